What follows belongs to an exercise in optimizing a design on an open flow for small area and a short achievable clock period; a production flow would make more cautious choices.
The RTL was checked by simulation tests, not by an equivalence proof against the original design.
The runs stand in the order in which they began. Some may have run side by side, so a run need not build on the results above it, and the first need not be the original design.
Not every run is shown, and edits may drop behaviour that the tests do not exercise.

File: design.v
`timescale 1ns / 1ps
module hamming_distance#(
    parameter DEBUG = 0
)(
    input       clk,
    input       reset_n,
    input       i_vld,
    input [1:0] i_mask,
    input [1:0] i_a,
    input [1:0] i_b,    
    output      o_vld,
    output[1:0] o_metric    
);
reg       result[1:0];
reg [1:0] bit_cnt;
reg [1:0] sh_vld;
genvar i;
generate
    for(i=0; i<2; i=i+1) begin   
        always@(posedge clk) begin
            if  (!reset_n) result[i] <= 0;           
            else if(i_vld) result[i] <= (i_a[i] ^ i_b[i]) & i_mask[i];
        end
    end
endgenerate
always@(posedge clk) begin
    if(!reset_n) begin
        sh_vld  <= 0;
        bit_cnt <= 0;
    end else begin
        if(sh_vld[0]) 
            bit_cnt <= result[1] + result[0];
        sh_vld  <= {sh_vld[0], i_vld};        
    end
end
assign o_vld = sh_vld[1];
assign o_metric = bit_cnt;
endmodule
`timescale 1ns / 1ps
module metric_calc#(
    parameter DEBUG = 0
)(
    input       clk,
    input       reset_n,
    input       i_vld,
    input [7:0] i_delta_T,
    input [1:0] i_rib_0,          
    input [1:0] i_rib_1,          
    input [1:0] i_cur_rib,        
    input       A,                
    output              o_vld,
    output        [1:0] o_path,         
    output signed [5:0] o_metric,       
    output              o_decode_sym    
);
localparam mask = 2'b11;
wire             hamm_vld;
wire       [1:0] metric_0, metric_1;
reg              sh_vld;
reg              decode_sym;
reg        [1:0] path;
reg signed [5:0] metric;
reg        [1:0] rib_0r, rib_1r, cur_rib_r;
reg              vld_rsn;
reg        [7:0] delta_T;
always@(posedge clk) begin
    if(!reset_n) delta_T <= i_delta_T;
end
always@(posedge clk) begin
    vld_rsn   <= i_vld;
    rib_0r    <= i_rib_0;
    rib_1r    <= i_rib_1;
    cur_rib_r <= i_cur_rib;
end
hamming_distance#(
    .DEBUG(DEBUG)
) hamm0(
    .clk     (clk      ),
    .reset_n (reset_n  ),
    .i_vld   (vld_rsn  ),
    .i_mask  (mask     ),
    .i_a     (rib_0r   ),
    .i_b     (cur_rib_r),
    .o_vld   (),
    .o_metric(metric_0)
);
hamming_distance#(
    .DEBUG(DEBUG)
) hamm1(
    .clk     (clk      ),
    .reset_n (reset_n  ),
    .i_vld   (vld_rsn  ),
    .i_mask  (mask     ),
    .i_a     (rib_1r   ),
    .i_b     (cur_rib_r),
    .o_vld   (hamm_vld ),
    .o_metric(metric_1 )
);
always@(posedge clk) begin
    if (!reset_n) begin
        path       <= 0;
        decode_sym <= 0;
        metric     <= 0;
        sh_vld     <= 0;
    end else begin
        if (hamm_vld) begin
            if (metric_0 >= metric_1) begin
                path       <= A ? rib_0r : rib_1r;
                decode_sym <= A ? 1'b0 : 1'b1;
                if(metric_1 == 2'b0)                     
                    metric <= A ? $signed({1'b0, metric_0}) * $signed(-delta_T) : $signed(1);                   
                else
                    metric <= A ? $signed({1'b0, metric_0}) * $signed(-delta_T) : $signed({1'b0, metric_1}) * $signed(-delta_T); 
            end else begin                
                path       <= A ? rib_1r : rib_0r;
                decode_sym <= A ? 1'b1 : 1'b0;
                if(metric_0 == 2'b0)
                    metric <= A ? $signed({1'b0, metric_1}) * $signed(-delta_T) : $signed(1);
                else
                    metric <= A ? $signed({1'b0, metric_1}) * $signed(-delta_T) : $signed({1'b0, metric_0}) * $signed(-delta_T);
            end
        end
        sh_vld <= hamm_vld;
    end
end
assign o_path       = path;
assign o_metric     = (metric == 5'b1) ? metric : metric + 5'b1;  
assign o_decode_sym = decode_sym;
assign o_vld        = sh_vld;
endmodule
`timescale 1ns / 1ps
module recover_encoder #(
    parameter DEBUG = 0
)(
    input        clk,
    input        reset_n,
    input        i_diff_en,     
    input [1 :0] i_code_rate,   
    input        i_vld,
    input [88:0] i_data,
    output       o_vld,
    output[1 :0] o_rib_0,
    output[1 :0] o_rib_1    
);
localparam[88:0] mask_1_2 = 89'hD354E3267;                       
localparam[88:0] mask_3_4 = 89'h87AFC51E7688DDEE;                
localparam[88:0] mask_7_8 = 89'o77663166177600720153763372136;   
wire [127:0] data_mask0, data_mask1;
reg  [88 :0] data_r0, data_r1;
reg  [88 :0] mask;
reg  [7  :0] vld_rsn;
reg          diff_reg0, diff_reg1;
reg          parity_0, parity_1;
reg xor_0_0[63 :0];
reg xor_0_1[63 :0];
reg xor_1_0[31 :0];
reg xor_1_1[31 :0];
reg xor_2_0[15 :0];
reg xor_2_1[15 :0];
reg xor_3_0[7  :0];
reg xor_3_1[7  :0];
reg xor_4_0[3  :0];
reg xor_4_1[3  :0];
reg xor_5_0[1  :0];
reg xor_5_1[1  :0];
always@(posedge clk) begin
    if (!reset_n) begin
        case (i_code_rate)
            2'b00:   mask[88:0] <= mask_1_2[88:0];
            2'b01:   mask[88:0] <= mask_3_4[88:0];
            2'b10:   mask[88:0] <= mask_7_8[88:0];
            default: mask[88:0] <= mask_1_2[88:0];
        endcase
    end
end
always@(posedge clk) begin
    if(!reset_n) vld_rsn <= 0;
    else         vld_rsn[7:0] <= {vld_rsn[6:0], i_vld};
end
always@(posedge clk) begin
    if (!reset_n) begin
        diff_reg0  <= 0;
        diff_reg1  <= 1;
    end else if (i_vld) begin  
        if (i_diff_en) begin
            diff_reg0  <= 1'b0 ^ i_data[1];   
            diff_reg1  <= 1'b1 ^ i_data[1];   
        end else begin
            diff_reg0  <= 1'b0;
            diff_reg1  <= 1'b1;
        end
    end
end
always@(posedge clk) begin
    if(!reset_n) begin
        data_r0 <= 0;
        data_r1 <= 0;
    end else begin
        data_r0[88:0] <= {i_data[88:1], diff_reg0} ;  
        data_r1[88:0] <= {i_data[88:1], diff_reg1} ;
    end
end
assign data_mask0 = {{39{1'b0}}, data_r0[88:0]} & mask[88:0];
assign data_mask1 = {{39{1'b0}}, data_r1[88:0]} & mask[88:0];
genvar i;
generate 
    for (i=0; i<64; i++) begin
        always@(posedge clk) begin            
            if (!reset_n) begin
                xor_0_0[i] <= 0;
                xor_0_1[i] <= 0;
            end else begin
                xor_0_0[i] <= data_mask0[2*i] ^ data_mask0[2*i+1];
                xor_0_1[i] <= data_mask1[2*i] ^ data_mask1[2*i+1];
            end
        end
    end
endgenerate
generate
    for (i=0; i<32; i++) begin
        always@(posedge clk) begin
            if (!reset_n) begin
                xor_1_0[i] <= 0;
                xor_1_1[i] <= 0;
            end else begin
                xor_1_0[i] <= xor_0_0[2*i] ^ xor_0_0[2*i+1];
                xor_1_1[i] <= xor_0_1[2*i] ^ xor_0_1[2*i+1];
            end
        end
    end
endgenerate
generate
    for (i=0; i<16; i++) begin
        always@(posedge clk) begin
            if (!reset_n) begin
                xor_2_0[i] <= 0;
                xor_2_1[i] <= 0;
            end else begin
                xor_2_0[i] <= xor_1_0[2*i] ^ xor_1_0[2*i+1];
                xor_2_1[i] <= xor_1_1[2*i] ^ xor_1_1[2*i+1];
            end
        end
    end
endgenerate
generate
    for (i=0; i<8; i++) begin
        always@(posedge clk) begin
            if (!reset_n) begin
                xor_3_0[i] <= 0;
                xor_3_1[i] <= 0;
            end else begin        
                xor_3_0[i] <= xor_2_0[2*i] ^ xor_2_0[2*i+1];
                xor_3_1[i] <= xor_2_1[2*i] ^ xor_2_1[2*i+1];
            end
        end
    end
endgenerate
generate
    for (i=0; i<4; i++) begin
        always@(posedge clk) begin
            if (!reset_n) begin
                xor_4_0[i] <= 0;
                xor_4_1[i] <= 0;
            end else begin
                xor_4_0[i] <= xor_3_0[2*i] ^ xor_3_0[2*i+1];
                xor_4_1[i] <= xor_3_1[2*i] ^ xor_3_1[2*i+1];
            end
        end
    end
endgenerate
generate
    for (i=0; i<2; i++) begin
        always@(posedge clk) begin
            if (!reset_n) begin
                xor_5_0[i] <= 0;
                xor_5_1[i] <= 0;
            end else begin
                xor_5_0[i] <= xor_4_0[2*i] ^ xor_4_0[2*i+1];
                xor_5_1[i] <= xor_4_1[2*i] ^ xor_4_1[2*i+1];
            end
        end
    end
endgenerate
always@(posedge clk) begin
    if (!reset_n) begin
        parity_0 <= 0;
        parity_1 <= 0;
    end else begin
        parity_0 <= xor_5_0[0] ^ xor_5_0[1];
        parity_1 <= xor_5_1[0] ^ xor_5_1[1];
    end
end
assign o_vld   = vld_rsn[7];
assign o_rib_0 = {1'b0, parity_0};
assign o_rib_1 = {1'b1, parity_1};
endmodule
`timescale 1ns / 1ps
module fano_decoder#(
    parameter MAX_SH_W           = 256    
)(
    input                         clk,
    input                         reset_n,
    input                         i_vld,
    input [1                  :0] i_data,              
    input                         i_diff_en,
    input [7                  :0] i_delta_T,
    input [15                 :0] i_forward_step,
    output                        o_vld,
    output                        o_dec_sym
);
localparam code_len1_2 = 36;
localparam mask_1_2    = 89'hFFFFFFFFF;
reg[3:0] state, nextstate;
reg[MAX_SH_W-1:0] A;
reg start_rib_calc;
reg forward_move;
reg back_move;
reg start_init;
reg T_up, T_down;
reg inverse_A;
reg norm_en, norm_en_next;
reg metric_norm;
reg [MAX_SH_W-1:0] pointer;
reg [MAX_SH_W-1:0] sh_d;
reg [MAX_SH_W-1:0] sh_p;
reg [MAX_SH_W-1:0] decode_sh;
reg                metric_vld_sh, forward_move_sh, back_move_sh;
wire[1         :0] rib_0, rib_1;
wire[1         :0] cur_rib;
wire[88        :0] data_to_enc;
wire               rib_d, rib_p;
wire               A_w;
wire               A_back;
wire               to_enc_vld;
wire               encode_vld;
wire               metric_vld;
wire               dec_sym;
wire[1         :0] path;
wire signed[5  :0] metric;
reg                metric_vld_mp_sh;
wire [88       :0] data_to_enc_mp;
wire               to_enc_vld_mp;
wire               rib_mp_d, rib_mp_p;
wire               A_w_mp;
wire [1        :0] cur_rib_mp;
wire [1        :0] rib_1_mp, rib_0_mp;
wire               encode_vld_mp;
wire [1        :0] path_mp;
wire signed [5 :0] metric_mp;
wire               dec_sym_mp;
wire               metric_vld_mp;
reg                A_bit_erase;
reg               in_vld;
reg [1        :0] in_data;
reg signed [15:0] T;
reg signed [15:0] Mp, Mc, Ms;
reg        [11:0] forward_cnt;
reg                nlocal_rst;
always@(posedge clk) begin
    nlocal_rst  <= reset_n;
    in_data     <= i_data;
    if(!reset_n) in_vld <= 1'b0;
    else         in_vld <= i_vld;
end
always@(posedge clk) begin
    if(!nlocal_rst) begin
        sh_d        <= 0;
        sh_p        <= 0;
    end else if(in_vld) begin
        sh_d        <= {sh_d[MAX_SH_W-2:0], in_data[1]};
        sh_p        <= {sh_p[MAX_SH_W-2:0], in_data[0]};
    end
end
assign data_to_enc[88:0] = (decode_sh >> (pointer-1)) & mask_1_2;
assign to_enc_vld = start_rib_calc;
recover_encoder recover_encoder_inst(
    .clk        (clk        ),
    .reset_n    (nlocal_rst ),
    .i_diff_en  (i_diff_en  ),
    .i_code_rate(2'b00      ),
    .i_vld      (to_enc_vld ),
    .i_data     (data_to_enc),
    .o_vld      (encode_vld ),
    .o_rib_0    (rib_0      ),
    .o_rib_1    (rib_1      )
);
assign rib_d = sh_d >> (pointer-1);
assign rib_p = sh_p >> (pointer-1);
assign cur_rib = {rib_d, rib_p};
assign A_w = A >> pointer;
metric_calc metric_calc_inst0(
    .clk         (clk       ),
    .reset_n     (nlocal_rst),
    .i_vld       (encode_vld),
    .i_delta_T   (i_delta_T ),
    .i_rib_0     (rib_0     ),
    .i_rib_1     (rib_1     ),
    .i_cur_rib   (cur_rib   ),
    .A           (A_w       ),
    .o_vld       (metric_vld),
    .o_path      (path      ),
    .o_metric    (metric    ),
    .o_decode_sym(dec_sym   )
);
assign data_to_enc_mp[88:0] = (decode_sh >> pointer) & mask_1_2;
assign to_enc_vld_mp = back_move_sh;
recover_encoder recover_encoder_mp_inst(
    .clk        (clk           ),
    .reset_n    (nlocal_rst    ),
    .i_diff_en  (i_diff_en     ),
    .i_code_rate(2'b00         ),
    .i_vld      (to_enc_vld_mp ),
    .i_data     (data_to_enc_mp),
    .o_vld      (encode_vld_mp ),
    .o_rib_0    (rib_0_mp      ),
    .o_rib_1    (rib_1_mp      )
);
assign rib_mp_d   = sh_d >> pointer;
assign rib_mp_p   = sh_p >> pointer;
assign cur_rib_mp = {rib_mp_d, rib_mp_p};
assign A_w_mp     = A >> (pointer+1);
metric_calc metric_calc_inst1(
    .clk         (clk          ),
    .reset_n     (nlocal_rst   ),
    .i_vld       (encode_vld_mp),
    .i_delta_T   (i_delta_T    ),
    .i_rib_0     (rib_0_mp     ),
    .i_rib_1     (rib_1_mp     ),
    .i_cur_rib   (cur_rib_mp   ),
    .A           (A_w_mp       ),
    .o_vld       (metric_vld_mp),
    .o_path      (path_mp      ),
    .o_metric    (metric_mp    ),
    .o_decode_sym(dec_sym_mp   )
);
always@(posedge clk) begin
    if(!nlocal_rst) begin
        Ms               <= 0;
        metric_vld_sh    <= 0;
        forward_move_sh  <= 0;
        back_move_sh     <= 0;
        metric_vld_mp_sh <= 0;
    end else begin
        if(metric_vld) Ms <= Mc + metric;
        metric_vld_sh     <= metric_vld;
        metric_vld_mp_sh  <= metric_vld_mp;
        forward_move_sh   <= forward_move;
        back_move_sh      <= back_move;
    end
end
always@(posedge clk) begin
    if(!nlocal_rst)
        decode_sh <= 0;
    else if(in_vld)
        decode_sh <= decode_sh << 1;
    else if(forward_move)
        decode_sh <= dec_sym ?  decode_sh |  ({{(MAX_SH_W-1){1'b0}}, 1'b1} << (pointer-1)):
                                decode_sh & ~({{(MAX_SH_W-1){1'b0}}, 1'b1} << (pointer-1));
end
always@(posedge clk) begin
    if(!nlocal_rst) begin
        Mc <= 0;
        Mp <= 0;
    end else if (forward_move) begin
        Mp <= Mc;
        Mc <= Ms;
    end else if (back_move) begin
        Mc <= Mp;
    end else if(metric_norm) begin
        Mp <= Mp >> 1;
        Mc <= Mc >> 1;
    end else if(metric_vld_mp) begin
        if     (forward_cnt == 0) Mp <= -16'd32768;
        else if(forward_cnt == 1) Mp <= 16'd0;
        else                      Mp <= Mp - metric_mp;
    end
end
always@(posedge clk) begin
    if   (!nlocal_rst || start_init) pointer <= 0;
    else if(in_vld || back_move    ) pointer <= pointer < MAX_SH_W - code_len1_2 ? pointer + 1 : pointer;
    else if(forward_move           ) pointer <= pointer > 0                      ? pointer - 1 : 0;
end
always@(posedge clk) begin
    if(!nlocal_rst || start_init) T <= 0;
    else if(T_down              ) T <= T - i_delta_T;
    else if(T_up                ) T <= T + i_delta_T;
    else if(metric_norm         ) T <= T >> 1;
end
always@(posedge clk) begin
    if  (!nlocal_rst || start_init) forward_cnt <= 0;
    else if(forward_move          ) forward_cnt <= forward_cnt < MAX_SH_W ? forward_cnt + 1 : forward_cnt;
    else if(back_move             ) forward_cnt <= forward_cnt > 0        ? forward_cnt - 1 : 0;
end
always@(posedge clk) begin
    if     (!nlocal_rst || start_init  ) A <= 0;
    else if(in_vld                     ) A <= A << 1;
    else if(inverse_A                  ) A <= A |  ({{(MAX_SH_W-1){1'b0}}, 1'b1} << pointer);
    else if(forward_move || A_bit_erase) A <= A & ~({{(MAX_SH_W-1){1'b0}}, 1'b1} << pointer);
end
always@(posedge clk) begin
    if(!nlocal_rst) norm_en <= 1'b0;
    else            norm_en <= norm_en_next;
end
localparam INIT          = 0;
localparam IDLE          = 1;
localparam METRIC_CALC   = 2;
localparam FORWARD_MOVE  = 3;
localparam BACKWARD_MOVE = 4;
always@(posedge clk) begin
    if(!nlocal_rst) state <= INIT;
    else            state <= nextstate;
end
reg signed[15:0] thresh;
always@(posedge clk) begin
    thresh <= T + i_delta_T;
end
assign A_back = A >> (pointer-1);
always@(*) begin
    nextstate         = INIT;
    start_rib_calc    = 0;
    forward_move      = 0;
    back_move         = 0;
    start_init        = 0;
    T_up              = 0;
    T_down            = 0;
    inverse_A         = 0;
    metric_norm       = 0;
    A_bit_erase       = 0;
    norm_en_next      = norm_en;
    case(state)
        INIT: begin
            start_init = 1;
            nextstate  = IDLE;
        end
        IDLE: begin
            nextstate = IDLE;
            if( T == i_forward_step && norm_en) begin
                metric_norm  = 1;
                norm_en_next = 0;
            end
            if(pointer > 0) begin
                start_rib_calc = 1;
                A_bit_erase    = 1;
                nextstate      = METRIC_CALC;
            end
        end
        METRIC_CALC: begin
            nextstate    = METRIC_CALC;
            norm_en_next = 1;
            T_down       = 0;
            if(metric_vld_sh) begin
                if(Ms >= T) begin
                    forward_move = 1;
                    nextstate = FORWARD_MOVE;
                end else if(Mp >= T) begin
                    back_move = 1;
                    nextstate = BACKWARD_MOVE;
                end else begin
                    T_down    = 1;
                    nextstate = IDLE;
                end
            end
        end
        FORWARD_MOVE: begin
            nextstate    = FORWARD_MOVE;
            norm_en_next = 1;
            if(forward_move_sh) begin
                if(Mp < thresh) T_up = 1;
                nextstate = IDLE;
            end
        end
        BACKWARD_MOVE: begin
            nextstate    = BACKWARD_MOVE;
            norm_en_next = 1;
            if(metric_vld_mp_sh) begin
                if (A_back) begin
                    if(Mp >= T) begin
                        back_move = 1;
                        nextstate = BACKWARD_MOVE;
                    end else begin
                        T_down    = 1;
                        nextstate = IDLE;
                    end
                end else begin
                    inverse_A  = 1;
                    start_rib_calc = 1;
                    nextstate  = METRIC_CALC;
                end
            end
        end
        default: begin
            nextstate = INIT;
        end
    endcase
end
assign o_dec_sym = decode_sh[MAX_SH_W-1];
assign o_vld     = in_vld;
endmodule
File: run.sh
#!/bin/bash
# synth_recipe.tcl (not shown) runs the flow's synth.tcl, then flattens the netlist and writes it again
# the make line also repeats each setting of config.mk as NAME=value (left out here)
make -C /OpenROAD-flow-scripts/flow DESIGN_CONFIG=/design/flow/config.mk WORK_HOME=/design/flow/orfs CLKGATE_MAP_FILE= SYNTH_SCRIPT=/design/flow/synth_recipe.tcl finish
File: config.mk
export PLATFORM = sky130hd
export DESIGN_NAME = fano_decoder
export DESIGN_NICKNAME = fano_decoder
export VERILOG_FILES = /design/flow/design.v
export SDC_FILE = /design/flow/constraint.sdc
export NUM_CORES = 4
export LEC_CHECK = 0
export CAP_MARGIN = 20
export CORE_MARGIN = 2
export CORE_UTILIZATION = 40
export PLACE_DENSITY = 0.6
export SLEW_MARGIN = 20
File: constraint.sdc
create_clock -name core_clock -period 11.0 [get_ports {clk}]
set_input_delay 2.2000 -clock core_clock [delete_from_list [all_inputs] [get_ports {clk}]]
set_output_delay 2.2000 -clock core_clock [all_outputs]
set_load 0.01 [all_outputs]
==> summary.txt, run 1 <==
Clock transition at path regs=60 ps; first drt pass iteration count=10; Clock Tree Root=clkbuf_16; post-DP HPWL=525 mm; most common cell after layout, fill and taps aside=dfxtp_1; Post-synth EDFFs=6; flop and latch count out of synthesis=1,579; final WL=730 mm; initial DRC count=23,300; area taken by multi-input logic gates=89,200 sq um; Die H=568 um; status=timing/DRC/antenna clean; final instance area=139,000 sq um; CP startpoint=pointer[0]; vias in the first global route=123,000; GR Overflow Total=0; CTS tree=built; clk latency of the worst-skew pair=960 ps; Worst EP arrival=10,690 ps; # IOs=32; Critical Path End Type=register; Initial Util=0.401; DR vias=138,000; port bufs=31; initial antenna violation count=75; syn avg cell area=8.14 sq um; critical setup path kind=register to register; WL/cell=38.2 um; post-synth cell types=105; post-CTS sizing=0; Clock Skews=92.6 ps; most frequent cells in the layout=1,563 x dfxtp_1, 1,560 x nor2_1, 1,448 x nand2_1, 978 x mux2i_1, 904 x a21oi_1; # setup viols final=0; RR Startpoint=pointer[0]; CTS Hold Bufs=0; Register Area=31,700 sq um; crit-path max FO=40; CP required=11,780 ps; vias per cell=7.22; routability cong.=1.12; Fmax=101 MHz; Die ar.=323,000 sq um; setup TNS=0 ps; asr flop ratio synth=0; ys flop type=dfxtp_1; Tcrit/Tclk final=0.901; crit path launch type=register; Tightest Hold Check Type=register to register; Max Cap Viol=0; first-pass GRT wire length=1010 mm; share of synthesized area occupied by flip-flops and latches=0.249; pin count of the biggest net entering global routing=178; P&R area growth vs syn=9.40%; Max clock buf depth=4; RSZ-0062 raised after global routing=false; yosys warns=17; Period minus WS final=9910 ps; relative slew slack=0.0901; worst-margin pin slew=1350 ps; post-synth top area cell=dfxtp_1; DR DRC count=0; synthesized instance count=15,700; post-CTS setup buffers=0; endpoints failing hold=0; syn_nets=15,800; Netlist Area Pre-Place=127,000 sq um; hold path start=recover_encoder_inst.parity_1; CTS sink count=1,579; Final Slew Violations=0; Core Region=318,000 sq um; die width=568 um; Final nets=14,900; Synth area leaders=dfxtp_1 25%, mux4_2 13%, mux2i_1 7.7%, nor2_1 4.7%, nand2_1 4.3%; row count=207; fill count=31,600; ANT nets after route=0; Synth top area share=0.247; CTS Buf Count=196; Total GRT Usage=0.433; fraction of layout cells with a size suffix above 1=0.143; Placed Area=132,000 sq um; CTS HTree Levels=4
[Yosys cell counts (299+ instances only)]
library cell  count
nor2_1         1610
dfxtp_1        1573
nand2_1        1451
clkbuf_1       1311
mux2i_1         978
a21oi_1         907
mux4_2          749
nand3_1         637
o21ai_0         590
nor3_1          480
xnor2_1         355
o211ai_1        328
buf_1           327
a211oi_1        314
nand4_1         307
nor4_1          299
[worst paths after layout]
check                           depth (start not counted)                     endpoint  slack, ps
worst max-delay path                                   18  metric_calc_inst1.metric[4]       1090
worst min-delay path                                    0  metric_calc_inst0.rib_1r[0]        330
worst max register to register                         18  metric_calc_inst1.metric[4]       1090
worst min register to register                          0  metric_calc_inst0.rib_1r[0]        330
[cell families after synthesis]
group | after synthesis | share of synthesized area
AO/OA/AOI/OAI | 3844 | 0.203
XOR/XNOR | 524 | 0.0360
adder cells (fa/ha/maj) | 147 | 0.0149
buffers and inverters | 1946 | 0.0588
flip-flops | 1579 | 0.249
multiplexers | 1859 | 0.221
AND/OR/NAND/NOR | 5752 | 0.217
[layout make-up]
cell class,instances,area share
Clock inverter,76,0.00718
Multi-Input combinational cell,12100,0.640
Antenna cell,43,0.000772
Clock buffer,279,0.0413
Tap cell,4180,0.0375
Timing Repair Buffer,646,0.0412
Inverter,163,0.00467
Sequential cell,1579,0.227
[metrics by stage]
stage | util | setup WS, ps | instances | hold WS, ps
finish | 0.439 | 1090 | 19100 | 326
floorplan | - | 697 | 15700 | 310
global placement | 0.417 | 1910 | 18700 | 311
detailed placement | 0.417 | 2140 | 18700 | 314
CTS | 0.438 | 2090 | 19000 | 330
global route | 0.439 | 1480 | 19100 | 338
[metal layers]
layer	vias up	track usage	routed length, um
li1	57300	-	-
met1	67700	0.560	278000
met2	10400	0.594	288000
met3	2439	0.154	99500
met4	58	0.307	63400
met5	-	0	416
[worst max-delay path, cell delays in order (launching register included)]
cell and delay [ps]:
dfxtp_4 920, ha_1 470, nand3_1 240, or3_1 590, nor4_1 350, buf_4 260, nand4_1 730, nand4bb_1 990
nor2_1 1020, nand2_1 220, xnor2_1 340, or4_1 810, or4_1 540, nor4_1 1120, nand4_1 190, buf_4 310
mux2_2 290, a22oi_1 180, a21oi_1 80
Power of run 1 is not shown: default switching activity piles up to over one toggle a cycle in this logic, so the estimate is an artifact.
==> inputs of run 2 (changes only) <==
==> design.v (replaced) <==
`timescale 1ns / 1ps
module fano_decoder#(
    parameter MAX_SH_W           = 256    
)(
    input                         clk,
    input                         reset_n,
    input                         i_vld,
    input [1                  :0] i_data,              
    input                         i_diff_en,
    input [7                  :0] i_delta_T,
    input [15                 :0] i_forward_step,
    output                        o_vld,
    output                        o_dec_sym
);
localparam        PMAX   = MAX_SH_W - 36;    
localparam [35:0] PMASK  = 36'hD354E3267;
localparam        AW     = PMAX + 2;         
localparam        SW     = PMAX + 1;         
localparam [2:0] S_INIT = 3'd0, S_IDLE = 3'd1, S_MC = 3'd2, S_FM = 3'd3, S_BM = 3'd4;
reg        nlocal_rst;
reg        in_vld;
reg [1:0]  in_data;
reg        diff_en;
reg [7:0]  dT;
reg [15:0] fstep;
always @(posedge clk) begin
    nlocal_rst <= reset_n;
    in_data    <= i_data;
    in_vld     <= reset_n & i_vld;
    diff_en    <= i_diff_en;
    dT         <= i_delta_T;
    fstep      <= i_forward_step;
end
reg [2:0]          state;
reg [3:0]          ph;           
reg                norm_en;
reg [7:0]          pointer;
reg [8:0]          fcnt;
reg [SW-1:0]       sh_d, sh_p;
reg [MAX_SH_W-1:0] decode_sh;
reg [AW-1:0]       A;
reg signed [15:0]  T, Mp, Mc, Ms;
reg                tup;          
reg        diff0, diffm;         
reg        par;                  
reg        e_r, d_r;             
reg        sym;                  
reg [5:0]  om;                   
wire st_mc = state == S_MC;
wire st_bm = state == S_BM;
wire [35:0] win   = decode_sh >> pointer;           
wire [7:0]  shidx = pointer - {7'd0, st_mc};        
wire        rd_d  = sh_d >> shidx;
wire        rd_p  = sh_p >> shidx;
wire [2:0]  awin  = {A, 1'b0} >> pointer;           
function automatic par0_f(input [35:0] w);          
    integer k;
    begin
        par0_f = 1'b0;
        for (k = 1; k < 36; k = k + 1) par0_f = par0_f ^ (PMASK[k] & w[k-1]);
    end
endfunction
function automatic parm_f(input [35:0] w);          
    integer k;
    begin
        parm_f = 1'b0;
        for (k = 1; k < 36; k = k + 1) parm_f = parm_f ^ (PMASK[k] & w[k]);
    end
endfunction
wire [5:0] nd  = -dT[5:0];
wire [5:0] n2  = {nd[4:0], 1'b0};
wire [5:0] c1  = (nd == 6'd1) ? 6'd1 : nd + 6'd1;    
wire [5:0] c2  = n2 + 6'd1;                          
reg [2:0] nextstate;
reg start_rib_calc, forward_move, back_move, T_up, T_down, inverse_A, metric_norm, A_bit_erase;
reg norm_en_next;
wire ptr_nz  = pointer != 8'd0;
wire ptr_sat = pointer == PMAX[7:0];
always @(*) begin
    nextstate      = S_INIT;
    start_rib_calc = 1'b0;
    forward_move   = 1'b0;
    back_move      = 1'b0;
    T_up           = 1'b0;
    T_down         = 1'b0;
    inverse_A      = 1'b0;
    metric_norm    = 1'b0;
    A_bit_erase    = 1'b0;
    norm_en_next   = norm_en;
    case (state)
        S_INIT: nextstate = S_IDLE;
        S_IDLE: begin
            nextstate = S_IDLE;
            if (T == $signed(fstep) && norm_en) begin
                metric_norm  = 1'b1;
                norm_en_next = 1'b0;
            end
            if (ptr_nz) begin
                start_rib_calc = 1'b1;
                A_bit_erase    = 1'b1;
                nextstate      = S_MC;
            end
        end
        S_MC: begin
            nextstate    = S_MC;
            norm_en_next = 1'b1;
            if (ph == 4'd13) begin
                if (Ms >= T) begin
                    forward_move = 1'b1;
                    nextstate    = S_FM;
                end else if (Mp >= T) begin
                    back_move    = 1'b1;
                    nextstate    = S_BM;
                end else begin
                    T_down       = 1'b1;
                    nextstate    = S_IDLE;
                end
            end
        end
        S_FM: begin
            norm_en_next = 1'b1;
            T_up         = tup;
            nextstate    = S_IDLE;
        end
        S_BM: begin
            nextstate    = S_BM;
            norm_en_next = 1'b1;
            if (ph == 4'd14) begin
                if (awin[0]) begin
                    if (Mp >= T) begin
                        back_move = 1'b1;
                    end else begin
                        T_down    = 1'b1;
                        nextstate = S_IDLE;
                    end
                end else begin
                    inverse_A      = 1'b1;
                    start_rib_calc = 1'b1;
                    nextstate      = S_MC;
                end
            end
        end
        default: nextstate = S_INIT;
    endcase
end
wire start_init = state == S_INIT;
always @(posedge clk) begin
    if (!nlocal_rst) begin
        state   <= S_INIT;
        norm_en <= 1'b0;
        ph      <= 4'd0;
    end else begin
        state   <= nextstate;
        norm_en <= norm_en_next;
        ph      <= (start_rib_calc || back_move) ? 4'd1 : ph + 4'd1;
    end
end
always @(posedge clk) begin
    if (!nlocal_rst) begin
        diff0 <= 1'b0;
        diffm <= 1'b0;
        par   <= 1'b0;
        e_r   <= 1'b0;
        d_r   <= 1'b0;
        sym   <= 1'b0;
        om    <= 6'd0;
    end else begin
        if (start_rib_calc) begin
            par   <= par0_f(win) ^ diff0;
            diff0 <= diff_en & win[0];
        end else if (st_bm && ph == 4'd1) begin
            par   <= parm_f(win) ^ diffm;
            diffm <= diff_en & win[1];
        end
        if ((st_mc && ph == 4'd8) || (st_bm && ph == 4'd9)) begin
            e_r <= rd_d ^ rd_p ^ par;
            d_r <= rd_d;
        end
        if (st_mc && ph == 4'd11) begin
            om  <= e_r ? c1 : awin[1] ? c2 : 6'd1;
            sym <= awin[1] ^ (e_r | d_r);
        end else if (st_bm && ph == 4'd12) begin
            om  <= e_r ? c1 : awin[2] ? c2 : 6'd1;
        end
    end
end
always @(posedge clk) begin
    if (!nlocal_rst) begin
        sh_d <= {SW{1'b0}};
        sh_p <= {SW{1'b0}};
    end else if (in_vld) begin
        sh_d <= {sh_d[SW-2:0], in_data[1]};
        sh_p <= {sh_p[SW-2:0], in_data[0]};
    end
end
always @(posedge clk) begin
    if (!nlocal_rst)
        decode_sh <= {MAX_SH_W{1'b0}};
    else if (in_vld)
        decode_sh <= decode_sh << 1;
    else if (forward_move)
        decode_sh <= sym ? decode_sh |  ({{(MAX_SH_W-1){1'b0}}, 1'b1} << (pointer - 8'd1))
                         : decode_sh & ~({{(MAX_SH_W-1){1'b0}}, 1'b1} << (pointer - 8'd1));
end
always @(posedge clk) begin
    if (!nlocal_rst || start_init) A <= {AW{1'b0}};
    else if (in_vld)               A <= A << 1;
    else if (inverse_A)            A <= A |  ({{(AW-1){1'b0}}, 1'b1} << pointer);
    else if (forward_move || A_bit_erase)
                                   A <= A & ~({{(AW-1){1'b0}}, 1'b1} << pointer);
end
always @(posedge clk) begin
    if (!nlocal_rst || start_init)  pointer <= 8'd0;
    else if (in_vld || back_move)   pointer <= ptr_sat ? pointer : pointer + 8'd1;
    else if (forward_move)          pointer <= pointer - 8'd1;
end
always @(posedge clk) begin
    if (!nlocal_rst || start_init)  fcnt <= 9'd0;
    else if (forward_move)          fcnt <= fcnt[8] ? fcnt : fcnt + 9'd1;
    else if (back_move)             fcnt <= (fcnt != 9'd0) ? fcnt - 9'd1 : 9'd0;
end
always @(posedge clk) begin
    if (!nlocal_rst || start_init)  T <= 16'sd0;
    else if (T_down)                T <= T - $signed({8'd0, dT});
    else if (T_up)                  T <= T + $signed({8'd0, dT});
    else if (metric_norm)           T <= {1'b0, T[15:1]};
end
always @(posedge clk) begin
    if (!nlocal_rst) tup <= 1'b0;
    else             tup <= Mc < (T + $signed({8'd0, dT}));
end
wire signed [15:0] om_x = {{10{om[5]}}, om};
always @(posedge clk) begin
    if (!nlocal_rst)
        Ms <= 16'sd0;
    else if (st_mc && ph == 4'd12)
        Ms <= Mc + om_x;
end
always @(posedge clk) begin
    if (!nlocal_rst) begin
        Mc <= 16'sd0;
        Mp <= 16'sd0;
    end else if (forward_move) begin
        Mp <= Mc;
        Mc <= Ms;
    end else if (back_move) begin
        Mc <= Mp;
    end else if (metric_norm) begin
        Mp <= {1'b0, Mp[15:1]};
        Mc <= {1'b0, Mc[15:1]};
    end else if (st_bm && ph == 4'd13) begin
        if      (fcnt == 9'd0) Mp <= 16'h8000;
        else if (fcnt == 9'd1) Mp <= 16'sd0;
        else                   Mp <= Mp - om_x;
    end
end
assign o_dec_sym = decode_sh[MAX_SH_W-1];
assign o_vld     = in_vld;
endmodule
==> run 2 against run 1 <==
Compared with the run above: cell count shrank 47%; critical path depth shrank 5; via count shrank 50%; worst setup slack gained 3400 ps; final area shrank 41%; register-to-register slack gained 3400 ps; sequential share of layout area grew 3.0 points; still clean on timing, DRC and antenna; global-route usage shrank 12 points; non-clock buffer count shrank 461; worst hold slack gained 140 ps; first-iteration DRC count shrank 56%; routed wire length shrank 57%.
==> summary.txt, run 2 <==
WL/cell=31.2 um; yosys warns=1; relative slew slack=0.130; row count=160; Tcrit/Tclk final=0.594; most frequent cells in the layout=1,041 x dfxtp_1, 1,016 x mux2i_1, 1,003 x nor2_1, 697 x mux4_2, 513 x o21ai_0; flop and latch count out of synthesis=1,051; CTS HTree Levels=3; CP delay by family, top=buffers and inverters; Fmax=153 MHz; crit-path max FO=113; ys flop type=dfxtp_1; Worst EP arrival=7270 ps; ANT nets after route=0; vias in the first global route=63,400; CP required=11,730 ps; count leader, synth=dfxtp_1; synthesized instance count=7,997; Clock transition at path regs=60 ps; vias per cell=6.82; worst-margin pin slew=1270 ps; CTS tree=built; met3 Usage GRT=0.0927; CTS Hold Bufs=0; first drt pass iteration count=8; Netlist Area Pre-Place=76,400 sq um; RSZ-0062 raised after global routing=false; clk latency of the worst-skew pair=840 ps; port bufs=31; Post-synth EDFFs=0; die width=441 um; status=timing/DRC/antenna clean; most common cell after layout, fill and taps aside=dfxtp_1; CTS sink count=1,051; routability cong.=1.10; Final Slew Violations=0; critical setup path kind=register to register; Max Cap Viol=0; Top Usage Layer GRT=met2; Die ar.=194,000 sq um; Period minus WS final=6540 ps; pin count of the biggest net entering global routing=261; CTS Buf Count=118; DR DRC count=0; DR vias=68,700; post-synth top area cell=dfxtp_1; CP max stage delay=790 ps; P&R area growth vs syn=7.02%; Tightest Hold Check Type=register to register; GR Overflow Total=0; asr flop ratio synth=0; Critical Path, Cell by Cell=buf_12 > buf_4 > mux4_2 > mux4_2 > nand2b_1 > o211ai_1 > a41o_1 > and2_4 > buf_4 > buf_4 > nand2_1 > o311a_1 > nor2_1; syn avg cell area=9.55 sq um; fraction of layout cells with a size suffix above 1=0.164; crit path launch type=register; Synth area leaders=dfxtp_1 28%, mux4_2 21%, mux2i_1 13%, nor2_1 5.0%, o21ai_0 3.4%; # setup viols final=0; met2 layer usage reported by global route=0.458; first-pass GRT wire length=457 mm; Critical Path End Type=register; Synth top area share=0.276; Slowest-stage cell, CP=buf_4; WP buf/inv=4; final std cells w/o fill=10,100; # IOs=32; endpoints failing hold=0; Core Region=190,000 sq um; post-DP HPWL=214 mm; placed cell count=9,853; initial DRC count=10,200; Initial Util=0.402; Clock Skews=73.0 ps; fill count=18,100; post-synth cell types=87; Die H=441 um; post-CTS sizing=0; synth cell count leaders=1,051 x dfxtp_1, 1,016 x mux2i_1, 1,010 x nor2_1; setup TNS=0 ps; Total GRT Usage=0.315; Final nets=7,611; Max clock buf depth=3; initial antenna violation count=27; final WL=315 mm; GR Layer Usage met1=0.421; share of synthesized area occupied by flip-flops and latches=0.276; post-CTS setup buffers=0; Clock Tree Root=clkbuf_16; syn_nets=8,145; CP dominant cell by count=buf_4
## run 2: cell count changes in the layout (fill, tap and decap cells not counted), moves of 268 or more
| cell | before | now |
|---|---|---|
| nand3_1 | 635 | 148 |
| o211ai_1 | 328 | 56 |
| nand4_1 | 307 | 23 |
| xnor2_1 | 339 | 71 |
| nor2_1 | 1560 | 1003 |
| nor3_1 | 460 | 186 |
| dfxtp_1 | 1563 | 1041 |
| nand2_1 | 1448 | 414 |
| a21oi_1 | 904 | 378 |
| buf_4 | 548 | 137 |
## run 2: logic make-up after synthesis
logic type	Yosys count	share of synthesized area
adder cells (fa/ha/maj)	118	0.0197
buffers and inverters	932	0.0539
AO/OA/AOI/OAI	1896	0.166
AND/OR/NAND/NOR	2076	0.118
XOR/XNOR	105	0.0126
flip-flops	1051	0.276
multiplexers	1819	0.355
## run 2: cell type report
cell class	count	area (sq um)	share of cell area
Multi-Input combinational cell	6014	51400	0.629
Sequential cell	1051	21100	0.258
Clock buffer	174	3390	0.0415
Tap cell	2511	3140	0.0384
Timing Repair Buffer	185	1690	0.0207
Clock inverter	44	592	0.00724
Inverter	93	377	0.00461
Antenna cell	7	17.5	0.000214
## run 2: through the flow
| stage | utilization | setup slack [ps] | hold slack, ps | instance area (sq um) |
|---|---|---|---|---|
| 2_1_floorplan | - | 5310 | 441 | 76400 |
| 3_3_place_gp | 0.409 | 4550 | 457 | 77600 |
| 3_5_place_dp | 0.409 | 4440 | 460 | 77700 |
| 4_1_cts | 0.430 | 4420 | 475 | 81700 |
| 5_1_grt | 0.430 | 4010 | 489 | 81700 |
| 6_report | 0.430 | 4460 | 468 | 81700 |
## run 2: path summary, 6_finish.rpt
check	start	to	slack [ps]	cells past startpoint
min	sh_d[195]	sh_d[196]	470	2
min reg2reg	sh_d[195]	sh_d[196]	470	2
max reg2reg	pointer[0]	register	4460	13
max	pointer[0]	register	4460	13
## run 2: worst reg2reg max path, cell delays in order, from the launching register on
cell	delay [ps]
dfxtp_4	590
buf_12	640
buf_4	710
mux4_2	620
mux4_2	470
nand2b_1	170
o211ai_1	130
a41o_1	290
and2_4	590
buf_4	790
buf_4	680
nand2_1	260
o311a_1	410
nor2_1	110
## run 2: routing by layer
| layer | vias to the layer above | routed length [um] |
|---|---|---|
| met3 | 940 | 35700 |
| met4 | 22 | 19100 |
| met2 | 4142 | 133000 |
| li1 | 29500 | - |
| met1 | 34100 | 127000 |
| met5 | - | 242 |
Power of run 2 is not shown: the default activity estimate is doubtful for this run.
==> inputs of run 3 (changes only) <==
==> design.v (replaced) <==
`timescale 1ns / 1ps
module fano_decoder#(
    parameter MAX_SH_W           = 256    
)(
    input                         clk,
    input                         reset_n,
    input                         i_vld,
    input [1                  :0] i_data,              
    input                         i_diff_en,
    input [7                  :0] i_delta_T,
    input [15                 :0] i_forward_step,
    output                        o_vld,
    output                        o_dec_sym
);
localparam        PMAX   = MAX_SH_W - 36;    
localparam [35:0] PMASK  = 36'hD354E3267;
localparam        AW     = PMAX + 2;         
localparam        SW     = PMAX + 1;         
localparam        NW     = 36;               
localparam [2:0] S_INIT = 3'd0, S_IDLE = 3'd1, S_MC = 3'd2, S_FM = 3'd3, S_BM = 3'd4;
reg        nlocal_rst;
reg        in_vld;
reg [1:0]  in_data;
reg        diff_en;
reg [7:0]  dT;
reg [15:0] fstep;
always @(posedge clk) begin
    nlocal_rst <= reset_n;
    in_data    <= i_data;
    in_vld     <= reset_n & i_vld;
    diff_en    <= i_diff_en;
    dT         <= i_delta_T;
    fstep      <= i_forward_step;
end
reg [2:0]          state;
reg [3:0]          ph;           
reg                norm_en;
reg [7:0]          pointer;
reg [8:0]          fcnt;
reg [SW-1:0]       sh_d, sh_p;
reg [MAX_SH_W-1:0] decode_sh;
reg [AW-1:0]       A;
reg [NW-1:0]       W;            
reg signed [15:0]  T, Mp, Mc, Ms;
reg                tup;          
reg        diff0, diffm;         
reg        par;                  
reg        e_r, d_r;             
reg        sym;                  
reg [5:0]  om;                   
reg        fm_r, bm_r, td_r, inv_r;    
wire st_init = state == S_INIT;
wire st_idle = state == S_IDLE;
wire st_mc   = state == S_MC;
wire st_fm   = state == S_FM;
wire st_bm   = state == S_BM;
wire ptr_nz  = |pointer;
wire ptr_sat = pointer == PMAX[7:0];
wire metric_norm    = st_idle & norm_en & (T == $signed(fstep));
wire A_bit_erase    = st_idle & ptr_nz;
wire forward_move   = fm_r;
wire back_move      = bm_r;
wire T_down         = td_r;
wire inverse_A      = inv_r;
wire start_rib_calc = A_bit_erase | inv_r;
wire T_up           = st_fm & tup;
reg  [7:0] ridx;
wire [7:0] ptr_next = (!nlocal_rst || st_init) ? 8'd0 :
                      (in_vld || back_move)    ? (ptr_sat ? pointer : pointer + 8'd1) :
                      forward_move             ? pointer - 8'd1 : pointer;
wire       k_neg    = (st_mc && ph == 4'd7) || (st_bm && ph == 4'd12);
wire       k_pos    = st_bm && ph == 4'd11;
always @(posedge clk) begin
    ridx <= ptr_next + {{7{k_neg}}, k_neg | k_pos};
end
wire [AW-1:0] rsel;
genvar gi;
generate
    for (gi = 0; gi < AW; gi = gi + 1) begin : g_sel
        assign rsel[gi] = ridx == gi;
    end
endgenerate
reg  [7:0] nrx;
always @(posedge clk) begin
    if (!nlocal_rst)                 nrx <= 8'd0;
    else if (in_vld && nrx != SW[7:0]) nrx <= nrx + 8'd1;
end
wire rx_ok  = ridx < nrx;
wire rd_d   = rx_ok & |(rsel[SW-1:0] & sh_d);
wire rd_p   = rx_ok & |(rsel[SW-1:0] & sh_p);
wire rd_a   = |(rsel & A);
wire rd_top = |(rsel[PMAX-1:0] & decode_sh[MAX_SH_W-1:NW]);    
function automatic par0_f(input [NW-1:0] w);          
    integer k;
    begin
        par0_f = 1'b0;
        for (k = 1; k < 36; k = k + 1) par0_f = par0_f ^ (PMASK[k] & w[k-1]);
    end
endfunction
function automatic parm_f(input [NW-1:0] w);          
    integer k;
    begin
        parm_f = 1'b0;
        for (k = 1; k < 36; k = k + 1) parm_f = parm_f ^ (PMASK[k] & w[k]);
    end
endfunction
wire [5:0] nd  = -dT[5:0];
wire [5:0] c1  = (nd == 6'd1) ? 6'd1 : nd + 6'd1;    
wire [5:0] c2  = {nd[4:0], 1'b1};                    
wire signed [15:0] om_x = {{10{om[5]}}, om};
always @(posedge clk) begin
    if (!nlocal_rst) begin
        state   <= S_INIT;
        norm_en <= 1'b0;
        ph      <= 4'd0;
    end else begin
        case (state)
            S_INIT: state <= S_IDLE;
            S_IDLE: if (ptr_nz) state <= S_MC;
            S_MC:   if (fm_r) state <= S_FM; else if (bm_r) state <= S_BM; else if (td_r) state <= S_IDLE;
            S_FM:   state <= S_IDLE;
            S_BM:   if (td_r) state <= S_IDLE; else if (inv_r) state <= S_MC;
            default: state <= S_INIT;
        endcase
        if (st_idle) begin
            if (metric_norm) norm_en <= 1'b0;
        end else if (!st_init) norm_en <= 1'b1;
        ph <= (start_rib_calc || back_move) ? 4'd1 : ph + 4'd1;
    end
end
wire signed [15:0] ms_n = Mc + om_x;
wire signed [15:0] mp_n = (fcnt == 9'd0) ? 16'sh8000 : (fcnt == 9'd1) ? 16'sd0 : Mp - om_x;
wire fwd_n  = ms_n >= T;
wire bck_n  = Mp >= T;
wire mpge_n = mp_n >= T;
wire dmc    = st_mc && ph == 4'd12;
wire dbm    = st_bm && ph == 4'd13;
wire ab_n   = (in_vld && ptr_sat) ? A[PMAX-2] : rd_a;      
always @(posedge clk) begin
    if (!nlocal_rst) begin
        fm_r  <= 1'b0;
        bm_r  <= 1'b0;
        td_r  <= 1'b0;
        inv_r <= 1'b0;
    end else begin
        fm_r  <= dmc & fwd_n;
        bm_r  <= (dmc & ~fwd_n & bck_n) | (dbm & ab_n & mpge_n);
        td_r  <= (dmc & ~fwd_n & ~bck_n) | (dbm & ab_n & ~mpge_n);
        inv_r <= dbm & ~ab_n;
    end
end
always @(posedge clk) begin
    if (!nlocal_rst) begin
        diff0 <= 1'b0;
        diffm <= 1'b0;
        par   <= 1'b0;
        e_r   <= 1'b0;
        d_r   <= 1'b0;
        sym   <= 1'b0;
        om    <= 6'd0;
    end else begin
        if (start_rib_calc) begin
            par   <= par0_f(W) ^ diff0;
            diff0 <= diff_en & W[0];
        end else if (st_bm && ph == 4'd1) begin
            par   <= parm_f(W) ^ diffm;
            diffm <= diff_en & W[1];
        end
        if ((st_mc && ph == 4'd8) || (st_bm && ph == 4'd9)) begin
            e_r <= rd_d ^ rd_p ^ par;
            d_r <= rd_d;
        end
        if (st_mc && ph == 4'd11) begin
            om  <= e_r ? c1 : rd_a ? c2 : 6'd1;
            sym <= rd_a ^ (e_r | d_r);
        end else if (st_bm && ph == 4'd12) begin
            om  <= e_r ? c1 : rd_a ? c2 : 6'd1;
        end
    end
end
always @(posedge clk) begin
    if (in_vld) begin
        sh_d <= {sh_d[SW-2:0], in_data[1]};
        sh_p <= {sh_p[SW-2:0], in_data[0]};
    end
end
wire [MAX_SH_W-1:0] wsel = {{(MAX_SH_W-AW+1){1'b0}}, rsel[AW-1:1]};   
always @(posedge clk) begin
    if (!nlocal_rst)
        decode_sh <= {MAX_SH_W{1'b0}};
    else if (in_vld)
        decode_sh <= decode_sh << 1;
    else if (forward_move)
        decode_sh <= (decode_sh & ~wsel) | ({MAX_SH_W{sym}} & wsel);
end
wire a_wr = inverse_A | forward_move | A_bit_erase;
always @(posedge clk) begin
    if (!nlocal_rst || st_init) A <= {AW{1'b0}};
    else if (in_vld)            A <= A << 1;
    else if (a_wr)              A <= (A & ~rsel) | ({AW{inverse_A}} & rsel);
end
always @(posedge clk) begin
    if (!nlocal_rst || st_init) W <= {NW{1'b0}};
    else if (in_vld) begin
        if (ptr_sat)            W <= {W[NW-2:0], decode_sh[PMAX-1]};
    end else if (back_move) begin
        if (!ptr_sat)           W <= {rd_top, W[NW-1:1]};
    end else if (forward_move)  W <= {W[NW-2:0], sym};
end
always @(posedge clk) begin
    pointer <= ptr_next;
end
always @(posedge clk) begin
    if (!nlocal_rst || st_init)  fcnt <= 9'd0;
    else if (forward_move)       fcnt <= fcnt[8] ? fcnt : fcnt + 9'd1;
    else if (back_move)          fcnt <= (fcnt != 9'd0) ? fcnt - 9'd1 : 9'd0;
end
always @(posedge clk) begin
    if (!nlocal_rst || st_init)  T <= 16'sd0;
    else if (T_down)             T <= T - $signed({8'd0, dT});
    else if (T_up)               T <= T + $signed({8'd0, dT});
    else if (metric_norm)        T <= {1'b0, T[15:1]};
end
always @(posedge clk) begin
    if (!nlocal_rst) tup <= 1'b0;
    else             tup <= Mc < (T + $signed({8'd0, dT}));
end
always @(posedge clk) begin
    if (!nlocal_rst) Ms <= 16'sd0;
    else if (dmc)    Ms <= ms_n;
end
always @(posedge clk) begin
    if (!nlocal_rst) begin
        Mc <= 16'sd0;
        Mp <= 16'sd0;
    end else if (forward_move) begin
        Mp <= Mc;
        Mc <= Ms;
    end else if (back_move) begin
        Mc <= Mp;
    end else if (metric_norm) begin
        Mp <= {1'b0, Mp[15:1]};
        Mc <= {1'b0, Mc[15:1]};
    end else if (dbm) begin
        Mp <= mp_n;
    end
end
assign o_dec_sym = decode_sh[MAX_SH_W-1];
assign o_vld     = in_vld;
endmodule
==> run 3 against run 2 <==
Compared with the run above: highest routed layer unchanged; utilization up 1.3 points; still clean; critical path depth down 3; via count down 22%.
==> summary.txt, run 3 <==
Period minus WS final=5390 ps; first drt pass iteration count=9; Clock transition at path regs=60 ps; Die H=390 um; crit path launch type=register; CTS Hold Bufs=0; WL/cell=28.3 um; die width=390 um; Max Cap Viol=0; Final Slew Violations=0; initial antenna violation count=6; pin count of the biggest net entering global routing=253; synthesized instance count=6,626; endpoints failing hold=0; Critical Path, Cell by Cell=buf_4 > nand4bb_1 > nor2_1 > a2111oi_0 > nand4_1 > or4_1 > nor4_2 > nand3_1 > o2111ai_1 > o32ai_1; CTS Buf Count=130; Slowest-stage cell, CP=a2111oi_0; crit-path max FO=52; Tightest Hold Check Type=register to register; port bufs=31; Initial Util=0.403; CP delay by family, top=simple AND/OR/NAND/NOR gates; synth cell count leaders=990 x nand2_1, 665 x dfxtp_1, 485 x mux2i_1; Max clock buf depth=3; post-CTS sizing=0; post-DP HPWL=152 mm; Max Used Layer=met5; P&R area growth vs syn=9.93%; Synth top area share=0.224; post-CTS setup buffers=0; flop and latch count out of synthesis=1,107; syn avg cell area=8.98 sq um; setup TNS=0 ps; Fmax=186 MHz; ys flop type=dfxtp_1; CTS sink count=1,107; final instance area=65,400 sq um; Die ar.=152,000 sq um; metal3 WL=30.5 mm; Synth area leaders=dfxtp_1 22%, edfxtp_1 22%, mux2i_1 8.2%, nand2_1 6.2%, a21oi_1 3.2%; WP buf/inv=1; routability cong.=1.03; worst-margin pin slew=1240 ps; first-pass GRT wire length=340 mm; Core Region=148,000 sq um; final WL=236 mm; CTS tree=built; Placed Area=60,900 sq um; DR vias=53,300; CP max stage delay=840 ps; critical setup path kind=register to register; count leader, synth=nand2_1; Total GRT Usage=0.299; most frequent cells in the layout=990 x nand2_1, 652 x dfxtp_1, 485 x mux2i_1, 442 x edfxtp_1, 404 x nor2_1; post-synth top area cell=dfxtp_1; max reg flops=255; DR DRC count=0; vias per cell=6.40; # setup viols final=0; ANT nets after route=0; CTS HTree Levels=4; vias in the first global route=48,600; relative slew slack=0.169; Netlist Area Pre-Place=59,500 sq um; Met2 Wirelength=97.9 mm; Post-synth EDFFs=442; fraction of layout cells with a size suffix above 1=0.0660; # IOs=32; GR Overflow Total=0; RSZ-0062 raised after global routing=false; Tcrit/Tclk final=0.490; asr flop ratio synth=0; most common cell after layout, fill and taps aside=nand2_1; Critical Path End Type=register; Clock Tree Root=clkbuf_16; Worst EP arrival=6040 ps; clk latency of the worst-skew pair=820 ps; row count=141; status=timing/DRC/antenna clean; wire length on met1=94.6 mm; yosys warns=1; share of synthesized area occupied by flip-flops and latches=0.447; Clock Skews=43.3 ps; syn_nets=6,798; Final nets=6,475; post-synth cell types=94; initial DRC count=8,458; register bank with the most flops=decode_sh; CP required=11,650 ps
## run 3: cell types whose count changed after synthesis, moves of 228 or more
cell / previous run / this run
edfxtp_1: 0 / 442
o21ai_0: 514 / 286
mux4_2: 697 / 0
nand2_1: 419 / 990
mux2i_1: 1016 / 485
nor2_1: 1010 / 405
dfxtp_1: 1051 / 665
## run 3: kinds of logic (layout without fill, tap and decap cells)
group | after synthesis | after routing | share of synthesized area
and+or+nand+nor | 2523 | 2523 | 0.204
adders and majority gates | 142 | 142 | 0.0305
AOI/OAI and AO/OA | 1554 | 1554 | 0.167
muxes | 505 | 505 | 0.0855
other | 0 | 3 | 0
buffers and inverters | 676 | 455 | 0.0485
DFF | 1107 | 1107 | 0.447
xor gates and xnor gates | 119 | 119 | 0.0175
## run 3: area by class of cell
cell class              count  area, sq um
clock buffers             171         3620
diodes                      3         7.51
flip-flops and latches   1107        26600
multi-input cells        4843        30300
fillers                 14100        82300
clock inverters            63          825
well taps                1930         2410
repair buffers            146         1280
inverters                  75          282
## run 3: final timing paths
path	depth (start not counted)	slack, ps	to	startpoint
worst max-delay path	10	5610	td_r	ridx[1]
worst min-delay path	0	410	sh_p[0]	in_data[0]
worst max register to register	10	5610	td_r	ridx[1]
worst min register to register	0	410	sh_p[0]	in_data[0]
## run 3: metrics by stage
step | cells | hold slack (ps) | utilization | worst slack (ps)
finish | 8338 | 409 | 0.443 | 5610
global route | 8335 | 414 | 0.443 | 5460
CTS | 8334 | 413 | 0.442 | 5780
detailed placement | 8100 | 391 | 0.412 | 5820
global placement | 8099 | 403 | 0.412 | 5790
floorplan | 6626 | 386 | - | 3050
## run 3: layer usage
metal	up-vias	track usage
met5	-	0.00670
met4	10	0.141
met3	706	0.0882
met2	3531	0.427
met1	25800	0.411
li1	23300	-
Power of run 3 is not shown: the default activity estimate is doubtful for this run.
==> inputs of run 4 (changes only) <==
--- a/design.v
+++ b/design.v
@@ -74,11 +74,24 @@
     ridx <= ptr_next + {{7{k_neg}}, k_neg | k_pos};
 end
-wire [AW-1:0] rsel;
+wire [15:0] hi_r, lo_r;
 genvar gi;
 generate
-    for (gi = 0; gi < AW; gi = gi + 1) begin : g_sel
-        assign rsel[gi] = ridx == gi;
+    for (gi = 0; gi < 16; gi = gi + 1) begin : g_pre
+        assign hi_r[gi] = ridx[7:4] == gi;
+        assign lo_r[gi] = ridx[3:0] == gi;
     end
 endgenerate
+function automatic rd_f(input [255:0] x, input [15:0] h, input [15:0] l);
+    integer a, b;
+    reg g;
+    begin
+        rd_f = 1'b0;
+        for (a = 0; a < 16; a = a + 1) begin
+            g = 1'b0;
+            for (b = 0; b < 16; b = b + 1) g = g | (l[b] & x[16*a+b]);
+            rd_f = rd_f | (h[a] & g);
+        end
+    end
+endfunction
 reg  [7:0] nrx;
 always @(posedge clk) begin
@@ -87,8 +100,8 @@
 end
 wire rx_ok  = ridx < nrx;
-wire rd_d   = rx_ok & |(rsel[SW-1:0] & sh_d);
-wire rd_p   = rx_ok & |(rsel[SW-1:0] & sh_p);
-wire rd_a   = |(rsel & A);
-wire rd_top = |(rsel[PMAX-1:0] & decode_sh[MAX_SH_W-1:NW]);    
+wire rd_d   = rx_ok & rd_f({{(256-SW){1'b0}}, sh_d}, hi_r, lo_r);
+wire rd_p   = rx_ok & rd_f({{(256-SW){1'b0}}, sh_p}, hi_r, lo_r);
+wire rd_a   = rd_f({{(256-AW){1'b0}}, A}, hi_r, lo_r);
+wire rd_top = rd_f({{(256-PMAX){1'b0}}, decode_sh[MAX_SH_W-1:NW]}, hi_r, lo_r);    
 function automatic par0_f(input [NW-1:0] w);          
     integer k;
@@ -185,19 +198,39 @@
     end
 end
-wire [MAX_SH_W-1:0] wsel = {{(MAX_SH_W-AW+1){1'b0}}, rsel[AW-1:1]};   
-always @(posedge clk) begin
-    if (!nlocal_rst)
-        decode_sh <= {MAX_SH_W{1'b0}};
-    else if (in_vld)
-        decode_sh <= decode_sh << 1;
-    else if (forward_move)
-        decode_sh <= (decode_sh & ~wsel) | ({MAX_SH_W{sym}} & wsel);
-end
-wire a_wr = inverse_A | forward_move | A_bit_erase;
-always @(posedge clk) begin
-    if (!nlocal_rst || st_init) A <= {AW{1'b0}};
-    else if (in_vld)            A <= A << 1;
-    else if (a_wr)              A <= (A & ~rsel) | ({AW{inverse_A}} & rsel);
-end
+wire        clr_a  = !nlocal_rst || st_init;
+wire        a_wr   = inverse_A | forward_move | A_bit_erase;
+wire [15:0] hi_wa  = (hi_r & {16{a_wr}}) | {16{clr_a}};
+wire [15:0] lo_wa  = lo_r | {16{clr_a}};
+wire        a_dat  = inverse_A & !clr_a;
+wire        a_sh   = in_vld & !st_init;
+wire        clr_d  = !nlocal_rst;
+wire [15:0] hi_wd  = (hi_r & {16{forward_move}}) | {16{clr_d}};
+wire [15:0] lo_wd  = lo_r | {16{clr_d}};
+wire        d_dat  = sym & !clr_d;
+always @(posedge clk) begin
+    if (in_vld) decode_sh[0] <= 1'b0;
+    else if (hi_wd[0] & lo_wd[1]) decode_sh[0] <= d_dat;        
+end
+generate
+    for (gi = 1; gi < MAX_SH_W; gi = gi + 1) begin : g_dec
+        if (gi < PMAX) begin : g_w
+            always @(posedge clk) begin
+                if (in_vld)                                        decode_sh[gi] <= decode_sh[gi-1];
+                else if (hi_wd[(gi+1)/16] & lo_wd[(gi+1)%16])    decode_sh[gi] <= d_dat;
+            end
+        end else begin : g_nw
+            always @(posedge clk) begin
+                if (in_vld)      decode_sh[gi] <= decode_sh[gi-1];
+                else if (clr_d)  decode_sh[gi] <= 1'b0;
+            end
+        end
+    end
+    for (gi = 0; gi < AW; gi = gi + 1) begin : g_a
+        always @(posedge clk) begin
+            if (a_sh)                              A[gi] <= (gi == 0) ? 1'b0 : A[(gi == 0) ? 0 : gi-1];
+            else if (hi_wa[gi/16] & lo_wa[gi%16])  A[gi] <= a_dat;
+        end
+    end
+endgenerate
 always @(posedge clk) begin
     if (!nlocal_rst || st_init) W <= {NW{1'b0}};
==> run 4 against run 3 <==
Compared with the run above: still clean; first-iteration DRC count shrank 26%; worst hold slack improved by 10 ps; critical path depth rose by 7; critical endpoint is now bm_r.
==> summary.txt, run 4 <==
Max clock buf depth=3; Fmax=200 MHz; first drt pass iteration count=9; CP delay by family, top=compound AO/OA/AOI/OAI gates; syn_nets=5,046; Critical Path End Type=register; Netlist Area Pre-Place=54,100 sq um; Final nets=4,876; Max Cap Viol=0; count leader, synth=edfxtp_1; row count=134; max reg flops=256; routability cong.=0.868; first-pass GRT wire length=258 mm; Critical Path, Cell by Cell=inv_1 > ha_1 > o21a_1 > o2111a_1 > o41a_1 > nor3_1 > o31ai_1 > a21oi_1 > or3_1 > nand3_1 > ha_1 > nand3_1 > or3_1 > nand2b_1 > a22oi_1 > o32ai_1 > o32ai_1; CTS tree=built; most frequent cells in the layout=918 x edfxtp_1, 668 x nand2_1, 550 x o21ai_0, 244 x a21o_1, 204 x a22oi_1; Core Region=134,000 sq um; Clock Skews=70.0 ps; GR Overflow Total=0; Met2 Wirelength=77.1 mm; CTS sink count=1,107; Initial Util=0.404; CTS Buf Count=117; Period minus WS final=5010 ps; RSZ-0062 raised after global routing=false; synth cell count leaders=918 x edfxtp_1, 670 x nand2_1, 550 x o21ai_0; pin count of the biggest net entering global routing=222; # setup viols final=0; Clock transition at path regs=60 ps; WL/cell=26.7 um; fill count=12,200; post-DP HPWL=106 mm; share of synthesized area occupied by flip-flops and latches=0.579; CTS HTree Levels=3; Final Util=0.447; CP required=11,650 ps; wire length on met1=73.0 mm; Clock Tree Root=clkbuf_16; asr flop ratio synth=0; fraction of layout cells with a size suffix above 1=0.0812; CP max stage delay=820 ps; Register Area=31,400 sq um; P&R area growth vs syn=10.6%; most common cell after layout, fill and taps aside=edfxtp_1; status=timing/DRC/antenna clean; post-synth top area cell=edfxtp_1; metal3 WL=19.2 mm; synthesized instance count=4,874; initial antenna violation count=4; Die H=372 um; crit-path max FO=14; Tightest Hold Check Type=register to register; Synth area leaders=edfxtp_1 51%, dfxtp_1 7.0%, o21ai_0 5.1%, nand2_1 4.6%, a21o_1 3.4%; WP buf/inv=1; post-CTS sizing=0; Post-synth EDFFs=918; Slowest-stage cell, CP=dfxtp_1; Ant. Diodes=0; post-CTS setup buffers=0; Final Slew Violations=0; ys flop type=edfxtp_1; DR vias=41,200; clk latency of the worst-skew pair=770 ps; critical setup path kind=register to register; Total GRT Usage=0.248; crit path launch type=register; Max Used Layer=met5; Worst EP arrival=5660 ps; syn avg cell area=11.1 sq um; flop and latch count out of synthesis=1,107; area taken by multi-input logic gates=21,100 sq um; ANT nets after route=0; initial DRC count=6,250; port bufs=31; # IOs=32; Tcrit/Tclk final=0.456; yosys warns=1; relative slew slack=0.105; endpoints failing hold=0; DR DRC count=0; vias per cell=6.26; worst-margin pin slew=1340 ps; top flop regs=decode_sh: 256 flops, A: 222 flops; CTS Hold Bufs=0; setup TNS=0 ps; post-synth cell types=90; vias in the first global route=38,500; final WL=175 mm; register bank with the most flops=decode_sh; die width=372 um; Die ar.=138,000 sq um; Synth top area share=0.509
==> run 4: layout make-up <==
class | instances | share of cell area
clock inverters | 64 | 0.0119
flip-flops and latches | 1107 | 0.524
multi-input cells | 3274 | 0.352
well taps | 1768 | 0.0369
inverters | 78 | 0.00489
clock buffers | 155 | 0.0528
repair buffers | 126 | 0.0180
==> run 4: final timing paths <==
kind,startpoint,to,slack [ps],cells past startpoint
min,in_data[1],sh_d[0],420,0
max,om[5],bm_r,5990,17
max reg2reg,om[5],bm_r,5990,17
min reg2reg,in_data[1],sh_d[0],420,0
==> run 4: per-layer routing <==
layer,vias up,track usage
met5,-,0
met4,2,0.0796
met3,349,0.0570
met2,2346,0.372
met1,20500,0.354
li1,18000,-
==> run 4: stage by stage <==
| step | cell area (sq um) | instances | setup slack, ps | hold slack (ps) |
|---|---|---|---|---|
| 4_1_cts | 59800 | 6570 | 6090 | 428 |
| 3_5_place_dp | 56000 | 6351 | 6120 | 392 |
| 6_report | 59900 | 6572 | 5990 | 419 |
| 2_1_floorplan | 54100 | 4874 | 2080 | 386 |
| 5_1_grt | 59900 | 6572 | 5700 | 424 |
| 3_3_place_gp | 55900 | 6351 | 6230 | 407 |
==> run 4: cells by family after synthesis <==
logic type                 synth area share
AOI/OAI and AO/OA                     0.199
xor gates and xnor gates             0.0190
adders and majority gates            0.0335
buffers and inverters                0.0369
DFF                                   0.579
muxes                                0.0231
and+or+nand+nor                       0.109
Power of run 4 is not shown: the default activity estimate is doubtful for this run.
==> inputs of run 5 (changes only) <==
==> design.v (replaced) <==
`timescale 1ns / 1ps
module fano_decoder#(
    parameter MAX_SH_W           = 256    
)(
    input                         clk,
    input                         reset_n,
    input                         i_vld,
    input [1                  :0] i_data,              
    input                         i_diff_en,
    input [7                  :0] i_delta_T,
    input [15                 :0] i_forward_step,
    output                        o_vld,
    output                        o_dec_sym
);
localparam        PMAX   = MAX_SH_W - 36;    
localparam [35:0] PMASK  = 36'hD354E3267;
localparam        AW     = PMAX + 2;         
localparam        SW     = PMAX + 1;         
localparam        NW     = 36;               
localparam [2:0] S_INIT = 3'd0, S_IDLE = 3'd1, S_MC = 3'd2, S_FM = 3'd3, S_BM = 3'd4;
reg        nlocal_rst;
reg        in_vld;
reg [1:0]  in_data;
reg        diff_en;
reg [7:0]  dT;
reg [15:0] fstep;
always @(posedge clk) begin
    nlocal_rst <= reset_n;
    in_data    <= i_data;
    in_vld     <= reset_n & i_vld;
    diff_en    <= i_diff_en;
    dT         <= i_delta_T;
    fstep      <= i_forward_step;
end
reg [2:0]          state;
reg [3:0]          ph;           
reg                norm_en;
reg [7:0]          pointer;
reg [7:0]          ridx;         
reg [7:0]          nrx;          
reg [8:0]          fcnt;
reg [SW-1:0]       sh_d, sh_p;
reg [MAX_SH_W-1:0] decode_sh;
reg [AW-1:0]       A;
reg [NW-1:0]       W;            
reg signed [15:0]  T, Mp, Mc;
reg signed [15:0]  thr;          
reg                tup;          
reg                mp_ge;        
reg        diff0, diffm;         
reg        par;                  
reg        rdd, rdp;             
reg        rda;                  
reg        ab;                   
reg        top;                  
reg        e_r, d_r;             
reg signed [15:0] s;             
reg        f0, f1;               
reg        fm_r, bm_r, td_r, inv_r;    
wire st_init = state == S_INIT;
wire st_idle = state == S_IDLE;
wire st_mc   = state == S_MC;
wire st_fm   = state == S_FM;
wire st_bm   = state == S_BM;
wire ptr_nz  = |pointer;
wire ptr_sat = pointer == PMAX[7:0];
wire sat_sh  = in_vld & ptr_sat;           
wire [3:0] q = st_bm ? ph - 4'd1 : ph;
wire metric_norm    = st_idle & norm_en & (T == $signed(fstep));
wire A_bit_erase    = st_idle & ptr_nz;
wire forward_move   = fm_r;
wire back_move      = bm_r;
wire T_down         = td_r;
wire inverse_A      = inv_r;
wire start_rib_calc = A_bit_erase | inv_r;
wire T_up           = st_fm & tup;
always @(posedge clk) begin
    if (!nlocal_rst) begin
        state   <= S_INIT;
        norm_en <= 1'b0;
        ph      <= 4'd0;
    end else begin
        case (state)
            S_INIT: state <= S_IDLE;
            S_IDLE: if (ptr_nz) state <= S_MC;
            S_MC:   if (fm_r) state <= S_FM; else if (bm_r) state <= S_BM; else if (td_r) state <= S_IDLE;
            S_FM:   state <= S_IDLE;
            S_BM:   if (td_r) state <= S_IDLE; else if (inv_r) state <= S_MC;
            default: state <= S_INIT;
        endcase
        if (st_idle) begin
            if (metric_norm) norm_en <= 1'b0;
        end else if (!st_init) norm_en <= 1'b1;
        ph <= (start_rib_calc || back_move) ? 4'd1 : ph + 4'd1;
    end
end
wire [7:0] ptr_next = (!nlocal_rst || st_init) ? 8'd0 :
                      (in_vld || back_move)    ? (ptr_sat ? pointer : pointer + 8'd1) :
                      forward_move             ? pointer - 8'd1 : pointer;
wire k_neg = (st_mc && ph == 4'd6) || (st_bm && ph == 4'd9);
wire k_pos = st_bm && ph == 4'd10;
always @(posedge clk) begin
    pointer <= ptr_next;
    ridx    <= ptr_next + {{7{k_neg}}, k_neg | k_pos};
end
always @(posedge clk) begin
    if (!nlocal_rst || st_init)  fcnt <= 9'd0;
    else if (forward_move)       fcnt <= fcnt[8] ? fcnt : fcnt + 9'd1;
    else if (back_move)          fcnt <= (fcnt != 9'd0) ? fcnt - 9'd1 : 9'd0;
end
wire [15:0] hi_r, lo_r;
genvar gi;
generate
    for (gi = 0; gi < 16; gi = gi + 1) begin : g_pre
        assign hi_r[gi] = ridx[7:4] == gi;
        assign lo_r[gi] = ridx[3:0] == gi;
    end
endgenerate
function automatic rd_f(input [255:0] x, input [15:0] h, input [15:0] l);
    integer a, b;
    reg g;
    begin
        rd_f = 1'b0;
        for (a = 0; a < 16; a = a + 1) begin
            g = 1'b0;
            for (b = 0; b < 16; b = b + 1) g = g | (l[b] & x[16*a+b]);
            rd_f = rd_f | (h[a] & g);
        end
    end
endfunction
always @(posedge clk) begin
    if (!nlocal_rst)                   nrx <= 8'd0;
    else if (in_vld && nrx != SW[7:0]) nrx <= nrx + 8'd1;
end
wire pl_d   = (ridx < nrx) & rd_f({{(256-SW){1'b0}}, sh_d}, hi_r, lo_r);
wire pl_p   = (ridx < nrx) & rd_f({{(256-SW){1'b0}}, sh_p}, hi_r, lo_r);
wire pl_a   = rd_f({{(256-AW){1'b0}}, A}, hi_r, lo_r);
wire pl_top = rd_f({{(256-PMAX){1'b0}}, decode_sh[MAX_SH_W-1:NW]}, hi_r, lo_r);
always @(posedge clk) begin
    if (st_mc && ph == 4'd7) begin            
        rdd <= sat_sh ? sh_d[PMAX-2] & (nrx > PMAX-2) : pl_d;
        rdp <= sat_sh ? sh_p[PMAX-2] & (nrx > PMAX-2) : pl_p;
    end else if (st_bm && ph == 4'd8) begin   
        rdd <= sat_sh ? sh_d[PMAX-1] & (nrx > PMAX-1) : pl_d;
        rdp <= sat_sh ? sh_p[PMAX-1] & (nrx > PMAX-1) : pl_p;
    end
    if (st_mc && ph == 4'd10)                 
        rda <= sat_sh ? A[PMAX-1] : pl_a;
    else if (st_bm && ph == 4'd11)            
        rda <= sat_sh ? A[PMAX] : pl_a;
    if (st_bm && ph == 4'd10)                 
        ab  <= sat_sh ? A[PMAX-2] : pl_a;
    else if (sat_sh)
        ab  <= A[PMAX-2];
    if ((st_mc && ph == 4'd12) || (st_bm && ph == 4'd13))
        top <= pl_top;                        
end
function automatic par0_f(input [NW-1:0] w);          
    integer k;
    begin
        par0_f = 1'b0;
        for (k = 1; k < 36; k = k + 1) par0_f = par0_f ^ (PMASK[k] & w[k-1]);
    end
endfunction
function automatic parm_f(input [NW-1:0] w);          
    integer k;
    begin
        parm_f = 1'b0;
        for (k = 1; k < 36; k = k + 1) parm_f = parm_f ^ (PMASK[k] & w[k]);
    end
endfunction
always @(posedge clk) begin
    if (!nlocal_rst) begin
        diff0 <= 1'b0;
        diffm <= 1'b0;
        par   <= 1'b0;
        e_r   <= 1'b0;
        d_r   <= 1'b0;
    end else begin
        if (start_rib_calc) begin
            par   <= par0_f(W) ^ diff0;
            diff0 <= diff_en & W[0];
        end else if (st_bm && ph == 4'd1) begin
            par   <= parm_f(W) ^ diffm;
            diffm <= diff_en & W[1];
        end
        if (q == 4'd8 && (st_mc || st_bm)) begin
            e_r <= rdd ^ rdp ^ par;
            d_r <= rdd;
        end
    end
end
wire [5:0] nd  = -dT[5:0];
wire [5:0] c1  = (nd == 6'd1) ? 6'd1 : nd + 6'd1;
wire [5:0] c2  = {nd[4:0], 1'b1};
wire [5:0] om  = e_r ? c1 : (q == 4'd9 || (q == 4'd10 ? 1'b0 : !rda)) ? 6'd1 : c2;
wire signed [15:0] om_x = {{10{om[5]}}, om};
wire       sym = rda ^ (e_r | d_r);               
always @(posedge clk) begin
    s   <= st_bm ? Mp - om_x : Mc + om_x;
    if (q == 4'd10) f0 <= s >= T;
    if (q == 4'd11) f1 <= s >= T;
    thr   <= T + $signed({8'd0, dT});
    tup   <= Mc < thr;
    mp_ge <= Mp >= T;
end
wire dmc    = st_mc && ph == 4'd12;
wire dbm    = st_bm && ph == 4'd13;
wire fwd    = rda ? f1 : f0;
wire mpge_n = (fcnt == 9'd0) ? (T == 16'sh8000) :
              (fcnt == 9'd1) ? (T <= 16'sd0)    : fwd;
wire ab_n   = sat_sh ? A[PMAX-2] : ab;
always @(posedge clk) begin
    if (!nlocal_rst) begin
        fm_r  <= 1'b0;
        bm_r  <= 1'b0;
        td_r  <= 1'b0;
        inv_r <= 1'b0;
    end else begin
        fm_r  <= dmc & fwd;
        bm_r  <= (dmc & ~fwd & mp_ge) | (dbm & ab_n & mpge_n);
        td_r  <= (dmc & ~fwd & ~mp_ge) | (dbm & ab_n & ~mpge_n);
        inv_r <= dbm & ~ab_n;
    end
end
always @(posedge clk) begin
    if (!nlocal_rst || st_init)  T <= 16'sd0;
    else if (T_down)             T <= T - $signed({8'd0, dT});
    else if (T_up)               T <= thr;
    else if (metric_norm)        T <= {1'b0, T[15:1]};
end
always @(posedge clk) begin
    if (!nlocal_rst) begin
        Mc <= 16'sd0;
        Mp <= 16'sd0;
    end else if (forward_move) begin
        Mp <= Mc;
        Mc <= s;
    end else if (back_move) begin
        Mc <= Mp;
    end else if (metric_norm) begin
        Mp <= {1'b0, Mp[15:1]};
        Mc <= {1'b0, Mc[15:1]};
    end else if (dbm) begin
        Mp <= (fcnt == 9'd0) ? 16'sh8000 : (fcnt == 9'd1) ? 16'sd0 : s;
    end
end
wire        clr_a  = !nlocal_rst || st_init;
wire        a_wr   = inverse_A | forward_move | A_bit_erase;
wire [15:0] hi_wa  = (hi_r & {16{a_wr}}) | {16{clr_a}};
wire [15:0] lo_wa  = lo_r | {16{clr_a}};
wire        a_dat  = inverse_A & !clr_a;
wire        a_sh   = in_vld & !st_init;
wire        clr_d  = !nlocal_rst;
wire [15:0] hi_wd  = (hi_r & {16{forward_move}}) | {16{clr_d}};
wire [15:0] lo_wd  = lo_r | {16{clr_d}};
wire        d_dat  = sym & !clr_d;
always @(posedge clk) begin
    if (in_vld) begin
        sh_d <= {sh_d[SW-2:0], in_data[1]};
        sh_p <= {sh_p[SW-2:0], in_data[0]};
    end
end
always @(posedge clk) begin
    if (in_vld) decode_sh[0] <= 1'b0;
    else if (hi_wd[0] & lo_wd[1]) decode_sh[0] <= d_dat;        
end
generate
    for (gi = 1; gi < MAX_SH_W; gi = gi + 1) begin : g_dec
        if (gi < PMAX) begin : g_w
            always @(posedge clk) begin
                if (in_vld)                                      decode_sh[gi] <= decode_sh[gi-1];
                else if (hi_wd[(gi+1)/16] & lo_wd[(gi+1)%16])    decode_sh[gi] <= d_dat;
            end
        end else begin : g_nw
            always @(posedge clk) begin
                if (in_vld)      decode_sh[gi] <= decode_sh[gi-1];
                else if (clr_d)  decode_sh[gi] <= 1'b0;
            end
        end
    end
    for (gi = 0; gi < AW; gi = gi + 1) begin : g_a
        always @(posedge clk) begin
            if (a_sh)                              A[gi] <= (gi == 0) ? 1'b0 : A[(gi == 0) ? 0 : gi-1];
            else if (hi_wa[gi/16] & lo_wa[gi%16])  A[gi] <= a_dat;
        end
    end
endgenerate
always @(posedge clk) begin
    if (!nlocal_rst || st_init) W <= {NW{1'b0}};
    else if (in_vld) begin
        if (ptr_sat)            W <= {W[NW-2:0], decode_sh[PMAX-1]};
    end else if (back_move) begin
        if (!ptr_sat)           W <= {top, W[NW-1:1]};
    end else if (forward_move)  W <= {W[NW-2:0], sym};
end
assign o_dec_sym = decode_sh[MAX_SH_W-1];
assign o_vld     = in_vld;
endmodule
--- a/config.mk
+++ b/config.mk
@@ -8,5 +8,6 @@
 export CAP_MARGIN = 20
 export CORE_MARGIN = 2
-export CORE_UTILIZATION = 40
-export PLACE_DENSITY = 0.6
+export CORE_UTILIZATION = 60
+export PLACE_DENSITY = 0.75
+export SETUP_SLACK_MARGIN = 5
 export SLEW_MARGIN = 20
==> run 5 against run 4 <==
Compared with the run above: still clean; utilization up 21 points; clock skew shrank 21 ps; routed wire length shrank 0.51%; count of clock-buffer cells in the layout decreased by 12; first-iteration DRC count up 32%; global-route usage grew 12 points; worst hold slack lost 16 ps; fmax down 3.4%; die area fell by 33%; critical path type unchanged.
==> summary.txt, run 5 <==
fraction of layout cells with a size suffix above 1=0.0836; Synth top area share=0.509; routability cong.=0.942; Tightest Hold Check Type=register to register; post-CTS sizing=0; setup TNS=0 ps; WL/cell=28.9 um; CTS Buf Count=117; worst-margin pin slew=1270 ps; CTS Hold Bufs=0; top flop regs=decode_sh: 256 flops, A: 222 flops; vias in the first global route=40,100; CP required=11,600 ps; P&R area growth vs syn=9.21%; count leader, synth=edfxtp_1; Post-synth EDFFs=924; most common cell after layout, fill and taps aside=edfxtp_1; reg2reg end=s[15]; vias per cell=7.11; first-pass GRT wire length=256 mm; Max clock buf depth=3; synth cell count leaders=924 x edfxtp_1, 670 x nand2_1, 562 x o21ai_0; final std cells w/o fill=6,030; synthesized instance count=4,896; Tcrit/Tclk final=0.472; GR Overflow Total=0; Final Util=0.662; share of synthesized area occupied by flip-flops and latches=0.582; syn avg cell area=11.1 sq um; Die ar.=93,300 sq um; # IOs=32; row count=110; initial antenna violation count=7; Fmax=193 MHz; post-DP HPWL=107 mm; CP dominant cell by count=inv_1; post-CTS setup buffers=0; ys flop type=edfxtp_1; Final Slew Violations=0; Die H=305 um; register bank with the most flops=decode_sh; ANT nets after route=0; max reg flops=256; clk latency of the worst-skew pair=740 ps; Final nets=4,902; Slowest-stage cell, CP=dfxtp_1; Core Region=90,000 sq um; CP max stage delay=500 ps; crit path launch type=register; hold path start=in_data[1]; Initial Util=0.606; Worst EP arrival=5790 ps; flop and latch count out of synthesis=1,124; Total GRT Usage=0.365; Clock transition at path regs=60 ps; critical setup path kind=register to register; most frequent cells in the layout=924 x edfxtp_1, 667 x nand2_1, 562 x o21ai_0, 236 x a21o_1, 227 x nor2_1; Critical Path End Type=register; final WL=174 mm; worst reg2reg path depth=22; post-synth cell types=93; status=timing/DRC/antenna clean; Hold Crit Depth=0; final worst hold slack=403 ps; WP buf/inv=4; CTS sink count=1,124; DR DRC count=0; Max Cap Viol=0; # setup viols final=0; asr flop ratio synth=0; CP delay by family, top=compound AO/OA/AOI/OAI gates; Netlist Area Pre-Place=54,500 sq um; RR Startpoint=ph[0]; post-synth top area cell=edfxtp_1; initial DRC count=8,252; CTS HTree Levels=3; Period minus WS final=5190 ps; first drt pass iteration count=8; worst reg2reg setup slack=5810 ps; yosys warns=1; relative slew slack=0.151; die width=305 um; crit-path max FO=12; endpoints failing hold=0; syn_nets=5,054; Clock Skews=49.2 ps; fill count=6,745; CTS tree=built; Clock Tree Root=clkbuf_16; Synth area leaders=edfxtp_1 51%, dfxtp_1 7.3%, o21ai_0 5.2%, nand2_1 4.6%, a21o_1 3.2%; pin count of the biggest net entering global routing=222; RSZ-0062 raised after global routing=false; placed cell count=5,800; Hold Path End=sh_d[0]; port bufs=31; DR vias=42,900; Critical Path, Cell by Cell=inv_1 > ha_1 > and2_1 > a21o_1 > a21oi_1 > nor3_1 > a31oi_1 > o21ai_0 > nor3b_1 > a211oi_1 > buf_4 > inv_1 > ha_1 > nor3_1 > inv_1 > o311a_1 > o41ai_1 > o2111ai_1 > o211ai_1 > xor2_1 > mux2i_1 > xnor2_1
run 5: worst reg2reg max path, delay by kind of cell, from the launching register on:
family                   cells  cell delay, ps
AO/OA/AOI/OAI                9            2170
XOR/XNOR                     2             320
multiplexers                 1              90
adder cells (fa/ha/maj)      2             530
buffers and inverters        4             680
AND/OR/NAND/NOR              4             770
flip-flops                   1             500
run 5: layer usage:
layer,GRT usage,up-vias,share of wire
met5,0,-,0.00017
met4,0.197,4,0.064
met3,0.0949,691,0.14
met2,0.539,3535,0.43
met1,0.496,20600,0.36
li1,-,18100,-
run 5: layout make-up:
class                           instances  area (sq um)  share of cell area
Sequential cell                      1124         31800               0.534
Multi-Input combinational cell       3287         21000               0.353
Clock buffer                          143          3090              0.0518
Tap cell                             1176          1470              0.0247
Timing Repair Buffer                  125          1080              0.0181
Clock inverter                         79           783              0.0132
Inverter                               89           334             0.00561
Antenna cell                            7          17.5            0.000294
run 5: kinds of logic (layout without fill, tap and decap cells):
logic type               count (synthesis)  after routing  synth area share
buffers and inverters                  485            436            0.0375
other                                    0              7                 0
XOR/XNOR                               123            123            0.0198
adder cells (fa/ha/maj)                128            128            0.0301
AND/OR/NAND/NOR                       1281           1281             0.103
AO/OA/AOI/OAI                         1611           1611             0.199
flip-flops                            1124           1124             0.582
multiplexers                           144            144            0.0284
run 5: worst max-delay path by stage:
stage | from | to | slack [ps] | cells after the start
floorplan | in_vld | ridx[6] | 5190 | 13
global placement | ph[0] | s[15] | 6020 | 22
detailed placement | ph[0] | s[15] | 5970 | 22
CTS | ph[0] | s[15] | 5920 | 22
global route | ph[0] | s[15] | 5360 | 22
finish | ph[0] | s[15] | 5810 | 22
run 5: per-stage QoR:
step                      worst slack, ps  instance area, sq um
after floorplan                      5190                 54500
after global placement               6020                 55600
after detailed placement             5970                 55600
after CTS                            5920                 59500
after global routing                 5360                 59500
final                                5810                 59500
Power of run 5 is not shown: the default activity estimate is doubtful for this run.
==> inputs of run 6 (changes only) <==
--- a/config.mk
+++ b/config.mk
@@ -8,6 +8,5 @@
 export CAP_MARGIN = 20
 export CORE_MARGIN = 2
-export CORE_UTILIZATION = 60
-export PLACE_DENSITY = 0.75
-export SETUP_SLACK_MARGIN = 5
+export CORE_UTILIZATION = 40
+export PLACE_DENSITY = 0.6
 export SLEW_MARGIN = 20
==> run 6 against run 5 <==
Compared with the run above: fmax fell by 0.63%; register-to-register slack got worse by 30 ps; global-route usage fell by 11 points; count of clock-buffer cells in the layout rose by 14; sequential share of layout area fell by 0.78 points; synthesized cell count did not move; worst setup slack got worse by 33 ps; cell count rose by 10%; final area rose by 1.5%; critical path type unchanged; critical endpoint unchanged; largest cell class unchanged; highest routed layer unchanged.
==> summary.txt, run 6 <==
initial DRC count=6,396; worst-margin pin slew=1260 ps; Netlist Area Pre-Place=54,500 sq um; Max Used Layer=met5; first-pass GRT wire length=267 mm; Critical Path End Type=register; wire length on met1=71.1 mm; CTS Hold Bufs=0; row count=135; P&R area growth vs syn=10.8%; DR DRC count=0; syn avg cell area=11.1 sq um; Clock Skews=44.4 ps; Post-synth EDFFs=924; crit-path max FO=12; vias per cell=6.27; yosys warns=1; # IOs=32; clk latency of the worst-skew pair=760 ps; asr flop ratio synth=0; syn_nets=5,054; die width=373 um; worst reg2reg path depth=22; Die H=373 um; Period minus WS final=5220 ps; crit path launch type=register; Final Slew Violations=0; Placement Setup Slack=5890 ps; Final nets=4,928; Tcrit/Tclk final=0.475; Max clock buf depth=3; first drt pass iteration count=10; post-CTS setup buffers=0; GR Overflow Total=0; Worst EP arrival=5880 ps; CTS sink count=1,124; ANT nets after route=0; Clock Tree Root=clkbuf_16; CTS HTree Levels=3; Synth top area share=0.509; count leader, synth=edfxtp_1; ys flop type=edfxtp_1; # setup viols final=0; post-CTS sizing=0; Fmax=191 MHz; initial antenna violation count=6; setup TNS=0 ps; vias in the first global route=39,700; Die ar.=139,000 sq um; most frequent cells in the layout=924 x edfxtp_1, 667 x nand2_1, 562 x o21ai_0, 236 x a21o_1, 229 x nor2_1; pin count of the biggest net entering global routing=222; RSZ-0062 raised after global routing=false; metal3 WL=21.3 mm; DR vias=41,700; relative slew slack=0.159; synthesized instance count=4,896; status=timing/DRC/antenna clean; Met2 Wirelength=82.3 mm; Synth area leaders=edfxtp_1 51%, dfxtp_1 7.3%, o21ai_0 5.2%, nand2_1 4.6%, a21o_1 3.2%; Core Region=135,000 sq um; Final WS setup=5780 ps; Total GRT Usage=0.255; critical setup path kind=register to register; port bufs=31; share of synthesized area occupied by flip-flops and latches=0.582; Clock transition at path regs=60 ps; Initial Util=0.403; CP required=11,650 ps; Final Util=0.447; flop and latch count out of synthesis=1,124; fraction of layout cells with a size suffix above 1=0.0895; Hold Crit Depth=0; final WL=184 mm; max reg flops=256; register bank with the most flops=decode_sh; post-synth top area cell=edfxtp_1; synth cell count leaders=924 x edfxtp_1, 670 x nand2_1, 562 x o21ai_0; top flop regs=decode_sh: 256 flops, A: 222 flops; CTS Buf Count=120; post-synth cell types=93; routability cong.=0.897; Max Cap Viol=0; WL/cell=27.6 um; most common cell after layout, fill and taps aside=edfxtp_1; Tightest Hold Check Type=register to register; endpoints failing hold=0; CTS tree=built; post-DP HPWL=114 mm
==> run 6: cells by family (layout without fill, tap and decap cells) <==
family,count (synthesis),count (layout),synth area share
other,0,2,0
buffers and inverters,485,458,0.0375
AO/OA/AOI/OAI,1611,1611,0.199
adder cells (fa/ha/maj),128,128,0.0301
AND/OR/NAND/NOR,1281,1281,0.103
XOR/XNOR,123,123,0.0198
flip-flops,1124,1124,0.582
multiplexers,144,144,0.0284
==> run 6: layout make-up <==
| cell class | instances | area (sq um) |
|---|---|---|
| multi-input combinational | 3287 | 21000 |
| antenna | 2 | 5.00 |
| clock buffer | 157 | 3310 |
| sequential | 1124 | 31800 |
| fill | 12400 | 74900 |
| inverter | 89 | 334 |
| tap | 1781 | 2230 |
| clock inverter | 64 | 533 |
| timing repair buffer | 148 | 1260 |
==> run 6: worst paths after layout <==
check             start       to  slack [ps]
max reg2reg       ph[0]    s[15]        5780
max               ph[0]    s[15]        5780
min reg2reg  in_data[1]  sh_d[0]         410
min          in_data[1]  sh_d[0]         410
==> run 6: per-stage QoR <==
step / area [sq um] / std cells / hold WS (ps)
finish: 60400 / 6652 / 408
global route: 60400 / 6651 / 431
CTS: 60400 / 6649 / 412
detailed placement: 56600 / 6428 / 396
global placement: 56500 / 6424 / 419
floorplan: 54500 / 4896 / 386
==> run 6: layer usage <==
metal / global-route usage / vias to the layer above
met1: 0.343 / 20600
met2: 0.396 / 2560
met3: 0.0550 / 478
met5: 0 / -
li1: - / 18100
met4: 0.113 / 10
==> run 6: critical path, stage by stage, from the launching register on <==
cell and delay (ps):
dfxtp_1 490, inv_1 140, ha_1 240, and2_1 180
a21o_1 150, a21oi_1 130, nor3_1 60, a31oi_1 220
o21ai_0 230, nor3b_1 220, a211oi_1 180, buf_4 240
inv_1 200, ha_1 280, nor3_1 300, inv_1 90
o311a_1 390, o41ai_1 600, o2111ai_1 220, o211ai_1 150
xor2_1 160, mux2i_1 90, xnor2_1 160
Power of run 6 is not shown: the default activity estimate is doubtful for this run.
==> inputs of run 7 (changes only) <==
--- a/design.v
+++ b/design.v
@@ -66,5 +66,11 @@
 wire ptr_sat = pointer == PMAX[7:0];
 wire sat_sh  = in_vld & ptr_sat;           
-wire [3:0] q = st_bm ? ph - 4'd1 : ph;
+reg q8, q9, q10, q11;
+always @(posedge clk) begin
+    q8  <= (st_mc && ph == 4'd7)  || (st_bm && ph == 4'd8);
+    q9  <= (st_mc && ph == 4'd8)  || (st_bm && ph == 4'd9);
+    q10 <= (st_mc && ph == 4'd9)  || (st_bm && ph == 4'd10);
+    q11 <= (st_mc && ph == 4'd10) || (st_bm && ph == 4'd11);
+end
 wire metric_norm    = st_idle & norm_en & (T == $signed(fstep));
 wire A_bit_erase    = st_idle & ptr_nz;
@@ -185,5 +191,5 @@
             diffm <= diff_en & W[1];
         end
-        if (q == 4'd8 && (st_mc || st_bm)) begin
+        if (q8) begin
             e_r <= rdd ^ rdp ^ par;
             d_r <= rdd;
@@ -192,13 +198,20 @@
 end
 wire [5:0] nd  = -dT[5:0];
-wire [5:0] c1  = (nd == 6'd1) ? 6'd1 : nd + 6'd1;
-wire [5:0] c2  = {nd[4:0], 1'b1};
-wire [5:0] om  = e_r ? c1 : (q == 4'd9 || (q == 4'd10 ? 1'b0 : !rda)) ? 6'd1 : c2;
+reg  [5:0] c1, c2;
+always @(posedge clk) begin
+    c1 <= (nd == 6'd1) ? 6'd1 : nd + 6'd1;
+    c2 <= {nd[4:0], 1'b1};
+end
+wire [5:0] om  = e_r ? c1 : q9 ? 6'd1 : c2;      
 wire signed [15:0] om_x = {{10{om[5]}}, om};
 wire       sym = rda ^ (e_r | d_r);               
+reg signed [15:0] s0;
 always @(posedge clk) begin
-    s   <= st_bm ? Mp - om_x : Mc + om_x;
-    if (q == 4'd10) f0 <= s >= T;
-    if (q == 4'd11) f1 <= s >= T;
+    if (q9 || q10) s <= st_bm ? Mp - om_x : Mc + om_x;
+    if (q10) begin
+        s0 <= s;
+        f0 <= s >= T;
+    end
+    if (q11) f1 <= s >= T;
     thr   <= T + $signed({8'd0, dT});
     tup   <= Mc < thr;
@@ -208,4 +221,5 @@
 wire dbm    = st_bm && ph == 4'd13;
 wire fwd    = rda ? f1 : f0;
+wire signed [15:0] s_m = rda ? s : s0;          
 wire mpge_n = (fcnt == 9'd0) ? (T == 16'sh8000) :
               (fcnt == 9'd1) ? (T <= 16'sd0)    : fwd;
@@ -236,5 +250,5 @@
     end else if (forward_move) begin
         Mp <= Mc;
-        Mc <= s;
+        Mc <= s_m;
     end else if (back_move) begin
         Mc <= Mp;
@@ -243,5 +257,5 @@
         Mc <= {1'b0, Mc[15:1]};
     end else if (dbm) begin
-        Mp <= (fcnt == 9'd0) ? 16'sh8000 : (fcnt == 9'd1) ? 16'sd0 : s;
+        Mp <= (fcnt == 9'd0) ? 16'sh8000 : (fcnt == 9'd1) ? 16'sd0 : s_m;
     end
 end
==> flow/run.sh (new file) <==
#!/bin/bash
set -euo pipefail
bash standard.sh SETUP_SLACK_MARGIN=7.7 finish > standard_flow.log 2>&1
==> standard.sh (new file) <==
#!/bin/bash
# synth_recipe.tcl (not shown) runs the flow's synth.tcl, then flattens the netlist and writes it again
# the make line also repeats each setting of config.mk as NAME=value (left out here)
make -C /OpenROAD-flow-scripts/flow DESIGN_CONFIG=/design/flow/config.mk WORK_HOME=/design/flow/orfs CLKGATE_MAP_FILE= SYNTH_SCRIPT=/design/flow/synth_recipe.tcl "${@:-finish}"
--- a/config.mk
+++ b/config.mk
@@ -8,5 +8,7 @@
 export CAP_MARGIN = 20
 export CORE_MARGIN = 2
-export CORE_UTILIZATION = 40
-export PLACE_DENSITY = 0.6
+export CORE_UTILIZATION = 55
+export CTS_CLUSTER_DIAMETER = 100
+export CTS_CLUSTER_SIZE = 20
+export PLACE_DENSITY = 0.7
 export SLEW_MARGIN = 20
removed: run.sh
==> run 7 against run 6 <==
Compared with the run above: area after synthesis rose by 1.4%; critical endpoint is now rdd; fmax increased by 48%; critical path type unchanged; worst hold slack improved by 22 ps.
==> summary.txt, run 7 <==
status=timing/DRC/antenna clean; GR Overflow Total=0; DR DRC count=0; post-synth cell types=85; pin count of the biggest net entering global routing=223; Post-synth EDFFs=956; Slowest-stage cell, CP=a222oi_1; Tightest Hold Check Type=register to register; die width=321 um; Period minus WS final=3530 ps; Die H=321 um; Synth top area share=0.519; fraction of layout cells with a size suffix above 1=0.0928; Clock Tree Root=clkbuf_16; Critical Path, Cell by Cell=buf_12 > nand2_2 > buf_8 > nor2_4 > buf_6 > a222oi_1 > nand3_1 > o21ai_1 > o2111ai_1 > a211o_1 > nor4_4 > o22ai_1; RSZ-0062 raised after global routing=true; post-DP HPWL=112 mm; first-pass GRT wire length=261 mm; Critical Path End Type=register; CTS Hold Bufs=0; Max clock buf depth=3; crit path launch type=register; WP buf/inv=3; Netlist Area Pre-Place=55,300 sq um; Total GRT Usage=0.340; Fmax=283 MHz; synth cell count leaders=956 x edfxtp_1, 579 x nand2_1, 547 x o21ai_0; ANT nets after route=0; Clock Skews=42.7 ps; vias in the first global route=39,300; routability cong.=0.971; synthesized instance count=4,895; CP required=11,410 ps; initial DRC count=8,062; initial antenna violation count=9; Final nets=4,908; worst-margin pin slew=1280 ps; DR vias=42,800; # setup viols final=0; endpoints failing hold=0; Worst EP arrival=3940 ps; Die ar.=103,000 sq um; Clock transition at path regs=90 ps; first drt pass iteration count=10; Final Slew Violations=0; CTS HTree Levels=3; max reg flops=256; Max Cap Viol=0; top flop regs=decode_sh: 256 flops, A: 222 flops; register bank with the most flops=decode_sh; final WL=180 mm; crit-path max FO=20; Placement Setup Slack=6310 ps; P&R area growth vs syn=8.55%; CTS tree=built; setup TNS=0 ps; clk latency of the worst-skew pair=700 ps; most frequent cells in the layout=956 x edfxtp_1, 573 x nand2_1, 535 x o21ai_0, 243 x a21o_1, 191 x nor2_1; fill count=8,129; Initial Util=0.554; CP delay by family, top=compound AO/OA/AOI/OAI gates; ys flop type=edfxtp_1; port bufs=31; CP max stage delay=420 ps; flop and latch count out of synthesis=1,155; CTS Buf Count=68; # IOs=32; most common cell after layout, fill and taps aside=edfxtp_1; asr flop ratio synth=0; Tcrit/Tclk final=0.321; syn_nets=5,052; critical setup path kind=register to register; share of synthesized area occupied by flip-flops and latches=0.591; post-synth top area cell=edfxtp_1; count leader, synth=edfxtp_1; WL/cell=29.6 um; syn avg cell area=11.3 sq um; yosys warns=1; Core Region=99,900 sq um; row count=116; CTS sink count=1,155; Synth area leaders=edfxtp_1 52%, dfxtp_1 7.2%, o21ai_0 5.0%, nand2_1 3.9%, a21o_1 3.3%; relative slew slack=0.144; Final WS setup=7470 ps; vias per cell=7.01
[run 7: cell types whose count changed in the layout (fill, tap and decap cells not counted), moves of 17 or more]
cell | before | now
edfxtp_1 | 924 | 956
o211a_1 | 20 | 3
clkinv_1 | 26 | 0
clkbuf_16 | 124 | 74
and2_1 | 71 | 53
inv_1 | 85 | 108
nor2b_1 | 32 | 65
clkinv_2 | 24 | 0
nor2_1 | 229 | 191
nand2_1 | 667 | 573
a211oi_1 | 56 | 104
o21ai_0 | 562 | 535
[run 7: cell type report]
type                       count  area [sq um]  area share
timing repair buffer         184          1920      0.0320
multi-input combinational   3228         21200       0.354
antenna                        8          20.0    0.000334
inverter                     113           439     0.00732
tap                         1298          1620      0.0271
clock buffer                 107          1880      0.0313
clock inverter                 9           160     0.00267
sequential                  1155         32700       0.545
timing repair inverter         1          7.51    0.000125
[run 7: final timing paths]
path / from / end / slack, ps / depth (start not counted)
setup reg to reg: ridx[0] / rdd / 7470 / 12
hold reg to reg: in_data[1] / sh_d[0] / 430 / 0
hold / removal: in_data[1] / sh_d[0] / 430 / 0
setup / recovery: ridx[0] / rdd / 7470 / 12
[run 7: routing by layer]
| layer | vias up | GRT usage | routed length [um] |
|---|---|---|---|
| met5 | - | 0 | 13 |
| met4 | 2 | 0.159 | 9870 |
| met3 | 640 | 0.0968 | 26600 |
| met2 | 3426 | 0.485 | 76000 |
| met1 | 20600 | 0.479 | 68000 |
| li1 | 18100 | - | - |
[run 7: timing repair]
| action | in CTS | in global routing |
|---|---|---|
| cloned | 3 | 5 |
| endpoints found under the setup margin | 728 | 248 |
| buffers inserted | 23 | 22 |
| pin swaps | 6 | 18 |
| resized for setup | 92 | 68 |
[run 7: metrics by stage]
stage / utilization / cells / hold slack [ps] / area, sq um
floorplan: - / 4895 / 386 / 55900
global placement: 0.568 / 5925 / 409 / 56700
detailed placement: 0.568 / 5925 / 408 / 56700
CTS: 0.595 / 6067 / 431 / 59400
global route: 0.601 / 6097 / 432 / 60000
finish: 0.601 / 6103 / 430 / 60000
[run 7: kinds of logic after synthesis]
kind of cell	count (synthesis)	share of synthesized area
compound gates	1624	0.195
xor+xnor	118	0.0187
buf+inv	512	0.0376
simple gates	1211	0.0992
fa+ha+maj	128	0.0296
flops	1155	0.591
mux	147	0.0286
Power of run 7 is not shown: the default activity estimate is doubtful for this run.
==> inputs of run 8 (changes only) <==
--- a/config.mk
+++ b/config.mk
@@ -9,6 +9,4 @@
 export CORE_MARGIN = 2
 export CORE_UTILIZATION = 55
-export CTS_CLUSTER_DIAMETER = 100
-export CTS_CLUSTER_SIZE = 20
 export PLACE_DENSITY = 0.7
 export SLEW_MARGIN = 20
==> run 8 against run 7 <==
Compared with the run above: fmax increased by 0.73%; worst hold slack got worse by 4.4 ps; register-to-register slack improved by 150 ps; sequential share of layout area fell by 1.7 points; utilization increased by 1.9 points; first-iteration DRC count is 0.92% higher; critical path type is now register to output pin.
==> summary.txt, run 8 <==
critical path depth=1; Slowest-stage cell, CP=dfxtp_4; Core Region=99,900 sq um; vias in the first global route=40,000; status=timing/DRC/antenna clean; reg2reg end=rda; WL/cell=29.3 um; syn avg cell area=11.3 sq um; critical setup path kind=register to output pin; crit path launch type=register; GR Overflow Total=0; post-DP HPWL=112 mm; DR vias=43,200; WP buf/inv=1; yosys warns=1; Met2 Wirelength=75.9 mm; Worst EP arrival=1300 ps; Max Cap Viol=0; Period minus WS final=3500 ps; Tightest Hold Check Type=register to register; row count=116; Total GRT Usage=0.344; Max Used Layer=met5; Critical Path End Type=output pin; Max clock buf depth=3; area taken by multi-input logic gates=21,300 sq um; Initial Util=0.554; max reg flops=256; Synth area leaders=edfxtp_1 52%, dfxtp_1 7.2%, o21ai_0 5.0%, nand2_1 3.9%, a21o_1 3.3%; P&R area growth vs syn=12.0%; worst reg2reg setup slack=7620 ps; worst-margin pin slew=1300 ps; CTS tree=built; most frequent cells in the layout=956 x edfxtp_1, 572 x nand2_1, 537 x o21ai_0, 243 x a21o_1, 193 x nor2_1; post-synth cell types=85; CP required=8800 ps; share of synthesized area occupied by flip-flops and latches=0.591; RSZ-0062 raised after global routing=true; Final Slew Violations=0; ANT nets after route=0; CTS HTree Levels=3; fill count=7,901; initial antenna violation count=7; Post-synth EDFFs=956; clk latency of the worst-skew pair=760 ps; initial DRC count=8,136; synth cell count leaders=956 x edfxtp_1, 579 x nand2_1, 547 x o21ai_0; metal3 WL=27.8 mm; synthesized instance count=4,895; wire length on met1=67.7 mm; pin count of the biggest net entering global routing=223; first drt pass iteration count=12; Die H=321 um; # IOs=32; CP delay by family, top=flip-flops; asr flop ratio synth=0; relative slew slack=0.126; port bufs=31; Final nets=4,959; Clock Skews=44.8 ps; setup TNS=0 ps; count leader, synth=edfxtp_1; Die ar.=103,000 sq um; DR DRC count=0; Critical Path, Cell by Cell=buf_8; Final Util=0.620; crit-path max FO=5; Placed Area=56,700 sq um; Setup crit end=o_vld; # setup viols final=0; post-synth top area cell=edfxtp_1; Hold Crit Depth=0; ys flop type=edfxtp_1; Fmax=285 MHz; endpoints failing hold=0; register bank with the most flops=decode_sh; most common cell after layout, fill and taps aside=edfxtp_1; flop and latch count out of synthesis=1,155; routability cong.=0.971; CTS sink count=1,155; final instance area=61,900 sq um; fraction of layout cells with a size suffix above 1=0.113; die width=321 um; Clock transition at path regs=60 ps; CTS Hold Bufs=0; CP max stage delay=410 ps; final WL=182 mm; vias per cell=6.96; Synth top area share=0.519; Tcrit/Tclk final=0.319; top flop regs=decode_sh: 256 flops, A: 222 flops; CP startpoint=in_vld; CTS Buf Count=118; syn_nets=5,052; Register Area=32,700 sq um; Clock Tree Root=clkbuf_16; worst reg2reg path depth=12; first-pass GRT wire length=265 mm; Netlist Area Pre-Place=55,300 sq um; RR Startpoint=ridx[3]
-- run 8: cell counts after synthesis --
Identical to the previous run, type by type.
-- run 8: final cells by class --
type                    instances  area share
diodes                          9    0.000364
clock buffers                 155      0.0514
clock inverters                67      0.0118
inverters                     113     0.00709
multi-input cells            3229       0.344
flip-flops and latches       1155       0.529
well taps                    1298      0.0262
repair buffers                184      0.0303
repair inverters                1    0.000121
-- run 8: worst min-delay path by stage --
stage,startpoint,endpoint
3_5_place_dp,in_data[1],sh_d[0]
6_report,in_data[1],sh_d[0]
3_3_place_gp,in_data[1],sh_d[0]
4_1_cts,q11,f1
2_1_floorplan,in_data[1],sh_d[0]
5_1_grt,in_data[1],sh_d[0]
-- run 8: per-stage QoR --
step	setup slack [ps]	hold WS, ps	cells
final	7500	425	6211
after global routing	7470	428	6202
after CTS	7260	427	6179
after detailed placement	6310	408	5925
after global placement	6460	409	5925
after floorplan	5560	386	4895
-- run 8: logic make-up after synthesis --
logic type / synth area share
compound gates: 0.195
xor+xnor: 0.0187
fa+ha+maj: 0.0296
buf+inv: 0.0376
flops: 0.591
mux: 0.0286
simple gates: 0.0992
-- run 8: repair_timing --
item,in CTS,in global routing
pin swaps,6,19
setup buffers,29,20
setup endpoints to repair,728,314
gates cloned,3,3
gates resized for setup,95,84
-- run 8: routing by layer --
| metal | global-route usage | vias up |
|---|---|---|
| met5 | 0 | - |
| met4 | 0.162 | 2 |
| met3 | 0.108 | 710 |
| met2 | 0.488 | 3483 |
| met1 | 0.482 | 20800 |
| li1 | - | 18200 |
Power of run 8 is not shown: the default activity estimate is doubtful for this run.
==> inputs of run 9 (changes only) <==
--- a/design.v
+++ b/design.v
@@ -18,7 +18,7 @@
 localparam        SW     = PMAX + 1;         
 localparam        NW     = 36;               
-localparam [2:0] S_INIT = 3'd0, S_IDLE = 3'd1, S_MC = 3'd2, S_FM = 3'd3, S_BM = 3'd4;
 reg        nlocal_rst;
 reg        in_vld;
+reg        sh_en;          
 reg [1:0]  in_data;
 reg        diff_en;
@@ -29,9 +29,10 @@
     in_data    <= i_data;
     in_vld     <= reset_n & i_vld;
+    sh_en      <= i_vld;
     diff_en    <= i_diff_en;
     dT         <= i_delta_T;
     fstep      <= i_forward_step;
 end
-reg [2:0]          state;
+reg                st_init, st_idle, st_mc, st_fm, st_bm;    
 reg [3:0]          ph;           
 reg                norm_en;
@@ -58,11 +59,6 @@
 reg        f0, f1;               
 reg        fm_r, bm_r, td_r, inv_r;    
-wire st_init = state == S_INIT;
-wire st_idle = state == S_IDLE;
-wire st_mc   = state == S_MC;
-wire st_fm   = state == S_FM;
-wire st_bm   = state == S_BM;
-wire ptr_nz  = |pointer;
-wire ptr_sat = pointer == PMAX[7:0];
+reg  ptr_nz;                               
+reg  ptr_sat;                              
 wire sat_sh  = in_vld & ptr_sat;           
 reg q8, q9, q10, q11;
@@ -83,16 +79,17 @@
 always @(posedge clk) begin
     if (!nlocal_rst) begin
-        state   <= S_INIT;
+        st_init <= 1'b1;
+        st_idle <= 1'b0;
+        st_mc   <= 1'b0;
+        st_fm   <= 1'b0;
+        st_bm   <= 1'b0;
         norm_en <= 1'b0;
         ph      <= 4'd0;
     end else begin
-        case (state)
-            S_INIT: state <= S_IDLE;
-            S_IDLE: if (ptr_nz) state <= S_MC;
-            S_MC:   if (fm_r) state <= S_FM; else if (bm_r) state <= S_BM; else if (td_r) state <= S_IDLE;
-            S_FM:   state <= S_IDLE;
-            S_BM:   if (td_r) state <= S_IDLE; else if (inv_r) state <= S_MC;
-            default: state <= S_INIT;
-        endcase
+        st_init <= 1'b0;
+        st_idle <= st_init | (st_idle & !ptr_nz) | td_r | st_fm;
+        st_mc   <= (st_idle & ptr_nz) | inv_r | (st_mc & !fm_r & !bm_r & !td_r);
+        st_fm   <= fm_r;
+        st_bm   <= bm_r | (st_bm & !td_r & !inv_r);
         if (st_idle) begin
             if (metric_norm) norm_en <= 1'b0;
@@ -101,12 +98,29 @@
     end
 end
-wire [7:0] ptr_next = (!nlocal_rst || st_init) ? 8'd0 :
-                      (in_vld || back_move)    ? (ptr_sat ? pointer : pointer + 8'd1) :
-                      forward_move             ? pointer - 8'd1 : pointer;
-wire k_neg = (st_mc && ph == 4'd6) || (st_bm && ph == 4'd9);
-wire k_pos = st_bm && ph == 4'd10;
+wire       ptr_clr  = !nlocal_rst || st_init;
+wire       ptr_inc  = (in_vld || back_move) && !ptr_sat;
+wire       ptr_dec  = !(in_vld || back_move) && forward_move;
+wire [7:0] ptr_m2   = pointer - 8'd2;
+wire [7:0] ptr_m1   = pointer - 8'd1;
+wire [7:0] ptr_p1   = pointer + 8'd1;
+wire [7:0] ptr_p2   = pointer + 8'd2;
+wire [7:0] ptr_next = ptr_clr ? 8'd0 : ptr_inc ? ptr_p1 : ptr_dec ? ptr_m1 : pointer;
+reg  k_neg, k_pos;                           
+always @(posedge clk) begin
+    k_neg <= (st_mc && ph == 4'd5) || (st_bm && ph == 4'd8);
+    k_pos <= st_bm && ph == 4'd9;
+end
+reg  [7:0] ridx_next;
+always @(*) begin
+    if (ptr_clr)                  ridx_next = 8'd0;
+    else if (ptr_inc)             ridx_next = k_pos ? ptr_p2 : k_neg ? pointer : ptr_p1;
+    else if (ptr_dec)             ridx_next = k_pos ? pointer : k_neg ? ptr_m2 : ptr_m1;
+    else                          ridx_next = k_pos ? ptr_p1 : k_neg ? ptr_m1 : pointer;
+end
 always @(posedge clk) begin
     pointer <= ptr_next;
-    ridx    <= ptr_next + {{7{k_neg}}, k_neg | k_pos};
+    ptr_nz  <= ptr_next != 8'd0;
+    ptr_sat <= ptr_next == PMAX[7:0];
+    ridx    <= ridx_next;
 end
 always @(posedge clk) begin
@@ -115,10 +129,12 @@
     else if (back_move)          fcnt <= (fcnt != 9'd0) ? fcnt - 9'd1 : 9'd0;
 end
-wire [15:0] hi_r, lo_r;
+reg  [15:0] hi_r, lo_r;
 genvar gi;
 generate
     for (gi = 0; gi < 16; gi = gi + 1) begin : g_pre
-        assign hi_r[gi] = ridx[7:4] == gi;
-        assign lo_r[gi] = ridx[3:0] == gi;
+        always @(posedge clk) begin
+            hi_r[gi] <= (gi < 14) && ridx_next[7:4] == gi;
+            lo_r[gi] <= ridx_next[3:0] == gi;
+        end
     end
 endgenerate
@@ -271,5 +287,5 @@
 wire        d_dat  = sym & !clr_d;
 always @(posedge clk) begin
-    if (in_vld) begin
+    if (sh_en) begin
         sh_d <= {sh_d[SW-2:0], in_data[1]};
         sh_p <= {sh_p[SW-2:0], in_data[0]};
--- a/config.mk
+++ b/config.mk
@@ -9,4 +9,6 @@
 export CORE_MARGIN = 2
 export CORE_UTILIZATION = 55
+export CTS_CLUSTER_DIAMETER = 100
+export CTS_CLUSTER_SIZE = 20
 export PLACE_DENSITY = 0.7
 export SLEW_MARGIN = 20
==> run 9 against run 8 <==
Compared with the run above: still clean; via count down 9.3%; fmax up 3.3%; clock skew down 12 ps; global-route usage down 6.4 points; critical path type unchanged; critical endpoint is now o_dec_sym.
==> summary.txt, run 9 <==
CTS Buf Count=69; post-DP HPWL=82.8 mm; initial antenna violation count=2; Tcrit/Tclk final=0.308; Tightest Hold Check Type=register to register; synth cell count leaders=956 x edfxtp_1, 546 x nand2_1, 462 x a21o_1; Clock transition at path regs=80 ps; Synth Area in Compound Gates=0.206; hold path start=in_data[1]; initial DRC count=5,610; Synth area leaders=edfxtp_1 52%, dfxtp_1 8.5%, a21o_1 6.3%, nand2_1 3.7%, a221oi_1 2.7%; P&R area growth vs syn=6.12%; Period minus WS final=3390 ps; RSZ-0062 raised after global routing=true; Max Cap Viol=0; CP required=8800 ps; final std cells w/o fill=5,886; Clock Skews=33.1 ps; synthesized instance count=4,784; Max clock buf depth=3; final WL=148 mm; Worst EP arrival=1190 ps; DR vias=39,200; Post-synth EDFFs=956; Met2 Wirelength=68.6 mm; flop and latch count out of synthesis=1,192; post-synthesis mux area share=0.0123; yosys warns=1; CTS sink count=1,192; # IOs=32; Netlist Area Pre-Place=55,400 sq um; largest family of logic cells by synthesized area=compound AO/OA/AOI/OAI gates; DR DRC count=0; most common cell after layout, fill and taps aside=edfxtp_1; Critical Path, Cell by Cell=buf_2; Final Slew Violations=0; endpoints failing hold=0; Final Util=0.588; CP delay by family, top=flip-flops; count leader, synth=edfxtp_1; placed cell count=5,741; Core Region=100,000 sq um; Slowest-stage cell, CP=edfxtp_1; vias in the first global route=37,100; Die ar.=103,000 sq um; Final nets=4,679; WP buf/inv=1; CTS HTree Levels=3; Synth top area share=0.518; Die H=321 um; relative slew slack=0.0747; Total GRT Usage=0.281; top flop regs=decode_sh: 256 flops, A: 222 flops; GR Overflow Total=0; post-synth cell types=84; worst-margin pin slew=1390 ps; Fmax=295 MHz; crit-path max FO=2; # setup viols final=0; first-pass GRT wire length=225 mm; Final WS setup=7610 ps; syn avg cell area=11.6 sq um; RR Startpoint=lo_r[8]; crit path launch type=register; vias per cell=6.66; share of synthesized area occupied by flip-flops and latches=0.604; ANT nets after route=0; CTS tree=built; worst reg2reg setup slack=7780 ps; Synth Area in XOR/XNOR=0.0183; critical setup path kind=register to output pin; Placement Setup Slack=6790 ps; CP max stage delay=390 ps; status=timing/DRC/antenna clean; metal3 WL=13.9 mm; die width=321 um; Adder-Cell Fraction of Synth Area=0.0285; simple-gate share of the synthesized area=0.0951; syn_nets=4,936; row count=116; Max Used Layer=met4; pin count of the biggest net entering global routing=223; fill count=8,024; post-synth top area cell=edfxtp_1; max reg flops=256; register bank with the most flops=decode_sh; asr flop ratio synth=0; routability cong.=0.873; fraction of layout cells with a size suffix above 1=0.0524; WL/cell=25.1 um; Critical Path End Type=output pin; CTS Hold Bufs=0; port bufs=31; CP startpoint=decode_sh[255]; wire length on met1=60.4 mm; setup TNS=0 ps; Clock Tree Root=clkbuf_16; ys flop type=edfxtp_1; clk latency of the worst-skew pair=680 ps; first drt pass iteration count=8; most frequent cells in the layout=956 x edfxtp_1, 545 x nand2_1, 462 x a21o_1, 291 x o21ai_0, 216 x dfxtp_1; Initial Util=0.554
## run 9: changes by cell type after synthesis, moves of 37 or more
cell	change
a22oi_1	-48
a221oi_1	+99
buf_2	-46
a21o_1	+219
mux2i_1	-40
dfxtp_1	+37
o21ai_0	-252
clkbuf_1	+52
nor2b_1	-55
a22o_1	+89
a21oi_1	-38
## run 9: per-layer routing
| layer | vias up | track usage |
|---|---|---|
| met5 | - | 0 |
| met4 | 0 | 0.0987 |
| met3 | 326 | 0.0464 |
| met2 | 1980 | 0.442 |
| met1 | 19400 | 0.395 |
| li1 | 17500 | - |
## run 9: final timing paths
check,cells after the start,endpoint
hold reg to reg,0,sh_d[0]
setup / recovery,1,o_dec_sym
hold / removal,0,sh_d[0]
setup reg to reg,9,top
## run 9: kinds of logic after synthesis
kind of cell,after synthesis
and+or+nand+nor,1159
xor gates and xnor gates,116
AOI/OAI and AO/OA,1590
DFF,1192
adders and majority gates,124
muxes,68
buffers and inverters,535
## run 9: cell type report
cell class,instances,area [sq um],area share
antenna,4,10.0,0.000170
clock buffer,122,1990,0.0338
clock inverter,6,125,0.00213
inverter,112,424,0.00722
multi-input combinational,3057,20200,0.343
sequential,1192,33500,0.570
tap,1298,1620,0.0276
timing repair buffer,95,947,0.0161
## run 9: what timing repair did
action | CTS | global route
pin swaps | 0 | 10
setup endpoints to repair | 188 | 287
resized for setup | 19 | 43
setup buffers | 7 | 4
## run 9: per-stage QoR
step	instance area (sq um)	hold WS [ps]
2_1_floorplan	55400	386
3_3_place_gp	56300	389
3_5_place_dp	56300	405
4_1_cts	58500	415
5_1_grt	58800	406
6_report	58800	408
Power of run 9 is not shown: the default activity estimate is doubtful for this run.
==> inputs of run 10 (changes only) <==
--- a/config.mk
+++ b/config.mk
@@ -9,6 +9,4 @@
 export CORE_MARGIN = 2
 export CORE_UTILIZATION = 55
-export CTS_CLUSTER_DIAMETER = 100
-export CTS_CLUSTER_SIZE = 20
 export PLACE_DENSITY = 0.7
 export SLEW_MARGIN = 20
==> run 10 against run 9 <==
Compared with the run above: cell count up 1.9%; non-clock buffer count down 3; final area up 3.8%; die area unchanged; area after synthesis unchanged; sequential share of layout area down 2.1 points; critical path type unchanged.
==> summary.txt, run 10 <==
Slowest-stage cell, CP=edfxtp_1; asr flop ratio synth=0; CP max stage delay=380 ps; Synth top area share=0.518; Die H=321 um; Max Cap Viol=0; endpoints failing hold=0; Initial Util=0.554; Die ar.=103,000 sq um; max reg flops=256; syn_nets=4,936; Tcrit/Tclk final=0.316; RSZ-0062 raised after global routing=true; Clock Skews=29.2 ps; vias per cell=6.64; flop and latch count out of synthesis=1,192; CTS tree=built; Critical Path, Cell by Cell=buf_2; post-synthesis mux area share=0.0123; synth cell count leaders=956 x edfxtp_1, 546 x nand2_1, 462 x a21o_1; CTS sink count=1,192; crit path launch type=register; Synth Area in Compound Gates=0.206; Core Region=100,000 sq um; WP buf/inv=1; vias in the first global route=37,900; yosys warns=1; ys flop type=edfxtp_1; # setup viols final=0; Tightest Hold Check Type=register to register; simple-gate share of the synthesized area=0.0951; Final Util=0.610; first drt pass iteration count=9; CTS Hold Bufs=0; most common cell after layout, fill and taps aside=edfxtp_1; port bufs=31; synthesized instance count=4,784; share of synthesized area occupied by flip-flops and latches=0.604; post-synth top area cell=edfxtp_1; worst-margin pin slew=1250 ps; Clock Tree Root=clkbuf_16; most frequent cells in the layout=956 x edfxtp_1, 545 x nand2_1, 462 x a21o_1, 292 x o21ai_0, 215 x dfxtp_1; fraction of layout cells with a size suffix above 1=0.0775; crit-path max FO=2; first-pass GRT wire length=229 mm; Max clock buf depth=3; DR vias=39,800; GR Overflow Total=0; ANT nets after route=0; Worst EP arrival=1280 ps; Final Slew Violations=0; Synth area leaders=edfxtp_1 52%, dfxtp_1 8.5%, a21o_1 6.3%, nand2_1 3.7%, a221oi_1 2.7%; initial DRC count=5,568; Clock transition at path regs=60 ps; WL/cell=25.0 um; Fmax=287 MHz; CTS Buf Count=132; syn avg cell area=11.6 sq um; row count=116; register bank with the most flops=decode_sh; status=timing/DRC/antenna clean; die width=321 um; setup TNS=0 ps; Period minus WS final=3480 ps; CP required=8800 ps; clk latency of the worst-skew pair=760 ps; Adder-Cell Fraction of Synth Area=0.0285; top flop regs=decode_sh: 256 flops, A: 222 flops; post-synth cell types=84; DR DRC count=0; Critical Path End Type=output pin; CP delay by family, top=flip-flops; P&R area growth vs syn=10.2%; Final nets=4,739; post-DP HPWL=82.8 mm; relative slew slack=0.164; final WL=150 mm; Post-synth EDFFs=956; critical setup path kind=register to output pin; Synth Area in XOR/XNOR=0.0183; Netlist Area Pre-Place=55,400 sq um; CTS HTree Levels=4; largest family of logic cells by synthesized area=compound AO/OA/AOI/OAI gates; pin count of the biggest net entering global routing=223; # IOs=32; routability cong.=0.873; Total GRT Usage=0.286; initial antenna violation count=4; count leader, synth=edfxtp_1
[run 10: cell types whose count changed in the layout (fill, tap and decap cells not counted), sizes merged]
cell and change:
clkbuf +52, bufinv +7, clkinv +47, diode -2
buf -3, clkinvlp +4, inv +5
[run 10: cell type report]
| type | count | area (sq um) |
|---|---|---|
| flip-flops and latches | 1192 | 33500 |
| clock buffers | 174 | 3710 |
| repair buffers | 92 | 915 |
| clock inverters | 69 | 716 |
| inverters | 112 | 424 |
| fillers | 7789 | 39000 |
| multi-input cells | 3057 | 20100 |
| diodes | 2 | 5.00 |
| well taps | 1298 | 1620 |
[run 10: cell families (layout without fill, tap and decap cells)]
kind of cell	count (synthesis)	in the layout
simple gates	1159	1159
buf+inv	535	447
flops	1192	1192
xor+xnor	116	116
compound gates	1590	1590
fa+ha+maj	124	124
other cells	0	2
mux	68	68
[run 10: final timing paths]
| check | startpoint | end | slack, ps | cells past startpoint |
|---|---|---|---|---|
| setup / recovery | decode_sh[255] | o_dec_sym | 7520 | 1 |
| setup reg to reg | e_r | s[15] | 7780 | 11 |
| hold reg to reg | in_data[1] | sh_d[0] | 410 | 0 |
| hold / removal | in_data[1] | sh_d[0] | 410 | 0 |
[run 10: metal layers]
metal  track usage  wire length (um)
met5             0                10
met4         0.105              5070
met3        0.0503             14100
met2         0.447             69600
met1         0.402             61000
[run 10: repair_timing]
| action | CTS | global route |
|---|---|---|
| pin swaps | 0 | 3 |
| setup endpoints to repair | 260 | 145 |
| resized for setup | 29 | 26 |
| hold endpoints to repair | 0 | 0 |
| setup buffers | 7 | 3 |
[run 10: through the flow]
| step | instance area (sq um) | setup slack, ps | hold slack [ps] | cells |
|---|---|---|---|---|
| finish | 61000 | 7520 | 409 | 5996 |
| CTS | 60900 | 7470 | 399 | 5991 |
| detailed placement | 56300 | 6790 | 405 | 5741 |
| global route | 61000 | 7470 | 406 | 5994 |
| floorplan | 55400 | 7280 | 386 | 4784 |
| global placement | 56300 | 6840 | 389 | 5741 |
Power of run 10 is not shown: the default activity estimate is doubtful for this run.
==> inputs of run 11 (changes only) <==
--- a/design.v
+++ b/design.v
@@ -71,4 +71,5 @@
 wire metric_norm    = st_idle & norm_en & (T == $signed(fstep));
 wire A_bit_erase    = st_idle & ptr_nz;
+wire idle_n         = st_init | (st_idle & !ptr_nz) | td_r | st_fm;    
 wire forward_move   = fm_r;
 wire back_move      = bm_r;
@@ -88,5 +89,5 @@
     end else begin
         st_init <= 1'b0;
-        st_idle <= st_init | (st_idle & !ptr_nz) | td_r | st_fm;
+        st_idle <= idle_n;
         st_mc   <= (st_idle & ptr_nz) | inv_r | (st_mc & !fm_r & !bm_r & !td_r);
         st_fm   <= fm_r;
@@ -241,4 +242,6 @@
               (fcnt == 9'd1) ? (T <= 16'sd0)    : fwd;
 wire ab_n   = sat_sh ? A[PMAX-2] : ab;
+wire fm_n   = dmc & fwd;
+wire inv_n  = dbm & ~ab_n;
 always @(posedge clk) begin
     if (!nlocal_rst) begin
@@ -248,8 +251,8 @@
         inv_r <= 1'b0;
     end else begin
-        fm_r  <= dmc & fwd;
+        fm_r  <= fm_n;
         bm_r  <= (dmc & ~fwd & mp_ge) | (dbm & ab_n & mpge_n);
         td_r  <= (dmc & ~fwd & ~mp_ge) | (dbm & ab_n & ~mpge_n);
-        inv_r <= dbm & ~ab_n;
+        inv_r <= inv_n;
     end
 end
@@ -277,5 +280,6 @@
 end
 wire        clr_a  = !nlocal_rst || st_init;
-wire        a_wr   = inverse_A | forward_move | A_bit_erase;
+reg         a_wr;
+always @(posedge clk) a_wr <= nlocal_rst & (inv_n | fm_n | (idle_n & (ptr_next != 8'd0)));
 wire [15:0] hi_wa  = (hi_r & {16{a_wr}}) | {16{clr_a}};
 wire [15:0] lo_wa  = lo_r | {16{clr_a}};
--- a/config.mk
+++ b/config.mk
@@ -9,4 +9,6 @@
 export CORE_MARGIN = 2
 export CORE_UTILIZATION = 55
+export CTS_CLUSTER_DIAMETER = 100
+export CTS_CLUSTER_SIZE = 20
 export PLACE_DENSITY = 0.7
 export SLEW_MARGIN = 20
==> run 11 against run 10 <==
Compared with the run above: still clean; sequential share of layout area up 2.2 points; register-to-register slack worse by 40 ps; sequential cell count up 1; first-iteration DRC count down 5.7%; area after synthesis up 0.30%; worst hold slack about the same; synthesized cell count up 1.1%; non-clock buffer count down 2; critical path type unchanged; largest cell class unchanged.
==> summary.txt, run 11 <==
status=timing/DRC/antenna clean; Netlist Area Pre-Place=55,600 sq um; CTS Hold Bufs=0; area taken by multi-input logic gates=20,300 sq um; yosys warns=1; syn_nets=4,989; setup TNS=0 ps; CP required=8800 ps; synthesized instance count=4,837; DR vias=39,700; initial antenna violation count=4; fraction of layout cells with a size suffix above 1=0.0531; Synth top area share=0.517; max reg flops=256; worst-margin pin slew=1290 ps; Post-synth EDFFs=956; Synth area leaders=edfxtp_1 52%, dfxtp_1 8.5%, a21o_1 6.1%, nand2_1 3.8%, o21ai_0 2.9%; post-synth cell types=86; CP max stage delay=460 ps; Tcrit/Tclk final=0.317; Critical Path, Cell by Cell=buf_2; ys flop type=edfxtp_1; fill count=8,176; Clock transition at path regs=80 ps; clk latency of the worst-skew pair=660 ps; DR DRC count=0; die width=322 um; Worst EP arrival=1290 ps; WL/cell=25.5 um; CP delay by family, top=flip-flops; critical setup path kind=register to output pin; Period minus WS final=3490 ps; Core Region=100,000 sq um; post-DP HPWL=85.9 mm; register bank with the most flops=decode_sh; relative slew slack=0.140; vias per cell=6.70; final WL=151 mm; pin count of the biggest net entering global routing=230; row count=116; CTS sink count=1,193; first-pass GRT wire length=228 mm; # setup viols final=0; port bufs=31; crit path launch type=register; first drt pass iteration count=7; Clock Tree Root=clkbuf_16; ANT nets after route=0; endpoints failing hold=0; Clock Skews=25.1 ps; Die H=322 um; CTS Buf Count=70; Die ar.=104,000 sq um; Fmax=287 MHz; Max Cap Viol=0; share of synthesized area occupied by flip-flops and latches=0.602; count leader, synth=edfxtp_1; initial DRC count=5,251; routability cong.=0.862; most common cell after layout, fill and taps aside=edfxtp_1; Placement Setup Slack=6910 ps; Final Slew Violations=0; asr flop ratio synth=0; crit-path max FO=2; Initial Util=0.555; Final WS setup=7510 ps; Total GRT Usage=0.286; flop and latch count out of synthesis=1,193; GR Overflow Total=0; CTS HTree Levels=3; Final nets=4,728; RSZ-0062 raised after global routing=true; Critical Path End Type=output pin; final worst hold slack=410 ps; # IOs=32; Slowest-stage cell, CP=edfxtp_1; Register Area=33,500 sq um; synth cell count leaders=956 x edfxtp_1, 568 x nand2_1, 452 x a21o_1; CTS tree=built; most frequent cells in the layout=956 x edfxtp_1, 566 x nand2_1, 452 x a21o_1, 318 x o21ai_0, 257 x nor2_1; top flop regs=decode_sh: 256 flops, A: 222 flops; post-synth top area cell=edfxtp_1; vias in the first global route=37,300; syn avg cell area=11.5 sq um; WP buf/inv=1; Tightest Hold Check Type=register to register; Max clock buf depth=3; P&R area growth vs syn=5.77%
-- run 11: cell count changes in the layout (fill, tap and decap cells not counted), moves of 26 or more --
| cell | change |
|---|---|
| a21oi_1 | +34 |
| o21ai_0 | +26 |
| clkinv_2 | -30 |
| nor2_1 | +51 |
| a211oi_1 | -49 |
| a22oi_1 | +39 |
| clkbuf_1 | +26 |
| clkbuf_16 | -63 |
-- run 11: final timing paths --
kind               end           start  slack (ps)  cells past startpoint
max reg2reg        rdp         lo_r[4]        7740                      8
max          o_dec_sym  decode_sh[255]        7510                      1
min reg2reg    sh_d[0]      in_data[1]         410                      0
min            sh_d[0]      in_data[1]         410                      0
-- run 11: metal layers --
metal	routed length [um]	global-route usage	vias up
li1	-	-	17500
met1	62000	0.415	19600
met2	68000	0.433	2242
met3	16400	0.0574	333
met4	4820	0.0877	4
met5	23	0	-
-- run 11: per-stage QoR --
stage | utilization | instance area, sq um | std cells
finish | 0.587 | 58800 | 5933
global route | 0.587 | 58800 | 5932
CTS | 0.585 | 58600 | 5928
detailed placement | 0.564 | 56500 | 5794
global placement | 0.564 | 56400 | 5793
floorplan | - | 55600 | 4837
-- run 11: area by class of cell --
type / instances / area share
Inverter: 98 / 0.00626
Tap cell: 1298 / 0.0276
Clock inverter: 7 / 0.00117
Timing Repair Buffer: 90 / 0.0147
Antenna cell: 2 / 0.0000852
Multi-Input combinational cell: 3123 / 0.345
Clock buffer: 122 / 0.0342
Sequential cell: 1193 / 0.571
-- run 11: kinds of logic after synthesis --
family	after synthesis	synth area share
adders and majority gates	124	0.0284
buffers and inverters	521	0.0363
xor gates and xnor gates	124	0.0195
muxes	97	0.0178
DFF	1193	0.602
AOI/OAI and AO/OA	1569	0.198
and+or+nand+nor	1209	0.0975
-- run 11: repair_timing --
action	in CTS	in global routing
resized for setup	12	33
buffers inserted	5	2
pin swaps	0	1
cloned	0	1
endpoints found under the setup margin	190	469
hold endpoints to repair	0	0
Power of run 11 is not shown: the default activity estimate is doubtful for this run.
==> inputs of run 12 (changes only) <==
--- a/config.mk
+++ b/config.mk
@@ -8,7 +8,7 @@
 export CAP_MARGIN = 20
 export CORE_MARGIN = 2
-export CORE_UTILIZATION = 55
+export CORE_UTILIZATION = 70
 export CTS_CLUSTER_DIAMETER = 100
 export CTS_CLUSTER_SIZE = 20
-export PLACE_DENSITY = 0.7
+export PLACE_DENSITY = 0.8
 export SLEW_MARGIN = 20
==> run 12 against run 11 <==
Compared with the run above: count of clock-buffer cells in the layout is 12 lower; register-to-register slack worse by 40 ps; still clean; cell count is 4.4% lower; worst hold slack better by 17 ps; sequential share of layout area is 0.40 points higher; first-iteration DRC count is 22% higher; area after synthesis stayed put; final area is 0.70% lower; routed wire length is 2.7% lower.
==> summary.txt, run 12 <==
status=timing/DRC/antenna clean; max reg flops=256; ys flop type=edfxtp_1; # IOs=32; endpoints failing hold=0; Synth top area share=0.517; most common cell after layout, fill and taps aside=edfxtp_1; RR Startpoint=lo_r[8]; metal3 WL=18.1 mm; synthesized instance count=4,837; fraction of layout cells with a size suffix above 1=0.0518; post-DP HPWL=84.6 mm; Period minus WS final=3380 ps; initial antenna violation count=5; top flop regs=decode_sh: 256 flops, A: 222 flops; Clock Tree Root=clkbuf_16; critical setup path kind=register to output pin; CTS sink count=1,193; hold path start=sh_p[28]; crit-path max FO=2; port bufs=31; worst-margin pin slew=1240 ps; DR vias=40,000; worst reg2reg path depth=6; Tcrit/Tclk final=0.307; Final Slew Violations=0; routability cong.=0.904; # setup viols final=0; clk latency of the worst-skew pair=660 ps; Max Cap Viol=0; Tightest Hold Check Type=register to register; initial DRC count=6,396; die width=286 um; most frequent cells in the layout=956 x edfxtp_1, 566 x nand2_1, 452 x a21o_1, 320 x o21ai_0, 257 x nor2_1; yosys warns=1; wire length on met1=56.4 mm; Synth area leaders=edfxtp_1 52%, dfxtp_1 8.5%, a21o_1 6.1%, nand2_1 3.8%, o21ai_0 2.9%; fill count=5,329; DR DRC count=0; asr flop ratio synth=0; CP delay by family, top=flip-flops; Netlist Area Pre-Place=55,600 sq um; Initial Util=0.706; WP buf/inv=1; Worst EP arrival=1180 ps; Post-synth EDFFs=956; RSZ-0062 raised after global routing=true; reg2reg end=top; Max Used Layer=met5; Die H=286 um; worst reg2reg setup slack=7700 ps; P&R area growth vs syn=5.03%; Critical Path, Cell by Cell=buf_2; post-synth top area cell=edfxtp_1; first-pass GRT wire length=222 mm; Final nets=4,724; synth cell count leaders=956 x edfxtp_1, 568 x nand2_1, 452 x a21o_1; vias in the first global route=37,600; Max clock buf depth=3; relative slew slack=0.172; CTS tree=built; Slowest-stage cell, CP=edfxtp_1; syn avg cell area=11.5 sq um; CTS Buf Count=69; CP max stage delay=390 ps; Core Region=78,700 sq um; flop and latch count out of synthesis=1,193; Die ar.=81,600 sq um; count leader, synth=edfxtp_1; Critical Path End Type=output pin; share of synthesized area occupied by flip-flops and latches=0.602; vias per cell=7.05; register bank with the most flops=decode_sh; Clock Skews=34.0 ps; WL/cell=26.0 um; post-synth cell types=86; Clock transition at path regs=80 ps; CTS HTree Levels=3; Met2 Wirelength=66.4 mm; final WL=147 mm; final worst hold slack=427 ps; pin count of the biggest net entering global routing=223; Hold Path End=sh_p[29]; syn_nets=4,989; row count=103; first drt pass iteration count=6; Fmax=296 MHz; Hold Crit Depth=0; GR Overflow Total=0; ANT nets after route=0; crit path launch type=register; setup TNS=0 ps; CP required=8800 ps; Total GRT Usage=0.350
[run 12: stage by stage]
stage          utilization  cells  instance area, sq um  setup WS, ps
2_1_floorplan            -   4837                 55600          7280
6_report             0.741   5669                 58300          7620
4_1_cts              0.738   5663                 58100          7610
3_5_place_dp         0.712   5542                 56100          7170
5_1_grt              0.741   5668                 58300          7590
3_3_place_gp         0.712   5542                 56100          7240
[run 12: area by class of cell]
class                   count  area, sq um  area share
diodes                      1         2.50   0.0000429
inverters                  98          372     0.00637
well taps                1050         1310      0.0225
clock inverters             7          113     0.00193
multi-input cells        3123        20300       0.348
flip-flops and latches   1193        33500       0.575
clock buffers             110         1880      0.0322
repair buffers             87          836      0.0143
[run 12: cells by family after synthesis]
group                      Yosys count  share of synthesized area
AOI/OAI and AO/OA                 1569                      0.198
and+or+nand+nor                   1209                     0.0975
DFF                               1193                      0.602
buffers and inverters              521                     0.0363
xor gates and xnor gates           124                     0.0195
adders and majority gates          124                     0.0284
muxes                               97                     0.0178
[run 12: repair_timing]
action	CTS	global route
buffers inserted	4	4
resized for setup	21	29
setup endpoints to repair	333	354
pin swaps	0	1
hold buffers	0	0
[run 12: worst max-delay path by stage]
stage	end	slack (ps)	cells after the start	startpoint
after global routing	o_dec_sym	7590	1	decode_sh[255]
after global placement	decode_sh[207]	7240	5	rda
final	o_dec_sym	7620	1	decode_sh[255]
after floorplan	sh_d[0]	7280	0	sh_en
after CTS	o_dec_sym	7610	1	decode_sh[255]
after detailed placement	decode_sh[103]	7170	5	rda
[run 12: per-layer routing]
| metal | global-route usage | vias to the layer above |
|---|---|---|
| met4 | 0.137 | 8 |
| met1 | 0.502 | 19300 |
| met2 | 0.533 | 2652 |
| met3 | 0.0693 | 434 |
| li1 | - | 17500 |
| met5 | 0 | - |
Power of run 12 is not shown: the default activity estimate is doubtful for this run.
==> inputs of run 13 (changes only) <==
--- a/design.v
+++ b/design.v
@@ -285,5 +285,6 @@
 wire [15:0] lo_wa  = lo_r | {16{clr_a}};
 wire        a_dat  = inverse_A & !clr_a;
-wire        a_sh   = in_vld & !st_init;
+reg         a_sh;
+always @(posedge clk) a_sh <= reset_n & i_vld & nlocal_rst;
 wire        clr_d  = !nlocal_rst;
 wire [15:0] hi_wd  = (hi_r & {16{forward_move}}) | {16{clr_d}};
@@ -307,9 +308,12 @@
                 else if (hi_wd[(gi+1)/16] & lo_wd[(gi+1)%16])    decode_sh[gi] <= d_dat;
             end
-        end else begin : g_nw
+        end else if (gi < MAX_SH_W-1) begin : g_nw
             always @(posedge clk) begin
                 if (in_vld)      decode_sh[gi] <= decode_sh[gi-1];
                 else if (clr_d)  decode_sh[gi] <= 1'b0;
             end
+        end else begin : g_out
+            always @(posedge clk)
+                decode_sh[gi] <= (in_vld & decode_sh[gi-1]) | (!in_vld & !clr_d & decode_sh[gi]);
         end
     end
--- a/config.mk
+++ b/config.mk
@@ -8,7 +8,7 @@
 export CAP_MARGIN = 20
 export CORE_MARGIN = 2
-export CORE_UTILIZATION = 70
+export CORE_UTILIZATION = 55
 export CTS_CLUSTER_DIAMETER = 100
 export CTS_CLUSTER_SIZE = 20
-export PLACE_DENSITY = 0.8
+export PLACE_DENSITY = 0.7
 export SLEW_MARGIN = 20
==> run 13 against run 12 <==
Compared with the run above: still clean; register-to-register slack gained 100 ps; fmax grew 1.6%; global-route usage shrank 6.3 points; sequential cell count grew 1; via count grew 2.1%; count of clock-buffer cells in the layout is the same; routed wire length grew 3.2%; critical endpoint is now o_vld; largest cell class unchanged; highest routed layer unchanged.
==> summary.txt, run 13 <==
worst-margin pin slew=1130 ps; CTS tree=built; clk latency of the worst-skew pair=680 ps; post-DP HPWL=85.6 mm; Clock Tree Root=clkbuf_16; # IOs=32; RSZ-0062 raised after global routing=true; Critical Path, Cell by Cell=buf_6; flop and latch count out of synthesis=1,194; pin count of the biggest net entering global routing=210; initial DRC count=5,708; Critical Path End Type=output pin; Final WS setup=7670 ps; Tcrit/Tclk final=0.302; initial antenna violation count=3; DR DRC count=0; final WL=152 mm; asr flop ratio synth=0; Final Slew Violations=0; ANT nets after route=0; Clock transition at path regs=90 ps; Core Region=101,000 sq um; Max clock buf depth=3; vias per cell=6.33; Post-synth EDFFs=955; routability cong.=0.880; CP delay by family, top=flip-flops; Fmax=301 MHz; setup TNS=0 ps; GR Overflow Total=0; crit path launch type=register; syn avg cell area=10.6 sq um; post-synth cell types=76; RR Startpoint=st_init; vias in the first global route=38,500; synth cell count leaders=1,487 x nand2_1, 955 x edfxtp_1, 372 x clkbuf_1; # setup viols final=0; CTS Buf Count=69; most frequent cells in the layout=1,485 x nand2_1, 955 x edfxtp_1, 257 x nor2_1, 235 x a21o_1, 214 x dfxtp_1; P&R area growth vs syn=5.53%; Placement Setup Slack=7070 ps; synthesized instance count=5,300; top flop regs=decode_sh: 256 flops, A: 222 flops; hold path start=in_data[0]; Slowest-stage cell, CP=dfxtp_4; DR vias=40,800; final instance area=59,200 sq um; crit-path max FO=2; Period minus WS final=3330 ps; Worst EP arrival=1130 ps; relative slew slack=0.243; Placed Area=56,900 sq um; port bufs=31; count leader, synth=nand2_1; Register Area=33,500 sq um; area taken by multi-input logic gates=20,700 sq um; WL/cell=23.6 um; first drt pass iteration count=8; Initial Util=0.553; Clock Skews=31.6 ps; CTS HTree Levels=3; Total GRT Usage=0.287; Die H=323 um; die width=323 um; status=timing/DRC/antenna clean; fraction of layout cells with a size suffix above 1=0.0448; CP max stage delay=350 ps; Netlist Area Pre-Place=56,100 sq um; CTS sink count=1,194; share of synthesized area occupied by flip-flops and latches=0.597; CTS Hold Bufs=0; endpoints failing hold=0; most common cell after layout, fill and taps aside=nand2_1; WP buf/inv=1; syn_nets=5,452; Synth area leaders=edfxtp_1 51%, nand2_1 10%, dfxtp_1 8.5%, a21o_1 3.1%, ha_1 2.6%; CP startpoint=in_vld; final worst hold slack=425 ps; critical setup path kind=register to output pin; first-pass GRT wire length=231 mm; max reg flops=256; yosys warns=1; register bank with the most flops=decode_sh; CP required=8800 ps; Tightest Hold Check Type=register to register; fill count=8,501; row count=117; post-synth top area cell=edfxtp_1; Max Cap Viol=0; Final nets=5,178; Synth top area share=0.511; ys flop type=edfxtp_1; Die ar.=105,000 sq um
-- run 13: final cells by class --
class / count / area share
sequential: 1194 / 0.567
multi-input combinational: 3574 / 0.350
clock buffer: 110 / 0.0318
tap: 1368 / 0.0289
timing repair buffer: 88 / 0.0140
inverter: 99 / 0.00628
clock inverter: 7 / 0.00197
antenna: 2 / 0.0000846
-- run 13: worst paths after layout --
kind | to | slack (ps) | cells past startpoint
max reg2reg | A[40] | 7800 | 5
max | o_vld | 7670 | 1
min reg2reg | sh_p[0] | 430 | 0
min | sh_p[0] | 430 | 0
-- run 13: through the flow --
| stage | std cells | utilization |
|---|---|---|
| after CTS | 6438 | 0.582 |
| after floorplan | 5300 | - |
| after global routing | 6440 | 0.583 |
| final | 6442 | 0.583 |
| after global placement | 6311 | 0.561 |
| after detailed placement | 6311 | 0.561 |
-- run 13: per-layer routing --
metal / vias to the layer above / GRT usage / part of all wire
met5: - / 0 / 0.00014
met4: 4 / 0.0876 / 0.031
met1: 20000 / 0.407 / 0.41
met2: 2139 / 0.456 / 0.47
met3: 312 / 0.0433 / 0.096
li1: 18400 / - / -
-- run 13: cell families after synthesis --
family,synth area share
adder cells (fa/ha/maj),0.0278
flip-flops,0.597
XOR/XNOR,0.0197
buffers and inverters,0.0362
AO/OA/AOI/OAI,0.145
multiplexers,0.0181
AND/OR/NAND/NOR,0.156
-- run 13: what timing repair did --
item                       CTS  global route
gates cloned                 2             0
gates resized for setup     24            20
setup endpoints to repair  436           462
buffers inserted             8             2
pin swaps                    3             2
Power of run 13 is not shown: the default activity estimate is doubtful for this run.
==> inputs of run 14 (changes only) <==
--- a/config.mk
+++ b/config.mk
@@ -8,7 +8,7 @@
 export CAP_MARGIN = 20
 export CORE_MARGIN = 2
-export CORE_UTILIZATION = 55
+export CORE_UTILIZATION = 70
 export CTS_CLUSTER_DIAMETER = 100
 export CTS_CLUSTER_SIZE = 20
-export PLACE_DENSITY = 0.7
+export PLACE_DENSITY = 0.8
 export SLEW_MARGIN = 20
==> run 14 against run 13 <==
Compared with the run above: utilization grew 16 points; fmax shrank 0.53%; critical endpoint is now o_dec_sym; cell count shrank 4.8%; via count grew 2.1%; synthesized cell count is the same; still clean; non-clock buffer count grew 15; count of clock-buffer cells in the layout shrank 4; critical path type unchanged; first-iteration DRC count grew 4.1%.
==> summary.txt, run 14 <==
final WL=150 mm; ANT nets after route=0; CTS HTree Levels=3; Tightest Hold Check Type=register to register; Core Region=79,100 sq um; post-synth top area cell=edfxtp_1; Die H=287 um; crit-path max FO=2; max reg flops=256; # IOs=32; count leader, synth=nand2_1; syn_nets=5,452; Slowest-stage cell, CP=dfxtp_4; top flop regs=decode_sh: 256 flops, A: 222 flops; die width=287 um; Period minus WS final=3340 ps; row count=103; initial DRC count=5,942; post-DP HPWL=87.6 mm; Post-synth EDFFs=955; endpoints failing hold=0; CP max stage delay=370 ps; RSZ-0062 raised after global routing=true; Synth top area share=0.511; most common cell after layout, fill and taps aside=nand2_1; synthesized instance count=5,300; post-synth cell types=76; Final Slew Violations=0; placed cell count=5,999; final worst hold slack=411 ps; asr flop ratio synth=0; Register Area=33,500 sq um; share of synthesized area occupied by flip-flops and latches=0.597; most frequent cells in the layout=1,485 x nand2_1, 955 x edfxtp_1, 256 x nor2_1, 235 x a21o_1, 215 x dfxtp_1; synth cell count leaders=1,487 x nand2_1, 955 x edfxtp_1, 372 x clkbuf_1; Final nets=5,192; CP startpoint=decode_sh[255]; Setup crit end=o_dec_sym; port bufs=31; Initial Util=0.709; vias per cell=6.79; setup TNS=0 ps; crit path launch type=register; CTS sink count=1,194; initial antenna violation count=4; flop and latch count out of synthesis=1,194; Hold Crit Depth=0; Max clock buf depth=3; Final WS setup=7660 ps; fill count=5,368; DR DRC count=0; critical path depth=1; Worst EP arrival=1140 ps; relative slew slack=0.245; reg2reg end=rda; vias in the first global route=39,000; CTS tree=built; Clock Tree Root=clkbuf_16; P&R area growth vs syn=5.16%; # setup viols final=0; Clock Skews=26.7 ps; clk latency of the worst-skew pair=660 ps; GR Overflow Total=0; Placement Setup Slack=7120 ps; CTS Buf Count=69; area taken by multi-input logic gates=20,700 sq um; Fmax=299 MHz; Max Cap Viol=0; syn avg cell area=10.6 sq um; RR Startpoint=lo_r[15]; routability cong.=0.891; Critical Path, Cell by Cell=buf_6; ys flop type=edfxtp_1; register bank with the most flops=decode_sh; first-pass GRT wire length=229 mm; worst reg2reg setup slack=7680 ps; worst-margin pin slew=1130 ps; DR vias=41,700; Tcrit/Tclk final=0.304; Die ar.=82,400 sq um; Total GRT Usage=0.360; WP buf/inv=1; final std cells w/o fill=6,135; Synth area leaders=edfxtp_1 51%, nand2_1 10%, dfxtp_1 8.5%, a21o_1 3.1%, ha_1 2.6%; Netlist Area Pre-Place=56,100 sq um; worst reg2reg path depth=12; CP required=8800 ps; critical setup path kind=register to output pin; WL/cell=24.5 um; Clock transition at path regs=80 ps; status=timing/DRC/antenna clean; Critical Path End Type=output pin; pin count of the biggest net entering global routing=118; CP delay by family, top=flip-flops; fraction of layout cells with a size suffix above 1=0.0492; first drt pass iteration count=8; yosys warns=1
==> run 14: cell counts after synthesis <==
No cell type changed its count.
==> run 14: worst min path at each step <==
stage	end	from
after CTS	sh_p[0]	in_data[0]
after floorplan	sh_d[0]	in_data[1]
after global routing	sh_d[0]	in_data[1]
after global placement	sh_p[0]	in_data[0]
after detailed placement	sh_p[0]	in_data[0]
final	sh_p[0]	in_data[0]
==> run 14: per-stage QoR <==
| stage | area (sq um) | utilization |
|---|---|---|
| final | 59000 | 0.745 |
| after global routing | 59000 | 0.745 |
| after detailed placement | 56600 | 0.715 |
| after CTS | 58800 | 0.743 |
| after floorplan | 56100 | - |
| after global placement | 56600 | 0.715 |
==> run 14: timing repair <==
item	4_1_cts	5_1_grt
pin swaps	2	7
hold buffers	0	0
endpoints found under the setup margin	255	77
gates resized for setup	30	30
buffers inserted	11	8
endpoints found under the hold margin	0	0
gates cloned	1	0
==> run 14: area by class of cell <==
cell class | instances | area share
repair buffers | 103 | 0.0160
well taps | 1050 | 0.0223
inverters | 99 | 0.00630
flip-flops and latches | 1194 | 0.569
clock buffers | 106 | 0.0329
multi-input cells | 3573 | 0.352
diodes | 5 | 0.000212
clock inverters | 5 | 0.00157
==> run 14: kinds of logic after synthesis <==
family	count (synthesis)	share of synthesized area
compound gates	1113	0.145
xor+xnor	126	0.0197
fa+ha+maj	122	0.0278
buf+inv	534	0.0362
flops	1194	0.597
mux	99	0.0181
simple gates	2112	0.156
==> run 14: metal layers <==
layer / global-route usage / share of wire / vias up
met5: 0 / 0.000080 / -
met4: 0.150 / 0.043 / 2
met3: 0.0575 / 0.11 / 448
met2: 0.567 / 0.47 / 2715
met1: 0.502 / 0.38 / 20100
li1: - / - / 18400
Power of run 14 is not shown: the default activity estimate is doubtful for this run.
==> inputs of run 15 (changes only) <==
==> flow/run.sh (replaced) <==
#!/bin/bash
set -euo pipefail
bash standard.sh SETUP_SLACK_MARGIN=8.0 finish > standard_flow.log 2>&1
==> run 15 against run 14 <==
Compared with the run above: routed wire length increased by 1.4%; still clean on timing, DRC and antenna; critical path type unchanged; critical path depth unchanged; non-clock buffer count grew 5; sequential cell count did not move; area after synthesis is the same; via count increased by 0.20%; global-route usage fell by 0.15 points; final area up 0.69%; register-to-register slack gained 320 ps; clock skew grew 5.4 ps.
==> summary.txt, run 15 <==
most common cell after layout, fill and taps aside=nand2_1; Period minus WS final=3320 ps; worst-margin pin slew=1160 ps; Tcrit/Tclk final=0.302; row count=103; CP required=8800 ps; Final WS setup=7680 ps; Setup crit end=o_vld; clk latency of the worst-skew pair=670 ps; Register Area=33,500 sq um; syn avg cell area=10.6 sq um; critical setup path kind=register to output pin; syn_nets=5,452; Die H=287 um; post-synth cell types=76; Placement Setup Slack=6980 ps; Critical Path End Type=output pin; crit path launch type=register; CTS HTree Levels=3; most frequent cells in the layout=1,485 x nand2_1, 955 x edfxtp_1, 256 x nor2_1, 235 x a21o_1, 212 x dfxtp_1; pin count of the biggest net entering global routing=260; asr flop ratio synth=0; Critical Path, Cell by Cell=buf_6; Core Region=79,100 sq um; Synth Area in XOR/XNOR=0.0197; Fmax=301 MHz; synth cell count leaders=1,487 x nand2_1, 955 x edfxtp_1, 372 x clkbuf_1; routability cong.=0.887; Max clock buf depth=3; largest family of logic cells by synthesized area=simple AND/OR/NAND/NOR gates; max reg flops=256; Clock transition at path regs=80 ps; first drt pass iteration count=6; CP delay by family, top=flip-flops; post-synthesis mux area share=0.0181; Synth top area share=0.511; share of synthesized area occupied by flip-flops and latches=0.597; DR vias=41,800; Final Util=0.750; P&R area growth vs syn=5.89%; vias in the first global route=38,700; DR DRC count=0; critical path depth=1; CTS tree=built; CP max stage delay=360 ps; simple-gate share of the synthesized area=0.156; Adder-Cell Fraction of Synth Area=0.0278; Final nets=5,197; top flop regs=decode_sh: 256 flops, A: 222 flops; post-synth top area cell=edfxtp_1; fill count=5,311; Netlist Area Pre-Place=56,100 sq um; WL/cell=24.8 um; ys flop type=edfxtp_1; placed cell count=5,989; Slowest-stage cell, CP=dfxtp_4; Synth Area in Compound Gates=0.145; final std cells w/o fill=6,145; ANT nets after route=0; first-pass GRT wire length=228 mm; Final Slew Violations=0; initial antenna violation count=3; worst reg2reg path depth=13; Worst EP arrival=1120 ps; CTS Hold Bufs=0; Tightest Hold Check Type=register to register; # setup viols final=0; yosys warns=1; synthesized instance count=5,300; die width=287 um; Max Cap Viol=0; fraction of layout cells with a size suffix above 1=0.0559; endpoints failing hold=0; area taken by multi-input logic gates=21,000 sq um; CTS sink count=1,194; flop and latch count out of synthesis=1,194; port bufs=31; status=timing/DRC/antenna clean; worst reg2reg setup slack=8000 ps; # IOs=32; final WL=153 mm; Clock Tree Root=clkbuf_16; setup TNS=0 ps; CTS Buf Count=69; crit-path max FO=2; vias per cell=6.79; Clock Skews=32.2 ps; relative slew slack=0.228; initial DRC count=6,308; Synth area leaders=edfxtp_1 51%, nand2_1 10%, dfxtp_1 8.5%, a21o_1 3.1%, ha_1 2.6%; Initial Util=0.709; register bank with the most flops=decode_sh; count leader, synth=nand2_1; CP startpoint=in_vld; Post-synth EDFFs=955; post-DP HPWL=84.7 mm; reg2reg end=s[13]; RR Startpoint=e_r; Total GRT Usage=0.358; GR Overflow Total=0; WP buf/inv=1; Die ar.=82,400 sq um; RSZ-0062 raised after global routing=true
## run 15: cell counts after synthesis
Identical to the previous run, type by type.
## run 15: how the worst min path moves through the flow
stage	from	slack, ps	end	cells after the start
after global routing	in_data[0]	430	sh_p[0]	0
after detailed placement	in_data[0]	410	sh_p[0]	0
after CTS	in_data[0]	430	sh_p[0]	0
after global placement	in_data[0]	390	sh_p[0]	0
final	in_data[0]	430	sh_p[0]	0
after floorplan	in_data[1]	390	sh_d[0]	0
## run 15: what timing repair did
| item | 4_1_cts | 5_1_grt |
|---|---|---|
| endpoints found under the setup margin | 369 | 472 |
| gates resized for setup | 51 | 52 |
| cloned | 0 | 3 |
| pin swaps | 14 | 26 |
| setup buffers | 17 | 15 |
## run 15: kinds of logic after synthesis
family          after synthesis
fa+ha+maj                   122
flops                      1194
mux                          99
buf+inv                     534
simple gates               2112
xor+xnor                    126
compound gates             1113
## run 15: stage by stage
step | hold WS [ps] | area [sq um]
detailed placement | 406 | 56600
finish | 429 | 59400
CTS | 432 | 59000
floorplan | 386 | 56100
global route | 435 | 59400
global placement | 391 | 56600
## run 15: final cells by class
class,count,share of cell area
inverters,99,0.00630
multi-input cells,3573,0.353
flip-flops and latches,1194,0.565
clock inverters,7,0.00209
diodes,1,0.0000421
well taps,1050,0.0221
clock buffers,113,0.0324
repair buffers,108,0.0192
## run 15: per-layer routing
layer	up-vias	wire length, um	track usage
met5	-	0	0
met4	0	5980	0.120
met3	423	18000	0.0614
met2	2808	70200	0.556
met1	20100	58500	0.518
li1	18400	-	-
Power of run 15 is not shown: the default activity estimate is doubtful for this run.
==> inputs of run 16 (changes only) <==
--- a/design.v
+++ b/design.v
@@ -21,4 +21,6 @@
 reg        in_vld;
 reg        sh_en;          
+reg        a_sh_n;         
+wire       a_sh  = !a_sh_n;
 reg [1:0]  in_data;
 reg        diff_en;
@@ -30,4 +32,5 @@
     in_vld     <= reset_n & i_vld;
     sh_en      <= i_vld;
+    a_sh_n     <= !(reset_n & i_vld & nlocal_rst);    
     diff_en    <= i_diff_en;
     dT         <= i_delta_T;
@@ -61,5 +64,5 @@
 reg  ptr_nz;                               
 reg  ptr_sat;                              
-wire sat_sh  = in_vld & ptr_sat;           
+wire sat_sh  = a_sh & ptr_sat;             
 reg q8, q9, q10, q11;
 always @(posedge clk) begin
@@ -100,6 +103,6 @@
 end
 wire       ptr_clr  = !nlocal_rst || st_init;
-wire       ptr_inc  = (in_vld || back_move) && !ptr_sat;
-wire       ptr_dec  = !(in_vld || back_move) && forward_move;
+wire       ptr_inc  = (a_sh || back_move) && !ptr_sat;
+wire       ptr_dec  = !(a_sh || back_move) && forward_move;
 wire [7:0] ptr_m2   = pointer - 8'd2;
 wire [7:0] ptr_m1   = pointer - 8'd1;
@@ -130,11 +133,12 @@
     else if (back_move)          fcnt <= (fcnt != 9'd0) ? fcnt - 9'd1 : 9'd0;
 end
-reg  [15:0] hi_r, lo_r;
+reg  [15:0] hi_n, lo_n;
+wire [15:0] hi_r = ~hi_n, lo_r = ~lo_n;
 genvar gi;
 generate
     for (gi = 0; gi < 16; gi = gi + 1) begin : g_pre
         always @(posedge clk) begin
-            hi_r[gi] <= (gi < 14) && ridx_next[7:4] == gi;
-            lo_r[gi] <= ridx_next[3:0] == gi;
+            hi_n[gi] <= !((gi < 14) && ridx_next[7:4] == gi);
+            lo_n[gi] <= ridx_next[3:0] != gi;
         end
     end
@@ -280,11 +284,10 @@
 end
 wire        clr_a  = !nlocal_rst || st_init;
-reg         a_wr;
-always @(posedge clk) a_wr <= nlocal_rst & (inv_n | fm_n | (idle_n & (ptr_next != 8'd0)));
+reg         a_wr_n;
+always @(posedge clk) a_wr_n <= !(nlocal_rst & (inv_n | fm_n | (idle_n & (ptr_next != 8'd0))));
+wire        a_wr   = !a_wr_n;
 wire [15:0] hi_wa  = (hi_r & {16{a_wr}}) | {16{clr_a}};
 wire [15:0] lo_wa  = lo_r | {16{clr_a}};
 wire        a_dat  = inverse_A & !clr_a;
-reg         a_sh;
-always @(posedge clk) a_sh <= reset_n & i_vld & nlocal_rst;
 wire        clr_d  = !nlocal_rst;
 wire [15:0] hi_wd  = (hi_r & {16{forward_move}}) | {16{clr_d}};
==> flow/run.sh (replaced) <==
#!/bin/bash
set -euo pipefail
bash standard.sh SETUP_SLACK_MARGIN=7.7 finish > standard_flow.log 2>&1
--- a/config.mk
+++ b/config.mk
@@ -8,7 +8,7 @@
 export CAP_MARGIN = 20
 export CORE_MARGIN = 2
-export CORE_UTILIZATION = 70
+export CORE_UTILIZATION = 55
 export CTS_CLUSTER_DIAMETER = 100
 export CTS_CLUSTER_SIZE = 20
-export PLACE_DENSITY = 0.8
+export PLACE_DENSITY = 0.7
 export SLEW_MARGIN = 20
==> run 16 against run 15 <==
Compared with the run above: sequential cell count unchanged; die area rose by 25%; utilization is 16 points lower; sequential share of layout area increased by 0.70 points; area after synthesis down 1.7%; fmax down 0.84%; synthesized cell count decreased by 5.7%; via count shrank 3.4%; count of clock-buffer cells in the layout up 1; critical path type unchanged; largest cell class unchanged.
==> summary.txt, run 16 <==
status=timing/DRC/antenna clean; hold path start=in_data[0]; first-pass GRT wire length=232 mm; asr flop ratio synth=0; Tightest Hold Check Type=register to register; Synth area leaders=edfxtp_1 52%, dfxtp_1 8.7%, o21ai_0 6.8%, nand2_1 4.0%, ha_1 2.7%; register bank with the most flops=decode_sh; initial antenna violation count=4; Critical Path, Cell by Cell=buf_6; CTS Hold Bufs=0; most common cell after layout, fill and taps aside=edfxtp_1; Final Util=0.588; initial DRC count=6,203; vias per cell=6.59; DR vias=40,300; flop and latch count out of synthesis=1,194; Max clock buf depth=3; Final nets=4,921; WP buf/inv=1; Initial Util=0.553; crit path launch type=register; Worst EP arrival=1150 ps; synthesized instance count=4,999; RR Startpoint=lo_n[1]; Hold Path End=sh_p[0]; most frequent cells in the layout=955 x edfxtp_1, 743 x o21ai_0, 583 x nand2_1, 312 x inv_1, 215 x dfxtp_1; WL/cell=25.3 um; final WL=155 mm; Netlist Area Pre-Place=55,100 sq um; final worst hold slack=399 ps; Post-synth EDFFs=955; worst reg2reg path depth=10; vias in the first global route=37,500; CP required=8800 ps; critical path depth=1; reg2reg end=rdp; worst reg2reg setup slack=7690 ps; post-synth cell types=79; Die H=321 um; endpoints failing hold=0; first drt pass iteration count=6; Clock Skews=28.6 ps; Critical Path End Type=output pin; setup TNS=0 ps; Slowest-stage cell, CP=dfxtp_4; Clock Tree Root=clkbuf_16; Hold Crit Depth=0; Tcrit/Tclk final=0.304; share of synthesized area occupied by flip-flops and latches=0.607; Period minus WS final=3350 ps; relative slew slack=0.265; critical setup path kind=register to output pin; Clock transition at path regs=90 ps; crit-path max FO=2; CP delay by family, top=flip-flops; port bufs=31; # IOs=32; syn_nets=5,152; P&R area growth vs syn=6.29%; ANT nets after route=0; Final Slew Violations=0; CP max stage delay=370 ps; Fmax=299 MHz; CTS Buf Count=69; # setup viols final=0; post-DP HPWL=89.7 mm; pin count of the biggest net entering global routing=217; CTS sink count=1,194; RSZ-0062 raised after global routing=true; yosys warns=1; row count=116; fill count=8,077; ys flop type=edfxtp_1; fraction of layout cells with a size suffix above 1=0.0559; routability cong.=0.869; Core Region=99,700 sq um; Die ar.=103,000 sq um; synth cell count leaders=955 x edfxtp_1, 744 x o21ai_0, 585 x nand2_1; DR DRC count=0; die width=321 um; Max Cap Viol=0; Synth top area share=0.520; CTS tree=built; worst-margin pin slew=1100 ps; post-synth top area cell=edfxtp_1; Total GRT Usage=0.295; top flop regs=decode_sh: 256 flops, A: 222 flops; CTS HTree Levels=3; max reg flops=256; clk latency of the worst-skew pair=680 ps; GR Overflow Total=0; count leader, synth=edfxtp_1; syn avg cell area=11.0 sq um
## run 16: cell count changes in the layout (fill, tap and decap cells not counted), sizes merged, moves of 28 or more
cell and delta:
nand2 -902, o21ai +635, inv +230, a21o -217, a22oi -174, nor2 -72
nand4 -61, o22ai +60, a31oi +51, nor2b +46, a22o +34, a211oi +33
a221o +28
## run 16: layout make-up
class                      count  area [sq um]  area share
multi-input combinational   3060         19000       0.324
clock buffer                 114          1970      0.0336
clock inverter                 5          47.5    0.000811
tap                         1298          1620      0.0277
timing repair buffer         109          1140      0.0194
inverter                     334          1280      0.0218
antenna                        4          10.0    0.000171
sequential                  1194         33500       0.572
## run 16: timing repair
action	CTS	global route
pin swaps	3	4
setup endpoints to repair	433	300
buffers inserted	5	4
gates cloned	2	0
endpoints found under the hold margin	0	0
resized for setup	59	45
## run 16: cells by family after synthesis
kind of cell,share of synthesized area
DFF,0.607
AOI/OAI and AO/OA,0.183
adders and majority gates,0.0285
buffers and inverters,0.0523
muxes,0.0148
and+or+nand+nor,0.0948
xor gates and xnor gates,0.0195
## run 16: routing by layer
metal,global-route usage,share of wire,vias to the layer above,routed length [um]
li1,-,-,17800,-
met1,0.431,0.41,19700,62900
met2,0.436,0.44,2463,68100
met3,0.0631,0.12,300,18200
met4,0.102,0.034,0,5230
met5,0,0,-,0
## run 16: metrics by stage
stage / setup WS [ps] / cell area [sq um] / cells
floorplan: 7280 / 55100 / 4999
global placement: 7140 / 56100 / 5984
detailed placement: 7010 / 56100 / 5984
CTS: 7460 / 58400 / 6110
global route: 7630 / 58600 / 6114
finish: 7650 / 58600 / 6118
## run 16: how the worst max path moves through the flow
stage,start,to,slack (ps)
floorplan,sh_en,sh_d[0],7280
global placement,lo_n[4],rdp,7140
detailed placement,lo_n[1],rdp,7010
CTS,in_vld,o_vld,7460
global route,in_vld,o_vld,7630
finish,in_vld,o_vld,7650
Power of run 16 is not shown: the default activity estimate is doubtful for this run.
==> inputs of run 17 (changes only) <==
--- a/design.v
+++ b/design.v
@@ -21,6 +21,5 @@
 reg        in_vld;
 reg        sh_en;          
-reg        a_sh_n;         
-wire       a_sh  = !a_sh_n;
+reg        a_sh;           
 reg [1:0]  in_data;
 reg        diff_en;
@@ -32,5 +31,5 @@
     in_vld     <= reset_n & i_vld;
     sh_en      <= i_vld;
-    a_sh_n     <= !(reset_n & i_vld & nlocal_rst);    
+    a_sh       <= reset_n & i_vld & nlocal_rst;    
     diff_en    <= i_diff_en;
     dT         <= i_delta_T;
@@ -133,12 +132,11 @@
     else if (back_move)          fcnt <= (fcnt != 9'd0) ? fcnt - 9'd1 : 9'd0;
 end
-reg  [15:0] hi_n, lo_n;
-wire [15:0] hi_r = ~hi_n, lo_r = ~lo_n;
+reg  [15:0] hi_r, lo_r;
 genvar gi;
 generate
     for (gi = 0; gi < 16; gi = gi + 1) begin : g_pre
         always @(posedge clk) begin
-            hi_n[gi] <= !((gi < 14) && ridx_next[7:4] == gi);
-            lo_n[gi] <= ridx_next[3:0] != gi;
+            hi_r[gi] <= (gi < 14) && ridx_next[7:4] == gi;
+            lo_r[gi] <= ridx_next[3:0] == gi;
         end
     end
@@ -284,7 +282,6 @@
 end
 wire        clr_a  = !nlocal_rst || st_init;
-reg         a_wr_n;
-always @(posedge clk) a_wr_n <= !(nlocal_rst & (inv_n | fm_n | (idle_n & (ptr_next != 8'd0))));
-wire        a_wr   = !a_wr_n;
+reg         a_wr;
+always @(posedge clk) a_wr <= nlocal_rst & (inv_n | fm_n | (idle_n & (ptr_next != 8'd0)));
 wire [15:0] hi_wa  = (hi_r & {16{a_wr}}) | {16{clr_a}};
 wire [15:0] lo_wa  = lo_r | {16{clr_a}};
@@ -301,5 +298,5 @@
 end
 always @(posedge clk) begin
-    if (in_vld) decode_sh[0] <= 1'b0;
+    if (a_sh) decode_sh[0] <= 1'b0;
     else if (hi_wd[0] & lo_wd[1]) decode_sh[0] <= d_dat;        
 end
@@ -308,15 +305,15 @@
         if (gi < PMAX) begin : g_w
             always @(posedge clk) begin
-                if (in_vld)                                      decode_sh[gi] <= decode_sh[gi-1];
+                if (a_sh)                                        decode_sh[gi] <= decode_sh[gi-1];
                 else if (hi_wd[(gi+1)/16] & lo_wd[(gi+1)%16])    decode_sh[gi] <= d_dat;
             end
         end else if (gi < MAX_SH_W-1) begin : g_nw
             always @(posedge clk) begin
-                if (in_vld)      decode_sh[gi] <= decode_sh[gi-1];
+                if (a_sh)        decode_sh[gi] <= decode_sh[gi-1];
                 else if (clr_d)  decode_sh[gi] <= 1'b0;
             end
         end else begin : g_out
             always @(posedge clk)
-                decode_sh[gi] <= (in_vld & decode_sh[gi-1]) | (!in_vld & !clr_d & decode_sh[gi]);
+                decode_sh[gi] <= (a_sh & decode_sh[gi-1]) | (!a_sh & !clr_d & decode_sh[gi]);
         end
     end
@@ -330,5 +327,5 @@
 always @(posedge clk) begin
     if (!nlocal_rst || st_init) W <= {NW{1'b0}};
-    else if (in_vld) begin
+    else if (a_sh) begin
         if (ptr_sat)            W <= {W[NW-2:0], decode_sh[PMAX-1]};
     end else if (back_move) begin
==> run 17 against run 16 <==
Compared with the run above: worst hold slack improved by 8.2 ps; fmax fell by 0.77%; via count rose by 1.0%; die area rose by 1.5%; utilization fell by 0.37 points; global-route usage fell by 1.8 points; clock skew rose by 7.3 ps; synthesized cell count rose by 8.9%; critical path depth did not move; critical path type unchanged; largest cell class unchanged; highest routed layer is now met5.
==> summary.txt, run 17 <==
pin count of the biggest net entering global routing=223; Die ar.=104,000 sq um; post-DP HPWL=83.8 mm; initial antenna violation count=5; Total GRT Usage=0.276; post-synth top area cell=edfxtp_1; Hold Path End=sh_p[0]; Post-synth EDFFs=955; max reg flops=256; WP buf/inv=1; Period minus WS final=3370 ps; Tightest Hold Check Type=register to register; worst reg2reg setup slack=7660 ps; Placement Setup Slack=7400 ps; count leader, synth=nand2_1; CTS sink count=1,194; fraction of layout cells with a size suffix above 1=0.0406; CTS HTree Levels=3; DR DRC count=0; vias in the first global route=38,300; Hold Crit Depth=0; P&R area growth vs syn=5.68%; crit path launch type=register; post-synth cell types=77; CTS tree=built; synth cell count leaders=1,860 x nand2_1, 955 x edfxtp_1, 335 x clkbuf_1; routability cong.=0.867; register bank with the most flops=decode_sh; Max clock buf depth=3; Final WS setup=7630 ps; CTS Buf Count=69; CP delay by family, top=flip-flops; Synth top area share=0.512; worst reg2reg path depth=12; Initial Util=0.553; GR Overflow Total=0; die width=323 um; RR Startpoint=e_r; syn_nets=5,595; Placed Area=56,900 sq um; flop and latch count out of synthesis=1,194; port bufs=31; vias per cell=6.17; Synth area leaders=edfxtp_1 51%, nand2_1 12%, dfxtp_1 8.5%, a221oi_1 2.7%, ha_1 2.6%; syn avg cell area=10.3 sq um; relative slew slack=0.289; initial DRC count=5,462; Final nets=5,323; final instance area=59,200 sq um; top flop regs=decode_sh: 256 flops, A: 222 flops; ANT nets after route=0; share of synthesized area occupied by flip-flops and latches=0.598; RSZ-0062 raised after global routing=true; first-pass GRT wire length=224 mm; Slowest-stage cell, CP=dfxtp_4; setup TNS=0 ps; final WL=146 mm; Clock Tree Root=clkbuf_16; Max Cap Viol=0; hold path start=in_data[0]; most frequent cells in the layout=1,857 x nand2_1, 955 x edfxtp_1, 220 x nor2_1, 217 x dfxtp_1, 173 x a221oi_1; DR vias=40,700; CP required=8800 ps; Netlist Area Pre-Place=56,000 sq um; Worst EP arrival=1170 ps; worst-margin pin slew=1060 ps; synthesized instance count=5,443; most common cell after layout, fill and taps aside=nand2_1; status=timing/DRC/antenna clean; asr flop ratio synth=0; CP max stage delay=370 ps; Clock Skews=36.0 ps; endpoints failing hold=0; Die H=323 um; Clock transition at path regs=90 ps; Critical Path, Cell by Cell=buf_6; Fmax=297 MHz; first drt pass iteration count=7; critical setup path kind=register to output pin; reg2reg end=s[14]; row count=117; Tcrit/Tclk final=0.307; ys flop type=edfxtp_1; CTS Hold Bufs=0; # setup viols final=0; WL/cell=22.2 um; clk latency of the worst-skew pair=700 ps; Core Region=101,000 sq um; crit-path max FO=2; yosys warns=1; Critical Path End Type=output pin; Final Slew Violations=0; # IOs=32
run 17: repair_timing:
| item | 4_1_cts | 5_1_grt |
|---|---|---|
| resized for setup | 29 | 14 |
| buffers inserted | 3 | 2 |
| pin swaps | 2 | 1 |
| endpoints found under the setup margin | 273 | 200 |
| gates cloned | 0 | 0 |
run 17: cells by family (layout without fill, tap and decap cells):
family,Yosys count,after routing,synth area share
AND/OR/NAND/NOR,2480,2480,0.182
AO/OA/AOI/OAI,899,899,0.120
flip-flops,1194,1194,0.598
multiplexers,84,84,0.0151
buffers and inverters,538,323,0.0373
other,0,1,0
adder cells (fa/ha/maj),122,122,0.0278
XOR/XNOR,126,126,0.0197
run 17: area by class of cell:
class | instances | area, sq um
antenna | 1 | 2.50
timing repair buffer | 96 | 903
multi-input combinational | 3711 | 20500
clock inverter | 8 | 123
sequential | 1194 | 33500
clock buffer | 120 | 1950
tap | 1368 | 1710
inverter | 99 | 372
fill | 8527 | 42200
run 17: stage by stage:
| step | cells | hold slack (ps) | util |
|---|---|---|---|
| 6_report | 6597 | 407 | 0.584 |
| 5_1_grt | 6596 | 414 | 0.584 |
| 4_1_cts | 6594 | 407 | 0.583 |
| 3_5_place_dp | 6463 | 389 | 0.562 |
| 3_3_place_gp | 6462 | 388 | 0.561 |
| 2_1_floorplan | 5443 | 386 | - |
run 17: worst max-delay path by stage:
stage                   startpoint   endpoint  slack, ps  cells past startpoint
CTS                 decode_sh[255]  o_dec_sym       7590                      1
global route                   e_r      s[15]       7540                     14
finish              decode_sh[255]  o_dec_sym       7630                      1
global placement               e_r      s[15]       7440                     13
detailed placement             e_r      s[15]       7400                     13
floorplan                    sh_en    sh_d[0]       7280                      0
run 17: routing by layer:
metal,track usage,share of wire,up-vias
li1,-,-,18600
met1,0.391,0.41,19800
met2,0.432,0.46,2062
met3,0.0498,0.099,272
met4,0.0921,0.032,2
met5,0,0.000089,-
Power of run 17 is not shown: the default activity estimate is doubtful for this run.
==> inputs of run 18 (changes only) <==
--- a/config.mk
+++ b/config.mk
@@ -8,7 +8,7 @@
 export CAP_MARGIN = 20
 export CORE_MARGIN = 2
-export CORE_UTILIZATION = 55
+export CORE_UTILIZATION = 70
 export CTS_CLUSTER_DIAMETER = 100
 export CTS_CLUSTER_SIZE = 20
-export PLACE_DENSITY = 0.7
+export PLACE_DENSITY = 0.8
 export SLEW_MARGIN = 20
==> run 18 against run 17 <==
Compared with the run above: clock skew shrank 11 ps; sequential share of layout area grew 0.33 points; routed wire length shrank 2.0%; register-to-register slack lost 50 ps; synthesized cell count is the same; global-route usage grew 6.7 points; via count grew 2.1%; fmax shrank 0.53%.
==> summary.txt, run 18 <==
DR DRC count=0; CTS HTree Levels=3; Max Cap Viol=0; pin count of the biggest net entering global routing=258; Initial Util=0.707; max reg flops=256; crit-path max FO=44; register bank with the most flops=decode_sh; first drt pass iteration count=7; Worst EP arrival=3940 ps; row count=103; met2 layer usage reported by global route=0.535; Tightest Hold Check Type=register to register; CTS sink count=1,194; Clock Tree Root=clkbuf_16; WL/cell=22.8 um; ys flop type=edfxtp_1; RSZ-0062 raised after global routing=true; most common cell after layout, fill and taps aside=nand2_1; post-DP HPWL=83.8 mm; final WL=143 mm; initial DRC count=5,782; CTS Buf Count=69; post-synth cell types=77; CTS Hold Bufs=0; Die ar.=82,200 sq um; Synth area leaders=edfxtp_1 51%, nand2_1 12%, dfxtp_1 8.5%, a221oi_1 2.7%, ha_1 2.6%; synthesized instance count=5,443; CTS tree=built; vias in the first global route=39,100; flop and latch count out of synthesis=1,194; status=timing/DRC/antenna clean; die width=287 um; CP required=11,550 ps; Critical Path End Type=register; clk latency of the worst-skew pair=670 ps; yosys warns=1; Netlist Area Pre-Place=56,000 sq um; count leader, synth=nand2_1; worst reg2reg setup slack=7610 ps; worst-margin pin slew=1130 ps; Top Usage Layer GRT=met2; Slowest-stage cell, CP=buf_4; Critical Path, Cell by Cell=buf_4 > buf_4 > a22oi_1 > nand4_1 > o21ai_0 > nand4_1 > a221oi_1 > nand4_1 > mux2_2 > mux2_2; DR vias=41,600; syn avg cell area=10.3 sq um; share of synthesized area occupied by flip-flops and latches=0.598; initial antenna violation count=4; post-synth top area cell=edfxtp_1; synth cell count leaders=1,860 x nand2_1, 955 x edfxtp_1, 335 x clkbuf_1; asr flop ratio synth=0; met3 Usage GRT=0.0533; ANT nets after route=0; first-pass GRT wire length=222 mm; top flop regs=decode_sh: 256 flops, A: 222 flops; WP buf/inv=2; syn_nets=5,595; Clock Skews=25.1 ps; Tcrit/Tclk final=0.308; Register Area=33,500 sq um; relative slew slack=0.246; endpoints failing hold=0; Fmax=295 MHz; most frequent cells in the layout=1,857 x nand2_1, 955 x edfxtp_1, 220 x nor2_1, 216 x dfxtp_1, 173 x a221oi_1; Final nets=5,327; Total GRT Usage=0.344; critical setup path kind=register to register; P&R area growth vs syn=5.08%; port bufs=31; # setup viols final=0; CP dominant cell by count=nand4_1; fraction of layout cells with a size suffix above 1=0.0422; Final Slew Violations=0; GR Layer Usage met1=0.503; setup TNS=0 ps; Clock transition at path regs=90 ps; Period minus WS final=3390 ps; # IOs=32; crit path launch type=register; Post-synth EDFFs=955; Die H=287 um; Max clock buf depth=3; routability cong.=0.908; vias per cell=6.62; Synth top area share=0.512; fill count=5,498; Core Region=79,100 sq um; area taken by multi-input logic gates=20,600 sq um; GR Overflow Total=0; CP max stage delay=430 ps; CP delay by family, top=compound AO/OA/AOI/OAI gates
-- run 18: final timing paths --
kind,start,end,depth (start not counted)
hold reg to reg,in_data[0],sh_p[0],0
hold / removal,in_data[0],sh_p[0],0
setup reg to reg,lo_r[1],ab,10
setup / recovery,lo_r[1],ab,10
-- run 18: cell type report --
| cell class | count | area share |
|---|---|---|
| tap | 1050 | 0.0223 |
| clock buffer | 120 | 0.0326 |
| sequential | 1194 | 0.570 |
| multi-input combinational | 3711 | 0.350 |
| timing repair buffer | 100 | 0.0156 |
| inverter | 99 | 0.00632 |
| antenna | 2 | 0.0000851 |
| clock inverter | 8 | 0.00289 |
-- run 18: worst register-to-register path, delay by kind of cell, from the launching register on --
family	cells	cell delay [ps]
simple gates	3	580
compound gates	3	940
flops	1	420
buf+inv	2	760
mux	2	580
-- run 18: stage by stage --
stage / setup slack (ps) / area (sq um) / util / hold slack [ps] / cells
2_1_floorplan: 7280 / 56000 / - / 386 / 5443
3_3_place_gp: 7320 / 56500 / 0.714 / 388 / 6144
3_5_place_dp: 7210 / 56500 / 0.714 / 393 / 6144
4_1_cts: 7600 / 58700 / 0.741 / 419 / 6275
5_1_grt: 7540 / 58800 / 0.743 / 421 / 6282
6_report: 7610 / 58800 / 0.743 / 413 / 6284
-- run 18: cells by family (layout without fill, tap and decap cells) --
family | Yosys count | after routing | synth area share
buffers and inverters | 538 | 327 | 0.0373
AOI/OAI and AO/OA | 899 | 899 | 0.120
xor gates and xnor gates | 126 | 126 | 0.0197
adders and majority gates | 122 | 122 | 0.0278
other | 0 | 2 | 0
and+or+nand+nor | 2480 | 2480 | 0.182
DFF | 1194 | 1194 | 0.598
muxes | 84 | 84 | 0.0151
-- run 18: routing by layer --
| layer | part of all wire | wire (um) |
|---|---|---|
| met5 | 0.00018 | 26 |
| met4 | 0.032 | 4640 |
| met3 | 0.12 | 16700 |
| met2 | 0.46 | 66300 |
| met1 | 0.39 | 55700 |
-- run 18: what timing repair did --
item / 4_1_cts / 5_1_grt
cloned: 0 / 0
gates resized for setup: 23 / 25
pin swaps: 1 / 5
setup buffers: 3 / 7
setup endpoints to repair: 91 / 420
Power of run 18 is not shown: the default activity estimate is doubtful for this run.

static timing again, ports no longer ideal:
The flow's constraints put no driver on any port. The routed layouts listed below were extracted and timed again, unchanged, in two steps.
Step 1 (the two cells are an assumption about what drives the block):
set clk [get_ports {clk}]
set_driving_cell -lib_cell sky130_fd_sc_hd__clkbuf_16 $clk
set_driving_cell -lib_cell sky130_fd_sc_hd__buf_2 [delete_from_list [all_inputs] $clk]
Step 2 adds t to the input delays and takes it off the output delays; t is the mean of the earliest and latest rising clock arrival at the registers after step 1. Input paths then give back, and output paths get back, about the clock's delay inside the block.
Three values: ideal ports, drivers, drivers and shift; two values: the first two.
| run | t, ns | slack for setup (ns) | worst setup path at the end | worst register clock-pin slew, ns | worst slew at a driven data input, ns |
|---|---|---|---|---|---|
| run 1 | 1.026 | 1.094 / 1.094 / 1.094 | register to register | 0.07 / 0.07 | 0.08 |
| run 2 | 0.887 | 4.462 / 4.462 / 4.462 | register to register | 0.09 / 0.09 | 0.07 |
| run 3 | 0.879 | 5.611 / 5.611 / 5.611 | register to register | 0.07 / 0.07 | 0.04 |
| run 4 | 0.809 | 5.988 / 5.988 / 5.988 | register to register | 0.07 / 0.07 | 0.04 |
| run 5 | 0.798 | 5.809 / 5.809 / 5.809 | register to register | 0.07 / 0.07 | 0.04 |
| run 6 | 0.825 | 5.777 / 5.777 / 5.777 | register to register | 0.07 / 0.07 | 0.04 |
| run 7 | 0.750 | 7.471 / 7.471 / 7.471 | register to register | 0.10 / 0.10 | 0.05 |
| run 8 | 0.809 | 7.496 / 7.425 / 7.620 | register to register | 0.07 / 0.07 | 0.05 |
| run 9 | 0.735 | 7.609 / 7.538 / 7.782 | register to register | 0.09 / 0.09 | 0.09 |
| run 10 | 0.826 | 7.519 / 7.443 / 7.778 | register to register | 0.07 / 0.07 | 0.08 |
| run 11 | 0.730 | 7.510 / 7.432 / 7.735 | register to register | 0.09 / 0.09 | 0.06 |
| run 12 | 0.716 | 7.619 / 7.547 / 7.703 | register to register | 0.10 / 0.10 | 0.08 |
| run 13 | 0.729 | 7.673 / 7.605 / 7.749 | input to register | 0.09 / 0.09 | 0.07 |
| run 14 | 0.714 | 7.655 / 7.589 / 7.680 | register to register | 0.09 / 0.09 | 0.07 |
| run 15 | 0.726 | 7.682 / 7.609 / 7.820 | input to register | 0.09 / 0.09 | 0.10 |
| run 16 | 0.729 | 7.654 / 7.588 / 7.692 | register to register | 0.09 / 0.09 | 0.05 |
| run 17 | 0.755 | 7.628 / 7.550 / 7.665 | register to register | 0.09 / 0.09 | 0.05 |
| run 18 | 0.728 | 7.610 / 7.537 / 7.610 | register to register | 0.09 / 0.09 | 0.07 |
After both steps every run listed still meets setup and hold.
